Context: an optimization exercise on an open-source flow, tuned for small area, a short achievable clock period and few clock cycles per item. The choices shown serve that exercise and are no tape-out recipe.
At most, simulation tests tie the RTL to the original design; equivalence was not proved.
Runs are listed by start time; runs that overlapped did not see each other's results, and the first one shown may already differ from the original design.
Some runs may be left out. An edit can pass the tests and still lose a function that they never use.
For runs 9, 10 and 12, only the layout was checked, not whether the RTL still works.
Power figures rest on the tool's default switching activity, not on a simulated workload.

File: design.v
`timescale 1ns/10ps
module geofence (clk,reset,X,Y,valid,is_inside);
input			clk;
input			reset;
input	[9:0]	X;
input	[9:0]	Y;
output			valid;
output			is_inside;
localparam READ_INIT = 3'd0;
localparam READ = 3'd1;
localparam SORT_INIT = 3'd2;
localparam SORT = 3'd3;
localparam CHK = 3'd4;
localparam FINISH = 3'd5;
reg [2:0] currentState;
reg [2:0] nextState;
reg [2:0] cnt;
reg [9:0] x_list [0:6], y_list [0:6];
reg [9:0] obj_x, obj_y;
reg [9:0] left_x, left_y;
reg signed [10:0] sort_list [0:6];
reg sort_index;
reg signed [10:0] vectorA_x, vectorA_y, vectorB_x, vectorB_y;
reg [2:0] chk_cnt;
reg inside_flag;
integer i;
wire [19:0] ans0, ans1;
reg inside_;
wire msb0, msb1;
multiply mul0(.clk(clk), .reset(reset), .a(vectorA_x), .b(vectorB_y), .ans(ans0), .carry(msb0));
multiply mul1(.clk(clk), .reset(reset), .a(vectorA_y), .b(vectorB_x), .ans(ans1), .carry(msb1));
always @(*) begin
    case ({msb0, msb1})
        2'b10: inside_ = 1'b0;
        2'b01: inside_ = (ans0 != 20'd0) || (ans1 != 20'd0);
        2'b00: inside_ = ans0 > ans1;
        2'b11: inside_ = ans1 > ans0; 
        default: inside_ = 1'b0;
    endcase
end
assign valid = (currentState == FINISH);
assign is_inside = inside_flag;
always @(posedge clk or posedge reset) begin
    if (reset) begin
        currentState <= READ_INIT;
    end
    else currentState <= nextState;
end
always @(*) begin
    case (currentState)
		READ_INIT: nextState = READ;
        READ: nextState = (cnt == 3'd6)? SORT_INIT : READ;
        SORT_INIT: nextState = SORT;
        SORT: nextState = (cnt == 3'd6)? CHK : SORT;
        CHK: nextState = (cnt == 3'd6 || (~inside_ && chk_cnt > 1))? FINISH : CHK;
        FINISH: nextState = READ_INIT; 
        default: nextState = READ_INIT;
    endcase
end
always @(posedge clk or posedge reset) begin
    if (reset) begin
        cnt <= 0;
        left_x <= 10'd1023;
        left_y <= 0;
        sort_index <= 0;
		vectorA_x <= 0;
		vectorA_y <= 0;
		vectorB_x <= 0;
		vectorB_y <= 0;
		chk_cnt <= 0;
		inside_flag <= 0;
    end
    else begin
        case (currentState)
			READ_INIT: begin
                obj_x <= X;
                obj_y <= Y;
			end
            READ: begin
				cnt <= cnt + 3'd1;
                x_list[cnt] <= X;
                y_list[cnt] <= Y;
                if (cnt == 3'd0 || X < left_x) begin
                    left_x <= X;
                    left_y <= Y;
                end                
            end
            SORT_INIT: begin
				cnt <= 0;
                for (i = 0; i < 7; i = i + 1) begin
                    sort_list[i] <= (y_list[i] < left_y)? ~x_list[i] + 11'd1 : x_list[i];
                end
            end
            SORT: begin
                cnt <= (cnt == 3'd6)? 3'd0 : cnt + 3'd1;
                sort_index <= ~sort_index;
                if (sort_index) begin
                    for (i = 0; i < 5; i = i + 2) begin
                        sort_list[i] <= (sort_list[i] > sort_list[i + 1])? sort_list[i + 1] : sort_list[i];
                        x_list[i] <= (sort_list[i] > sort_list[i + 1])? x_list[i + 1] : x_list[i];
                        y_list[i] <= (sort_list[i] > sort_list[i + 1])? y_list[i + 1] : y_list[i];
                        sort_list[i + 1] <= (sort_list[i] > sort_list[i + 1])? sort_list[i] : sort_list[i + 1];
                        x_list[i + 1] <= (sort_list[i] > sort_list[i + 1])? x_list[i] : x_list[i + 1];
                        y_list[i + 1] <= (sort_list[i] > sort_list[i + 1])? y_list[i] : y_list[i + 1];
                    end
                end
                else begin
                    for (i = 1; i < 6; i = i + 2) begin
                        sort_list[i] <= (sort_list[i] > sort_list[i + 1])? sort_list[i + 1] : sort_list[i];
                        x_list[i] <= (sort_list[i] > sort_list[i + 1])? x_list[i + 1] : x_list[i];
                        y_list[i] <= (sort_list[i] > sort_list[i + 1])? y_list[i + 1] : y_list[i];
                        sort_list[i + 1] <= (sort_list[i] > sort_list[i + 1])? sort_list[i] : sort_list[i + 1];
                        x_list[i + 1] <= (sort_list[i] > sort_list[i + 1])? x_list[i] : x_list[i + 1];
                        y_list[i + 1] <= (sort_list[i] > sort_list[i + 1])? y_list[i] : y_list[i + 1];
                    end
                end
            end
			CHK: begin
				chk_cnt <= (chk_cnt == 6)? chk_cnt : chk_cnt + 3'd1;
				vectorB_x <= x_list[chk_cnt] - obj_x;
				vectorB_y <= y_list[chk_cnt] - obj_y;
				vectorA_x <= (chk_cnt == 3'd6)? x_list[0] - x_list[chk_cnt] : x_list[chk_cnt + 1] - x_list[chk_cnt];
				vectorA_y <= (chk_cnt == 3'd6)? y_list[0] - y_list[chk_cnt] : y_list[chk_cnt + 1] - y_list[chk_cnt];
				cnt <= (chk_cnt > 1)? cnt + 3'd1 : cnt;
				inside_flag <= inside_;
			end
            FINISH: begin
				cnt <= 0;
                left_x <= 10'd1023;
                chk_cnt <= 0;
            end  
        endcase
    end
end
endmodule
module multiply (
	clk,
	reset,
	a,
	b,
	ans,
    carry
);
parameter  MUL_WIDTH  = 11;
parameter  MUL_RESULT = 21;
input                    clk;
input                  reset;
input [MUL_WIDTH-1:0]      a;
input [MUL_WIDTH-1:0]      b;
output [MUL_RESULT-2:0]  ans;
output                 carry;
reg                             msb;
reg [MUL_RESULT-2:0]            add;
wire [MUL_WIDTH-1:0]      mul_a_reg;
wire [MUL_WIDTH-1:0]      mul_b_reg;
wire [MUL_WIDTH-2:0]   inv_a, inv_b;
wire [19:0]  stored0, stored2, stored4, stored6, stored8;
wire [19:0]  stored1, stored3, stored5, stored7, stored9;
assign inv_a = ~a[9:0] + 10'd1;
assign inv_b = ~b[9:0] + 10'd1;
assign mul_a_reg = (a[10] == 0)? a : {1'b1, inv_a};
assign mul_b_reg = (b[10] == 0)? b : {1'b1, inv_b};
assign ans = add;
assign carry = msb;
assign stored0 = mul_b_reg[0]? mul_a_reg[9:0] : 10'b0;
assign stored1 = mul_b_reg[1]? mul_a_reg[9:0] : 10'b0;
assign stored2 = mul_b_reg[2]? mul_a_reg[9:0] : 10'b0;
assign stored3 = mul_b_reg[3]? mul_a_reg[9:0] : 10'b0;
assign stored4 = mul_b_reg[4]? mul_a_reg[9:0] : 10'b0;
assign stored5 = mul_b_reg[5]? mul_a_reg[9:0] : 10'b0;
assign stored6 = mul_b_reg[6]? mul_a_reg[9:0] : 10'b0;
assign stored7 = mul_b_reg[7]? mul_a_reg[9:0] : 10'b0;
assign stored8 = mul_b_reg[8]? mul_a_reg[9:0] : 10'b0;
assign stored9 = mul_b_reg[9]? mul_a_reg[9:0] : 10'b0;
always @(posedge clk or posedge reset) begin
	if (reset) begin		
		msb<=0;
		add<=0;	
	end
	else begin
		msb <= a[10] ^ b[10];
		add <= ((({stored1, 1'b0} + stored0) + {({stored3, 1'b0} + stored2), 2'b0}) + 
               {(({stored5, 1'b0} + stored4) + {({stored7, 1'b0} + stored6),2'b0}), 4'b0}) + 
               {({stored9, 1'b0} + stored8), 8'b0};
	end
end
endmodule
File: run.sh
#!/bin/bash
# synth_recipe.tcl (not shown) runs the flow's synth.tcl, then flattens the netlist and writes it again
# the make line also repeats each setting of config.mk as NAME=value (left out here)
make -C /OpenROAD-flow-scripts/flow DESIGN_CONFIG=/design/flow/config.mk WORK_HOME=/design/flow/orfs CLKGATE_MAP_FILE= SYNTH_SCRIPT=/design/flow/synth_recipe.tcl finish
File: config.mk
export PLATFORM = sky130hd
export DESIGN_NAME = geofence
export DESIGN_NICKNAME = geofence
export VERILOG_FILES = /design/flow/design.v
export SDC_FILE = /design/flow/constraint.sdc
export NUM_CORES = 4
export LEC_CHECK = 0
export CAP_MARGIN = 20
export CORE_MARGIN = 2
export CORE_UTILIZATION = 40
export SLEW_MARGIN = 20
File: constraint.sdc
create_clock -name core_clock -period 8.0 [get_ports {clk}]
set_input_delay 1.6000 -clock core_clock [delete_from_list [all_inputs] [get_ports {clk}]]
set_output_delay 1.6000 -clock core_clock [all_outputs]
set_load 0.01 [all_outputs]
==> impl_metrics.yaml, run 1 <==
run_status:
  status: "timing/DRC/antenna clean"
cts:
  clk_root_buffer_cell: "clkbuf_16"
  clock_path_buffers: 3
  hold_buffers: 0
  clk_pin_slew_ns: 0.06
  cts_htree_levels: 2
  cts_sinks: 354
  post_cts.repair.setup_buffers: 0
  cts_tree: "built"
  worstSkewPairLatency_ns: 0.63
  cts_resized: 0
  cts_buffers: 44
synth:
  syn_inst: 3613
  synthTopCellsByCount: "427 x nor2_1, 398 x ha_1, 354 x nand2_1"
  syn-cell-area_mm2: 0.0320
  synth-seq-area-share_pct: 31.5
  syn-num-nets: 4079
  synthTopCellsByArea: "edfxtp_1 22%, ha_1 16%, dfrtp_1 8.4%, nor2_1 5.0%, a21oi_1 4.4%"
  avgSynthCellArea_um2: 8.85
  synth-edff-count: 237
  synth_most_common_cell: "nor2_1"
  synth_flop_cell: "edfxtp_1"
  synth_top_area_share_pct: 22.3
  synth_top_area_cell: "edfxtp_1"
  ys_types: 75
  ys_ff_latch: 354
  synth-async-reset-ratio_pct: 33.1
  ys_warn_count: 5
setup_path:
  crit_family: "adder cells"
  start_kind: "register"
  max_stage_delay_ns: 0.64
  slowest_stage: "xor2_1"
  crit_path_frequent_cell: "ha_1"
  crit_type: "register to register"
  cp_num_buf_inv: 2
  arrival_ns: 7.39
  cp.required_ns: 8.46
  cp_max_fo: 11
  end_kind: "register"
floorplan:
  row_count: 103
  dieArea_mm2: 0.0822
  initial_utilization_pct: 40.5
  ioPinCount: 24
  die_w_um: 287
  core_mm2: 0.0790
  fp.dieH_um: 287
sta:
  relSlewSlack_pct: 25.6
  finalSetupTns_ns: 0
  fmax_ghz: 0.144
  worst_slack_ns: 1.07
  finalSetupViolCount: 0
  period_needed_ns: 6.93
  finClkSkew_ns: 0.0462
  drv_slew: 0
  whs_ns: 0.525
  rsz0062_at_grt: "no"
  worst_slew_pin_slew_ns: 1.12
  finalCritPeriodShare_pct: 86.6
  finalHoldViolCount: 0
placement:
  gp_congestion: 0.906
  dp_hpwl_mm: 68.8
  dp_slack_ns: 1.10
  port-buffer-count: 23
global_route:
  first_global_vias: 25140
  antenna_found_initial: 1
  grt_pass1_wl_mm: 145
  gr-total-overflow: 0
  grt_use_total_pct: 22.5
  grt_max_degree: 100
hold_path:
  hold_class: "register to register"
route:
  wl_mm: 93.5
  ant_nets: 0
  drt_iter0_markers: 2457
  firstDrtPassIters: 7
  wl_per_cell_um: 20.0
  drcViolationCount: 0
  vias: 26324
  vias_per_cell: 5.63
final_layout:
  postLayoutCoreUtil_pct: 44.3
  nNetsFinal: 4054
  area_growth_syn_to_layout_pct: 9.56
  fill_cells: 7686
  antenna_cells: 0
  drive_gt1_share_pct: 6.76
run:
  maxCapViolCount: 0
worst register-to-register path: cells and delay by family, from the launching register on:
family,cells,cell delay (ns)
xor+xnor,4,1.16
simple gates,8,1.05
flops,1,0.40
compound gates,6,1.27
buf+inv,2,0.30
fa+ha+maj,7,2.60
flip-flops by register name (all words and copies together), names as in the netlist, 3 cells and up:
| signal | count |
|---|---|
| x_list | 70 |
| mul0.add | 20 |
| vectorB_x | 11 |
| cnt | 3 |
| obj_y | 10 |
| obj_x | 10 |
| mul1.add | 20 |
| vectorA_y | 11 |
| left_x | 10 |
| chk_cnt | 3 |
| y_list | 70 |
| sort_list | 77 |
| currentState | 3 |
| vectorA_x | 11 |
| vectorB_y | 11 |
| left_y | 10 |
layer usage:
layer	wire length (µm)	vias to the layer above	global-route usage [%]
met5	0	-	0
met4	2930	0	7.38
met2	42600	858	36.6
met1	41800	12448	30.9
met3	6250	162	3.05
li1	-	12856	-
kinds of logic (layout without fill, tap and decap cells):
kind of cell | count (synthesis) | in the layout | share of synthesized area (%)
AO/OA/AOI/OAI | 909 | 909 | 18.4
XOR/XNOR | 218 | 218 | 6.12
adder cells (fa/ha/maj) | 444 | 444 | 18.5
buffers and inverters | 408 | 419 | 4.82
flip-flops | 354 | 354 | 31.5
multiplexers | 161 | 161 | 5.27
AND/OR/NAND/NOR | 1119 | 1119 | 15.5
final timing paths:
kind	startpoint	endpoint	slack [ns]	cells after the start
worst min-delay path	left_x[8]	left_x[8]	0.52	2
worst max-delay path	vectorB_x[0]	mul1.add[19]	1.07	27
worst min register to register	left_x[8]	left_x[8]	0.52	2
max in group asynchronous	reset	sort_index	4.67	3
worst max register to register	vectorB_x[0]	mul1.add[19]	1.07	27
min in group asynchronous	reset	cnt[0]	2.01	2
cell type report:
| type | instances | area [µm²] | share of cell area (%) |
|---|---|---|---|
| repair buffers | 80 | 678 | 1.94 |
| inverters | 257 | 967 | 2.76 |
| clock inverters | 15 | 210 | 0.600 |
| flip-flops and latches | 354 | 10100 | 28.7 |
| multi-input cells | 2851 | 20500 | 58.5 |
| well taps | 1050 | 1310 | 3.75 |
| clock buffers | 67 | 1310 | 3.73 |
cell usage in the layout, fill, tap and decap left out, types with 35 or more instances in the layout:
| cell type | n |
|---|---|
| ha_1 | 396 |
| o21a_1 | 67 |
| dfrtp_1 | 105 |
| a31oi_1 | 40 |
| nor2_1 | 426 |
| o21ai_0 | 181 |
| a21o_1 | 67 |
| xnor2_1 | 144 |
| mux2i_1 | 102 |
| a21oi_1 | 281 |
| edfxtp_1 | 237 |
| nand2b_1 | 35 |
| clkbuf_16 | 44 |
| nor3_1 | 75 |
| nor2b_1 | 71 |
| fa_1 | 46 |
| nand2_1 | 353 |
| inv_1 | 256 |
| o211a_1 | 41 |
| xor2_1 | 69 |
| buf_4 | 56 |
| mux2_2 | 59 |
metrics by stage:
stage,instance area (µm²),instances
after floorplan,32000,3613
after global routing,35000,4674
after global placement,33500,4591
final,35000,4674
after detailed placement,33500,4591
after CTS,35000,4673
Testbench counts, summed over its fixed seeds: cycles 56,406, items 2,400.
Power of run 1 is not shown: default switching activity piles up to over one toggle a cycle in this logic, so the estimate is an artifact.
==> run 2, diff against run 1 <==
==> design.v (replaced) <==
`timescale 1ns/10ps
module geofence (clk,reset,X,Y,valid,is_inside);
input           clk;
input           reset;
input   [9:0]   X;
input   [9:0]   Y;
output          valid;
output          is_inside;
reg  [4:0]  cnt;
reg         valid_r;
reg         inside_r;
reg  [9:0]  ox, oy;
reg  signed [10:0] rx [0:6];
reg  signed [10:0] ry [0:6];
reg         rz [0:6];
reg  [2:0]  rk [0:6];
reg         plt [0:6][0:6];    
reg         peq [0:6][0:6];    
reg  signed [10:0] ly;
reg  signed [10:0] sx, sy;
integer i, j, k;
wire in_vtx = (cnt >= 5'd1) && (cnt <= 5'd7);
always @(posedge clk) begin
    if (cnt == 5'd0) begin
        ox <= X;
        oy <= Y;
    end
    if (in_vtx) begin
        rx[0] <= {1'b0, X} - {1'b0, ox};
        ry[0] <= {1'b0, Y} - {1'b0, oy};
        rz[0] <= (X == 10'd0);
    end else begin
        rx[0] <= rx[6];
        ry[0] <= ry[6];
        rz[0] <= rz[6];
    end
    for (i = 1; i < 7; i = i + 1) begin
        rx[i] <= rx[i-1];
        ry[i] <= ry[i-1];
        rz[i] <= rz[i-1];
    end
end
reg        clt [1:6];
reg        ceq [1:6];
reg        newmin;
always @(*) begin
    newmin = 1'b1;
    for (k = 1; k < 7; k = k + 1) begin
        clt[k] = rx[0] < rx[k];
        ceq[k] = rx[0] == rx[k];
        if (k <= cnt - 5'd2) newmin = newmin & clt[k];
    end
end
always @(posedge clk) begin
    for (j = 1; j < 7; j = j + 1)
        if (cnt == j + 2)
            for (i = 0; i < j; i = i + 1) begin
                plt[i][j] <= clt[j-i];
                peq[i][j] <= ceq[j-i];
            end
    if (cnt >= 5'd2 && cnt <= 5'd8 && newmin)
        ly <= ry[0];
end
reg        g [0:6];
reg        lt [0:6][0:6];    
reg  [2:0] rank [0:6];
always @(*) begin
    g[0] = (ry[0] < ly) && !rz[0];
    for (i = 1; i < 7; i = i + 1)
        g[i] = (ry[7-i] < ly) && !rz[7-i];
    for (i = 0; i < 7; i = i + 1)
        for (j = 0; j < 7; j = j + 1) lt[i][j] = 1'b0;
    for (i = 0; i < 7; i = i + 1)
        for (j = i + 1; j < 7; j = j + 1) begin
            if (!g[i] && !g[j])     lt[i][j] = !plt[i][j];
            else if (g[i] && g[j])  lt[i][j] = plt[i][j] || peq[i][j];
            else                    lt[i][j] = g[i];
            lt[j][i] = !lt[i][j];
        end
    for (j = 0; j < 7; j = j + 1) begin
        rank[j] = 3'd0;
        for (i = 0; i < 7; i = i + 1)
            rank[j] = rank[j] + {2'b0, lt[i][j]};
    end
end
always @(posedge clk) begin
    if (cnt == 5'd9) begin
        rk[1] <= rank[0];
        rk[0] <= rank[1];
        for (i = 2; i < 7; i = i + 1)
            rk[8-i] <= rank[i];
    end else begin
        rk[0] <= rk[6];
        for (i = 1; i < 7; i = i + 1)
            rk[i] <= rk[i-1];
    end
end
reg [2:0] tgt;
reg signed [10:0] nsx, nsy;
always @(*) begin
    tgt = (rk[6] == 3'd6) ? 3'd0 : rk[6] + 3'd1;
    nsx = 11'sd0;
    nsy = 11'sd0;
    for (i = 0; i < 7; i = i + 1)
        if (rk[i] == tgt) begin
            nsx = nsx | rx[i];
            nsy = nsy | ry[i];
        end
end
wire [10:0] a1 = sx, b1 = ry[0], a2 = sy, b2 = rx[0];
wire [21:0] ca, cb;
wire p1 = ~(a1[0] & b1[0]);
wire p2 = ~(a1[0] & b1[1]);
wire p3 = ~(a1[0] & b1[2]);
wire p4 = ~(a1[0] & b1[3]);
wire p5 = ~(a1[0] & b1[4]);
wire p6 = ~(a1[0] & b1[5]);
wire p7 = ~(a1[0] & b1[6]);
wire p8 = ~(a1[0] & b1[7]);
wire p9 = ~(a1[0] & b1[8]);
wire p10 = ~(a1[0] & b1[9]);
wire p11 = ~(a1[0] & b1[10]);
wire p12 = ~(a1[1] & b1[0]);
wire p13 = ~(a1[1] & b1[1]);
wire p14 = ~(a1[1] & b1[2]);
wire p15 = ~(a1[1] & b1[3]);
wire p16 = ~(a1[1] & b1[4]);
wire p17 = ~(a1[1] & b1[5]);
wire p18 = ~(a1[1] & b1[6]);
wire p19 = ~(a1[1] & b1[7]);
wire p20 = ~(a1[1] & b1[8]);
wire p21 = ~(a1[1] & b1[9]);
wire p22 = ~(a1[1] & b1[10]);
wire p23 = ~(a1[2] & b1[0]);
wire p24 = ~(a1[2] & b1[1]);
wire p25 = ~(a1[2] & b1[2]);
wire p26 = ~(a1[2] & b1[3]);
wire p27 = ~(a1[2] & b1[4]);
wire p28 = ~(a1[2] & b1[5]);
wire p29 = ~(a1[2] & b1[6]);
wire p30 = ~(a1[2] & b1[7]);
wire p31 = ~(a1[2] & b1[8]);
wire p32 = ~(a1[2] & b1[9]);
wire p33 = ~(a1[2] & b1[10]);
wire p34 = ~(a1[3] & b1[0]);
wire p35 = ~(a1[3] & b1[1]);
wire p36 = ~(a1[3] & b1[2]);
wire p37 = ~(a1[3] & b1[3]);
wire p38 = ~(a1[3] & b1[4]);
wire p39 = ~(a1[3] & b1[5]);
wire p40 = ~(a1[3] & b1[6]);
wire p41 = ~(a1[3] & b1[7]);
wire p42 = ~(a1[3] & b1[8]);
wire p43 = ~(a1[3] & b1[9]);
wire p44 = ~(a1[3] & b1[10]);
wire p45 = ~(a1[4] & b1[0]);
wire p46 = ~(a1[4] & b1[1]);
wire p47 = ~(a1[4] & b1[2]);
wire p48 = ~(a1[4] & b1[3]);
wire p49 = ~(a1[4] & b1[4]);
wire p50 = ~(a1[4] & b1[5]);
wire p51 = ~(a1[4] & b1[6]);
wire p52 = ~(a1[4] & b1[7]);
wire p53 = ~(a1[4] & b1[8]);
wire p54 = ~(a1[4] & b1[9]);
wire p55 = ~(a1[4] & b1[10]);
wire p56 = ~(a1[5] & b1[0]);
wire p57 = ~(a1[5] & b1[1]);
wire p58 = ~(a1[5] & b1[2]);
wire p59 = ~(a1[5] & b1[3]);
wire p60 = ~(a1[5] & b1[4]);
wire p61 = ~(a1[5] & b1[5]);
wire p62 = ~(a1[5] & b1[6]);
wire p63 = ~(a1[5] & b1[7]);
wire p64 = ~(a1[5] & b1[8]);
wire p65 = ~(a1[5] & b1[9]);
wire p66 = ~(a1[5] & b1[10]);
wire p67 = ~(a1[6] & b1[0]);
wire p68 = ~(a1[6] & b1[1]);
wire p69 = ~(a1[6] & b1[2]);
wire p70 = ~(a1[6] & b1[3]);
wire p71 = ~(a1[6] & b1[4]);
wire p72 = ~(a1[6] & b1[5]);
wire p73 = ~(a1[6] & b1[6]);
wire p74 = ~(a1[6] & b1[7]);
wire p75 = ~(a1[6] & b1[8]);
wire p76 = ~(a1[6] & b1[9]);
wire p77 = ~(a1[6] & b1[10]);
wire p78 = ~(a1[7] & b1[0]);
wire p79 = ~(a1[7] & b1[1]);
wire p80 = ~(a1[7] & b1[2]);
wire p81 = ~(a1[7] & b1[3]);
wire p82 = ~(a1[7] & b1[4]);
wire p83 = ~(a1[7] & b1[5]);
wire p84 = ~(a1[7] & b1[6]);
wire p85 = ~(a1[7] & b1[7]);
wire p86 = ~(a1[7] & b1[8]);
wire p87 = ~(a1[7] & b1[9]);
wire p88 = ~(a1[7] & b1[10]);
wire p89 = ~(a1[8] & b1[0]);
wire p90 = ~(a1[8] & b1[1]);
wire p91 = ~(a1[8] & b1[2]);
wire p92 = ~(a1[8] & b1[3]);
wire p93 = ~(a1[8] & b1[4]);
wire p94 = ~(a1[8] & b1[5]);
wire p95 = ~(a1[8] & b1[6]);
wire p96 = ~(a1[8] & b1[7]);
wire p97 = ~(a1[8] & b1[8]);
wire p98 = ~(a1[8] & b1[9]);
wire p99 = ~(a1[8] & b1[10]);
wire p100 = ~(a1[9] & b1[0]);
wire p101 = ~(a1[9] & b1[1]);
wire p102 = ~(a1[9] & b1[2]);
wire p103 = ~(a1[9] & b1[3]);
wire p104 = ~(a1[9] & b1[4]);
wire p105 = ~(a1[9] & b1[5]);
wire p106 = ~(a1[9] & b1[6]);
wire p107 = ~(a1[9] & b1[7]);
wire p108 = ~(a1[9] & b1[8]);
wire p109 = ~(a1[9] & b1[9]);
wire p110 = ~(a1[9] & b1[10]);
wire p111 = ~(a1[10] & b1[0]);
wire p112 = ~(a1[10] & b1[1]);
wire p113 = ~(a1[10] & b1[2]);
wire p114 = ~(a1[10] & b1[3]);
wire p115 = ~(a1[10] & b1[4]);
wire p116 = ~(a1[10] & b1[5]);
wire p117 = ~(a1[10] & b1[6]);
wire p118 = ~(a1[10] & b1[7]);
wire p119 = ~(a1[10] & b1[8]);
wire p120 = ~(a1[10] & b1[9]);
wire p121 = ~(a1[10] & b1[10]);
wire p122 = ~(a2[0] & b2[0]);
wire p123 = ~(a2[0] & b2[1]);
wire p124 = ~(a2[0] & b2[2]);
wire p125 = ~(a2[0] & b2[3]);
wire p126 = ~(a2[0] & b2[4]);
wire p127 = ~(a2[0] & b2[5]);
wire p128 = ~(a2[0] & b2[6]);
wire p129 = ~(a2[0] & b2[7]);
wire p130 = ~(a2[0] & b2[8]);
wire p131 = ~(a2[0] & b2[9]);
wire p132 = ~(a2[0] & b2[10]);
wire p133 = ~(a2[1] & b2[0]);
wire p134 = ~(a2[1] & b2[1]);
wire p135 = ~(a2[1] & b2[2]);
wire p136 = ~(a2[1] & b2[3]);
wire p137 = ~(a2[1] & b2[4]);
wire p138 = ~(a2[1] & b2[5]);
wire p139 = ~(a2[1] & b2[6]);
wire p140 = ~(a2[1] & b2[7]);
wire p141 = ~(a2[1] & b2[8]);
wire p142 = ~(a2[1] & b2[9]);
wire p143 = ~(a2[1] & b2[10]);
wire p144 = ~(a2[2] & b2[0]);
wire p145 = ~(a2[2] & b2[1]);
wire p146 = ~(a2[2] & b2[2]);
wire p147 = ~(a2[2] & b2[3]);
wire p148 = ~(a2[2] & b2[4]);
wire p149 = ~(a2[2] & b2[5]);
wire p150 = ~(a2[2] & b2[6]);
wire p151 = ~(a2[2] & b2[7]);
wire p152 = ~(a2[2] & b2[8]);
wire p153 = ~(a2[2] & b2[9]);
wire p154 = ~(a2[2] & b2[10]);
wire p155 = ~(a2[3] & b2[0]);
wire p156 = ~(a2[3] & b2[1]);
wire p157 = ~(a2[3] & b2[2]);
wire p158 = ~(a2[3] & b2[3]);
wire p159 = ~(a2[3] & b2[4]);
wire p160 = ~(a2[3] & b2[5]);
wire p161 = ~(a2[3] & b2[6]);
wire p162 = ~(a2[3] & b2[7]);
wire p163 = ~(a2[3] & b2[8]);
wire p164 = ~(a2[3] & b2[9]);
wire p165 = ~(a2[3] & b2[10]);
wire p166 = ~(a2[4] & b2[0]);
wire p167 = ~(a2[4] & b2[1]);
wire p168 = ~(a2[4] & b2[2]);
wire p169 = ~(a2[4] & b2[3]);
wire p170 = ~(a2[4] & b2[4]);
wire p171 = ~(a2[4] & b2[5]);
wire p172 = ~(a2[4] & b2[6]);
wire p173 = ~(a2[4] & b2[7]);
wire p174 = ~(a2[4] & b2[8]);
wire p175 = ~(a2[4] & b2[9]);
wire p176 = ~(a2[4] & b2[10]);
wire p177 = ~(a2[5] & b2[0]);
wire p178 = ~(a2[5] & b2[1]);
wire p179 = ~(a2[5] & b2[2]);
wire p180 = ~(a2[5] & b2[3]);
wire p181 = ~(a2[5] & b2[4]);
wire p182 = ~(a2[5] & b2[5]);
wire p183 = ~(a2[5] & b2[6]);
wire p184 = ~(a2[5] & b2[7]);
wire p185 = ~(a2[5] & b2[8]);
wire p186 = ~(a2[5] & b2[9]);
wire p187 = ~(a2[5] & b2[10]);
wire p188 = ~(a2[6] & b2[0]);
wire p189 = ~(a2[6] & b2[1]);
wire p190 = ~(a2[6] & b2[2]);
wire p191 = ~(a2[6] & b2[3]);
wire p192 = ~(a2[6] & b2[4]);
wire p193 = ~(a2[6] & b2[5]);
wire p194 = ~(a2[6] & b2[6]);
wire p195 = ~(a2[6] & b2[7]);
wire p196 = ~(a2[6] & b2[8]);
wire p197 = ~(a2[6] & b2[9]);
wire p198 = ~(a2[6] & b2[10]);
wire p199 = ~(a2[7] & b2[0]);
wire p200 = ~(a2[7] & b2[1]);
wire p201 = ~(a2[7] & b2[2]);
wire p202 = ~(a2[7] & b2[3]);
wire p203 = ~(a2[7] & b2[4]);
wire p204 = ~(a2[7] & b2[5]);
wire p205 = ~(a2[7] & b2[6]);
wire p206 = ~(a2[7] & b2[7]);
wire p207 = ~(a2[7] & b2[8]);
wire p208 = ~(a2[7] & b2[9]);
wire p209 = ~(a2[7] & b2[10]);
wire p210 = ~(a2[8] & b2[0]);
wire p211 = ~(a2[8] & b2[1]);
wire p212 = ~(a2[8] & b2[2]);
wire p213 = ~(a2[8] & b2[3]);
wire p214 = ~(a2[8] & b2[4]);
wire p215 = ~(a2[8] & b2[5]);
wire p216 = ~(a2[8] & b2[6]);
wire p217 = ~(a2[8] & b2[7]);
wire p218 = ~(a2[8] & b2[8]);
wire p219 = ~(a2[8] & b2[9]);
wire p220 = ~(a2[8] & b2[10]);
wire p221 = ~(a2[9] & b2[0]);
wire p222 = ~(a2[9] & b2[1]);
wire p223 = ~(a2[9] & b2[2]);
wire p224 = ~(a2[9] & b2[3]);
wire p225 = ~(a2[9] & b2[4]);
wire p226 = ~(a2[9] & b2[5]);
wire p227 = ~(a2[9] & b2[6]);
wire p228 = ~(a2[9] & b2[7]);
wire p229 = ~(a2[9] & b2[8]);
wire p230 = ~(a2[9] & b2[9]);
wire p231 = ~(a2[9] & b2[10]);
wire p232 = ~(a2[10] & b2[0]);
wire p233 = ~(a2[10] & b2[1]);
wire p234 = ~(a2[10] & b2[2]);
wire p235 = ~(a2[10] & b2[3]);
wire p236 = ~(a2[10] & b2[4]);
wire p237 = ~(a2[10] & b2[5]);
wire p238 = ~(a2[10] & b2[6]);
wire p239 = ~(a2[10] & b2[7]);
wire p240 = ~(a2[10] & b2[8]);
wire p241 = ~(a2[10] & b2[9]);
wire p242 = ~(a2[10] & b2[10]);
wire s243 = p131 ^ p141;
wire c244 = p131 | p141;
wire s245 = p11 ^ p111;
wire c246 = p11 | p111;
wire s247 = p21 ^ p31 ^ p41;
wire c248 = (p21 & p31) | (p41 & (p21 ^ p31));
wire s249 = p142 ^ p152;
wire c250 = p142 & p152;
wire s251 = p22 ^ p112;
wire c252 = p22 | p112;
wire s253 = p32 ^ p42 ^ p52;
wire c254 = (p32 & p42) | (p52 & (p32 ^ p42));
wire s255 = p153 ^ p163;
wire c256 = p153 & p163;
wire s257 = p43 ^ p53 ^ p63;
wire c258 = (p43 & p53) | (p63 & (p43 ^ p53));
wire s259 = p128 ^ p138;
wire c260 = p128 | p138;
wire s261 = p129 ^ p139;
wire c262 = p129 | p139;
wire s263 = p8 ^ p18 ^ p28;
wire c264 = (p8 & p18) | (p28 & (p8 ^ p18));
wire s265 = p149 ^ p159;
wire c266 = p149 & p159;
wire s267 = p130 ^ p140;
wire c268 = p130 | p140;
wire s269 = p9 ^ p19 ^ p29;
wire c270 = (p9 & p19) | (p29 & (p9 ^ p19));
wire s271 = p39 ^ p49 ^ p59;
wire c272 = (p39 & p49) | (p59 & (p39 ^ p49));
wire s273 = p69 ^ p79 ^ p89;
wire c274 = (p69 & p79) | (p89 & (p69 ^ p79));
wire s275 = p150 ^ p160;
wire c276 = p150 & p160;
wire s277 = p10 ^ p20 ^ p30;
wire c278 = (p10 & p20) | (p30 & (p10 ^ p20));
wire s279 = p40 ^ p50 ^ p60;
wire c280 = (p40 & p50) | (p60 & (p40 ^ p50));
wire s281 = p70 ^ p80 ^ p90;
wire c282 = (p70 & p80) | (p90 & (p70 ^ p80));
wire s283 = p151 ^ p161 ^ p171;
wire c284 = (p151 & p161) | (p171 & (p151 ^ p161));
wire s285 = p181 ^ p191 ^ p201;
wire c286 = (p181 & p191) | (p201 & (p181 ^ p191));
wire s287 = p211 ^ p221;
wire c288 = p211 & p221;
wire s289 = p51 ^ p61 ^ p71;
wire c290 = (p51 & p61) | (p71 & (p51 ^ p61));
wire s291 = p81 ^ p91 ^ p101;
wire c292 = (p81 & p91) | (p101 & (p81 ^ p91));
wire s293 = p132 ^ p232 ^ s245;
wire c294 = (p132 & p232) | (s245 & (p132 ^ p232));
wire s295 = p162 ^ p172 ^ p182;
wire c296 = (p162 & p172) | (p182 & (p162 ^ p172));
wire s297 = p192 ^ p202 ^ p212;
wire c298 = (p192 & p202) | (p212 & (p192 ^ p202));
wire s299 = p222 ^ c244 ^ s249;
wire c300 = (p222 & c244) | (s249 & (p222 ^ c244));
wire s301 = p62 ^ p72 ^ p82;
wire c302 = (p62 & p72) | (p82 & (p62 ^ p72));
wire s303 = p92 ^ p102 ^ p143;
wire c304 = (p92 & p102) | (p143 & (p92 ^ p102));
wire s305 = p233 ^ c248 ^ s251;
wire c306 = (p233 & c248) | (s251 & (p233 ^ c248));
wire s307 = p173 ^ p183 ^ p193;
wire c308 = (p173 & p183) | (p193 & (p173 ^ p183));
wire s309 = p203 ^ p213 ^ p223;
wire c310 = (p203 & p213) | (p223 & (p203 ^ p213));
wire s311 = c246 ^ c250 ^ s255;
wire c312 = (c246 & c250) | (s255 & (c246 ^ c250));
wire s313 = p73 ^ p83 ^ p93;
wire c314 = (p73 & p83) | (p93 & (p73 ^ p83));
wire s315 = p103 ^ p154 ^ p234;
wire c316 = (p103 & p154) | (p234 & (p103 ^ p154));
wire s317 = p33 ^ p113 ^ p164;
wire c318 = (p33 & p113) | (p164 & (p33 ^ p113));
wire s319 = p174 ^ p184 ^ p194;
wire c320 = (p174 & p184) | (p194 & (p174 ^ p184));
wire s321 = p204 ^ p214 ^ p224;
wire c322 = (p204 & p214) | (p224 & (p204 ^ p214));
wire i323 = ~c254;
wire s324 = c252 ^ c256 ^ i323;
wire c325 = (c252 & c256) | (i323 & (c252 ^ c256));
wire s326 = p54 ^ p64 ^ p74;
wire c327 = (p54 & p64) | (p74 & (p54 ^ p64));
wire s328 = p84 ^ p94 ^ p104;
wire c329 = (p84 & p94) | (p104 & (p84 ^ p94));
wire s330 = p165 ^ p235 ^ c258;
wire c331 = (p165 & p235) | (c258 & (p165 ^ p235));
wire s332 = p44 ^ p114 ^ p175;
wire c333 = (p44 & p114) | (p175 & (p44 ^ p114));
wire s334 = p185 ^ p195 ^ p205;
wire c335 = (p185 & p195) | (p205 & (p185 ^ p195));
wire s336 = p65 ^ p75 ^ p85;
wire c337 = (p65 & p75) | (p85 & (p65 ^ p75));
wire s338 = p95 ^ p105 ^ p176;
wire c339 = (p95 & p105) | (p176 & (p95 ^ p105));
wire s340 = p55 ^ p115 ^ p186;
wire c341 = (p55 & p115) | (p186 & (p55 ^ p115));
wire s342 = p76 ^ p86 ^ p96;
wire c343 = (p76 & p86) | (p96 & (p76 ^ p86));
wire s344 = p126 ^ p136;
wire c345 = p126 | p136;
wire s346 = p127 ^ p137;
wire c347 = p127 | p137;
wire s348 = p6 ^ p16 ^ p26;
wire c349 = (p6 & p16) | (p26 & (p6 ^ p16));
wire s350 = p147 ^ p157;
wire c351 = p147 & p157;
wire s352 = p7 ^ p17 ^ p27;
wire c353 = (p7 & p17) | (p27 & (p7 ^ p17));
wire s354 = p37 ^ p47 ^ p57;
wire c355 = (p37 & p47) | (p57 & (p37 ^ p47));
wire s356 = p148 ^ p158 ^ p168;
wire c357 = (p148 & p158) | (p168 & (p148 ^ p158));
wire s358 = p178 ^ p188;
wire c359 = p178 & p188;
wire s360 = p38 ^ p48 ^ p58;
wire c361 = (p38 & p48) | (p58 & (p38 ^ p48));
wire s362 = p68 ^ p78 ^ s261;
wire c363 = (p68 & p78) | (s261 & (p68 ^ p78));
wire s364 = p169 ^ p179 ^ p189;
wire c365 = (p169 & p179) | (p189 & (p169 ^ p179));
wire s366 = p199 ^ c260 ^ s265;
wire c367 = (p199 & c260) | (s265 & (p199 ^ c260));
wire s368 = c264 ^ s267 ^ s269;
wire c369 = (c264 & s267) | (s269 & (c264 ^ s267));
wire s370 = p170 ^ p180 ^ p190;
wire c371 = (p170 & p180) | (p190 & (p170 ^ p180));
wire s372 = p200 ^ p210 ^ c262;
wire c373 = (p200 & p210) | (c262 & (p200 ^ p210));
wire i374 = ~s271;
wire s375 = c266 ^ s275 ^ i374;
wire c376 = (c266 & s275) | (i374 & (c266 ^ s275));
wire s377 = p100 ^ s243 ^ c270;
wire c378 = (p100 & s243) | (c270 & (p100 ^ s243));
wire s379 = c272 ^ c274 ^ s277;
wire c380 = (c272 & c274) | (s277 & (c272 ^ c274));
wire s381 = c268 ^ c276 ^ s283;
wire c382 = (c268 & c276) | (s283 & (c268 ^ c276));
wire i383 = ~s279;
wire s384 = s285 ^ s287 ^ i383;
wire c385 = (s285 & s287) | (i383 & (s285 ^ s287));
wire s386 = s247 ^ c278 ^ c280;
wire c387 = (s247 & c278) | (c280 & (s247 ^ c278));
wire s388 = c282 ^ s289 ^ s291;
wire c389 = (c282 & s289) | (s291 & (c282 ^ s289));
wire s390 = c284 ^ c286 ^ c288;
wire c391 = (c284 & c286) | (c288 & (c284 ^ c286));
wire s392 = s295 ^ s297 ^ s299;
wire c393 = (s295 & s297) | (s299 & (s295 ^ s297));
wire s394 = s253 ^ c290 ^ c292;
wire c395 = (s253 & c290) | (c292 & (s253 ^ c290));
wire s396 = c294 ^ s301 ^ s303;
wire c397 = (c294 & s301) | (s303 & (c294 ^ s301));
wire s398 = c296 ^ c298 ^ c300;
wire c399 = (c296 & c298) | (c300 & (c296 ^ c298));
wire s400 = s307 ^ s309 ^ s311;
wire c401 = (s307 & s309) | (s311 & (s307 ^ s309));
wire s402 = s257 ^ c302 ^ c304;
wire c403 = (s257 & c302) | (c304 & (s257 ^ c302));
wire s404 = c306 ^ s313 ^ s315;
wire c405 = (c306 & s313) | (s315 & (c306 ^ s313));
wire s406 = c308 ^ c310 ^ c312;
wire c407 = (c308 & c310) | (c312 & (c308 ^ c310));
wire s408 = s317 ^ s319 ^ s321;
wire c409 = (s317 & s319) | (s321 & (s317 ^ s319));
wire s410 = c314 ^ c316 ^ s326;
wire c411 = (c314 & c316) | (s326 & (c314 ^ c316));
wire s412 = p215 ^ p225 ^ c318;
wire c413 = (p215 & p225) | (c318 & (p215 ^ p225));
wire s414 = c320 ^ c322 ^ c325;
wire c415 = (c320 & c322) | (c325 & (c320 ^ c322));
wire i416 = ~s328;
wire s417 = s332 ^ s334 ^ i416;
wire c418 = (s332 & s334) | (i416 & (s332 ^ s334));
wire s419 = p236 ^ c327 ^ c329;
wire c420 = (p236 & c327) | (c329 & (p236 ^ c327));
wire s421 = c331 ^ s336 ^ s338;
wire c422 = (c331 & s336) | (s338 & (c331 ^ s336));
wire s423 = p196 ^ p206 ^ p216;
wire c424 = (p196 & p206) | (p216 & (p196 ^ p206));
wire s425 = p226 ^ c333 ^ c335;
wire c426 = (p226 & c333) | (c335 & (p226 ^ c333));
wire s427 = p106 ^ p187 ^ p237;
wire c428 = (p106 & p187) | (p237 & (p106 ^ p187));
wire s429 = c337 ^ c339 ^ s342;
wire c430 = (c337 & c339) | (s342 & (c337 ^ c339));
wire s431 = p66 ^ p116 ^ p197;
wire c432 = (p66 & p116) | (p197 & (p66 ^ p116));
wire s433 = p207 ^ p217 ^ p227;
wire c434 = (p207 & p217) | (p227 & (p207 ^ p217));
wire s435 = p87 ^ p97 ^ p107;
wire c436 = (p87 & p97) | (p107 & (p87 ^ p97));
wire s437 = p198 ^ p238 ^ c343;
wire c438 = (p198 & p238) | (c343 & (p198 ^ p238));
wire s439 = p77 ^ p117 ^ p208;
wire c440 = (p77 & p117) | (p208 & (p77 ^ p117));
wire s441 = p98 ^ p108 ^ p209;
wire c442 = (p98 & p108) | (p209 & (p98 ^ p108));
wire s443 = p124 ^ p134;
wire c444 = p124 & p134;
wire s445 = p125 ^ p135;
wire c446 = p125 | p135;
wire s447 = p4 ^ p14 ^ p24;
wire c448 = (p4 & p14) | (p24 & (p4 ^ p14));
wire s449 = p5 ^ p15 ^ p25;
wire c450 = (p5 & p15) | (p25 & (p5 ^ p15));
wire s451 = p35 ^ p45 ^ s344;
wire c452 = (p35 & p45) | (s344 & (p35 ^ p45));
wire s453 = p146 ^ p156;
wire c454 = p146 & p156;
wire s455 = p36 ^ p46 ^ p56;
wire c456 = (p36 & p46) | (p56 & (p36 ^ p46));
wire s457 = p167 ^ p177 ^ c345;
wire c458 = (p167 & p177) | (c345 & (p167 ^ p177));
wire i459 = ~s350;
wire s460 = i459 ^ s346 ^ s348;
wire c461 = (i459 & s346) | (s348 & (i459 ^ s346));
wire s462 = p67 ^ s259 ^ c349;
wire c463 = (p67 & s259) | (c349 & (p67 ^ s259));
wire s464 = c347 ^ c351 ^ s356;
wire c465 = (c347 & c351) | (s356 & (c347 ^ c351));
wire i466 = ~s358;
wire s467 = i466 ^ s352 ^ s354;
wire c468 = (i466 & s352) | (s354 & (i466 ^ s352));
wire s469 = s263 ^ c353 ^ c355;
wire c470 = (s263 & c353) | (c355 & (s263 ^ c353));
wire s471 = c357 ^ c359 ^ s364;
wire c472 = (c357 & c359) | (s364 & (c357 ^ c359));
wire i473 = ~s366;
wire s474 = i473 ^ s360 ^ s362;
wire c475 = (i473 & s360) | (s362 & (i473 ^ s360));
wire s476 = s273 ^ c361 ^ c363;
wire c477 = (s273 & c361) | (c363 & (s273 ^ c361));
wire s478 = c365 ^ c367 ^ s370;
wire c479 = (c365 & c367) | (s370 & (c365 ^ c367));
wire i480 = ~s368;
wire s481 = s372 ^ s375 ^ i480;
wire c482 = (s372 & s375) | (i480 & (s372 ^ s375));
wire s483 = s281 ^ c369 ^ s377;
wire c484 = (s281 & c369) | (s377 & (s281 ^ c369));
wire s485 = c371 ^ c373 ^ c376;
wire c486 = (c371 & c373) | (c376 & (c371 ^ c373));
wire i487 = ~s379;
wire s488 = s381 ^ s384 ^ i487;
wire c489 = (s381 & s384) | (i487 & (s381 ^ s384));
wire s490 = s293 ^ c378 ^ c380;
wire c491 = (s293 & c378) | (c380 & (s293 ^ c378));
wire s492 = c382 ^ c385 ^ s390;
wire c493 = (c382 & c385) | (s390 & (c382 ^ c385));
wire i494 = ~s392;
wire s495 = i494 ^ s386 ^ s388;
wire c496 = (i494 & s386) | (s388 & (i494 ^ s386));
wire s497 = s305 ^ c387 ^ c389;
wire c498 = (s305 & c387) | (c389 & (s305 ^ c387));
wire s499 = c391 ^ c393 ^ s398;
wire c500 = (c391 & c393) | (s398 & (c391 ^ c393));
wire i501 = ~s400;
wire s502 = i501 ^ s394 ^ s396;
wire c503 = (i501 & s394) | (s396 & (i501 ^ s394));
wire s504 = c395 ^ c397 ^ s402;
wire c505 = (c395 & c397) | (s402 & (c395 ^ c397));
wire s506 = s324 ^ c399 ^ c401;
wire c507 = (s324 & c399) | (c401 & (s324 ^ c399));
wire i508 = ~s404;
wire s509 = s406 ^ s408 ^ i508;
wire c510 = (s406 & s408) | (i508 & (s406 ^ s408));
wire s511 = s330 ^ c403 ^ c405;
wire c512 = (s330 & c403) | (c405 & (s330 ^ c403));
wire s513 = c407 ^ c409 ^ s412;
wire c514 = (c407 & c409) | (s412 & (c407 ^ c409));
wire i515 = ~s410;
wire s516 = s414 ^ s417 ^ i515;
wire c517 = (s414 & s417) | (i515 & (s414 ^ s417));
wire s518 = c411 ^ s419 ^ s421;
wire c519 = (c411 & s419) | (s421 & (c411 ^ s419));
wire s520 = s340 ^ c413 ^ c415;
wire c521 = (s340 & c413) | (c415 & (s340 ^ c413));
wire s522 = c418 ^ s423 ^ s425;
wire c523 = (c418 & s423) | (s425 & (c418 ^ s423));
wire s524 = c420 ^ c422 ^ s427;
wire c525 = (c420 & c422) | (s427 & (c420 ^ c422));
wire s526 = c341 ^ c424 ^ c426;
wire c527 = (c341 & c424) | (c426 & (c341 ^ c424));
wire i528 = ~s429;
wire s529 = s431 ^ s433 ^ i528;
wire c530 = (s431 & s433) | (i528 & (s431 ^ s433));
wire s531 = c428 ^ c430 ^ s435;
wire c532 = (c428 & c430) | (s435 & (c428 ^ c430));
wire s533 = p218 ^ p228 ^ c432;
wire c534 = (p218 & p228) | (c432 & (p218 ^ p228));
wire i535 = ~s437;
wire s536 = c434 ^ s439 ^ i535;
wire c537 = (c434 & s439) | (i535 & (c434 ^ s439));
wire s538 = p239 ^ c436 ^ c438;
wire c539 = (p239 & c436) | (c438 & (p239 ^ c436));
wire s540 = p88 ^ p118 ^ p219;
wire c541 = (p88 & p118) | (p219 & (p88 ^ p118));
wire i542 = ~s441;
wire s543 = p229 ^ c440 ^ i542;
wire c544 = (p229 & c440) | (i542 & (p229 ^ c440));
wire s545 = p109 ^ p220 ^ p240;
wire c546 = (p109 & p220) | (p240 & (p109 ^ p220));
wire s547 = p99 ^ p119 ^ p230;
wire c548 = (p99 & p119) | (p230 & (p99 ^ p119));
wire s549 = p123 ^ p133;
wire c550 = p123 & p133;
wire s551 = p144 ^ s443;
wire c552 = p144 | s443;
wire s553 = p3 ^ p13;
wire c554 = ~p3 & ~p13;
wire s555 = p34 ^ s445 ^ s447;
wire c556 = (p34 & s445) | (s447 & (p34 ^ s445));
wire s557 = p145 ^ p155 ^ c444;
wire c558 = (p145 & p155) | (c444 & (p145 ^ p155));
wire s559 = c448 ^ s449 ^ s451;
wire c560 = (c448 & s449) | (s451 & (c448 ^ s449));
wire s561 = p166 ^ c446 ^ s453;
wire c562 = (p166 & c446) | (s453 & (p166 ^ c446));
wire s563 = c450 ^ c452 ^ s455;
wire c564 = (c450 & c452) | (s455 & (c450 ^ c452));
wire i565 = ~s460;
wire s566 = c454 ^ s457 ^ i565;
wire c567 = (c454 & s457) | (i565 & (c454 ^ s457));
wire s568 = c456 ^ c461 ^ s462;
wire c569 = (c456 & c461) | (s462 & (c456 ^ c461));
wire i570 = ~s467;
wire s571 = c458 ^ s464 ^ i570;
wire c572 = (c458 & s464) | (i570 & (c458 ^ s464));
wire s573 = c463 ^ c468 ^ s469;
wire c574 = (c463 & c468) | (s469 & (c463 ^ c468));
wire i575 = ~s474;
wire s576 = c465 ^ s471 ^ i575;
wire c577 = (c465 & s471) | (i575 & (c465 ^ s471));
wire s578 = c470 ^ c475 ^ s476;
wire c579 = (c470 & c475) | (s476 & (c470 ^ c475));
wire s580 = c472 ^ s478 ^ s481;
wire c581 = (c472 & s478) | (s481 & (c472 ^ s478));
wire s582 = c479 ^ c482 ^ s485;
wire c583 = (c479 & c482) | (s485 & (c479 ^ c482));
wire i584 = ~s488;
wire s585 = i584 ^ c477 ^ s483;
wire c586 = (i584 & c477) | (s483 & (i584 ^ c477));
wire s587 = c484 ^ s490 ^ s495;
wire c588 = (c484 & s490) | (s495 & (c484 ^ s490));
wire s589 = c486 ^ c489 ^ s492;
wire c590 = (c486 & c489) | (s492 & (c486 ^ c489));
wire s591 = c491 ^ c496 ^ s497;
wire c592 = (c491 & c496) | (s497 & (c491 ^ c496));
wire i593 = ~s502;
wire s594 = c493 ^ s499 ^ i593;
wire c595 = (c493 & s499) | (i593 & (c493 ^ s499));
wire s596 = c498 ^ c503 ^ s504;
wire c597 = (c498 & c503) | (s504 & (c498 ^ c503));
wire s598 = c500 ^ s506 ^ s509;
wire c599 = (c500 & s506) | (s509 & (c500 ^ s506));
wire s600 = c507 ^ c510 ^ s513;
wire c601 = (c507 & c510) | (s513 & (c507 ^ c510));
wire i602 = ~s516;
wire s603 = i602 ^ c505 ^ s511;
wire c604 = (i602 & c505) | (s511 & (i602 ^ c505));
wire s605 = c514 ^ c517 ^ s520;
wire c606 = (c514 & c517) | (s520 & (c514 ^ c517));
wire i607 = ~s522;
wire s608 = i607 ^ c512 ^ s518;
wire c609 = (i607 & c512) | (s518 & (i607 ^ c512));
wire s610 = c521 ^ c523 ^ s526;
wire c611 = (c521 & c523) | (s526 & (c521 ^ c523));
wire i612 = ~s529;
wire s613 = i612 ^ c519 ^ s524;
wire c614 = (i612 & c519) | (s524 & (i612 ^ c519));
wire s615 = c527 ^ c530 ^ s533;
wire c616 = (c527 & c530) | (s533 & (c527 ^ c530));
wire i617 = ~s536;
wire s618 = i617 ^ c525 ^ s531;
wire c619 = (i617 & c525) | (s531 & (i617 ^ c525));
wire s620 = c534 ^ c537 ^ s540;
wire c621 = (c534 & c537) | (s540 & (c534 ^ c537));
wire i622 = ~s543;
wire s623 = i622 ^ c532 ^ s538;
wire c624 = (i622 & c532) | (s538 & (i622 ^ c532));
wire s625 = c442 ^ c539 ^ s545;
wire c626 = (c442 & c539) | (s545 & (c442 ^ c539));
wire s627 = c541 ^ c544 ^ s547;
wire c628 = (c541 & c544) | (s547 & (c541 ^ c544));
wire s629 = p231 ^ p241 ^ c546;
wire c630 = (p231 & p241) | (c546 & (p231 ^ p241));
wire s631 = p110 ^ p120 ^ c548;
wire c632 = (p110 & p120) | (c548 & (p110 ^ p120));
wire s633 = s549 ^ p2;
wire c634 = s549 & ~p2;
wire i635 = ~p23;
wire s636 = c550 ^ s553 ^ i635;
wire c637 = (c550 & s553) | (i635 & (c550 ^ s553));
wire s638 = c552 ^ c554 ^ s557;
wire c639 = (c552 & c554) | (s557 & (c552 ^ c554));
wire i640 = ~c556;
wire s641 = c558 ^ s561 ^ i640;
wire c642 = (c558 & s561) | (i640 & (c558 ^ s561));
wire i643 = ~c560;
wire s644 = c562 ^ s566 ^ i643;
wire c645 = (c562 & s566) | (i643 & (c562 ^ s566));
wire i646 = ~c564;
wire s647 = c567 ^ s571 ^ i646;
wire c648 = (c567 & s571) | (i646 & (c567 ^ s571));
wire i649 = ~c569;
wire s650 = c572 ^ s576 ^ i649;
wire c651 = (c572 & s576) | (i649 & (c572 ^ s576));
wire i652 = ~c574;
wire s653 = c577 ^ s580 ^ i652;
wire c654 = (c577 & s580) | (i652 & (c577 ^ s580));
wire i655 = ~c579;
wire s656 = c581 ^ s582 ^ i655;
wire c657 = (c581 & s582) | (i655 & (c581 ^ s582));
wire i658 = ~c586;
wire s659 = c583 ^ s589 ^ i658;
wire c660 = (c583 & s589) | (i658 & (c583 ^ s589));
wire i661 = ~c588;
wire s662 = c590 ^ s594 ^ i661;
wire c663 = (c590 & s594) | (i661 & (c590 ^ s594));
wire i664 = ~c592;
wire s665 = c595 ^ s598 ^ i664;
wire c666 = (c595 & s598) | (i664 & (c595 ^ s598));
wire i667 = ~c597;
wire s668 = c599 ^ s600 ^ i667;
wire c669 = (c599 & s600) | (i667 & (c599 ^ s600));
wire i670 = ~c604;
wire s671 = c601 ^ s605 ^ i670;
wire c672 = (c601 & s605) | (i670 & (c601 ^ s605));
wire i673 = ~c609;
wire s674 = c606 ^ s610 ^ i673;
wire c675 = (c606 & s610) | (i673 & (c606 ^ s610));
wire i676 = ~c614;
wire s677 = c611 ^ s615 ^ i676;
wire c678 = (c611 & s615) | (i676 & (c611 ^ s615));
wire i679 = ~c619;
wire s680 = c616 ^ s620 ^ i679;
wire c681 = (c616 & s620) | (i679 & (c616 ^ s620));
wire i682 = ~c624;
wire s683 = c621 ^ s627 ^ i682;
wire c684 = (c621 & s627) | (i682 & (c621 ^ s627));
wire i685 = ~c626;
wire s686 = c628 ^ s631 ^ i685;
wire c687 = (c628 & s631) | (i685 & (c628 ^ s631));
wire i688 = ~p121;
wire s689 = p242 ^ c632 ^ i688;
wire c690 = (p242 & c632) | (i688 & (p242 ^ c632));
wire s691 = p12 ^ s633;
wire c692 = ~p12 & ~s633;
wire i693 = ~s551;
wire s694 = c634 ^ s636 ^ i693;
wire c695 = (c634 & s636) | (i693 & (c634 ^ s636));
wire i696 = ~s555;
wire s697 = c637 ^ s638 ^ i696;
wire c698 = (c637 & s638) | (i696 & (c637 ^ s638));
wire i699 = ~s559;
wire s700 = c639 ^ s641 ^ i699;
wire c701 = (c639 & s641) | (i699 & (c639 ^ s641));
wire i702 = ~s563;
wire s703 = c642 ^ s644 ^ i702;
wire c704 = (c642 & s644) | (i702 & (c642 ^ s644));
wire i705 = ~s568;
wire s706 = c645 ^ s647 ^ i705;
wire c707 = (c645 & s647) | (i705 & (c645 ^ s647));
wire i708 = ~s573;
wire s709 = c648 ^ s650 ^ i708;
wire c710 = (c648 & s650) | (i708 & (c648 ^ s650));
wire i711 = ~s578;
wire s712 = c651 ^ s653 ^ i711;
wire c713 = (c651 & s653) | (i711 & (c651 ^ s653));
wire i714 = ~s585;
wire s715 = c654 ^ s656 ^ i714;
wire c716 = (c654 & s656) | (i714 & (c654 ^ s656));
wire i717 = ~s587;
wire s718 = c657 ^ s659 ^ i717;
wire c719 = (c657 & s659) | (i717 & (c657 ^ s659));
wire i720 = ~s591;
wire s721 = c660 ^ s662 ^ i720;
wire c722 = (c660 & s662) | (i720 & (c660 ^ s662));
wire i723 = ~s596;
wire s724 = c663 ^ s665 ^ i723;
wire c725 = (c663 & s665) | (i723 & (c663 ^ s665));
wire i726 = ~s603;
wire s727 = c666 ^ s668 ^ i726;
wire c728 = (c666 & s668) | (i726 & (c666 ^ s668));
wire i729 = ~s608;
wire s730 = c669 ^ s671 ^ i729;
wire c731 = (c669 & s671) | (i729 & (c669 ^ s671));
wire i732 = ~s613;
wire s733 = c672 ^ s674 ^ i732;
wire c734 = (c672 & s674) | (i732 & (c672 ^ s674));
wire i735 = ~s618;
wire s736 = c675 ^ s677 ^ i735;
wire c737 = (c675 & s677) | (i735 & (c675 ^ s677));
wire i738 = ~s623;
wire s739 = c678 ^ s680 ^ i738;
wire c740 = (c678 & s680) | (i738 & (c678 ^ s680));
wire i741 = ~s625;
wire s742 = c681 ^ s683 ^ i741;
wire c743 = (c681 & s683) | (i741 & (c681 ^ s683));
wire i744 = ~s629;
wire s745 = c684 ^ s686 ^ i744;
wire c746 = (c684 & s686) | (i744 & (c684 ^ s686));
wire i747 = ~c630;
wire s748 = c687 ^ s689 ^ i747;
wire c749 = (c687 & s689) | (i747 & (c687 ^ s689));
assign ca = {c690, c746, c743, c740, c737, c734, c731, c728, c725, c722, c719, c716, c713, c710, c707, c704, c701, c698, c695, c692, s691, p122};
assign cb = {c749, s748, s745, s742, s739, s736, s733, s730, s727, s724, s721, s718, s715, s712, s709, s706, s703, s700, s697, s694, 1'b1, ~p1};
reg  [21:0] csa, csb;
always @(posedge clk) begin
    sx <= nsx;
    sy <= nsy;
    csa <= ca;
    csb <= cb;
end
wire [21:0] dm1 = csa + csb;
wire pass = !dm1[21];
wire chk  = (cnt >= 5'd12) && (cnt <= 5'd18);
always @(posedge clk) begin
    if (reset) begin
        cnt <= 5'd0;
        valid_r <= 1'b0;
    end else begin
        cnt <= valid_r ? 5'd0 : cnt + 5'd1;
        valid_r <= !valid_r && chk && (!pass || cnt == 5'd18);
    end
end
always @(posedge clk)
    inside_r <= pass;
assign valid = valid_r;
assign is_inside = inside_r;
endmodule
==> run 2 against run 1 <==
Core utilization up 0.25 points. Maximum frequency increased by 49%. Non-clock buffer count shrank 51. Critical endpoint is now rk[5][1]. Largest cell class unchanged.
==> impl_metrics.yaml, run 2 <==
sta:
  period_needed_ns: 4.63
  drv_slew: 0
  whs_ns: 0.360
  finClkSkew_ns: 0.0243
  fmax_ghz: 0.216
  worst_slew_pin_slew_ns: 1.08
  finalSetupViolCount: 0
  finalHoldViolCount: 0
  rsz0062_at_grt: "no"
  finalCritPeriodShare_pct: 57.9
  finalSetupTns_ns: 0
  relSlewSlack_pct: 27.8
synth:
  synth-seq-area-share_pct: 34.0
  synth_most_common_cell: "inv_1"
  synthAdderAreaFrac_pct: 33.3
  synth-async-reset-ratio_pct: 0
  synth_top_area_share_pct: 23.8
  synth_flop_cell: "dfxtp_1"
  avgSynthCellArea_um2: 10.6
  ys_warn_count: 12
  yosys.area_share.xor_xnor_pct: 0.818
  synth_top_area_cell: "dfxtp_1"
  synth-edff-count: 73
  synthTopCellsByArea: "dfxtp_1 24%, fa_1 21%, ha_1 13%, edfxtp_1 10%, and2_1 6.3%"
  synth_compound_area_share_pct: 10.6
  syn-cell-area_mm2: 0.0214
  synthTopCellsByCount: "336 x inv_1, 254 x dfxtp_1, 222 x fa_1"
  ys_types: 75
  muxShareOfSynthArea_pct: 1.33
  syn-num-nets: 2481
  synthSimpleGateAreaFrac_pct: 12.5
  synth_top_family_by_area: "adder cells"
  syn_inst: 2022
  ys_ff_latch: 327
setup_path:
  r2r_end: "rk[5][1]"
  crit_type: "register to register"
  end_kind: "register"
  cp-startpoint: "ly[5]"
  r2r_start: "ly[5]"
  start_kind: "register"
  reg2reg_slack_ns: 3.37
  cp.required_ns: 8.46
  r2r.worst_path.cells: 13
  cp_max_fo: 11
  arrival_ns: 5.09
final_layout:
  final_common_cell: "inv_1"
  fill_cells: 4982
  area_growth_syn_to_layout_pct: 9.92
  drive_gt1_share_pct: 5.43
  final_cell_mix: "336 x inv_1, 254 x dfxtp_1, 222 x fa_1"
  top_regs: "rx: 77 flops, ry: 77 flops, csa: 22 flops"
  nNetsFinal: 2476
  layout.cells.non_filler: 2734
  final_cell_area_mm2: 0.0235
run_status:
  status: "timing/DRC/antenna clean"
cts:
  cts_htree_levels: 2
  clk_pin_slew_ns: 0.06
  cts_sinks: 327
  cts_resized: 0
  cts_buffers: 36
  hold_buffers: 0
  clk_root_buffer_cell: "clkbuf_16"
  clock_path_buffers: 3
  cts_tree: "built"
  worstSkewPairLatency_ns: 0.57
  post_cts.repair.setup_buffers: 0
floorplan:
  core_mm2: 0.0528
  dieArea_mm2: 0.0554
  die_w_um: 235
  initial_utilization_pct: 40.6
  ioPinCount: 24
  row_count: 84
  fp.dieH_um: 235
route:
  drcViolationCount: 0
  vias_per_cell: 5.17
  ant_nets: 0
  wl_mm: 52.0
  vias: 14135
  drt_iter0_markers: 839
  firstDrtPassIters: 5
  wl_per_cell_um: 19.0
placement:
  placed_cells_incl_taps: 2667
  dp_hpwl_mm: 39.2
  dpl_cell_area_mm2: 0.0223
  gp_congestion: 0.862
  port-buffer-count: 23
hold_path:
  hold_class: "register to register"
  min_from: "rz[4]"
  min_path_cells: 0
  worst_hold_path.endpoint: "rz[5]"
global_route:
  grt_max_degree: 49
  first_global_vias: 15235
  antenna_found_initial: 2
  grt_use_total_pct: 19.4
  grt_pass1_wl_mm: 84.3
  gr-total-overflow: 0
run:
  maxCapViolCount: 0
run 2: layout make-up:
cell class / count / area, µm² / share of cell area [%]
sequential: 327 / 7280 / 30.9
inverter: 337 / 1260 / 5.38
timing repair buffer: 29 / 275 / 1.17
tap: 688 / 861 / 3.66
clock inverter: 13 / 185 / 0.787
multi-input combinational: 1286 / 12600 / 53.6
clock buffer: 52 / 1040 / 4.44
antenna: 2 / 5.00 / 0.0213
run 2: how the worst max path moves through the flow:
stage               depth (start not counted)  slack, ns       end
floorplan                                  13       3.82   csb[11]
global placement                           14       3.42  rk[2][1]
detailed placement                         13       3.39  rk[5][1]
CTS                                        12       3.39  rk[3][1]
global route                               13       3.05  rk[5][1]
finish                                     13       3.37  rk[5][1]
run 2: layer usage:
layer,part of all wire [%],up-vias,global-route usage [%]
met3,4.0,89,2.91
met1,45,7102,25.7
li1,-,6697,-
met5,0,-,0
met4,2.6,0,5.98
met2,48,247,32.9
run 2: cell families after synthesis:
group                    count (synthesis)
AND/OR/NAND/NOR                        485
adder cells (fa/ha/maj)                437
buffers and inverters                  409
flip-flops                             327
AO/OA/AOI/OAI                          318
multiplexers                            26
XOR/XNOR                                20
run 2: worst max-delay path, stage by stage, from the launching register on:
cell and delay, ns:
edfxtp_1 0.35, inv_1 0.25, ha_1 0.30, a211oi_1 0.24, o21ai_1 0.10, a31oi_1 0.25, o2111ai_1 0.15, a21oi_1 0.71
o32ai_1 0.26, fa_1 0.55, fa_1 0.49, ha_1 0.20, fa_1 0.42, mux2_2 0.27
run 2: metrics by stage:
| step | setup WS (ns) | utilization, % |
|---|---|---|
| floorplan | 3.82 | - |
| global placement | 3.42 | 42.2 |
| detailed placement | 3.39 | 42.2 |
| CTS | 3.39 | 44.6 |
| global route | 3.05 | 44.6 |
| finish | 3.37 | 44.6 |
Testbench counts for the RTL of run 2, summed over its fixed seeds: cycles 41,391, items 2,400.
Power of run 2 is left out for the same reason.
==> run 3, diff against run 2 <==
--- a/config.mk
+++ b/config.mk
@@ -8,4 +8,5 @@
 export CAP_MARGIN = 20
 export CORE_MARGIN = 2
 export CORE_UTILIZATION = 40
+export SETUP_SLACK_MARGIN = 4.0
 export SLEW_MARGIN = 20
==> run 3 against run 2 <==
Cell count up 2.8%. Sequential share of layout area down 0.98 points. Non-clock buffer count up 74. Critical path depth up 2. First-iteration DRC count up 10%. Via count up 3.7%. Clock skew down 0.0046 ns. Core utilization up 2.2 points. Die area unchanged. Critical endpoint is now rk[4][1].
==> impl_metrics.yaml, run 3 <==
synth:
  ys_types: 75
  syn-cell-area_mm2: 0.0214
  avgSynthCellArea_um2: 10.6
  synth_top_area_cell: "dfxtp_1"
  synth_most_common_cell: "inv_1"
  muxShareOfSynthArea_pct: 1.33
  ys_ff_latch: 327
  ys_warn_count: 12
  synthTopCellsByArea: "dfxtp_1 24%, fa_1 21%, ha_1 13%, edfxtp_1 10%, and2_1 6.3%"
  synth-async-reset-ratio_pct: 0
  syn_inst: 2022
  synth_compound_area_share_pct: 10.6
  synthSimpleGateAreaFrac_pct: 12.5
  synth-edff-count: 73
  synthAdderAreaFrac_pct: 33.3
  synth_top_area_share_pct: 23.8
  syn-num-nets: 2481
  synth_flop_cell: "dfxtp_1"
  synthTopCellsByCount: "336 x inv_1, 254 x dfxtp_1, 222 x fa_1"
  synth_top_family_by_area: "adder cells"
  yosys.area_share.xor_xnor_pct: 0.818
  synth-seq-area-share_pct: 34.0
cts:
  cts_htree_levels: 2
  worstSkewPairLatency_ns: 0.58
  cts_tree: "built"
  clk_root_buffer_cell: "clkbuf_16"
  clock_path_buffers: 3
  cts_buffers: 37
  hold_buffers: 0
  clk_pin_slew_ns: 0.07
  cts_sinks: 327
global_route:
  antenna_found_initial: 0
  gr-total-overflow: 0
  first_global_vias: 15471
  grt_use_total_pct: 20.3
  grt_max_degree: 49
  grt_pass1_wl_mm: 87.6
sta:
  worst_slack_ns: 3.82
  rsz0062_at_grt: "yes"
  finalSetupViolCount: 0
  worst_slew_pin_slew_ns: 1.07
  fmax_ghz: 0.239
  period_needed_ns: 4.18
  drv_slew: 0
  finClkSkew_ns: 0.0197
  finalSetupTns_ns: 0
  finalHoldViolCount: 0
  relSlewSlack_pct: 28.9
  whs_ns: 0.365
  finalCritPeriodShare_pct: 52.2
final_layout:
  nNetsFinal: 2553
  drive_gt1_share_pct: 14.6
  final_common_cell: "inv_1"
  area_growth_syn_to_layout_pct: 15.3
  final_cell_area_mm2: 0.0247
  fill_cells: 4899
  antenna_cells: 0
  top_regs: "rx: 77 flops, ry: 77 flops, csa: 22 flops"
  final_cell_mix: "322 x inv_1, 216 x dfxtp_1, 208 x and2_1"
route:
  wl_per_cell_um: 19.7
  drcViolationCount: 0
  vias_per_cell: 5.22
  wl_mm: 55.3
  ant_nets: 0
  drt_iter0_markers: 923
  vias: 14657
  firstDrtPassIters: 5
setup_path:
  cp_max_fo: 8
  crit_type: "register to register"
  start_kind: "register"
  end_kind: "register"
  arrival_ns: 4.64
  cp.required_ns: 8.46
placement:
  dpl_cell_area_mm2: 0.0223
  dp_hpwl_mm: 39.0
  dp_slack_ns: 3.37
  port-buffer-count: 23
  gp_congestion: 0.867
floorplan:
  core_mm2: 0.0528
  die_w_um: 235
  dieArea_mm2: 0.0554
  ioPinCount: 24
  row_count: 84
  initial_utilization_pct: 40.6
  fp.dieH_um: 235
run_status:
  status: "timing/DRC/antenna clean"
run:
  maxCapViolCount: 0
hold_path:
  hold_class: "register to register"
==> run 3: cell counts after synthesis <==
No cell type changed its count.
==> run 3: timing repair <==
item,CTS,global route
pin swaps,45,62
gates cloned,2,0
gates resized for setup,115,50
endpoints found under the setup margin,41,23
setup buffers,52,20
==> run 3: cell families after synthesis <==
| group | Yosys count |
|---|---|
| AND/OR/NAND/NOR | 485 |
| adder cells (fa/ha/maj) | 437 |
| buffers and inverters | 409 |
| flip-flops | 327 |
| AO/OA/AOI/OAI | 318 |
| multiplexers | 26 |
| XOR/XNOR | 20 |
==> run 3: metrics by stage <==
step / utilization [%] / instances
2_1_floorplan: - / 2022
3_3_place_gp: 42.3 / 2669
3_5_place_dp: 42.3 / 2669
4_1_cts: 46.1 / 2790
5_1_grt: 46.8 / 2810
6_report: 46.8 / 2810
==> run 3: final cells by class <==
cell class | count | area (µm²) | area share, %
Clock inverter | 15 | 149 | 0.604
Multi-Input combinational cell | 1288 | 13100 | 52.9
Inverter | 337 | 1270 | 5.14
Timing Repair Buffer | 103 | 882 | 3.58
Tap cell | 688 | 861 | 3.49
Clock buffer | 52 | 1060 | 4.31
Sequential cell | 327 | 7390 | 30.0
==> run 3: path summary, 6_finish.rpt <==
kind | startpoint | endpoint | slack, ns | cells past startpoint
worst max-delay path | ly[2] | rk[4][1] | 3.82 | 15
worst min-delay path | rx[2][10] | rx[3][10] | 0.36 | 0
worst max register to register | ly[2] | rk[4][1] | 3.82 | 15
worst min register to register | rx[2][10] | rx[3][10] | 0.36 | 0
==> run 3: per-layer routing <==
metal	part of all wire, %	track usage [%]	vias to the layer above	wire length [µm]
met2	48	33.9	301	26500
met5	0	0	-	0
li1	-	-	6858	-
met1	45	27.4	7411	25000
met3	3.8	2.57	87	2090
met4	3.0	6.70	0	1660
==> run 3: worst max-delay path, cell delays in order (launching register included) <==
cell	delay (ns)
edfxtp_1	0.39
inv_2	0.15
ha_4	0.22
a21oi_2	0.13
o21ai_2	0.08
a21oi_2	0.15
o21a_1	0.17
o21ai_2	0.08
a311o_2	0.49
o22a_1	0.27
fa_1	0.51
fa_1	0.52
inv_1	0.04
ha_1	0.18
fa_2	0.40
mux2_2	0.28
Power of run 3 is left out for the same reason.
==> run 4, diff against run 3 <==
--- a/config.mk
+++ b/config.mk
@@ -7,6 +7,7 @@
 export LEC_CHECK = 0
 export CAP_MARGIN = 20
 export CORE_MARGIN = 2
-export CORE_UTILIZATION = 40
+export CORE_UTILIZATION = 60
+export PLACE_DENSITY = 0.75
 export SETUP_SLACK_MARGIN = 4.0
 export SLEW_MARGIN = 20
==> run 4 against run 3 <==
Design area fell by 0.64%. Core utilization rose by 23 points. Via count rose by 2.0%. Worst setup slack improved by 0.067 ns. Flip-flop and latch count did not move. Maximum frequency rose by 1.6%. Largest cell class unchanged. Clock skew fell by 0.0033 ns.
==> impl_metrics.yaml, run 4 <==
cts:
  clk_pin_slew_ns: 0.06
  clock_path_buffers: 3
  hold_buffers: 0
  worstSkewPairLatency_ns: 0.57
  cts_sinks: 327
  cts_buffers: 37
  cts_tree: "built"
  clk_root_buffer_cell: "clkbuf_16"
  cts_htree_levels: 2
synth:
  synth_flop_cell: "dfxtp_1"
  synth_top_area_cell: "dfxtp_1"
  synth-edff-count: 73
  ys_ff_latch: 327
  synth_most_common_cell: "inv_1"
  ys_warn_count: 12
  syn_inst: 2022
  syn-cell-area_mm2: 0.0214
  synth_top_area_share_pct: 23.8
  avgSynthCellArea_um2: 10.6
  synthTopCellsByArea: "dfxtp_1 24%, fa_1 21%, ha_1 13%, edfxtp_1 10%, and2_1 6.3%"
  syn-num-nets: 2481
  synth-async-reset-ratio_pct: 0
  synth-seq-area-share_pct: 34.0
  synthTopCellsByCount: "336 x inv_1, 254 x dfxtp_1, 222 x fa_1"
  ys_types: 75
floorplan:
  initial_utilization_pct: 60.6
  fp.dieH_um: 193
  dieArea_mm2: 0.0372
  die_w_um: 193
  core_mm2: 0.0353
  ioPinCount: 24
  row_count: 69
placement:
  dp_hpwl_mm: 37.6
  gp_congestion: 0.910
  port-buffer-count: 23
global_route:
  grt_pass1_wl_mm: 85.6
  first_global_vias: 16091
  grt_max_degree: 26
  gr-total-overflow: 0
  antenna_found_initial: 0
  met1_usage_pct: 37.6
  grt.busiest_layer: "met2"
  use_met2_pct: 51.7
  grt_use_total_pct: 30.4
  use_met3_pct: 4.66
setup_path:
  start_kind: "register"
  cp.required_ns: 8.45
  end_kind: "register"
  cp_max_fo: 5
  crit_type: "register to register"
  arrival_ns: 4.56
sta:
  worst_slew_pin_slew_ns: 1.08
  period_needed_ns: 4.11
  finalSetupTns_ns: 0
  rsz0062_at_grt: "yes"
  relSlewSlack_pct: 28.0
  finClkSkew_ns: 0.0163
  finalSetupViolCount: 0
  drv_slew: 0
  fmax_ghz: 0.243
  finalHoldViolCount: 0
  finalCritPeriodShare_pct: 51.4
final_layout:
  fill_cells: 2540
  final_cell_mix: "312 x inv_1, 212 x dfxtp_1, 204 x and2_1"
  final_common_cell: "inv_1"
  drive_gt1_share_pct: 15.8
  area_growth_syn_to_layout_pct: 14.5
  antenna_cells: 0
  nNetsFinal: 2545
  top_regs: "rx: 77 flops, ry: 77 flops, csa: 22 flops"
route:
  vias: 14947
  vias_per_cell: 5.80
  ant_nets: 0
  wl_per_cell_um: 20.9
  drt_iter0_markers: 930
  drcViolationCount: 0
  wl_mm: 53.8
  firstDrtPassIters: 6
run:
  maxCapViolCount: 0
hold_path:
  hold_class: "register to register"
run_status:
  status: "timing/DRC/antenna clean"
==> run 4: logic make-up after synthesis <==
logic type / Yosys count / share of synthesized area (%)
fa+ha+maj: 437 / 33.3
flops: 327 / 34.0
mux: 26 / 1.33
xor+xnor: 20 / 0.818
buf+inv: 409 / 7.38
compound gates: 318 / 10.6
simple gates: 485 / 12.5
==> run 4: critical path: stages, from the launching register on <==
cell	delay (ns)
edfxtp_1	0.39
inv_4	0.08
buf_6	0.12
ha_4	0.25
nor2b_4	0.15
o21ai_4	0.08
a2111oi_4	0.44
o32ai_4	0.20
buf_6	0.16
o22a_1	0.22
fa_1	0.48
fa_1	0.55
ha_2	0.19
fa_1	0.41
mux2_4	0.26
==> run 4: timing repair <==
action                                 4_1_cts  5_1_grt
pin swaps                                   48       70
gates cloned                                 1        0
endpoints found under the hold margin        0        0
buffers inserted                            48       21
resized for setup                          115      105
setup endpoints to repair                   41       29
==> run 4: worst paths after layout <==
kind,to,slack [ns],startpoint,depth (start not counted)
max,rk[6][1],3.89,ly[2],14
min,rx[5][5],0.37,rx[4][5],0
max reg2reg,rk[6][1],3.89,ly[2],14
min reg2reg,rx[5][5],0.37,rx[4][5],0
==> run 4: stage by stage <==
stage	util (%)	cells	hold WS [ns]	area [µm²]	setup slack, ns
floorplan	-	2022	0.331	21500	3.99
global placement	62.3	2438	0.356	22000	3.43
detailed placement	62.3	2438	0.355	22000	3.41
CTS	67.8	2554	0.365	24000	3.98
global route	69.4	2575	0.371	24500	3.74
finish	69.4	2575	0.366	24500	3.89
==> run 4: final cells by class <==
| class | instances | area, µm² | share of cell area, % |
|---|---|---|---|
| Multi-Input combinational cell | 1287 | 13200 | 53.8 |
| Sequential cell | 327 | 7400 | 30.2 |
| Inverter | 337 | 1270 | 5.19 |
| Clock buffer | 57 | 1080 | 4.42 |
| Timing Repair Buffer | 96 | 867 | 3.54 |
| Tap cell | 461 | 577 | 2.35 |
| Clock inverter | 10 | 113 | 0.459 |
==> run 4: routing by layer <==
layer | vias to the layer above | share of wire, %
li1 | 6832 | -
met1 | 7482 | 41
met2 | 464 | 49
met3 | 169 | 5.3
met4 | 0 | 4.9
met5 | - | 0
Power of run 4 is left out for the same reason.
==> run 5, diff against run 4 <==
--- a/design.v
+++ b/design.v
@@ -7,73 +7,126 @@
 output          valid;
 output          is_inside;
 reg  [4:0]  cnt;
-reg         valid_r;
-reg         inside_r;
+reg         ph0, ph1, in_vtx, st8, chk, last;
+reg  [5:0]  vm;                
 reg  [9:0]  ox, oy;
 reg  signed [10:0] rx [0:6];
 reg  signed [10:0] ry [0:6];
-reg         rz [0:6];
+reg         rg [0:6];
+reg         rl [0:6];          
 reg  [2:0]  rk [0:6];
-reg         plt [0:6][0:6];    
-reg         peq [0:6][0:6];    
-reg  signed [10:0] ly;
+reg         pl [0:6][0:5];     
+reg         pe [0:6][0:5];     
+reg         yl [0:5];          
+reg         nyl, nyp, newl_r;  
 reg  signed [10:0] sx, sy;
 integer i, j, k;
-wire in_vtx = (cnt >= 5'd1) && (cnt <= 5'd7);
+function automatic [10:0] sub10(input [9:0] a, input [9:0] b);
+    reg [9:0] g, p, nb;
+    integer q, d;
+    begin
+        nb = ~b;
+        g = a & nb;
+        p = a | nb;
+        for (d = 1; d < 10; d = d * 2)
+            for (q = 9; q >= d; q = q - 1) begin
+                g[q] = g[q] | (p[q] & g[q-d]);
+                p[q] = p[q] & p[q-d];
+            end
+        sub10 = {~(g[9] | p[9]), (a ^ nb) ^ {g[8:0] | p[8:0], 1'b1}};
+    end
+endfunction
+function automatic [1:0] cmp11(input [10:0] a, input [10:0] b);
+    reg [10:0] ua, ub, g, p;
+    integer q, d;
+    begin
+        ua = {~a[10], a[9:0]};
+        ub = {~b[10], b[9:0]};
+        g = ub & ~ua;
+        p = ub | ~ua;
+        for (d = 1; d < 11; d = d * 2)
+            for (q = 10; q >= d; q = q - 1) begin
+                g[q] = g[q] | (p[q] & g[q-d]);
+                p[q] = p[q] & p[q-d];
+            end
+        cmp11 = {g[10], g[10] | p[10]};
+    end
+endfunction
+wire signed [10:0] nx = sub10(X, ox);
+wire signed [10:0] ny = sub10(Y, oy);
+wire        nz = (X == 10'd0);
+reg  [1:0] cx [0:5];
+reg  [1:0] cy [0:5];
+reg        cl;
+always @(*) begin
+    cl = 1'b0;
+    for (k = 0; k < 6; k = k + 1) begin
+        cx[k] = cmp11(nx, rx[k]);
+        cy[k] = cmp11(ry[k], ny);
+        if (k > 0) cl = cl | (rl[k] & !cy[k][0]);
+    end
+end
+reg        newl, ng;
+reg        gn [0:6];           
+always @(*) begin
+    newl = 1'b1;
+    for (k = 0; k < 6; k = k + 1)
+        newl = newl & (pl[0][k] | !vm[k]);
+    ng = !newl && (newl_r ? nyp : nyl);
+    gn[0] = ng;
+    for (k = 1; k < 7; k = k + 1)
+        gn[k] = newl ? yl[k-1] : rg[k];
+end
 always @(posedge clk) begin
-    if (cnt == 5'd0) begin
+    if (ph0) begin
         ox <= X;
         oy <= Y;
     end
+    for (k = 0; k < 6; k = k + 1) begin
+        pl[0][k] <= cx[k][1];
+        pe[0][k] <= cx[k][0];
+        yl[k] <= cy[k][1];
+    end
+    for (i = 1; i < 7; i = i + 1)
+        for (k = 0; k < 6; k = k + 1) begin
+            pl[i][k] <= pl[i-1][k];
+            pe[i][k] <= pe[i-1][k];
+        end
+    nyl <= cl && !nz;
+    nyp <= !cy[0][0] && !nz;
+    newl_r <= newl;
     if (in_vtx) begin
-        rx[0] <= {1'b0, X} - {1'b0, ox};
-        ry[0] <= {1'b0, Y} - {1'b0, oy};
-        rz[0] <= (X == 10'd0);
+        rx[0] <= nx;
+        ry[0] <= ny;
+        rg[0] <= 1'b0;
     end else begin
         rx[0] <= rx[6];
         ry[0] <= ry[6];
-        rz[0] <= rz[6];
+        rg[0] <= gn[6];
     end
+    rl[0] <= 1'b0;
+    rl[1] <= newl | rl[0];
     for (i = 1; i < 7; i = i + 1) begin
         rx[i] <= rx[i-1];
         ry[i] <= ry[i-1];
-        rz[i] <= rz[i-1];
-    end
-end
-reg        clt [1:6];
-reg        ceq [1:6];
-reg        newmin;
-always @(*) begin
-    newmin = 1'b1;
-    for (k = 1; k < 7; k = k + 1) begin
-        clt[k] = rx[0] < rx[k];
-        ceq[k] = rx[0] == rx[k];
-        if (k <= cnt - 5'd2) newmin = newmin & clt[k];
+        rg[i] <= gn[i-1];
+        if (i > 1) rl[i] <= rl[i-1] & !newl;
     end
 end
-always @(posedge clk) begin
-    for (j = 1; j < 7; j = j + 1)
-        if (cnt == j + 2)
-            for (i = 0; i < j; i = i + 1) begin
-                plt[i][j] <= clt[j-i];
-                peq[i][j] <= ceq[j-i];
-            end
-    if (cnt >= 5'd2 && cnt <= 5'd8 && newmin)
-        ly <= ry[0];
-end
 reg        g [0:6];
 reg        lt [0:6][0:6];    
 reg  [2:0] rank [0:6];
+reg        smax;
+reg        sel0 [0:6];       
 always @(*) begin
-    g[0] = (ry[0] < ly) && !rz[0];
-    for (i = 1; i < 7; i = i + 1)
-        g[i] = (ry[7-i] < ly) && !rz[7-i];
+    for (i = 0; i < 7; i = i + 1)
+        g[i] = gn[6-i];
     for (i = 0; i < 7; i = i + 1)
         for (j = 0; j < 7; j = j + 1) lt[i][j] = 1'b0;
     for (i = 0; i < 7; i = i + 1)
         for (j = i + 1; j < 7; j = j + 1) begin
-            if (!g[i] && !g[j])     lt[i][j] = !plt[i][j];
-            else if (g[i] && g[j])  lt[i][j] = plt[i][j] || peq[i][j];
+            if (!g[i] && !g[j])     lt[i][j] = !pl[6-j][j-1-i];
+            else if (g[i] && g[j])  lt[i][j] = pe[6-j][j-1-i];
             else                    lt[i][j] = g[i];
             lt[j][i] = !lt[i][j];
         end
@@ -82,13 +135,24 @@
         for (i = 0; i < 7; i = i + 1)
             rank[j] = rank[j] + {2'b0, lt[i][j]};
     end
+    smax = 1'b1;
+    for (j = 1; j < 7; j = j + 1)
+        smax = smax & !lt[0][j];
+    sel0[0] = 1'b0;
+    for (j = 1; j < 7; j = j + 1) begin
+        sel0[j] = smax ? 1'b1 : lt[0][j];
+        for (k = 0; k < 7; k = k + 1)
+            if (k != j) begin
+                if (smax) sel0[j] = sel0[j] & !lt[k][j];
+                else if (k != 0) sel0[j] = sel0[j] & !(lt[0][k] & lt[k][j]);
+            end
+    end
 end
 always @(posedge clk) begin
-    if (cnt == 5'd9) begin
-        rk[1] <= rank[0];
-        rk[0] <= rank[1];
-        for (i = 2; i < 7; i = i + 1)
-            rk[8-i] <= rank[i];
+    if (st8) begin
+        rk[0] <= rank[0];
+        for (i = 1; i < 7; i = i + 1)
+            rk[7-i] <= rank[i];
     end else begin
         rk[0] <= rk[6];
         for (i = 1; i < 7; i = i + 1)
@@ -96,13 +160,16 @@
     end
 end
 reg [2:0] tgt;
+reg       sel [0:6];
 reg signed [10:0] nsx, nsy;
 always @(*) begin
     tgt = (rk[6] == 3'd6) ? 3'd0 : rk[6] + 3'd1;
+    for (i = 0; i < 7; i = i + 1)
+        sel[i] = st8 ? sel0[6-i] : (rk[i] == tgt);
     nsx = 11'sd0;
     nsy = 11'sd0;
     for (i = 0; i < 7; i = i + 1)
-        if (rk[i] == tgt) begin
+        if (sel[i]) begin
             nsx = nsx | rx[i];
             nsy = nsy | ry[i];
         end
@@ -869,18 +936,28 @@
 end
 wire [21:0] dm1 = csa + csb;
 wire pass = !dm1[21];
-wire chk  = (cnt >= 5'd12) && (cnt <= 5'd18);
+wire done = chk && (!pass || last);
+wire [4:0] cnt_n = done ? 5'd0 : cnt + 5'd1;
 always @(posedge clk) begin
     if (reset) begin
         cnt <= 5'd0;
-        valid_r <= 1'b0;
+        ph0 <= 1'b1;
+        ph1 <= 1'b0;
+        in_vtx <= 1'b0;
+        st8 <= 1'b0;
+        chk <= 1'b0;
+        last <= 1'b0;
     end else begin
-        cnt <= valid_r ? 5'd0 : cnt + 5'd1;
-        valid_r <= !valid_r && chk && (!pass || cnt == 5'd18);
+        cnt <= cnt_n;
+        ph0 <= cnt_n == 5'd0;
+        ph1 <= cnt_n == 5'd1;
+        in_vtx <= cnt_n >= 5'd1 && cnt_n <= 5'd7;
+        st8 <= cnt_n == 5'd8;
+        chk <= cnt_n >= 5'd10 && cnt_n <= 5'd16;
+        last <= cnt_n == 5'd16;
     end
+    vm <= (ph0 || ph1) ? 6'd0 : {vm[4:0], 1'b1};
 end
-always @(posedge clk)
-    inside_r <= pass;
-assign valid = valid_r;
-assign is_inside = inside_r;
+assign valid = done;
+assign is_inside = pass;
 endmodule
--- a/config.mk
+++ b/config.mk
@@ -5,6 +5,7 @@
 export SDC_FILE = /design/flow/constraint.sdc
 export NUM_CORES = 4
 export LEC_CHECK = 0
+export ABC_AREA = 1
 export CAP_MARGIN = 20
 export CORE_MARGIN = 2
 export CORE_UTILIZATION = 60
==> run 5 against run 4 <==
Clock skew grew 0.0051 ns. Via count grew 23%. Maximum frequency fell by 0.12%. Critical endpoint is now valid. Largest cell class unchanged. Highest routed layer unchanged.
==> impl_metrics.yaml, run 5 <==
cts:
  clk_root_buffer_cell: "clkbuf_16"
  hold_buffers: 0
  worstSkewPairLatency_ns: 0.57
  clk_pin_slew_ns: 0.06
  cts_buffers: 38
  cts_sinks: 338
  clock_path_buffers: 3
  cts_htree_levels: 2
  cts_tree: "built"
power_and_ir_drop:
  p_int_mw: 5.42
  pwr-share-comb_pct: 52.2
  seq_power_share_pct: 28.6
  switching_share_pct: 44.7
  power_density_mw_per_mm2: 391
  ir_worst_vdd_v: 0.000297
  power.leakage_nw: 14.1
  p_switching_mw: 4.38
  p_clk_share_pct: 19.3
floorplan:
  die_w_um: 196
  ioPinCount: 24
  fp.dieH_um: 196
  initial_utilization_pct: 60.8
  row_count: 70
  core_mm2: 0.0365
  dieArea_mm2: 0.0386
synth:
  synth_top_area_cell: "dfxtp_1"
  synth_most_common_cell: "nand2_1"
  synthTopCellsByCount: "808 x nand2_1, 688 x inv_1, 318 x dfxtp_1"
  syn-cell-area_mm2: 0.0222
  synth-seq-area-share_pct: 31.4
  ys_ff_latch: 338
  syn-num-nets: 3283
  synth_top_area_share_pct: 28.7
  synth-async-reset-ratio_pct: 0
  syn_inst: 2944
  synth-edff-count: 20
  ys_types: 47
  synth_flop_cell: "dfxtp_1"
  synthTopCellsByArea: "dfxtp_1 29%, fa_1 20%, nand2_1 14%, inv_1 12%, ha_1 5.5%"
  ys_warn_count: 17
  avgSynthCellArea_um2: 7.54
setup_path:
  cp.required_ns: 6.40
  r2r_start: "ry[0][9]"
  slowest_stage: "dfxtp_1"
  start_kind: "register"
  max_stage_delay_ns: 0.30
  path_cells: "ha_1, nand4_1, buf_6, nor3_4, nand3_2, nand3_4, xor2_2, buf_6, nand2_4, nand2_4, inv_2, buf_6"
  cp_max_fo: 4
  r2r.worst_path.cells: 13
  end_kind: "primary output"
  crit_family: "simple AND/OR/NAND/NOR gates"
  arrival_ns: 2.52
  cp_num_buf_inv: 4
  reg2reg_slack_ns: 4.06
  worstSetupPathDepth: 12
  crit_path_frequent_cell: "buf_6"
  r2r_end: "csb[12]"
  crit_type: "register to primary output"
sta:
  period_needed_ns: 4.12
  fmax_ghz: 0.243
  worst_slack_ns: 3.88
  finalSetupViolCount: 0
  rsz0062_at_grt: "yes"
  relSlewSlack_pct: 30.9
  worst_slew_pin_slew_ns: 1.03
  finalHoldViolCount: 0
  finalSetupTns_ns: 0
  finClkSkew_ns: 0.0214
  finalCritPeriodShare_pct: 51.4
  drv_slew: 0
final_layout:
  ff_latch_area_mm2: 0.00710
  drive_gt1_share_pct: 10.4
  area_growth_syn_to_layout_pct: 12.8
  antenna_cells: 0
  multiInputGateArea_mm2: 0.0126
  final_common_cell: "nand2_1"
  final_cell_area_mm2: 0.0251
  top_regs: "rx: 77 flops, ry: 77 flops, csa: 22 flops"
  fill_cells: 3033
  final_cell_mix: "790 x nand2_1, 678 x inv_1, 273 x dfxtp_1"
  nNetsFinal: 3328
global_route:
  antenna_found_initial: 0
  first_global_vias: 18490
  gr-total-overflow: 0
  grt_max_degree: 40
  grt_pass1_wl_mm: 96.1
  grt_use_total_pct: 32.0
route:
  wl_per_cell_um: 17.1
  vias_per_cell: 5.29
  ant_nets: 0
  vias: 18447
  wl_mm: 59.6
  drt_iter0_markers: 1599
  drcViolationCount: 0
  firstDrtPassIters: 6
run:
  maxCapViolCount: 0
hold_path:
  hold_class: "register to register"
  min_path_cells: 0
  min_from: "pe[24]"
  worst_hold_path.endpoint: "pe[30]"
placement:
  port-buffer-count: 23
  dp_slack_ns: 3.38
  gp_congestion: 0.933
  dpl_cell_area_mm2: 0.0227
  dp_hpwl_mm: 43.6
run_status:
  status: "timing/DRC/antenna clean"
## run 5: cell types whose count changed in the layout (fill, tap and decap cells not counted), moves of 27 or more
cell,delta
a21oi_1,+33
nand2_2,+27
nand2_1,+721
o21ai_0,+97
dfxtp_1,+61
inv_1,+366
a22oi_1,-68
nor2_1,+125
and2_1,-204
edfxtp_1,-53
nand3_1,+87
ha_1,-103
## run 5: worst max path at each step
stage,from,slack (ns),endpoint
final,csb[11],3.88,valid
after global routing,csa[2],3.80,valid
after CTS,csb[11],3.83,valid
after detailed placement,Y[6],3.38,nyl
after global placement,X[0],3.49,pe[2]
after floorplan,ry[0][10],4.01,csb[11]
## run 5: per-layer routing
metal	share of wire, %	track usage [%]	vias up
li1	-	-	8815
met1	42	42.2	8784
met2	47	52.8	682
met3	6.9	4.88	166
met4	4.5	14.3	0
met5	0	0	-
## run 5: layout make-up
| type | instances | area share [%] |
|---|---|---|
| Multi-Input combinational cell | 1822 | 50.2 |
| Sequential cell | 338 | 28.3 |
| Inverter | 697 | 10.5 |
| Clock buffer | 49 | 4.24 |
| Timing Repair Buffer | 92 | 3.24 |
| Tap cell | 468 | 2.34 |
| Clock inverter | 20 | 1.16 |
## run 5: cell families (layout without fill, tap and decap cells)
group / Yosys count / in the layout / synth area share [%]
XOR/XNOR: 16 / 16 / 0.631
AND/OR/NAND/NOR: 1208 / 1209 / 22.3
AO/OA/AOI/OAI: 280 / 280 / 6.82
flip-flops: 338 / 338 / 31.4
adder cells (fa/ha/maj): 317 / 317 / 25.3
buffers and inverters: 785 / 858 / 13.6
## run 5: repair_timing
action,in CTS,in global routing
pin swaps,8,30
setup endpoints to repair,23,56
buffers inserted,23,34
gates cloned,0,1
gates resized for setup,89,109
## run 5: power groups by stage
stage	clock, mW	sequential, mW	combinational, mW
after floorplan	0	2.54	3.59
after global placement	0	2.82	4.48
after detailed placement	0	2.84	4.70
after CTS	1.91	2.79	4.93
after global routing	1.98	2.85	5.95
final	1.89	2.80	5.12
## run 5: metrics by stage
stage | utilization, % | std cells | hold WS [ns] | power, mW
2_1_floorplan | - | 2944 | 0.324 | 6.13
4_1_cts | 66.9 | 3451 | 0.343 | 9.63
3_3_place_gp | 62.2 | 3359 | 0.331 | 7.30
6_report | 68.6 | 3486 | 0.342 | 9.81
3_5_place_dp | 62.2 | 3359 | 0.331 | 7.53
5_1_grt | 68.6 | 3486 | 0.351 | 10.8
Testbench counts for the RTL of run 5, summed over its fixed seeds: cycles 34,026, items 2,400.
==> run 6, diff against run 5 <==
==> design.v (replaced) <==
`timescale 1ns/10ps
module geofence (clk,reset,X,Y,valid,is_inside);
input           clk;
input           reset;
input   [9:0]   X;
input   [9:0]   Y;
output          valid;
output          is_inside;
reg  [4:0]  cnt;
reg         ph0, ph1, in_vtx, st8, chk, last;
reg  [5:0]  vm;                
reg  [9:0]  ox, oy;
reg  signed [10:0] rx [0:6];
reg  signed [10:0] ry [0:6];
reg         rg [0:6];
reg         rl [0:6];          
reg  [2:0]  rk [0:6];
reg         pl [0:6][0:5];     
reg         pe [0:6][0:5];     
reg         yl [0:5];          
reg         nyl, nyp, newl_r;  
reg  signed [10:0] sx, sy;
integer i, j, k;
function automatic [10:0] sub10(input [9:0] a, input [9:0] b);
    reg [9:0] g, p, nb;
    integer q, d;
    begin
        nb = ~b;
        g = a & nb;
        p = a | nb;
        for (d = 1; d < 10; d = d * 2)
            for (q = 9; q >= d; q = q - 1) begin
                g[q] = g[q] | (p[q] & g[q-d]);
                p[q] = p[q] & p[q-d];
            end
        sub10 = {~(g[9] | p[9]), (a ^ nb) ^ {g[8:0] | p[8:0], 1'b1}};
    end
endfunction
function automatic [1:0] cmp11(input [10:0] a, input [10:0] b);
    reg [10:0] ua, ub, g, p;
    integer q, d;
    begin
        ua = {~a[10], a[9:0]};
        ub = {~b[10], b[9:0]};
        g = ub & ~ua;
        p = ub | ~ua;
        for (d = 1; d < 11; d = d * 2)
            for (q = 10; q >= d; q = q - 1) begin
                g[q] = g[q] | (p[q] & g[q-d]);
                p[q] = p[q] & p[q-d];
            end
        cmp11 = {g[10], g[10] | p[10]};
    end
endfunction
wire signed [10:0] nx = sub10(X, ox);
wire signed [10:0] ny = sub10(Y, oy);
wire        nz = (X == 10'd0);
reg  [1:0] cx [0:5];
reg  [1:0] cy [0:5];
reg        cl;
always @(*) begin
    cl = 1'b0;
    for (k = 0; k < 6; k = k + 1) begin
        cx[k] = cmp11(nx, rx[k]);
        cy[k] = cmp11(ry[k], ny);
        if (k > 0) cl = cl | (rl[k] & !cy[k][0]);
    end
end
reg        newl, ng;
reg        gn [0:6];           
always @(*) begin
    newl = 1'b1;
    for (k = 0; k < 6; k = k + 1)
        newl = newl & (pl[0][k] | !vm[k]);
    ng = !newl && (newl_r ? nyp : nyl);
    gn[0] = ng;
    for (k = 1; k < 7; k = k + 1)
        gn[k] = newl ? yl[k-1] : rg[k];
end
always @(posedge clk) begin
    if (ph0) begin
        ox <= X;
        oy <= Y;
    end
    for (k = 0; k < 6; k = k + 1) begin
        pl[0][k] <= cx[k][1];
        pe[0][k] <= cx[k][0];
        yl[k] <= cy[k][1];
    end
    for (i = 1; i < 7; i = i + 1)
        for (k = 0; k < 6; k = k + 1) begin
            pl[i][k] <= pl[i-1][k];
            pe[i][k] <= pe[i-1][k];
        end
    nyl <= cl && !nz;
    nyp <= !cy[0][0] && !nz;
    newl_r <= newl;
    if (in_vtx) begin
        rx[0] <= nx;
        ry[0] <= ny;
        rg[0] <= 1'b0;
    end else begin
        rx[0] <= rx[6];
        ry[0] <= ry[6];
        rg[0] <= gn[6];
    end
    rl[0] <= 1'b0;
    rl[1] <= newl | rl[0];
    for (i = 1; i < 7; i = i + 1) begin
        rx[i] <= rx[i-1];
        ry[i] <= ry[i-1];
        rg[i] <= gn[i-1];
        if (i > 1) rl[i] <= rl[i-1] & !newl;
    end
end
reg        g [0:6];
reg        lt [0:6][0:6];    
reg  [2:0] rank [0:6];
reg        smax;
reg        sel0 [0:6];       
always @(*) begin
    for (i = 0; i < 7; i = i + 1)
        g[i] = gn[6-i];
    for (i = 0; i < 7; i = i + 1)
        for (j = 0; j < 7; j = j + 1) lt[i][j] = 1'b0;
    for (i = 0; i < 7; i = i + 1)
        for (j = i + 1; j < 7; j = j + 1) begin
            if (!g[i] && !g[j])     lt[i][j] = !pl[6-j][j-1-i];
            else if (g[i] && g[j])  lt[i][j] = pe[6-j][j-1-i];
            else                    lt[i][j] = g[i];
            lt[j][i] = !lt[i][j];
        end
    for (j = 0; j < 7; j = j + 1) begin
        rank[j] = 3'd0;
        for (i = 0; i < 7; i = i + 1)
            rank[j] = rank[j] + {2'b0, lt[i][j]};
    end
    smax = 1'b1;
    for (j = 1; j < 7; j = j + 1)
        smax = smax & !lt[0][j];
    sel0[0] = 1'b0;
    for (j = 1; j < 7; j = j + 1) begin
        sel0[j] = smax ? 1'b1 : lt[0][j];
        for (k = 0; k < 7; k = k + 1)
            if (k != j) begin
                if (smax) sel0[j] = sel0[j] & !lt[k][j];
                else if (k != 0) sel0[j] = sel0[j] & !(lt[0][k] & lt[k][j]);
            end
    end
end
always @(posedge clk) begin
    if (st8) begin
        rk[0] <= rank[0];
        for (i = 1; i < 7; i = i + 1)
            rk[7-i] <= rank[i];
    end else begin
        rk[0] <= rk[6];
        for (i = 1; i < 7; i = i + 1)
            rk[i] <= rk[i-1];
    end
end
reg [2:0] tgt;
reg       sel [0:6];
reg signed [10:0] nsx, nsy;
always @(*) begin
    tgt = (rk[6] == 3'd6) ? 3'd0 : rk[6] + 3'd1;
    for (i = 0; i < 7; i = i + 1)
        sel[i] = st8 ? sel0[6-i] : (rk[i] == tgt);
    nsx = 11'sd0;
    nsy = 11'sd0;
    for (i = 0; i < 7; i = i + 1)
        if (sel[i]) begin
            nsx = nsx | rx[i];
            nsy = nsy | ry[i];
        end
end
wire [10:0] a1 = sx, b1 = ry[0], a2 = sy, b2 = rx[0];
wire [21:0] ca, cb;
wire p1 = ~(a1[0] & b1[0]);
wire p2 = ~(a1[0] & b1[1]);
wire p3 = ~(a1[0] & b1[2]);
wire p4 = ~(a1[0] & b1[3]);
wire p5 = ~(a1[0] & b1[4]);
wire p6 = ~(a1[0] & b1[5]);
wire p7 = ~(a1[0] & b1[6]);
wire p8 = ~(a1[0] & b1[7]);
wire p9 = ~(a1[0] & b1[8]);
wire p10 = ~(a1[0] & b1[9]);
wire p11 = ~(a1[0] & b1[10]);
wire p12 = ~(a1[1] & b1[0]);
wire p13 = ~(a1[1] & b1[1]);
wire p14 = ~(a1[1] & b1[2]);
wire p15 = ~(a1[1] & b1[3]);
wire p16 = ~(a1[1] & b1[4]);
wire p17 = ~(a1[1] & b1[5]);
wire p18 = ~(a1[1] & b1[6]);
wire p19 = ~(a1[1] & b1[7]);
wire p20 = ~(a1[1] & b1[8]);
wire p21 = ~(a1[1] & b1[9]);
wire p22 = ~(a1[1] & b1[10]);
wire p23 = ~(a1[2] & b1[0]);
wire p24 = ~(a1[2] & b1[1]);
wire p25 = ~(a1[2] & b1[2]);
wire p26 = ~(a1[2] & b1[3]);
wire p27 = ~(a1[2] & b1[4]);
wire p28 = ~(a1[2] & b1[5]);
wire p29 = ~(a1[2] & b1[6]);
wire p30 = ~(a1[2] & b1[7]);
wire p31 = ~(a1[2] & b1[8]);
wire p32 = ~(a1[2] & b1[9]);
wire p33 = ~(a1[2] & b1[10]);
wire p34 = ~(a1[3] & b1[0]);
wire p35 = ~(a1[3] & b1[1]);
wire p36 = ~(a1[3] & b1[2]);
wire p37 = ~(a1[3] & b1[3]);
wire p38 = ~(a1[3] & b1[4]);
wire p39 = ~(a1[3] & b1[5]);
wire p40 = ~(a1[3] & b1[6]);
wire p41 = ~(a1[3] & b1[7]);
wire p42 = ~(a1[3] & b1[8]);
wire p43 = ~(a1[3] & b1[9]);
wire p44 = ~(a1[3] & b1[10]);
wire p45 = ~(a1[4] & b1[0]);
wire p46 = ~(a1[4] & b1[1]);
wire p47 = ~(a1[4] & b1[2]);
wire p48 = ~(a1[4] & b1[3]);
wire p49 = ~(a1[4] & b1[4]);
wire p50 = ~(a1[4] & b1[5]);
wire p51 = ~(a1[4] & b1[6]);
wire p52 = ~(a1[4] & b1[7]);
wire p53 = ~(a1[4] & b1[8]);
wire p54 = ~(a1[4] & b1[9]);
wire p55 = ~(a1[4] & b1[10]);
wire p56 = ~(a1[5] & b1[0]);
wire p57 = ~(a1[5] & b1[1]);
wire p58 = ~(a1[5] & b1[2]);
wire p59 = ~(a1[5] & b1[3]);
wire p60 = ~(a1[5] & b1[4]);
wire p61 = ~(a1[5] & b1[5]);
wire p62 = ~(a1[5] & b1[6]);
wire p63 = ~(a1[5] & b1[7]);
wire p64 = ~(a1[5] & b1[8]);
wire p65 = ~(a1[5] & b1[9]);
wire p66 = ~(a1[5] & b1[10]);
wire p67 = ~(a1[6] & b1[0]);
wire p68 = ~(a1[6] & b1[1]);
wire p69 = ~(a1[6] & b1[2]);
wire p70 = ~(a1[6] & b1[3]);
wire p71 = ~(a1[6] & b1[4]);
wire p72 = ~(a1[6] & b1[5]);
wire p73 = ~(a1[6] & b1[6]);
wire p74 = ~(a1[6] & b1[7]);
wire p75 = ~(a1[6] & b1[8]);
wire p76 = ~(a1[6] & b1[9]);
wire p77 = ~(a1[6] & b1[10]);
wire p78 = ~(a1[7] & b1[0]);
wire p79 = ~(a1[7] & b1[1]);
wire p80 = ~(a1[7] & b1[2]);
wire p81 = ~(a1[7] & b1[3]);
wire p82 = ~(a1[7] & b1[4]);
wire p83 = ~(a1[7] & b1[5]);
wire p84 = ~(a1[7] & b1[6]);
wire p85 = ~(a1[7] & b1[7]);
wire p86 = ~(a1[7] & b1[8]);
wire p87 = ~(a1[7] & b1[9]);
wire p88 = ~(a1[7] & b1[10]);
wire p89 = ~(a1[8] & b1[0]);
wire p90 = ~(a1[8] & b1[1]);
wire p91 = ~(a1[8] & b1[2]);
wire p92 = ~(a1[8] & b1[3]);
wire p93 = ~(a1[8] & b1[4]);
wire p94 = ~(a1[8] & b1[5]);
wire p95 = ~(a1[8] & b1[6]);
wire p96 = ~(a1[8] & b1[7]);
wire p97 = ~(a1[8] & b1[8]);
wire p98 = ~(a1[8] & b1[9]);
wire p99 = ~(a1[8] & b1[10]);
wire p100 = ~(a1[9] & b1[0]);
wire p101 = ~(a1[9] & b1[1]);
wire p102 = ~(a1[9] & b1[2]);
wire p103 = ~(a1[9] & b1[3]);
wire p104 = ~(a1[9] & b1[4]);
wire p105 = ~(a1[9] & b1[5]);
wire p106 = ~(a1[9] & b1[6]);
wire p107 = ~(a1[9] & b1[7]);
wire p108 = ~(a1[9] & b1[8]);
wire p109 = ~(a1[9] & b1[9]);
wire p110 = ~(a1[9] & b1[10]);
wire p111 = ~(a1[10] & b1[0]);
wire p112 = ~(a1[10] & b1[1]);
wire p113 = ~(a1[10] & b1[2]);
wire p114 = ~(a1[10] & b1[3]);
wire p115 = ~(a1[10] & b1[4]);
wire p116 = ~(a1[10] & b1[5]);
wire p117 = ~(a1[10] & b1[6]);
wire p118 = ~(a1[10] & b1[7]);
wire p119 = ~(a1[10] & b1[8]);
wire p120 = ~(a1[10] & b1[9]);
wire p121 = ~(a1[10] & b1[10]);
wire p122 = ~(a2[0] & b2[0]);
wire p123 = ~(a2[0] & b2[1]);
wire p124 = ~(a2[0] & b2[2]);
wire p125 = ~(a2[0] & b2[3]);
wire p126 = ~(a2[0] & b2[4]);
wire p127 = ~(a2[0] & b2[5]);
wire p128 = ~(a2[0] & b2[6]);
wire p129 = ~(a2[0] & b2[7]);
wire p130 = ~(a2[0] & b2[8]);
wire p131 = ~(a2[0] & b2[9]);
wire p132 = ~(a2[0] & b2[10]);
wire p133 = ~(a2[1] & b2[0]);
wire p134 = ~(a2[1] & b2[1]);
wire p135 = ~(a2[1] & b2[2]);
wire p136 = ~(a2[1] & b2[3]);
wire p137 = ~(a2[1] & b2[4]);
wire p138 = ~(a2[1] & b2[5]);
wire p139 = ~(a2[1] & b2[6]);
wire p140 = ~(a2[1] & b2[7]);
wire p141 = ~(a2[1] & b2[8]);
wire p142 = ~(a2[1] & b2[9]);
wire p143 = ~(a2[1] & b2[10]);
wire p144 = ~(a2[2] & b2[0]);
wire p145 = ~(a2[2] & b2[1]);
wire p146 = ~(a2[2] & b2[2]);
wire p147 = ~(a2[2] & b2[3]);
wire p148 = ~(a2[2] & b2[4]);
wire p149 = ~(a2[2] & b2[5]);
wire p150 = ~(a2[2] & b2[6]);
wire p151 = ~(a2[2] & b2[7]);
wire p152 = ~(a2[2] & b2[8]);
wire p153 = ~(a2[2] & b2[9]);
wire p154 = ~(a2[2] & b2[10]);
wire p155 = ~(a2[3] & b2[0]);
wire p156 = ~(a2[3] & b2[1]);
wire p157 = ~(a2[3] & b2[2]);
wire p158 = ~(a2[3] & b2[3]);
wire p159 = ~(a2[3] & b2[4]);
wire p160 = ~(a2[3] & b2[5]);
wire p161 = ~(a2[3] & b2[6]);
wire p162 = ~(a2[3] & b2[7]);
wire p163 = ~(a2[3] & b2[8]);
wire p164 = ~(a2[3] & b2[9]);
wire p165 = ~(a2[3] & b2[10]);
wire p166 = ~(a2[4] & b2[0]);
wire p167 = ~(a2[4] & b2[1]);
wire p168 = ~(a2[4] & b2[2]);
wire p169 = ~(a2[4] & b2[3]);
wire p170 = ~(a2[4] & b2[4]);
wire p171 = ~(a2[4] & b2[5]);
wire p172 = ~(a2[4] & b2[6]);
wire p173 = ~(a2[4] & b2[7]);
wire p174 = ~(a2[4] & b2[8]);
wire p175 = ~(a2[4] & b2[9]);
wire p176 = ~(a2[4] & b2[10]);
wire p177 = ~(a2[5] & b2[0]);
wire p178 = ~(a2[5] & b2[1]);
wire p179 = ~(a2[5] & b2[2]);
wire p180 = ~(a2[5] & b2[3]);
wire p181 = ~(a2[5] & b2[4]);
wire p182 = ~(a2[5] & b2[5]);
wire p183 = ~(a2[5] & b2[6]);
wire p184 = ~(a2[5] & b2[7]);
wire p185 = ~(a2[5] & b2[8]);
wire p186 = ~(a2[5] & b2[9]);
wire p187 = ~(a2[5] & b2[10]);
wire p188 = ~(a2[6] & b2[0]);
wire p189 = ~(a2[6] & b2[1]);
wire p190 = ~(a2[6] & b2[2]);
wire p191 = ~(a2[6] & b2[3]);
wire p192 = ~(a2[6] & b2[4]);
wire p193 = ~(a2[6] & b2[5]);
wire p194 = ~(a2[6] & b2[6]);
wire p195 = ~(a2[6] & b2[7]);
wire p196 = ~(a2[6] & b2[8]);
wire p197 = ~(a2[6] & b2[9]);
wire p198 = ~(a2[6] & b2[10]);
wire p199 = ~(a2[7] & b2[0]);
wire p200 = ~(a2[7] & b2[1]);
wire p201 = ~(a2[7] & b2[2]);
wire p202 = ~(a2[7] & b2[3]);
wire p203 = ~(a2[7] & b2[4]);
wire p204 = ~(a2[7] & b2[5]);
wire p205 = ~(a2[7] & b2[6]);
wire p206 = ~(a2[7] & b2[7]);
wire p207 = ~(a2[7] & b2[8]);
wire p208 = ~(a2[7] & b2[9]);
wire p209 = ~(a2[7] & b2[10]);
wire p210 = ~(a2[8] & b2[0]);
wire p211 = ~(a2[8] & b2[1]);
wire p212 = ~(a2[8] & b2[2]);
wire p213 = ~(a2[8] & b2[3]);
wire p214 = ~(a2[8] & b2[4]);
wire p215 = ~(a2[8] & b2[5]);
wire p216 = ~(a2[8] & b2[6]);
wire p217 = ~(a2[8] & b2[7]);
wire p218 = ~(a2[8] & b2[8]);
wire p219 = ~(a2[8] & b2[9]);
wire p220 = ~(a2[8] & b2[10]);
wire p221 = ~(a2[9] & b2[0]);
wire p222 = ~(a2[9] & b2[1]);
wire p223 = ~(a2[9] & b2[2]);
wire p224 = ~(a2[9] & b2[3]);
wire p225 = ~(a2[9] & b2[4]);
wire p226 = ~(a2[9] & b2[5]);
wire p227 = ~(a2[9] & b2[6]);
wire p228 = ~(a2[9] & b2[7]);
wire p229 = ~(a2[9] & b2[8]);
wire p230 = ~(a2[9] & b2[9]);
wire p231 = ~(a2[9] & b2[10]);
wire p232 = ~(a2[10] & b2[0]);
wire p233 = ~(a2[10] & b2[1]);
wire p234 = ~(a2[10] & b2[2]);
wire p235 = ~(a2[10] & b2[3]);
wire p236 = ~(a2[10] & b2[4]);
wire p237 = ~(a2[10] & b2[5]);
wire p238 = ~(a2[10] & b2[6]);
wire p239 = ~(a2[10] & b2[7]);
wire p240 = ~(a2[10] & b2[8]);
wire p241 = ~(a2[10] & b2[9]);
wire p242 = ~(a2[10] & b2[10]);
wire s243 = p131 ^ p141;
wire c244 = p131 | p141;
wire s245 = p11 ^ p111;
wire c246 = p11 | p111;
wire s247, c248;
fadd us247 (.a(p21), .b(p31), .c(p41), .s(s247), .co(c248));
wire s249 = p142 ^ p152;
wire c250 = p142 & p152;
wire s251 = p22 ^ p112;
wire c252 = p22 | p112;
wire s253, c254;
fadd us253 (.a(p32), .b(p42), .c(p52), .s(s253), .co(c254));
wire s255 = p153 ^ p163;
wire c256 = p153 & p163;
wire s257, c258;
fadd us257 (.a(p43), .b(p53), .c(p63), .s(s257), .co(c258));
wire s259 = p128 ^ p138;
wire c260 = p128 | p138;
wire s261 = p129 ^ p139;
wire c262 = p129 | p139;
wire s263, c264;
fadd us263 (.a(p8), .b(p18), .c(p28), .s(s263), .co(c264));
wire s265 = p149 ^ p159;
wire c266 = p149 & p159;
wire s267 = p130 ^ p140;
wire c268 = p130 | p140;
wire s269, c270;
fadd us269 (.a(p9), .b(p19), .c(p29), .s(s269), .co(c270));
wire s271, c272;
fadd us271 (.a(p39), .b(p49), .c(p59), .s(s271), .co(c272));
wire s273, c274;
fadd us273 (.a(p69), .b(p79), .c(p89), .s(s273), .co(c274));
wire s275 = p150 ^ p160;
wire c276 = p150 & p160;
wire s277, c278;
fadd us277 (.a(p10), .b(p20), .c(p30), .s(s277), .co(c278));
wire s279, c280;
fadd us279 (.a(p40), .b(p50), .c(p60), .s(s279), .co(c280));
wire s281, c282;
fadd us281 (.a(p70), .b(p80), .c(p90), .s(s281), .co(c282));
wire s283, c284;
fadd us283 (.a(p151), .b(p161), .c(p171), .s(s283), .co(c284));
wire s285, c286;
fadd us285 (.a(p181), .b(p191), .c(p201), .s(s285), .co(c286));
wire s287 = p211 ^ p221;
wire c288 = p211 & p221;
wire s289, c290;
fadd us289 (.a(p51), .b(p61), .c(p71), .s(s289), .co(c290));
wire s291, c292;
fadd us291 (.a(p81), .b(p91), .c(p101), .s(s291), .co(c292));
wire s293, c294;
fadd us293 (.a(p132), .b(p232), .c(s245), .s(s293), .co(c294));
wire s295, c296;
fadd us295 (.a(p162), .b(p172), .c(p182), .s(s295), .co(c296));
wire s297, c298;
fadd us297 (.a(p192), .b(p202), .c(p212), .s(s297), .co(c298));
wire s299, c300;
fadd us299 (.a(p222), .b(c244), .c(s249), .s(s299), .co(c300));
wire s301, c302;
fadd us301 (.a(p62), .b(p72), .c(p82), .s(s301), .co(c302));
wire s303, c304;
fadd us303 (.a(p92), .b(p102), .c(p143), .s(s303), .co(c304));
wire s305, c306;
fadd us305 (.a(p233), .b(c248), .c(s251), .s(s305), .co(c306));
wire s307, c308;
fadd us307 (.a(p173), .b(p183), .c(p193), .s(s307), .co(c308));
wire s309, c310;
fadd us309 (.a(p203), .b(p213), .c(p223), .s(s309), .co(c310));
wire s311, c312;
fadd us311 (.a(c246), .b(c250), .c(s255), .s(s311), .co(c312));
wire s313, c314;
fadd us313 (.a(p73), .b(p83), .c(p93), .s(s313), .co(c314));
wire s315, c316;
fadd us315 (.a(p103), .b(p154), .c(p234), .s(s315), .co(c316));
wire s317, c318;
fadd us317 (.a(p33), .b(p113), .c(p164), .s(s317), .co(c318));
wire s319, c320;
fadd us319 (.a(p174), .b(p184), .c(p194), .s(s319), .co(c320));
wire s321, c322;
fadd us321 (.a(p204), .b(p214), .c(p224), .s(s321), .co(c322));
wire i323 = ~c254;
wire s324, c325;
fadd us324 (.a(c252), .b(c256), .c(i323), .s(s324), .co(c325));
wire s326, c327;
fadd us326 (.a(p54), .b(p64), .c(p74), .s(s326), .co(c327));
wire s328, c329;
fadd us328 (.a(p84), .b(p94), .c(p104), .s(s328), .co(c329));
wire s330, c331;
fadd us330 (.a(p165), .b(p235), .c(c258), .s(s330), .co(c331));
wire s332, c333;
fadd us332 (.a(p44), .b(p114), .c(p175), .s(s332), .co(c333));
wire s334, c335;
fadd us334 (.a(p185), .b(p195), .c(p205), .s(s334), .co(c335));
wire s336, c337;
fadd us336 (.a(p65), .b(p75), .c(p85), .s(s336), .co(c337));
wire s338, c339;
fadd us338 (.a(p95), .b(p105), .c(p176), .s(s338), .co(c339));
wire s340, c341;
fadd us340 (.a(p55), .b(p115), .c(p186), .s(s340), .co(c341));
wire s342, c343;
fadd us342 (.a(p76), .b(p86), .c(p96), .s(s342), .co(c343));
wire s344 = p126 ^ p136;
wire c345 = p126 | p136;
wire s346 = p127 ^ p137;
wire c347 = p127 | p137;
wire s348, c349;
fadd us348 (.a(p6), .b(p16), .c(p26), .s(s348), .co(c349));
wire s350 = p147 ^ p157;
wire c351 = p147 & p157;
wire s352, c353;
fadd us352 (.a(p7), .b(p17), .c(p27), .s(s352), .co(c353));
wire s354, c355;
fadd us354 (.a(p37), .b(p47), .c(p57), .s(s354), .co(c355));
wire s356, c357;
fadd us356 (.a(p148), .b(p158), .c(p168), .s(s356), .co(c357));
wire s358 = p178 ^ p188;
wire c359 = p178 & p188;
wire s360, c361;
fadd us360 (.a(p38), .b(p48), .c(p58), .s(s360), .co(c361));
wire s362, c363;
fadd us362 (.a(p68), .b(p78), .c(s261), .s(s362), .co(c363));
wire s364, c365;
fadd us364 (.a(p169), .b(p179), .c(p189), .s(s364), .co(c365));
wire s366, c367;
fadd us366 (.a(p199), .b(c260), .c(s265), .s(s366), .co(c367));
wire s368, c369;
fadd us368 (.a(c264), .b(s267), .c(s269), .s(s368), .co(c369));
wire s370, c371;
fadd us370 (.a(p170), .b(p180), .c(p190), .s(s370), .co(c371));
wire s372, c373;
fadd us372 (.a(p200), .b(p210), .c(c262), .s(s372), .co(c373));
wire i374 = ~s271;
wire s375, c376;
fadd us375 (.a(c266), .b(s275), .c(i374), .s(s375), .co(c376));
wire s377, c378;
fadd us377 (.a(p100), .b(s243), .c(c270), .s(s377), .co(c378));
wire s379, c380;
fadd us379 (.a(c272), .b(c274), .c(s277), .s(s379), .co(c380));
wire s381, c382;
fadd us381 (.a(c268), .b(c276), .c(s283), .s(s381), .co(c382));
wire i383 = ~s279;
wire s384, c385;
fadd us384 (.a(s285), .b(s287), .c(i383), .s(s384), .co(c385));
wire s386, c387;
fadd us386 (.a(s247), .b(c278), .c(c280), .s(s386), .co(c387));
wire s388, c389;
fadd us388 (.a(c282), .b(s289), .c(s291), .s(s388), .co(c389));
wire s390, c391;
fadd us390 (.a(c284), .b(c286), .c(c288), .s(s390), .co(c391));
wire s392, c393;
fadd us392 (.a(s295), .b(s297), .c(s299), .s(s392), .co(c393));
wire s394, c395;
fadd us394 (.a(s253), .b(c290), .c(c292), .s(s394), .co(c395));
wire s396, c397;
fadd us396 (.a(c294), .b(s301), .c(s303), .s(s396), .co(c397));
wire s398, c399;
fadd us398 (.a(c296), .b(c298), .c(c300), .s(s398), .co(c399));
wire s400, c401;
fadd us400 (.a(s307), .b(s309), .c(s311), .s(s400), .co(c401));
wire s402, c403;
fadd us402 (.a(s257), .b(c302), .c(c304), .s(s402), .co(c403));
wire s404, c405;
fadd us404 (.a(c306), .b(s313), .c(s315), .s(s404), .co(c405));
wire s406, c407;
fadd us406 (.a(c308), .b(c310), .c(c312), .s(s406), .co(c407));
wire s408, c409;
fadd us408 (.a(s317), .b(s319), .c(s321), .s(s408), .co(c409));
wire s410, c411;
fadd us410 (.a(c314), .b(c316), .c(s326), .s(s410), .co(c411));
wire s412, c413;
fadd us412 (.a(p215), .b(p225), .c(c318), .s(s412), .co(c413));
wire s414, c415;
fadd us414 (.a(c320), .b(c322), .c(c325), .s(s414), .co(c415));
wire i416 = ~s328;
wire s417, c418;
fadd us417 (.a(s332), .b(s334), .c(i416), .s(s417), .co(c418));
wire s419, c420;
fadd us419 (.a(p236), .b(c327), .c(c329), .s(s419), .co(c420));
wire s421, c422;
fadd us421 (.a(c331), .b(s336), .c(s338), .s(s421), .co(c422));
wire s423, c424;
fadd us423 (.a(p196), .b(p206), .c(p216), .s(s423), .co(c424));
wire s425, c426;
fadd us425 (.a(p226), .b(c333), .c(c335), .s(s425), .co(c426));
wire s427, c428;
fadd us427 (.a(p106), .b(p187), .c(p237), .s(s427), .co(c428));
wire s429, c430;
fadd us429 (.a(c337), .b(c339), .c(s342), .s(s429), .co(c430));
wire s431, c432;
fadd us431 (.a(p66), .b(p116), .c(p197), .s(s431), .co(c432));
wire s433, c434;
fadd us433 (.a(p207), .b(p217), .c(p227), .s(s433), .co(c434));
wire s435, c436;
fadd us435 (.a(p87), .b(p97), .c(p107), .s(s435), .co(c436));
wire s437, c438;
fadd us437 (.a(p198), .b(p238), .c(c343), .s(s437), .co(c438));
wire s439, c440;
fadd us439 (.a(p77), .b(p117), .c(p208), .s(s439), .co(c440));
wire s441, c442;
fadd us441 (.a(p98), .b(p108), .c(p209), .s(s441), .co(c442));
wire s443 = p124 ^ p134;
wire c444 = p124 & p134;
wire s445 = p125 ^ p135;
wire c446 = p125 | p135;
wire s447, c448;
fadd us447 (.a(p4), .b(p14), .c(p24), .s(s447), .co(c448));
wire s449, c450;
fadd us449 (.a(p5), .b(p15), .c(p25), .s(s449), .co(c450));
wire s451, c452;
fadd us451 (.a(p35), .b(p45), .c(s344), .s(s451), .co(c452));
wire s453 = p146 ^ p156;
wire c454 = p146 & p156;
wire s455, c456;
fadd us455 (.a(p36), .b(p46), .c(p56), .s(s455), .co(c456));
wire s457, c458;
fadd us457 (.a(p167), .b(p177), .c(c345), .s(s457), .co(c458));
wire i459 = ~s350;
wire s460, c461;
fadd us460 (.a(i459), .b(s346), .c(s348), .s(s460), .co(c461));
wire s462, c463;
fadd us462 (.a(p67), .b(s259), .c(c349), .s(s462), .co(c463));
wire s464, c465;
fadd us464 (.a(c347), .b(c351), .c(s356), .s(s464), .co(c465));
wire i466 = ~s358;
wire s467, c468;
fadd us467 (.a(i466), .b(s352), .c(s354), .s(s467), .co(c468));
wire s469, c470;
fadd us469 (.a(s263), .b(c353), .c(c355), .s(s469), .co(c470));
wire s471, c472;
fadd us471 (.a(c357), .b(c359), .c(s364), .s(s471), .co(c472));
wire i473 = ~s366;
wire s474, c475;
fadd us474 (.a(i473), .b(s360), .c(s362), .s(s474), .co(c475));
wire s476, c477;
fadd us476 (.a(s273), .b(c361), .c(c363), .s(s476), .co(c477));
wire s478, c479;
fadd us478 (.a(c365), .b(c367), .c(s370), .s(s478), .co(c479));
wire i480 = ~s368;
wire s481, c482;
fadd us481 (.a(s372), .b(s375), .c(i480), .s(s481), .co(c482));
wire s483, c484;
fadd us483 (.a(s281), .b(c369), .c(s377), .s(s483), .co(c484));
wire s485, c486;
fadd us485 (.a(c371), .b(c373), .c(c376), .s(s485), .co(c486));
wire i487 = ~s379;
wire s488, c489;
fadd us488 (.a(s381), .b(s384), .c(i487), .s(s488), .co(c489));
wire s490, c491;
fadd us490 (.a(s293), .b(c378), .c(c380), .s(s490), .co(c491));
wire s492, c493;
fadd us492 (.a(c382), .b(c385), .c(s390), .s(s492), .co(c493));
wire i494 = ~s392;
wire s495, c496;
fadd us495 (.a(i494), .b(s386), .c(s388), .s(s495), .co(c496));
wire s497, c498;
fadd us497 (.a(s305), .b(c387), .c(c389), .s(s497), .co(c498));
wire s499, c500;
fadd us499 (.a(c391), .b(c393), .c(s398), .s(s499), .co(c500));
wire i501 = ~s400;
wire s502, c503;
fadd us502 (.a(i501), .b(s394), .c(s396), .s(s502), .co(c503));
wire s504, c505;
fadd us504 (.a(c395), .b(c397), .c(s402), .s(s504), .co(c505));
wire s506, c507;
fadd us506 (.a(s324), .b(c399), .c(c401), .s(s506), .co(c507));
wire i508 = ~s404;
wire s509, c510;
fadd us509 (.a(s406), .b(s408), .c(i508), .s(s509), .co(c510));
wire s511, c512;
fadd us511 (.a(s330), .b(c403), .c(c405), .s(s511), .co(c512));
wire s513, c514;
fadd us513 (.a(c407), .b(c409), .c(s412), .s(s513), .co(c514));
wire i515 = ~s410;
wire s516, c517;
fadd us516 (.a(s414), .b(s417), .c(i515), .s(s516), .co(c517));
wire s518, c519;
fadd us518 (.a(c411), .b(s419), .c(s421), .s(s518), .co(c519));
wire s520, c521;
fadd us520 (.a(s340), .b(c413), .c(c415), .s(s520), .co(c521));
wire s522, c523;
fadd us522 (.a(c418), .b(s423), .c(s425), .s(s522), .co(c523));
wire s524, c525;
fadd us524 (.a(c420), .b(c422), .c(s427), .s(s524), .co(c525));
wire s526, c527;
fadd us526 (.a(c341), .b(c424), .c(c426), .s(s526), .co(c527));
wire i528 = ~s429;
wire s529, c530;
fadd us529 (.a(s431), .b(s433), .c(i528), .s(s529), .co(c530));
wire s531, c532;
fadd us531 (.a(c428), .b(c430), .c(s435), .s(s531), .co(c532));
wire s533, c534;
fadd us533 (.a(p218), .b(p228), .c(c432), .s(s533), .co(c534));
wire i535 = ~s437;
wire s536, c537;
fadd us536 (.a(c434), .b(s439), .c(i535), .s(s536), .co(c537));
wire s538, c539;
fadd us538 (.a(p239), .b(c436), .c(c438), .s(s538), .co(c539));
wire s540, c541;
fadd us540 (.a(p88), .b(p118), .c(p219), .s(s540), .co(c541));
wire i542 = ~s441;
wire s543, c544;
fadd us543 (.a(p229), .b(c440), .c(i542), .s(s543), .co(c544));
wire s545, c546;
fadd us545 (.a(p109), .b(p220), .c(p240), .s(s545), .co(c546));
wire s547, c548;
fadd us547 (.a(p99), .b(p119), .c(p230), .s(s547), .co(c548));
wire s549 = p123 ^ p133;
wire c550 = p123 & p133;
wire s551 = p144 ^ s443;
wire c552 = p144 | s443;
wire s553 = p3 ^ p13;
wire c554 = ~p3 & ~p13;
wire s555, c556;
fadd us555 (.a(p34), .b(s445), .c(s447), .s(s555), .co(c556));
wire s557, c558;
fadd us557 (.a(p145), .b(p155), .c(c444), .s(s557), .co(c558));
wire s559, c560;
fadd us559 (.a(c448), .b(s449), .c(s451), .s(s559), .co(c560));
wire s561, c562;
fadd us561 (.a(p166), .b(c446), .c(s453), .s(s561), .co(c562));
wire s563, c564;
fadd us563 (.a(c450), .b(c452), .c(s455), .s(s563), .co(c564));
wire i565 = ~s460;
wire s566, c567;
fadd us566 (.a(c454), .b(s457), .c(i565), .s(s566), .co(c567));
wire s568, c569;
fadd us568 (.a(c456), .b(c461), .c(s462), .s(s568), .co(c569));
wire i570 = ~s467;
wire s571, c572;
fadd us571 (.a(c458), .b(s464), .c(i570), .s(s571), .co(c572));
wire s573, c574;
fadd us573 (.a(c463), .b(c468), .c(s469), .s(s573), .co(c574));
wire i575 = ~s474;
wire s576, c577;
fadd us576 (.a(c465), .b(s471), .c(i575), .s(s576), .co(c577));
wire s578, c579;
fadd us578 (.a(c470), .b(c475), .c(s476), .s(s578), .co(c579));
wire s580, c581;
fadd us580 (.a(c472), .b(s478), .c(s481), .s(s580), .co(c581));
wire s582, c583;
fadd us582 (.a(c479), .b(c482), .c(s485), .s(s582), .co(c583));
wire i584 = ~s488;
wire s585, c586;
fadd us585 (.a(i584), .b(c477), .c(s483), .s(s585), .co(c586));
wire s587, c588;
fadd us587 (.a(c484), .b(s490), .c(s495), .s(s587), .co(c588));
wire s589, c590;
fadd us589 (.a(c486), .b(c489), .c(s492), .s(s589), .co(c590));
wire s591, c592;
fadd us591 (.a(c491), .b(c496), .c(s497), .s(s591), .co(c592));
wire i593 = ~s502;
wire s594, c595;
fadd us594 (.a(c493), .b(s499), .c(i593), .s(s594), .co(c595));
wire s596, c597;
fadd us596 (.a(c498), .b(c503), .c(s504), .s(s596), .co(c597));
wire s598, c599;
fadd us598 (.a(c500), .b(s506), .c(s509), .s(s598), .co(c599));
wire s600, c601;
fadd us600 (.a(c507), .b(c510), .c(s513), .s(s600), .co(c601));
wire i602 = ~s516;
wire s603, c604;
fadd us603 (.a(i602), .b(c505), .c(s511), .s(s603), .co(c604));
wire s605, c606;
fadd us605 (.a(c514), .b(c517), .c(s520), .s(s605), .co(c606));
wire i607 = ~s522;
wire s608, c609;
fadd us608 (.a(i607), .b(c512), .c(s518), .s(s608), .co(c609));
wire s610, c611;
fadd us610 (.a(c521), .b(c523), .c(s526), .s(s610), .co(c611));
wire i612 = ~s529;
wire s613, c614;
fadd us613 (.a(i612), .b(c519), .c(s524), .s(s613), .co(c614));
wire s615, c616;
fadd us615 (.a(c527), .b(c530), .c(s533), .s(s615), .co(c616));
wire i617 = ~s536;
wire s618, c619;
fadd us618 (.a(i617), .b(c525), .c(s531), .s(s618), .co(c619));
wire s620, c621;
fadd us620 (.a(c534), .b(c537), .c(s540), .s(s620), .co(c621));
wire i622 = ~s543;
wire s623, c624;
fadd us623 (.a(i622), .b(c532), .c(s538), .s(s623), .co(c624));
wire s625, c626;
fadd us625 (.a(c442), .b(c539), .c(s545), .s(s625), .co(c626));
wire s627, c628;
fadd us627 (.a(c541), .b(c544), .c(s547), .s(s627), .co(c628));
wire s629, c630;
fadd us629 (.a(p231), .b(p241), .c(c546), .s(s629), .co(c630));
wire s631, c632;
fadd us631 (.a(p110), .b(p120), .c(c548), .s(s631), .co(c632));
wire s633 = s549 ^ p2;
wire c634 = s549 & ~p2;
wire i635 = ~p23;
wire s636, c637;
fadd us636 (.a(c550), .b(s553), .c(i635), .s(s636), .co(c637));
wire s638, c639;
fadd us638 (.a(c552), .b(c554), .c(s557), .s(s638), .co(c639));
wire i640 = ~c556;
wire s641, c642;
fadd us641 (.a(c558), .b(s561), .c(i640), .s(s641), .co(c642));
wire i643 = ~c560;
wire s644, c645;
fadd us644 (.a(c562), .b(s566), .c(i643), .s(s644), .co(c645));
wire i646 = ~c564;
wire s647, c648;
fadd us647 (.a(c567), .b(s571), .c(i646), .s(s647), .co(c648));
wire i649 = ~c569;
wire s650, c651;
fadd us650 (.a(c572), .b(s576), .c(i649), .s(s650), .co(c651));
wire i652 = ~c574;
wire s653, c654;
fadd us653 (.a(c577), .b(s580), .c(i652), .s(s653), .co(c654));
wire i655 = ~c579;
wire s656, c657;
fadd us656 (.a(c581), .b(s582), .c(i655), .s(s656), .co(c657));
wire i658 = ~c586;
wire s659, c660;
fadd us659 (.a(c583), .b(s589), .c(i658), .s(s659), .co(c660));
wire i661 = ~c588;
wire s662, c663;
fadd us662 (.a(c590), .b(s594), .c(i661), .s(s662), .co(c663));
wire i664 = ~c592;
wire s665, c666;
fadd us665 (.a(c595), .b(s598), .c(i664), .s(s665), .co(c666));
wire i667 = ~c597;
wire s668, c669;
fadd us668 (.a(c599), .b(s600), .c(i667), .s(s668), .co(c669));
wire i670 = ~c604;
wire s671, c672;
fadd us671 (.a(c601), .b(s605), .c(i670), .s(s671), .co(c672));
wire i673 = ~c609;
wire s674, c675;
fadd us674 (.a(c606), .b(s610), .c(i673), .s(s674), .co(c675));
wire i676 = ~c614;
wire s677, c678;
fadd us677 (.a(c611), .b(s615), .c(i676), .s(s677), .co(c678));
wire i679 = ~c619;
wire s680, c681;
fadd us680 (.a(c616), .b(s620), .c(i679), .s(s680), .co(c681));
wire i682 = ~c624;
wire s683, c684;
fadd us683 (.a(c621), .b(s627), .c(i682), .s(s683), .co(c684));
wire i685 = ~c626;
wire s686, c687;
fadd us686 (.a(c628), .b(s631), .c(i685), .s(s686), .co(c687));
wire i688 = ~p121;
wire s689, c690;
fadd us689 (.a(p242), .b(c632), .c(i688), .s(s689), .co(c690));
wire s691 = p12 ^ s633;
wire c692 = ~p12 & ~s633;
wire i693 = ~s551;
wire s694, c695;
fadd us694 (.a(c634), .b(s636), .c(i693), .s(s694), .co(c695));
wire i696 = ~s555;
wire s697, c698;
fadd us697 (.a(c637), .b(s638), .c(i696), .s(s697), .co(c698));
wire i699 = ~s559;
wire s700, c701;
fadd us700 (.a(c639), .b(s641), .c(i699), .s(s700), .co(c701));
wire i702 = ~s563;
wire s703, c704;
fadd us703 (.a(c642), .b(s644), .c(i702), .s(s703), .co(c704));
wire i705 = ~s568;
wire s706, c707;
fadd us706 (.a(c645), .b(s647), .c(i705), .s(s706), .co(c707));
wire i708 = ~s573;
wire s709, c710;
fadd us709 (.a(c648), .b(s650), .c(i708), .s(s709), .co(c710));
wire i711 = ~s578;
wire s712, c713;
fadd us712 (.a(c651), .b(s653), .c(i711), .s(s712), .co(c713));
wire i714 = ~s585;
wire s715, c716;
fadd us715 (.a(c654), .b(s656), .c(i714), .s(s715), .co(c716));
wire i717 = ~s587;
wire s718, c719;
fadd us718 (.a(c657), .b(s659), .c(i717), .s(s718), .co(c719));
wire i720 = ~s591;
wire s721, c722;
fadd us721 (.a(c660), .b(s662), .c(i720), .s(s721), .co(c722));
wire i723 = ~s596;
wire s724, c725;
fadd us724 (.a(c663), .b(s665), .c(i723), .s(s724), .co(c725));
wire i726 = ~s603;
wire s727, c728;
fadd us727 (.a(c666), .b(s668), .c(i726), .s(s727), .co(c728));
wire i729 = ~s608;
wire s730, c731;
fadd us730 (.a(c669), .b(s671), .c(i729), .s(s730), .co(c731));
wire i732 = ~s613;
wire s733, c734;
fadd us733 (.a(c672), .b(s674), .c(i732), .s(s733), .co(c734));
wire i735 = ~s618;
wire s736, c737;
fadd us736 (.a(c675), .b(s677), .c(i735), .s(s736), .co(c737));
wire i738 = ~s623;
wire s739, c740;
fadd us739 (.a(c678), .b(s680), .c(i738), .s(s739), .co(c740));
wire i741 = ~s625;
wire s742, c743;
fadd us742 (.a(c681), .b(s683), .c(i741), .s(s742), .co(c743));
wire i744 = ~s629;
wire s745, c746;
fadd us745 (.a(c684), .b(s686), .c(i744), .s(s745), .co(c746));
wire i747 = ~c630;
wire s748, c749;
fadd us748 (.a(c687), .b(s689), .c(i747), .s(s748), .co(c749));
assign ca = {c690, c746, c743, c740, c737, c734, c731, c728, c725, c722, c719, c716, c713, c710, c707, c704, c701, c698, c695, c692, s691, p122};
assign cb = {c749, s748, s745, s742, s739, s736, s733, s730, s727, s724, s721, s718, s715, s712, s709, s706, s703, s700, s697, s694, 1'b1, ~p1};
reg  [21:0] csa, csb;
always @(posedge clk) begin
    sx <= nsx;
    sy <= nsy;
    csa <= ca;
    csb <= cb;
end
reg  [20:0] tg, tp;
integer q, d;
always @(*) begin
    tg = csa[20:0] & csb[20:0];
    tp = csa[20:0] | csb[20:0];
    for (d = 1; d < 16; d = d * 2)
        for (q = 2 * d - 1; q < 21; q = q + 2 * d) begin
            tg[q] = tg[q] | (tp[q] & tg[q-d]);
            tp[q] = tp[q] & tp[q-d];
        end
end
wire c20 = tg[19] | (tp[19] & tg[15]);
wire c21 = tg[20] | (tp[20] & c20);
wire pass = !(csa[21] ^ csb[21] ^ c21);
wire done = chk && (!pass || last);
wire [4:0] cnt_n = done ? 5'd0 : cnt + 5'd1;
always @(posedge clk) begin
    if (reset) begin
        cnt <= 5'd0;
        ph0 <= 1'b1;
        ph1 <= 1'b0;
        in_vtx <= 1'b0;
        st8 <= 1'b0;
        chk <= 1'b0;
        last <= 1'b0;
    end else begin
        cnt <= cnt_n;
        ph0 <= cnt_n == 5'd0;
        ph1 <= cnt_n == 5'd1;
        in_vtx <= cnt_n >= 5'd1 && cnt_n <= 5'd7;
        st8 <= cnt_n == 5'd8;
        chk <= cnt_n >= 5'd10 && cnt_n <= 5'd16;
        last <= cnt_n == 5'd16;
    end
    vm <= (ph0 || ph1) ? 6'd0 : {vm[4:0], 1'b1};
end
assign valid = done;
assign is_inside = pass;
endmodule
module fadd (a, b, c, s, co);
input  a, b, c;
output s, co;
assign s = a ^ b ^ c;
assign co = (a & b) | (c & (a ^ b));
endmodule
--- a/config.mk
+++ b/config.mk
@@ -12,3 +12,5 @@
 export PLACE_DENSITY = 0.75
 export SETUP_SLACK_MARGIN = 4.0
 export SLEW_MARGIN = 20
+export SYNTH_HIERARCHICAL = 1
+export SYNTH_MINIMUM_KEEP_SIZE = 0
==> run 6 against run 5 <==
Still clean on timing, DRC and antenna. Synthesized cell count fell by 9.6%. First-iteration DRC count fell by 12%. Design area is 5.4% lower. Core utilization decreased by 0.13 points. Clock skew down 0.0029 ns. Wire length shrank 3.6%. Global-route usage grew 0.055 points. Largest power group unchanged. Highest routed layer unchanged.
==> impl_metrics.yaml, run 6 <==
final_layout:
  fill_cells: 2735
  top_regs: "rx: 77 flops, ry: 77 flops, csa: 22 flops"
  final_cell_area_mm2: 0.0237
  nNetsFinal: 3003
  final_common_cell: "nand2_1"
  antenna_cells: 0
  postLayoutCoreUtil_pct: 68.5
  final_cell_mix: "783 x nand2_1, 370 x inv_1, 275 x dfxtp_1"
  area_growth_syn_to_layout_pct: 12.2
  drive_gt1_share_pct: 10.8
sta:
  finalSetupViolCount: 0
  drv_slew: 0
  whs_ns: 0.336
  relSlewSlack_pct: 31.8
  finalHoldViolCount: 0
  finalSetupTns_ns: 0
  worst_slew_pin_slew_ns: 1.02
  finClkSkew_ns: 0.0185
  fmax_ghz: 0.253
  finalCritPeriodShare_pct: 49.4
  rsz0062_at_grt: "yes"
  period_needed_ns: 3.95
route:
  firstDrtPassIters: 6
  wl_mm: 57.5
  vias_per_cell: 5.53
  vias: 17533
  drt_iter0_markers: 1403
  wl_per_cell_um: 18.1
  ant_nets: 0
  drcViolationCount: 0
cts:
  clk_pin_slew_ns: 0.06
  clock_path_buffers: 3
  cts_buffers: 39
  cts_htree_levels: 2
  clk_root_buffer_cell: "clkbuf_16"
  cts_sinks: 338
  worstSkewPairLatency_ns: 0.57
  cts_tree: "built"
hold_path:
  hold_class: "register to register"
setup_path:
  crit_type: "register to register"
  cp_max_fo: 11
  start_kind: "register"
  cp.required_ns: 8.44
  arrival_ns: 4.39
  end_kind: "register"
floorplan:
  dieArea_mm2: 0.0367
  fp.dieH_um: 192
  core_mm2: 0.0346
  ioPinCount: 24
  die_w_um: 192
  row_count: 68
  initial_utilization_pct: 61.0
synth:
  synth-async-reset-ratio_pct: 0
  ys_types: 54
  synth-seq-area-share_pct: 33.0
  syn_inst: 2660
  synthTopCellsByArea: "dfxtp_1 30%, fa_1 21%, nand2_1 14%, inv_1 6.6%, ha_1 4.6%"
  synth_top_area_cell: "dfxtp_1"
  synthTopCellsByCount: "808 x nand2_1, 374 x inv_1, 318 x dfxtp_1"
  synth_most_common_cell: "nand2_1"
  synth_top_area_share_pct: 30.1
  avgSynthCellArea_um2: 7.95
  synth_flop_cell: "dfxtp_1"
  syn-cell-area_mm2: 0.0211
  syn-num-nets: 2980
  ys_warn_count: 23
  synth-edff-count: 20
  ys_ff_latch: 338
global_route:
  grt_pass1_wl_mm: 90.4
  antenna_found_initial: 0
  first_global_vias: 17177
  grt_use_total_pct: 32.1
  grt_max_degree: 47
  gr-total-overflow: 0
run:
  maxCapViolCount: 0
power_and_ir_drop:
  power_density_mw_per_mm2: 365
  finalPower_mw: 8.65
  power.leakage_nw: 10.8
  ir_worst_vdd_v: 0.000518
placement:
  gp_congestion: 0.942
  port-buffer-count: 23
  dp_hpwl_mm: 41.4
  dpl_cell_area_mm2: 0.0216
run_status:
  status: "timing/DRC/antenna clean"
[run 6: cell types whose count changed after synthesis, moves of 5 or more]
cell,before,now
ha_1,97,78
o211ai_1,1,8
o21ai_0,149,115
buf_2,9,4
a211oi_1,2,10
clkinv_1,0,6
inv_1,688,374
nor2_1,188,235
nand3b_1,4,13
nand3_1,129,152
a21oi_1,79,50
[run 6: critical path, cell delays in order, from the launching register on]
cell and delay (ns):
dfxtp_1 0.66, nand2_1 0.18, fa_1 0.53, inv_1 0.06
fa_1 0.46, fa_1 0.52, inv_1 0.05, fa_1 0.41
inv_1 0.07, fa_1 0.43, fa_1 0.46
[run 6: final cells by class]
type | instances | area, µm² | area share (%)
Sequential cell | 338 | 7070 | 29.8
Clock buffer | 53 | 1170 | 4.94
Timing Repair Buffer | 65 | 578 | 2.44
Inverter | 385 | 1450 | 6.12
Tap cell | 455 | 569 | 2.40
Clock inverter | 18 | 178 | 0.749
Multi-Input combinational cell | 1854 | 12700 | 53.5
[run 6: cells by family after synthesis]
family                     synth area share [%]
and+or+nand+nor                            25.4
buffers and inverters                      8.71
DFF                                        33.0
adders and majority gates                  25.5
AOI/OAI and AO/OA                          6.64
xor gates and xnor gates                  0.829
[run 6: where the power goes]
group	total, mW	internal [mW]	switching [mW]
clock	1.86	1.10	0.754
combinational	4.10	1.54	2.56
sequential	2.70	2.22	0.479
[run 6: path summary, 6_finish.rpt]
check	from	to	slack (ns)	cells after the start
setup / recovery	sx[9]	csb[14]	4.05	10
hold / removal	rx[2][2]	rx[3][2]	0.34	0
setup reg to reg	sx[9]	csb[14]	4.05	10
hold reg to reg	rx[2][2]	rx[3][2]	0.34	0
[run 6: metrics by stage]
stage,std cells,setup WS [ns]
floorplan,2660,3.99
global placement,3063,3.26
detailed placement,3064,3.35
CTS,3149,3.95
global route,3168,3.88
finish,3168,4.05
[run 6: timing repair]
item | CTS | global route
pin swaps | 6 | 22
hold buffers | 0 | 0
buffers inserted | 14 | 17
gates cloned | 0 | 2
endpoints found under the setup margin | 31 | 64
gates resized for setup | 78 | 109
endpoints found under the hold margin | 0 | 0
[run 6: per-layer routing]
layer | vias up | part of all wire [%] | global-route usage, %
met5 | - | 0 | 0
met4 | 0 | 4.5 | 14.3
met3 | 172 | 7.8 | 5.23
met2 | 795 | 47 | 52.7
met1 | 8335 | 41 | 42.0
li1 | 8231 | - | -
[run 6: modules after synthesis, one instance, submodules excluded]
module	cells inside	cell area, µm²
geofence	2461	17200
fadd	1	20.0
Testbench counts for the RTL of run 6, summed over its fixed seeds: cycles 34,026, items 2,400.
==> run 7, diff against run 6 <==
--- a/design.v
+++ b/design.v
@@ -927,28 +927,45 @@
 fadd us748 (.a(c687), .b(s689), .c(i747), .s(s748), .co(c749));
 assign ca = {c690, c746, c743, c740, c737, c734, c731, c728, c725, c722, c719, c716, c713, c710, c707, c704, c701, c698, c695, c692, s691, p122};
 assign cb = {c749, s748, s745, s742, s739, s736, s733, s730, s727, s724, s721, s718, s715, s712, s709, s706, s703, s700, s697, s694, 1'b1, ~p1};
-reg  [21:0] csa, csb;
+function automatic carry8(input [7:0] a, input [7:0] b);
+    reg [7:0] g, p;
+    integer q, d;
+    begin
+        g = a & b;
+        p = a | b;
+        for (d = 1; d < 8; d = d * 2)
+            for (q = 2 * d - 1; q < 8; q = q + 2 * d) begin
+                g[q] = g[q] | (p[q] & g[q-d]);
+                p[q] = p[q] & p[q-d];
+            end
+        carry8 = g[7];
+    end
+endfunction
+reg  [21:8] csa, csb;
+reg         cs8;
 always @(posedge clk) begin
     sx <= nsx;
     sy <= nsy;
-    csa <= ca;
-    csb <= cb;
+    csa <= ca[21:8];
+    csb <= cb[21:8];
+    cs8 <= carry8(ca[7:0], cb[7:0]);
 end
-reg  [20:0] tg, tp;
+reg  [12:0] tg, tp;
 integer q, d;
 always @(*) begin
-    tg = csa[20:0] & csb[20:0];
-    tp = csa[20:0] | csb[20:0];
-    for (d = 1; d < 16; d = d * 2)
-        for (q = 2 * d - 1; q < 21; q = q + 2 * d) begin
+    tg = csa[20:8] & csb[20:8];
+    tp = csa[20:8] | csb[20:8];
+    for (d = 1; d < 8; d = d * 2)
+        for (q = 2 * d - 1; q < 13; q = q + 2 * d) begin
             tg[q] = tg[q] | (tp[q] & tg[q-d]);
             tp[q] = tp[q] & tp[q-d];
         end
 end
-wire c20 = tg[19] | (tp[19] & tg[15]);
-wire c21 = tg[20] | (tp[20] & c20);
+wire c16 = tg[7] | (tp[7] & cs8);
+wire c20 = tg[11] | (tp[11] & c16);
+wire c21 = tg[12] | (tp[12] & c20);
 wire pass = !(csa[21] ^ csb[21] ^ c21);
-wire done = chk && (!pass || last);
+wire done = last || (chk && !pass);
 wire [4:0] cnt_n = done ? 5'd0 : cnt + 5'd1;
 always @(posedge clk) begin
     if (reset) begin
--- a/config.mk
+++ b/config.mk
@@ -10,7 +10,7 @@
 export CORE_MARGIN = 2
 export CORE_UTILIZATION = 60
 export PLACE_DENSITY = 0.75
-export SETUP_SLACK_MARGIN = 4.0
+export SETUP_SLACK_MARGIN = 3.5
 export SLEW_MARGIN = 20
 export SYNTH_HIERARCHICAL = 1
 export SYNTH_MINIMUM_KEEP_SIZE = 0
==> run 7 against run 6 <==
Largest cell class unchanged. Clock-buffer cell count shrank 7. Worst setup slack lost 0.41 ns. First-iteration DRC count grew 21%. Highest routed layer unchanged. Design area shrank 5.7%. Flip-flop and latch count shrank 14. Critical path depth grew 6. Global-route usage shrank 0.73 points. Non-clock buffer count shrank 31.
==> impl_metrics.yaml, run 7 <==
sta:
  finalHoldViolCount: 0
  worst_slew_pin_slew_ns: 0.949
  finalSetupTns_ns: 0
  finalSetupViolCount: 0
  relSlewSlack_pct: 36.1
  period_needed_ns: 4.36
  rsz0062_at_grt: "no"
  fmax_ghz: 0.229
  drv_slew: 0
  finalCritPeriodShare_pct: 54.5
  finClkSkew_ns: 0.0286
setup_path:
  end_kind: "register"
  arrival_ns: 4.80
  r2r.worst_path.cells: 10
  cp_max_fo: 11
  crit_type: "primary input to register"
  r2r_start: "sy[3]"
  reg2reg_slack_ns: 3.69
  r2r_end: "csb[11]"
  cp.required_ns: 8.44
  start_kind: "primary input"
route:
  drt_iter0_markers: 1704
  vias_per_cell: 5.47
  drcViolationCount: 0
  ant_nets: 0
  vias: 16789
  firstDrtPassIters: 6
  wl_mm: 54.8
  wl_per_cell_um: 17.9
synth:
  synthAdderAreaFrac_pct: 26.1
  ys_warn_count: 23
  avgSynthCellArea_um2: 7.92
  synth_flop_cell: "dfxtp_1"
  muxShareOfSynthArea_pct: 0
  synthSimpleGateAreaFrac_pct: 24.7
  synthTopCellsByCount: "808 x nand2_1, 378 x inv_1, 304 x dfxtp_1"
  synth_top_area_cell: "dfxtp_1"
  ys_ff_latch: 324
  synth-async-reset-ratio_pct: 0
  synth_top_family_by_area: "adder cells"
  synth_most_common_cell: "nand2_1"
  syn-cell-area_mm2: 0.0206
  synth_top_area_share_pct: 29.5
  synth_compound_area_share_pct: 6.94
  syn_inst: 2606
  synth-edff-count: 20
  ys_types: 51
  yosys.area_share.xor_xnor_pct: 0.976
  synth-seq-area-share_pct: 32.4
  syn-num-nets: 2926
  synthTopCellsByArea: "dfxtp_1 29%, fa_1 21%, nand2_1 15%, inv_1 6.9%, ha_1 4.7%"
floorplan:
  dieArea_mm2: 0.0359
  initial_utilization_pct: 61.2
  ioPinCount: 24
  row_count: 67
  die_w_um: 189
  fp.dieH_um: 189
  core_mm2: 0.0337
global_route:
  grt_max_degree: 41
  grt_use_total_pct: 31.4
  grt_pass1_wl_mm: 87.5
  antenna_found_initial: 1
  gr-total-overflow: 0
  first_global_vias: 16703
cts:
  cts_tree: "built"
  cts_buffers: 35
  cts_sinks: 324
  clk_pin_slew_ns: 0.06
  hold_buffers: 0
  post_cts.repair.setup_buffers: 0
  worstSkewPairLatency_ns: 0.56
  clock_path_buffers: 3
  clk_root_buffer_cell: "clkbuf_16"
  cts_htree_levels: 2
run:
  maxCapViolCount: 0
placement:
  port-buffer-count: 23
  dp_hpwl_mm: 41.0
  gp_congestion: 0.974
hold_path:
  hold_class: "register to register"
  min_path_cells: 0
  min_from: "rx[4][6]"
  worst_hold_path.endpoint: "rx[5][6]"
run_status:
  status: "timing/DRC/antenna clean"
final_layout:
  final_cell_mix: "803 x nand2_1, 378 x inv_1, 293 x dfxtp_1"
  area_growth_syn_to_layout_pct: 8.39
  drive_gt1_share_pct: 5.57
  antenna_cells: 0
  top_regs: "rx: 77 flops, ry: 77 flops"
  nNetsFinal: 2914
  final_common_cell: "nand2_1"
## run 7: cell types whose count changed after synthesis, moves of 5 or more
cell	before	now
nor3_1	16	6
clkbuf_1	67	62
a31oi_1	6	12
nand3b_1	13	8
dfxtp_1	318	304
nor2_1	235	219
nand3_1	152	134
a211oi_1	10	0
a22oi_1	2	9
## run 7: cells by family after synthesis
| kind of cell | Yosys count |
|---|---|
| simple gates | 1245 |
| fa+ha+maj | 299 |
| compound gates | 245 |
| xor+xnor | 23 |
| buf+inv | 470 |
| flops | 324 |
## run 7: routing by layer
| metal | share of wire [%] | global-route usage (%) | routed length (µm) | vias to the layer above |
|---|---|---|---|---|
| li1 | - | - | - | 7984 |
| met1 | 43 | 42.5 | 23500 | 7972 |
| met2 | 46 | 51.6 | 25500 | 700 |
| met3 | 7.3 | 4.76 | 4030 | 133 |
| met4 | 3.3 | 10.9 | 1800 | 0 |
| met5 | 0 | 0 | 0 | - |
## run 7: how the worst max path moves through the flow
stage                         from       to  slack (ns)  cells after the start
after floorplan           ry[0][9]  csb[12]        3.81                     10
after global placement        Y[3]      nyp        3.25                     16
after detailed placement      Y[3]      nyp        3.19                     16
after CTS                   csa[8]    valid        3.50                     13
after global routing          Y[7]      nyp        3.51                     16
final                         Y[2]      nyp        3.64                     16
## run 7: cell type report
class,instances,area [µm²]
Timing Repair Buffer,34,315
Tap cell,448,561
Clock buffer,46,978
Fill cell,2890,11300
Multi-Input combinational cell,1812,12200
Sequential cell,324,6700
Inverter,387,1460
Clock inverter,16,185
## run 7: what timing repair did
| action | 4_1_cts | 5_1_grt |
|---|---|---|
| gates cloned | 0 | 0 |
| setup endpoints to repair | 5 | 32 |
| resized for setup | 10 | 19 |
| pin swaps | 1 | 1 |
## run 7: modules after synthesis, one instance, submodules excluded
module | flops+latches | cells inside | cell area (µm²) | copies in the design
fadd | 0 | 1 | 20.0 | 199
geofence | 324 | 2407 | 16700 | 1
## run 7: critical path: stages
cell and delay (ns):
clkdlybuf4s50_1 0.52, inv_1 0.06, ha_1 0.22, nor2_1 0.13, inv_1 0.09, nor2_1 0.19, and2_1 0.17, nand2_1 0.07
nand3_1 0.37, nor2_1 0.11, a31oi_1 0.27, nand3_1 0.13, nor3b_1 0.42, nand2_1 0.16, nand4_1 0.21, nor2_1 0.06
## run 7: through the flow
stage                     std cells  setup WS (ns)  utilization (%)  instance area [µm²]  hold WS [ns]
after floorplan                2606           3.81                -                20600         0.323
after global placement         3005           3.25             62.7                21100         0.325
after detailed placement       3005           3.19             62.7                21100         0.334
after CTS                      3067           3.50             66.3                22300         0.337
after global routing           3067           3.51             66.4                22400         0.348
final                          3067           3.64             66.4                22400         0.338
Testbench counts for the RTL of run 7, summed over its fixed seeds: cycles 34,026, items 2,400.
Power of run 7 is not shown: the default activity estimate is doubtful for this run.
==> run 8, diff against run 7 <==
--- a/design.v
+++ b/design.v
@@ -20,6 +20,7 @@
 reg         yl [0:5];          
 reg         nyl, nyp, newl_r;  
 reg  signed [10:0] sx, sy;
+reg         bxp, bxn, byp, byn;    
 integer i, j, k;
 function automatic [10:0] sub10(input [9:0] a, input [9:0] b);
     reg [9:0] g, p, nb;
@@ -92,6 +93,12 @@
             pl[i][k] <= pl[i-1][k];
             pe[i][k] <= pe[i-1][k];
         end
+    if (in_vtx) begin
+        bxp <= (bxp || ph1) && !nx[10];
+        bxn <= (bxn || ph1) && (nx[10] || X == ox);
+        byp <= (byp || ph1) && !ny[10];
+        byn <= (byn || ph1) && (ny[10] || Y == oy);
+    end
     nyl <= cl && !nz;
     nyp <= !cy[0][0] && !nz;
     newl_r <= newl;
@@ -965,7 +972,8 @@
 wire c20 = tg[11] | (tp[11] & c16);
 wire c21 = tg[12] | (tp[12] & c20);
 wire pass = !(csa[21] ^ csb[21] ^ c21);
-wire done = last || (chk && !pass);
+wire boxout = bxp || bxn || byp || byn;
+wire done = last || (chk && !pass) || (st8 && boxout);
 wire [4:0] cnt_n = done ? 5'd0 : cnt + 5'd1;
 always @(posedge clk) begin
     if (reset) begin
@@ -988,7 +996,7 @@
     vm <= (ph0 || ph1) ? 6'd0 : {vm[4:0], 1'b1};
 end
 assign valid = done;
-assign is_inside = pass;
+assign is_inside = pass && !st8;
 endmodule
 module fadd (a, b, c, s, co);
 input  a, b, c;
--- a/config.mk
+++ b/config.mk
@@ -9,8 +9,9 @@
 export CAP_MARGIN = 20
 export CORE_MARGIN = 2
 export CORE_UTILIZATION = 60
+export CTS_BUF_LIST = sky130_fd_sc_hd__clkbuf_4 sky130_fd_sc_hd__clkbuf_8
 export PLACE_DENSITY = 0.75
-export SETUP_SLACK_MARGIN = 3.5
+export SETUP_SLACK_MARGIN = 4.0
 export SLEW_MARGIN = 20
 export SYNTH_HIERARCHICAL = 1
 export SYNTH_MINIMUM_KEEP_SIZE = 0
==> run 8 against run 7 <==
Flip-flop and latch count increased by 4. Wire length grew 8.2%. Clock-buffer cell count up 30. Maximum frequency grew 8.0%. Core utilization up 2.4 points. Worst setup slack improved by 0.32 ns. Critical path type is now register to primary output.
==> impl_metrics.yaml, run 8 <==
placement:
  dpl_cell_area_mm2: 0.0216
  gp_congestion: 0.931
  dp_hpwl_mm: 42.0
  port-buffer-count: 23
  placed_cells_incl_taps: 3038
  dp_slack_ns: 3.34
global_route:
  grt_max_degree: 47
  first_global_vias: 17577
  gr-total-overflow: 0
  antenna_found_initial: 0
  grt_use_total_pct: 32.7
  grt_pass1_wl_mm: 92.2
synth:
  ys_types: 53
  ys_ff_latch: 328
  synth_flop_cell: "dfxtp_1"
  synth-seq-area-share_pct: 32.3
  syn-cell-area_mm2: 0.0211
  syn-num-nets: 2951
  synth_top_area_cell: "dfxtp_1"
  synth_most_common_cell: "nand2_1"
  avgSynthCellArea_um2: 8.01
  syn_inst: 2631
  synth-edff-count: 24
  ys_warn_count: 23
  synth_top_area_share_pct: 28.9
  synthTopCellsByArea: "dfxtp_1 29%, fa_1 21%, nand2_1 14%, inv_1 6.4%, ha_1 4.6%"
  synth-async-reset-ratio_pct: 0
  synthTopCellsByCount: "770 x nand2_1, 359 x inv_1, 304 x dfxtp_1"
route:
  vias_per_cell: 5.66
  firstDrtPassIters: 8
  wl_per_cell_um: 18.6
  wl_mm: 59.3
  drcViolationCount: 0
  ant_nets: 0
  drt_iter0_markers: 1835
  vias: 18067
sta:
  relSlewSlack_pct: 45.9
  worst_slack_ns: 3.97
  drv_slew: 0
  whs_ns: 0.339
  finalSetupViolCount: 0
  finalCritPeriodShare_pct: 50.4
  worst_slew_pin_slew_ns: 0.809
  finalSetupTns_ns: 0
  period_needed_ns: 4.03
  finalHoldViolCount: 0
  fmax_ghz: 0.248
  finClkSkew_ns: 0.0365
  rsz0062_at_grt: "yes"
final_layout:
  layout.cells.non_filler: 3192
  fill_cells: 2783
  nNetsFinal: 3016
  drive_gt1_share_pct: 13.9
  final_cell_area_mm2: 0.0237
  final_cell_mix: "748 x nand2_1, 353 x inv_1, 262 x dfxtp_1"
  final_common_cell: "nand2_1"
  ff_latch_area_mm2: 0.00692
  multiInputGateArea_mm2: 0.0128
  top_regs: "rx: 77 flops, ry: 77 flops"
  area_growth_syn_to_layout_pct: 12.7
cts:
  clk_pin_slew_ns: 0.06
  clk_root_buffer_cell: "clkbuf_8"
  clock_path_buffers: 3
  worstSkewPairLatency_ns: 0.68
  cts_tree: "built"
  cts_buffers: 53
  cts_sinks: 328
  cts_htree_levels: 2
setup_path:
  start_kind: "register"
  crit_type: "register to primary output"
  r2r.worst_path.cells: 9
  cp.required_ns: 6.40
  cp_max_fo: 2
  arrival_ns: 2.43
  end_kind: "primary output"
run:
  maxCapViolCount: 0
power_and_ir_drop:
  power_density_mw_per_mm2: 360
  ir_worst_vdd_v: 0.000276
  power.leakage_nw: 10.7
floorplan:
  core_mm2: 0.0345
  row_count: 68
  initial_utilization_pct: 61.0
  dieArea_mm2: 0.0366
  die_w_um: 191
  fp.dieH_um: 191
  ioPinCount: 24
hold_path:
  min_path_cells: 0
  hold_class: "register to register"
run_status:
  status: "timing/DRC/antenna clean"
==> run 8: routing by layer <==
metal	share of wire, %	track usage [%]	vias to the layer above
met1	40	43.5	8575
met2	46	52.0	1014
met5	0	0	-
met3	9.7	5.49	213
met4	4.4	16.0	0
li1	-	-	8265
==> run 8: final cells by class <==
class | count | area share [%]
Multi-Input combinational cell | 1846 | 54.0
Sequential cell | 328 | 29.2
Inverter | 372 | 5.92
Clock buffer | 76 | 3.98
Timing Repair Buffer | 95 | 3.59
Tap cell | 455 | 2.40
Clock inverter | 19 | 0.933
Antenna cell | 1 | 0.0105
==> run 8: logic make-up after synthesis <==
group	synth area share, %
adder cells (fa/ha/maj)	25.5
AND/OR/NAND/NOR	26.0
AO/OA/AOI/OAI	6.78
flip-flops	32.3
XOR/XNOR	0.908
buffers and inverters	8.50
==> run 8: timing repair <==
action | 4_1_cts | 5_1_grt
endpoints found under the setup margin | 45 | 67
buffers inserted | 26 | 31
hold buffers | 0 | 0
gates cloned | 0 | 1
pin swaps | 11 | 35
resized for setup | 92 | 100
==> run 8: worst paths after layout <==
check                           slack (ns)  startpoint         to
worst min register to register        0.34      pe[18]     pe[24]
worst max-delay path                  3.97     csa[11]  is_inside
worst min-delay path                  0.34      pe[18]     pe[24]
worst max register to register        4.05       sx[5]    csb[16]
==> run 8: worst max-delay path, stage by stage, from the launching register on <==
cell,delay (ns)
dfxtp_2,0.32
or2_4,0.25
nand3_2,0.06
nand2_2,0.06
o21ai_2,0.18
nand3_4,0.12
nand2_2,0.08
nand2_2,0.07
o21ai_4,0.08
nand3_2,0.12
buf_6,0.14
a21oi_4,0.16
buf_6,0.13
==> run 8: stage by stage <==
stage / util, % / power [mW]
4_1_cts: 67.0 / 8.34
2_1_floorplan: - / 5.37
6_report: 68.7 / 8.54
5_1_grt: 68.7 / 9.27
3_3_place_gp: 62.5 / 6.44
3_5_place_dp: 62.5 / 6.58
==> run 8: per-module statistics from Yosys (local to each module, per instance) <==
module	cells inside	area (µm²)
geofence	2432	17100
fadd	1	20.0
==> run 8: where the power goes <==
group / leakage (nW) / switching, mW / internal [mW] / total, mW
registers: 2.80 / 0.488 / 2.18 / 2.67
clock network: 0.610 / 0.714 / 0.897 / 1.61
logic: 7.25 / 2.61 / 1.65 / 4.26
total: 10.7 / 3.82 / 4.72 / 8.54
Testbench counts for the RTL of run 8, summed over its fixed seeds: cycles 30,239, items 2,400.
==> run 9, diff against run 8 <==
--- a/design.v
+++ b/design.v
@@ -95,9 +95,9 @@
         end
     if (in_vtx) begin
         bxp <= (bxp || ph1) && !nx[10];
-        bxn <= (bxn || ph1) && (nx[10] || X == ox);
+        bxn <= (bxn || ph1) && (nx[10] || nx == 11'd0);
         byp <= (byp || ph1) && !ny[10];
-        byn <= (byn || ph1) && (ny[10] || Y == oy);
+        byn <= (byn || ph1) && (ny[10] || ny == 11'd0);
     end
     nyl <= cl && !nz;
     nyp <= !cy[0][0] && !nz;
--- a/config.mk
+++ b/config.mk
@@ -8,9 +8,10 @@
 export ABC_AREA = 1
 export CAP_MARGIN = 20
 export CORE_MARGIN = 2
-export CORE_UTILIZATION = 60
-export CTS_BUF_LIST = sky130_fd_sc_hd__clkbuf_4 sky130_fd_sc_hd__clkbuf_8
-export PLACE_DENSITY = 0.75
+export CORE_UTILIZATION = 70
+export CTS_CLUSTER_DIAMETER = 100
+export CTS_CLUSTER_SIZE = 30
+export PLACE_DENSITY = 0.85
 export SETUP_SLACK_MARGIN = 4.0
 export SLEW_MARGIN = 20
 export SYNTH_HIERARCHICAL = 1
==> run 9 against run 8 <==
First-iteration DRC count grew 28%. Total power grew 13%. Sequential share of layout area grew 0.52 points. Maximum frequency grew 1.1%. Critical path type is now register to register. Largest power group unchanged. Highest routed layer is now met5.
==> impl_metrics.yaml, run 9 <==
run_status:
  status: "timing/DRC/antenna clean"
placement:
  placed_cells_incl_taps: 3016
  dp_slack_ns: 3.27
  gp_congestion: 0.991
  port-buffer-count: 23
  dp_hpwl_mm: 42.9
  dpl_cell_area_mm2: 0.0215
cts:
  hold_buffers: 0
  worstSkewPairLatency_ns: 0.54
  cts_tree: "built"
  cts_sinks: 328
  clk_pin_slew_ns: 0.11
  cts_htree_levels: 1
  clk_root_buffer_cell: "clkbuf_16"
  cts_buffers: 16
  clock_path_buffers: 3
global_route:
  grt_use_total_pct: 38.0
  first_global_vias: 17751
  use_met3_pct: 6.88
  gr-total-overflow: 0
  antenna_found_initial: 1
  grt_pass1_wl_mm: 92.3
  grt.busiest_layer: "met2"
  grt_max_degree: 44
  use_met2_pct: 61.8
  met1_usage_pct: 50.0
setup_path:
  max_stage_delay_ns: 0.56
  r2r_start: "rx[0][9]"
  cp.required_ns: 8.41
  start_kind: "register"
  slowest_stage: "fa_1"
  cp_max_fo: 6
  reg2reg_slack_ns: 4.01
  crit_family: "adder cells"
  path_cells: "buf_8, nand2_2, ha_4, fa_1, fa_1, inv_2, fa_1, inv_2, fa_2, fa_1, fa_1"
  crit_path_frequent_cell: "fa_1"
  r2r_end: "csb[11]"
  cp_num_buf_inv: 3
  crit_type: "register to register"
  cp-startpoint: "rx[0][9]"
  r2r.worst_path.cells: 11
  worstSetupPathDepth: 11
  crit_path_end: "csb[11]"
  end_kind: "register"
  arrival_ns: 4.41
sta:
  worst_slack_ns: 4.01
  rsz0062_at_grt: "yes"
  finalSetupTns_ns: 0
  relSlewSlack_pct: 28.3
  finClkSkew_ns: 0.0201
  finalCritPeriodShare_pct: 49.9
  finalSetupViolCount: 0
  period_needed_ns: 3.99
  drv_slew: 0
  finalHoldViolCount: 0
  fmax_ghz: 0.251
  worst_slew_pin_slew_ns: 1.06
final_layout:
  final_cell_area_mm2: 0.0233
  layout.cells.non_filler: 3115
  nNetsFinal: 3038
  antenna_cells: 0
  final_cell_mix: "773 x nand2_1, 380 x inv_1, 257 x dfxtp_1"
  drive_gt1_share_pct: 11.6
  top_regs: "rx: 77 flops, ry: 77 flops"
  final_common_cell: "nand2_1"
  area_growth_syn_to_layout_pct: 10.4
run:
  maxCapViolCount: 0
route:
  firstDrtPassIters: 14
  drcViolationCount: 0
  vias: 18514
  wl_per_cell_um: 19.8
  wl_mm: 61.7
  vias_per_cell: 5.94
  drt_iter0_markers: 2351
  ant_nets: 0
floorplan:
  ioPinCount: 24
  dieArea_mm2: 0.0316
  core_mm2: 0.0297
  fp.dieH_um: 178
  row_count: 63
  initial_utilization_pct: 71.2
  die_w_um: 178
synth:
  ys_ff_latch: 328
  synthTopCellsByCount: "798 x nand2_1, 391 x inv_1, 304 x dfxtp_1"
  synth_flop_cell: "dfxtp_1"
  syn-num-nets: 3002
  avgSynthCellArea_um2: 7.89
  synth-async-reset-ratio_pct: 0
  syn-cell-area_mm2: 0.0212
  ys_types: 51
  synth_most_common_cell: "nand2_1"
  synth_top_area_cell: "dfxtp_1"
  synth_top_area_share_pct: 28.8
  syn_inst: 2682
  synthTopCellsByArea: "dfxtp_1 29%, fa_1 21%, nand2_1 14%, inv_1 6.9%, ha_1 4.6%"
  synth-seq-area-share_pct: 32.2
  synth-edff-count: 24
  ys_warn_count: 23
power_and_ir_drop:
  p_switching_mw: 4.64
  pwr-share-comb_pct: 60.2
  p_clk_share_pct: 10.3
  power.leakage_nw: 10.6
  switching_share_pct: 48.2
  seq_power_share_pct: 29.6
  p_int_mw: 4.98
  ir_worst_vdd_v: 0.000230
  power_density_mw_per_mm2: 412
hold_path:
  hold_class: "register to register"
run 9: changes by cell type in the layout (fill, tap and decap cells not counted), moves of 16 or more:
cell and delta:
clkbuf_16 +17, clkbuf_4 -16, a21oi_1 +45, inv_1 +27, clkbuf_8 -60, nand2_1 +25
run 9: logic make-up after synthesis:
logic type	count (synthesis)	synth area share, %
simple gates	1271	25.1
buf+inv	489	9.11
flops	328	32.2
fa+ha+maj	298	25.4
compound gates	268	7.04
xor+xnor	28	1.16
run 9: power groups by stage:
stage	sequential (mW)	clock, mW	combinational (mW)
floorplan	2.49	0	3.94
global placement	2.83	0	4.81
detailed placement	2.85	0	5.16
CTS	2.81	0.998	5.42
global route	2.88	1.05	6.53
finish	2.84	0.991	5.79
run 9: cell type report:
class,count,area (µm²)
well taps,390,488
clock buffers,20,437
flip-flops and latches,328,6930
multi-input cells,1867,13000
inverters,401,1510
repair buffers,104,946
clock inverters,5,82.6
fillers,2044,6370
run 9: how the worst min path moves through the flow:
stage	cells past startpoint	to	from
after floorplan	0	pe[14]	pe[8]
after global placement	0	pe[14]	pe[8]
after detailed placement	0	pl[12]	pl[6]
after CTS	0	pl[12]	pl[6]
after global routing	0	pl[12]	pl[6]
final	0	pl[12]	pl[6]
run 9: per-module statistics from Yosys, one instance, submodules excluded:
| module | area, µm² | cells |
|---|---|---|
| fadd | 20.0 | 1 |
| geofence | 17200 | 2483 |
run 9: what timing repair did:
action                     CTS  global route
setup endpoints to repair   64            71
gates resized for setup    102           141
pin swaps                   14            46
cloned                       1             2
buffers inserted            24            47
run 9: metrics by stage:
step / util [%] / total power [mW] / hold WS (ns)
after floorplan: - / 6.43 / 0.324
after global placement: 72.4 / 7.64 / 0.328
after detailed placement: 72.4 / 8.01 / 0.333
after CTS: 75.7 / 9.23 / 0.354
after global routing: 78.6 / 10.5 / 0.353
final: 78.6 / 9.62 / 0.352
run 9: routing by layer:
layer | vias up | wire [µm]
li1 | 8317 | -
met2 | 1244 | 28200
met4 | 2 | 3250
met1 | 8662 | 23500
met5 | - | 16
met3 | 289 | 6640
run 9: worst register-to-register path: stages, from the launching register on:
cell and delay (ns):
dfxtp_2 0.35, buf_8 0.15, nand2_2 0.08, ha_4 0.29, fa_1 0.46, fa_1 0.56, inv_2 0.05, fa_1 0.49
inv_2 0.06, fa_2 0.54, fa_1 0.42, fa_1 0.43
==> run 10, diff against run 9 <==
--- a/config.mk
+++ b/config.mk
@@ -8,10 +8,10 @@
 export ABC_AREA = 1
 export CAP_MARGIN = 20
 export CORE_MARGIN = 2
-export CORE_UTILIZATION = 70
+export CORE_UTILIZATION = 60
 export CTS_CLUSTER_DIAMETER = 100
 export CTS_CLUSTER_SIZE = 30
-export PLACE_DENSITY = 0.85
+export PLACE_DENSITY = 0.75
 export SETUP_SLACK_MARGIN = 4.0
 export SLEW_MARGIN = 20
 export SYNTH_HIERARCHICAL = 1
==> run 10 against run 9 <==
Still clean. Synthesized cell count did not move. Clock skew increased by 0.021 ns. Flip-flop and latch count is the same. Cell count grew 2.2%. Critical path depth did not move. Sequential power hardly changed. Design area increased by 0.58%. Non-clock buffer count up 5. Via count fell by 2.6%. Critical path type unchanged.
==> impl_metrics.yaml, run 10 <==
placement:
  dp_slack_ns: 3.24
  gp_congestion: 0.979
  dp_hpwl_mm: 42.1
  dpl_cell_area_mm2: 0.0216
  port-buffer-count: 23
sta:
  rsz0062_at_grt: "yes"
  finClkSkew_ns: 0.0412
  finalHoldViolCount: 0
  finalSetupViolCount: 0
  relSlewSlack_pct: 39.3
  finalCritPeriodShare_pct: 50.7
  fmax_ghz: 0.246
  finalSetupTns_ns: 0
  drv_slew: 0
  worst_slew_pin_slew_ns: 0.909
  worst_slack_ns: 3.94
  period_needed_ns: 4.06
global_route:
  first_global_vias: 17262
  gr-total-overflow: 0
  use_met3_pct: 6.65
  met1_usage_pct: 43.4
  use_met2_pct: 50.8
  grt.busiest_layer: "met2"
  grt_pass1_wl_mm: 91.3
  grt_use_total_pct: 32.2
  antenna_found_initial: 0
  grt_max_degree: 44
synth:
  ys_types: 51
  synth-edff-count: 24
  synthTopCellsByCount: "798 x nand2_1, 391 x inv_1, 304 x dfxtp_1"
  synth_flop_cell: "dfxtp_1"
  synth-async-reset-ratio_pct: 0
  syn-num-nets: 3002
  syn-cell-area_mm2: 0.0212
  synth-seq-area-share_pct: 32.2
  synth_top_area_cell: "dfxtp_1"
  synth_most_common_cell: "nand2_1"
  ys_ff_latch: 328
  synth_top_area_share_pct: 28.8
  ys_warn_count: 23
  syn_inst: 2682
  avgSynthCellArea_um2: 7.89
  synthTopCellsByArea: "dfxtp_1 29%, fa_1 21%, nand2_1 14%, inv_1 6.9%, ha_1 4.6%"
floorplan:
  die_w_um: 192
  row_count: 68
  core_mm2: 0.0346
  dieArea_mm2: 0.0368
  ioPinCount: 24
  initial_utilization_pct: 61.1
  fp.dieH_um: 192
setup_path:
  crit_type: "register to register"
  cp.required_ns: 8.40
  start_kind: "register"
  slowest_stage: "fa_1"
  cp_max_fo: 4
  path_cells: "buf_8, nand2_4, ha_4, fa_1, fa_1, inv_1, fa_1, inv_2, fa_2, fa_2, fa_1"
  cp_num_buf_inv: 3
  crit_path_frequent_cell: "fa_1"
  max_stage_delay_ns: 0.57
  arrival_ns: 4.46
  end_kind: "register"
  crit_family: "adder cells"
final_layout:
  area_growth_syn_to_layout_pct: 11.0
  final_common_cell: "nand2_1"
  top_regs: "rx: 77 flops, ry: 77 flops"
  nNetsFinal: 3044
  antenna_cells: 0
  postLayoutCoreUtil_pct: 67.8
  drive_gt1_share_pct: 11.9
  final_cell_area_mm2: 0.0235
  fill_cells: 2791
  final_cell_mix: "771 x nand2_1, 382 x inv_1, 258 x dfxtp_1"
cts:
  clk_pin_slew_ns: 0.11
  clock_path_buffers: 3
  cts_sinks: 328
  cts_htree_levels: 1
  clk_root_buffer_cell: "clkbuf_16"
  worstSkewPairLatency_ns: 0.55
  hold_buffers: 0
  cts_buffers: 16
  cts_tree: "built"
power_and_ir_drop:
  power_density_mw_per_mm2: 402
  switching_share_pct: 47.8
  p_int_mw: 4.93
  ir_worst_vdd_v: 0.000324
  pwr-share-comb_pct: 59.8
  power.leakage_nw: 10.6
  p_switching_mw: 4.51
  p_clk_share_pct: 10.3
  seq_power_share_pct: 29.9
route:
  vias_per_cell: 5.66
  wl_per_cell_um: 18.8
  wl_mm: 59.8
  firstDrtPassIters: 8
  ant_nets: 0
  drcViolationCount: 0
  vias: 18034
  drt_iter0_markers: 1814
hold_path:
  hold_class: "register to register"
run:
  maxCapViolCount: 0
run_status:
  status: "timing/DRC/antenna clean"
## run 10: cell counts after synthesis
No cell type changed its count.
## run 10: stage by stage
stage               hold slack, ns  total power [mW]  cells
floorplan                    0.324              6.43   2682
global placement             0.329              7.68   3082
detailed placement           0.331              7.91   3082
CTS                          0.348              9.09   3135
global route                 0.358              10.4   3185
finish                       0.345              9.44   3185
## run 10: logic make-up (layout without fill, tap and decap cells)
group	count (synthesis)	after routing	synth area share [%]
AND/OR/NAND/NOR	1271	1274	25.1
AO/OA/AOI/OAI	268	268	7.04
flip-flops	328	328	32.2
buffers and inverters	489	534	9.11
adder cells (fa/ha/maj)	298	298	25.4
XOR/XNOR	28	28	1.16
## run 10: cell type report
| class | instances | area (µm²) | share of cell area (%) |
|---|---|---|---|
| Sequential cell | 328 | 6930 | 29.5 |
| Clock inverter | 6 | 88.8 | 0.378 |
| Inverter | 401 | 1510 | 6.44 |
| Tap cell | 455 | 569 | 2.42 |
| Multi-Input combinational cell | 1868 | 13000 | 55.3 |
| Timing Repair Buffer | 109 | 1000 | 4.26 |
| Clock buffer | 18 | 408 | 1.74 |
## run 10: timing repair
item | CTS | global route
pin swaps | 16 | 38
buffers inserted | 28 | 47
endpoints found under the setup margin | 65 | 76
gates cloned | 1 | 3
gates resized for setup | 100 | 149
## run 10: modules after synthesis, one instance, submodules excluded
| module | cells | flip-flops and latches | copies in the design |
|---|---|---|---|
| fadd | 1 | 0 | 199 |
| geofence | 2483 | 328 | 1 |
## run 10: worst paths after layout
path	cells past startpoint	slack [ns]	startpoint	endpoint
max	11	3.94	rx[0][8]	csb[11]
min	0	0.34	rx[1][2]	rx[2][2]
max reg2reg	11	3.94	rx[0][8]	csb[11]
min reg2reg	0	0.34	rx[1][2]	rx[2][2]
## run 10: metal layers
layer	share of wire (%)	wire length [µm]
met5	0	0
met4	4.3	2580
met3	11	6630
met2	45	26800
met1	40	23800
## run 10: power groups by stage
stage,logic [mW],clock network (mW),registers [mW]
floorplan,3.94,0,2.49
CTS,5.30,0.987,2.80
global placement,4.84,0,2.84
finish,5.64,0.973,2.82
global route,6.45,1.04,2.87
detailed placement,5.06,0,2.85
==> run 11, diff against run 10 <==
--- a/design.v
+++ b/design.v
@@ -7,8 +7,7 @@
 output          valid;
 output          is_inside;
 reg  [4:0]  cnt;
-reg         ph0, ph1, in_vtx, st8, chk, last;
-reg  [5:0]  vm;                
+reg         ph0, ph1, ph2, in_vtx, st8, chk, last;
 reg  [9:0]  ox, oy;
 reg  signed [10:0] rx [0:6];
 reg  signed [10:0] ry [0:6];
@@ -70,9 +69,9 @@
 reg        newl, ng;
 reg        gn [0:6];           
 always @(*) begin
-    newl = 1'b1;
+    newl = ph2;
     for (k = 0; k < 6; k = k + 1)
-        newl = newl & (pl[0][k] | !vm[k]);
+        newl = newl | (rl[k+1] & pl[0][k]);
     ng = !newl && (newl_r ? nyp : nyl);
     gn[0] = ng;
     for (k = 1; k < 7; k = k + 1)
@@ -980,6 +979,7 @@
         cnt <= 5'd0;
         ph0 <= 1'b1;
         ph1 <= 1'b0;
+        ph2 <= 1'b0;
         in_vtx <= 1'b0;
         st8 <= 1'b0;
         chk <= 1'b0;
@@ -988,12 +988,12 @@
         cnt <= cnt_n;
         ph0 <= cnt_n == 5'd0;
         ph1 <= cnt_n == 5'd1;
+        ph2 <= cnt_n == 5'd2;
         in_vtx <= cnt_n >= 5'd1 && cnt_n <= 5'd7;
         st8 <= cnt_n == 5'd8;
         chk <= cnt_n >= 5'd10 && cnt_n <= 5'd16;
         last <= cnt_n == 5'd16;
     end
-    vm <= (ph0 || ph1) ? 6'd0 : {vm[4:0], 1'b1};
 end
 assign valid = done;
 assign is_inside = pass && !st8;
--- a/config.mk
+++ b/config.mk
@@ -9,8 +9,6 @@
 export CAP_MARGIN = 20
 export CORE_MARGIN = 2
 export CORE_UTILIZATION = 60
-export CTS_CLUSTER_DIAMETER = 100
-export CTS_CLUSTER_SIZE = 30
 export PLACE_DENSITY = 0.75
 export SETUP_SLACK_MARGIN = 4.0
 export SLEW_MARGIN = 20
==> run 11 against run 10 <==
Sequential power is 7.4% lower. Design area is 1.1% higher. Critical endpoint unchanged. Clock-buffer cell count rose by 28. Wire length up 0.25%. Cell count is 0.13% lower.
==> impl_metrics.yaml, run 11 <==
run_status:
  status: "timing/DRC/antenna clean"
run:
  maxCapViolCount: 0
floorplan:
  initial_utilization_pct: 60.9
  fp.dieH_um: 191
  ioPinCount: 24
  die_w_um: 191
  dieArea_mm2: 0.0366
  core_mm2: 0.0345
  row_count: 68
synth:
  synth_top_area_cell: "dfxtp_1"
  syn-cell-area_mm2: 0.0210
  avgSynthCellArea_um2: 7.89
  synth-edff-count: 24
  yosys.area_share.xor_xnor_pct: 0.791
  syn_inst: 2666
  synthTopCellsByCount: "820 x nand2_1, 383 x inv_1, 300 x dfxtp_1"
  ys_types: 48
  synth_most_common_cell: "nand2_1"
  synthTopCellsByArea: "dfxtp_1 29%, fa_1 21%, nand2_1 15%, inv_1 6.8%, ha_1 4.6%"
  synth-async-reset-ratio_pct: 0
  ys_warn_count: 23
  ys_ff_latch: 324
  synth_compound_area_share_pct: 7.80
  synth_top_area_share_pct: 28.5
  synthAdderAreaFrac_pct: 25.6
  syn-num-nets: 2986
  synth-seq-area-share_pct: 32.0
  synth_top_family_by_area: "adder cells"
  synthSimpleGateAreaFrac_pct: 24.8
  muxShareOfSynthArea_pct: 0
  synth_flop_cell: "dfxtp_1"
final_layout:
  final_cell_mix: "800 x nand2_1, 373 x inv_1, 257 x dfxtp_1"
  postLayoutCoreUtil_pct: 68.7
  top_regs: "rx: 77 flops, ry: 77 flops"
  final_common_cell: "nand2_1"
  drive_gt1_share_pct: 12.0
  nNetsFinal: 3021
  antenna_cells: 0
  area_growth_syn_to_layout_pct: 12.8
cts:
  cts_htree_levels: 2
  cts_tree: "built"
  clk_pin_slew_ns: 0.07
  cts_buffers: 36
  cts_sinks: 324
  hold_buffers: 0
  clock_path_buffers: 3
  worstSkewPairLatency_ns: 0.54
  clk_root_buffer_cell: "clkbuf_16"
power_and_ir_drop:
  finalPower_mw: 9.14
  power.leakage_nw: 10.5
  ir_worst_vdd_v: 0.000619
  power_density_mw_per_mm2: 385
setup_path:
  cp.required_ns: 8.40
  start_kind: "register"
  crit_path_frequent_cell: "fa_1"
  end_kind: "register"
  crit_type: "register to register"
  cp_num_buf_inv: 2
  worstSetupPathDepth: 10
  arrival_ns: 4.38
  cp_max_fo: 5
  r2r.worst_path.cells: 10
  crit_family: "adder cells"
  slowest_stage: "fa_1"
  path_cells: "nand2_4, ha_4, fa_1, fa_1, inv_1, fa_1, inv_2, fa_1, fa_1, fa_1"
  max_stage_delay_ns: 0.56
placement:
  port-buffer-count: 23
  gp_congestion: 0.937
  dp_slack_ns: 3.07
  dp_hpwl_mm: 41.8
sta:
  drv_slew: 0
  relSlewSlack_pct: 27.0
  worst_slew_pin_slew_ns: 1.09
  whs_ns: 0.342
  finalSetupViolCount: 0
  rsz0062_at_grt: "yes"
  fmax_ghz: 0.251
  finClkSkew_ns: 0.0199
  finalSetupTns_ns: 0
  finalCritPeriodShare_pct: 49.8
  finalHoldViolCount: 0
  worst_slack_ns: 4.02
  period_needed_ns: 3.98
global_route:
  antenna_found_initial: 1
  grt_use_total_pct: 32.9
  grt_pass1_wl_mm: 92.6
  first_global_vias: 17719
  gr-total-overflow: 0
  grt_max_degree: 50
route:
  vias: 17831
  wl_mm: 60.0
  drcViolationCount: 0
  firstDrtPassIters: 6
  ant_nets: 0
  vias_per_cell: 5.61
  drt_iter0_markers: 1629
  wl_per_cell_um: 18.9
hold_path:
  min_path_cells: 0
  hold_class: "register to register"
-- run 11: cell types whose count changed after synthesis, sizes merged, moves of 4 or more --
| cell | before | now |
|---|---|---|
| nand3 | 152 | 127 |
| nand2 | 819 | 841 |
| inv | 401 | 385 |
| o21ai | 129 | 143 |
| nor2 | 227 | 217 |
| xor2 | 25 | 15 |
| o211ai | 2 | 9 |
| a21oi | 94 | 88 |
| dfxtp | 304 | 300 |
| o21bai | 6 | 2 |
-- run 11: worst paths after layout --
check,startpoint,end,slack [ns]
worst min-delay path,pe[12],pe[18],0.34
worst max register to register,rx[0][8],csb[11],4.02
worst max-delay path,rx[0][8],csb[11],4.02
worst min register to register,pe[12],pe[18],0.34
-- run 11: power by group --
| group | switching [mW] | internal [mW] | total, mW |
|---|---|---|---|
| clock | 0.694 | 0.988 | 1.68 |
| sequential | 0.473 | 2.13 | 2.61 |
| combinational | 3.09 | 1.77 | 4.85 |
-- run 11: cell type report --
type,count,area (µm²)
Multi-Input combinational cell,1866,12900
Clock buffer,46,1000
Fill cell,2758,10800
Clock inverter,17,190
Inverter,387,1460
Sequential cell,324,6840
Tap cell,455,569
Timing Repair Buffer,86,817
-- run 11: per-layer routing --
layer | vias to the layer above | wire (µm) | track usage [%]
met1 | 8461 | 23800 | 41.9
met5 | - | 9 | 0
li1 | 8310 | - | -
met4 | 2 | 3230 | 16.8
met3 | 203 | 4730 | 5.29
met2 | 855 | 28200 | 54.2
-- run 11: stage by stage --
stage	cells	cell area, µm²
6_report	3181	23700
5_1_grt	3181	23700
4_1_cts	3153	23100
3_5_place_dp	3065	21500
3_3_place_gp	3065	21500
2_1_floorplan	2666	21100
-- run 11: what timing repair did --
action	in CTS	in global routing
setup buffers	25	26
setup endpoints to repair	64	72
pin swaps	6	34
gates cloned	0	2
gates resized for setup	91	123
-- run 11: kinds of logic after synthesis --
logic type	count (synthesis)
flip-flops	324
AND/OR/NAND/NOR	1264
adder cells (fa/ha/maj)	299
buffers and inverters	478
XOR/XNOR	19
AO/OA/AOI/OAI	282
-- run 11: Yosys stat by module, one instance, submodules excluded --
module | copies in the design | flops+latches | area, µm² | cells inside
geofence | 1 | 324 | 17100 | 2467
fadd | 199 | 0 | 20.0 | 1
Testbench counts for the RTL of run 11, summed over its fixed seeds: cycles 30,239, items 2,400.
==> run 12, diff against run 11 <==
--- a/design.v
+++ b/design.v
@@ -7,19 +7,19 @@
 output          valid;
 output          is_inside;
 reg  [4:0]  cnt;
-reg         ph0, ph1, ph2, in_vtx, st8, chk, last;
+reg         ph0, ph2, in_vtx, st8, st9, chk, last;
 reg  [9:0]  ox, oy;
 reg  signed [10:0] rx [0:6];
 reg  signed [10:0] ry [0:6];
-reg         rg [0:6];
+reg         nzr;               
+reg         rg [0:6];          
 reg         rl [0:6];          
 reg  [2:0]  rk [0:6];
-reg         pl [0:6][0:5];     
-reg         pe [0:6][0:5];     
-reg         yl [0:5];          
-reg         nyl, nyp, newl_r;  
+reg         pl [1:6][0:5];     
+reg         pe [1:6][0:5];     
 reg  signed [10:0] sx, sy;
 reg         bxp, bxn, byp, byn;    
+reg         pr;                
 integer i, j, k;
 function automatic [10:0] sub10(input [9:0] a, input [9:0] b);
     reg [9:0] g, p, nb;
@@ -54,67 +54,64 @@
 endfunction
 wire signed [10:0] nx = sub10(X, ox);
 wire signed [10:0] ny = sub10(Y, oy);
-wire        nz = (X == 10'd0);
-reg  [1:0] cx [0:5];
-reg  [1:0] cy [0:5];
-reg        cl;
-always @(*) begin
-    cl = 1'b0;
-    for (k = 0; k < 6; k = k + 1) begin
-        cx[k] = cmp11(nx, rx[k]);
-        cy[k] = cmp11(ry[k], ny);
-        if (k > 0) cl = cl | (rl[k] & !cy[k][0]);
+always @(posedge clk) begin
+    if (ph0) begin
+        ox <= X;
+        oy <= Y;
+    end
+    if (in_vtx) begin
+        rx[0] <= nx;
+        ry[0] <= ny;
+        nzr <= (X == 10'd0);
+    end else begin
+        rx[0] <= rx[6];
+        ry[0] <= ry[6];
+    end
+    for (i = 1; i < 7; i = i + 1) begin
+        rx[i] <= rx[i-1];
+        ry[i] <= ry[i-1];
     end
 end
+reg first;
+always @(posedge clk) begin
+    if (in_vtx) begin
+        bxp <= (bxp || first) && !nx[10];
+        bxn <= (bxn || first) && (nx[10] || nx == 11'd0);
+        byp <= (byp || first) && !ny[10];
+        byn <= (byn || first) && (ny[10] || ny == 11'd0);
+    end
+end
+reg  [1:0] cx [1:6];
+reg  [1:0] cy [1:6];
 reg        newl, ng;
 reg        gn [0:6];           
 always @(*) begin
     newl = ph2;
-    for (k = 0; k < 6; k = k + 1)
-        newl = newl | (rl[k+1] & pl[0][k]);
-    ng = !newl && (newl_r ? nyp : nyl);
-    gn[0] = ng;
+    ng = 1'b0;
+    for (k = 1; k < 7; k = k + 1) begin
+        cx[k] = cmp11(rx[0], rx[k]);
+        cy[k] = cmp11(ry[k], ry[0]);
+        newl = newl | (rl[k] & cx[k][1]);
+        ng = ng | (rl[k] & !cy[k][0]);
+    end
+    gn[0] = !newl && ng && !nzr;
     for (k = 1; k < 7; k = k + 1)
-        gn[k] = newl ? yl[k-1] : rg[k];
+        gn[k] = newl ? cy[k][1] : rg[k];
 end
 always @(posedge clk) begin
-    if (ph0) begin
-        ox <= X;
-        oy <= Y;
-    end
-    for (k = 0; k < 6; k = k + 1) begin
-        pl[0][k] <= cx[k][1];
-        pe[0][k] <= cx[k][0];
-        yl[k] <= cy[k][1];
+    for (k = 1; k < 7; k = k + 1) begin
+        pl[1][k-1] <= cx[k][1];
+        pe[1][k-1] <= cx[k][0];
     end
-    for (i = 1; i < 7; i = i + 1)
+    for (i = 2; i < 7; i = i + 1)
         for (k = 0; k < 6; k = k + 1) begin
             pl[i][k] <= pl[i-1][k];
             pe[i][k] <= pe[i-1][k];
         end
-    if (in_vtx) begin
-        bxp <= (bxp || ph1) && !nx[10];
-        bxn <= (bxn || ph1) && (nx[10] || nx == 11'd0);
-        byp <= (byp || ph1) && !ny[10];
-        byn <= (byn || ph1) && (ny[10] || ny == 11'd0);
-    end
-    nyl <= cl && !nz;
-    nyp <= !cy[0][0] && !nz;
-    newl_r <= newl;
-    if (in_vtx) begin
-        rx[0] <= nx;
-        ry[0] <= ny;
-        rg[0] <= 1'b0;
-    end else begin
-        rx[0] <= rx[6];
-        ry[0] <= ry[6];
-        rg[0] <= gn[6];
-    end
     rl[0] <= 1'b0;
-    rl[1] <= newl | rl[0];
+    rl[1] <= newl;
+    rg[0] <= gn[6];
     for (i = 1; i < 7; i = i + 1) begin
-        rx[i] <= rx[i-1];
-        ry[i] <= ry[i-1];
         rg[i] <= gn[i-1];
         if (i > 1) rl[i] <= rl[i-1] & !newl;
     end
@@ -126,13 +123,13 @@
 reg        sel0 [0:6];       
 always @(*) begin
     for (i = 0; i < 7; i = i + 1)
-        g[i] = gn[6-i];
+        g[i] = rg[(7-i)%7];
     for (i = 0; i < 7; i = i + 1)
         for (j = 0; j < 7; j = j + 1) lt[i][j] = 1'b0;
     for (i = 0; i < 7; i = i + 1)
         for (j = i + 1; j < 7; j = j + 1) begin
-            if (!g[i] && !g[j])     lt[i][j] = !pl[6-j][j-1-i];
-            else if (g[i] && g[j])  lt[i][j] = pe[6-j][j-1-i];
+            if (!g[i] && !g[j])     lt[i][j] = !pl[7-j][j-1-i];
+            else if (g[i] && g[j])  lt[i][j] = pe[7-j][j-1-i];
             else                    lt[i][j] = g[i];
             lt[j][i] = !lt[i][j];
         end
@@ -142,23 +139,21 @@
             rank[j] = rank[j] + {2'b0, lt[i][j]};
     end
     smax = 1'b1;
-    for (j = 1; j < 7; j = j + 1)
-        smax = smax & !lt[0][j];
-    sel0[0] = 1'b0;
-    for (j = 1; j < 7; j = j + 1) begin
-        sel0[j] = smax ? 1'b1 : lt[0][j];
+    for (j = 0; j < 7; j = j + 1)
+        if (j != 1) smax = smax & !lt[1][j];
+    for (j = 0; j < 7; j = j + 1) begin
+        sel0[j] = (j == 1) ? 1'b0 : smax ? 1'b1 : lt[1][j];
         for (k = 0; k < 7; k = k + 1)
-            if (k != j) begin
+            if (k != j && j != 1) begin
                 if (smax) sel0[j] = sel0[j] & !lt[k][j];
-                else if (k != 0) sel0[j] = sel0[j] & !(lt[0][k] & lt[k][j]);
+                else if (k != 1) sel0[j] = sel0[j] & !(lt[1][k] & lt[k][j]);
             end
     end
 end
 always @(posedge clk) begin
-    if (st8) begin
-        rk[0] <= rank[0];
-        for (i = 1; i < 7; i = i + 1)
-            rk[7-i] <= rank[i];
+    if (st9) begin
+        for (i = 0; i < 7; i = i + 1)
+            rk[(8-i)%7] <= rank[i];
     end else begin
         rk[0] <= rk[6];
         for (i = 1; i < 7; i = i + 1)
@@ -171,7 +166,7 @@
 always @(*) begin
     tgt = (rk[6] == 3'd6) ? 3'd0 : rk[6] + 3'd1;
     for (i = 0; i < 7; i = i + 1)
-        sel[i] = st8 ? sel0[6-i] : (rk[i] == tgt);
+        sel[i] = st9 ? sel0[(7-i)%7] : (rk[i] == tgt);
     nsx = 11'sd0;
     nsy = 11'sd0;
     for (i = 0; i < 7; i = i + 1)
@@ -181,6 +176,8 @@
         end
 end
 wire [10:0] a1 = sx, b1 = ry[0], a2 = sy, b2 = rx[0];
+wire [80:0] mid;
+reg  [80:0] midr;
 wire [21:0] ca, cb;
 wire p1 = ~(a1[0] & b1[0]);
 wire p2 = ~(a1[0] & b1[1]);
@@ -814,189 +811,174 @@
 fadd us629 (.a(p231), .b(p241), .c(c546), .s(s629), .co(c630));
 wire s631, c632;
 fadd us631 (.a(p110), .b(p120), .c(c548), .s(s631), .co(c632));
-wire s633 = s549 ^ p2;
-wire c634 = s549 & ~p2;
-wire i635 = ~p23;
-wire s636, c637;
-fadd us636 (.a(c550), .b(s553), .c(i635), .s(s636), .co(c637));
-wire s638, c639;
-fadd us638 (.a(c552), .b(c554), .c(s557), .s(s638), .co(c639));
-wire i640 = ~c556;
-wire s641, c642;
-fadd us641 (.a(c558), .b(s561), .c(i640), .s(s641), .co(c642));
-wire i643 = ~c560;
-wire s644, c645;
-fadd us644 (.a(c562), .b(s566), .c(i643), .s(s644), .co(c645));
-wire i646 = ~c564;
-wire s647, c648;
-fadd us647 (.a(c567), .b(s571), .c(i646), .s(s647), .co(c648));
-wire i649 = ~c569;
-wire s650, c651;
-fadd us650 (.a(c572), .b(s576), .c(i649), .s(s650), .co(c651));
-wire i652 = ~c574;
-wire s653, c654;
-fadd us653 (.a(c577), .b(s580), .c(i652), .s(s653), .co(c654));
-wire i655 = ~c579;
-wire s656, c657;
-fadd us656 (.a(c581), .b(s582), .c(i655), .s(s656), .co(c657));
-wire i658 = ~c586;
-wire s659, c660;
-fadd us659 (.a(c583), .b(s589), .c(i658), .s(s659), .co(c660));
-wire i661 = ~c588;
-wire s662, c663;
-fadd us662 (.a(c590), .b(s594), .c(i661), .s(s662), .co(c663));
-wire i664 = ~c592;
-wire s665, c666;
-fadd us665 (.a(c595), .b(s598), .c(i664), .s(s665), .co(c666));
-wire i667 = ~c597;
-wire s668, c669;
-fadd us668 (.a(c599), .b(s600), .c(i667), .s(s668), .co(c669));
-wire i670 = ~c604;
-wire s671, c672;
-fadd us671 (.a(c601), .b(s605), .c(i670), .s(s671), .co(c672));
-wire i673 = ~c609;
-wire s674, c675;
-fadd us674 (.a(c606), .b(s610), .c(i673), .s(s674), .co(c675));
-wire i676 = ~c614;
-wire s677, c678;
-fadd us677 (.a(c611), .b(s615), .c(i676), .s(s677), .co(c678));
-wire i679 = ~c619;
-wire s680, c681;
-fadd us680 (.a(c616), .b(s620), .c(i679), .s(s680), .co(c681));
-wire i682 = ~c624;
-wire s683, c684;
-fadd us683 (.a(c621), .b(s627), .c(i682), .s(s683), .co(c684));
-wire i685 = ~c626;
-wire s686, c687;
-fadd us686 (.a(c628), .b(s631), .c(i685), .s(s686), .co(c687));
-wire i688 = ~p121;
-wire s689, c690;
-fadd us689 (.a(p242), .b(c632), .c(i688), .s(s689), .co(c690));
-wire s691 = p12 ^ s633;
-wire c692 = ~p12 & ~s633;
-wire i693 = ~s551;
+assign mid = {c632, c630, p121, p242, s631, s629, c628, c626, s627, s625, c624, c621, s623, s620, c619, c616, s618, s615, c614, c611, s613, s610, c609, c606, s608, s605, c604, c601, s603, s600, c599, c597, s598, s596, c595, c592, s594, s591, c590, c588, s589, s587, c586, c583, s585, s582, c581, c579, s580, s578, c577, c574, s576, s573, c572, c569, s571, s568, c567, c564, s566, s563, c562, c560, s561, s559, c558, c556, s557, s555, c554, c552, s553, s551, c550, p23, s549, p12, p2, p1, p122};
+wire s633 = midr[4] ^ midr[2];
+wire c634 = midr[4] & ~midr[2];
+wire i635 = ~midr[5];
+wire s636 = midr[6] ^ midr[8] ^ i635;
+wire c637 = (midr[6] & midr[8]) | (i635 & (midr[6] ^ midr[8]));
+wire s638 = midr[9] ^ midr[10] ^ midr[12];
+wire c639 = (midr[9] & midr[10]) | (midr[12] & (midr[9] ^ midr[10]));
+wire i640 = ~midr[13];
+wire s641 = midr[14] ^ midr[16] ^ i640;
+wire c642 = (midr[14] & midr[16]) | (i640 & (midr[14] ^ midr[16]));
+wire i643 = ~midr[17];
+wire s644 = midr[18] ^ midr[20] ^ i643;
+wire c645 = (midr[18] & midr[20]) | (i643 & (midr[18] ^ midr[20]));
+wire i646 = ~midr[21];
+wire s647 = midr[22] ^ midr[24] ^ i646;
+wire c648 = (midr[22] & midr[24]) | (i646 & (midr[22] ^ midr[24]));
+wire i649 = ~midr[25];
+wire s650 = midr[26] ^ midr[28] ^ i649;
+wire c651 = (midr[26] & midr[28]) | (i649 & (midr[26] ^ midr[28]));
+wire i652 = ~midr[29];
+wire s653 = midr[30] ^ midr[32] ^ i652;
+wire c654 = (midr[30] & midr[32]) | (i652 & (midr[30] ^ midr[32]));
+wire i655 = ~midr[33];
+wire s656 = midr[34] ^ midr[35] ^ i655;
+wire c657 = (midr[34] & midr[35]) | (i655 & (midr[34] ^ midr[35]));
+wire i658 = ~midr[38];
+wire s659 = midr[37] ^ midr[40] ^ i658;
+wire c660 = (midr[37] & midr[40]) | (i658 & (midr[37] ^ midr[40]));
+wire i661 = ~midr[41];
+wire s662 = midr[42] ^ midr[44] ^ i661;
+wire c663 = (midr[42] & midr[44]) | (i661 & (midr[42] ^ midr[44]));
+wire i664 = ~midr[45];
+wire s665 = midr[46] ^ midr[48] ^ i664;
+wire c666 = (midr[46] & midr[48]) | (i664 & (midr[46] ^ midr[48]));
+wire i667 = ~midr[49];
+wire s668 = midr[50] ^ midr[51] ^ i667;
+wire c669 = (midr[50] & midr[51]) | (i667 & (midr[50] ^ midr[51]));
+wire i670 = ~midr[54];
+wire s671 = midr[53] ^ midr[55] ^ i670;
+wire c672 = (midr[53] & midr[55]) | (i670 & (midr[53] ^ midr[55]));
+wire i673 = ~midr[58];
+wire s674 = midr[57] ^ midr[59] ^ i673;
+wire c675 = (midr[57] & midr[59]) | (i673 & (midr[57] ^ midr[59]));
+wire i676 = ~midr[62];
+wire s677 = midr[61] ^ midr[63] ^ i676;
+wire c678 = (midr[61] & midr[63]) | (i676 & (midr[61] ^ midr[63]));
+wire i679 = ~midr[66];
+wire s680 = midr[65] ^ midr[67] ^ i679;
+wire c681 = (midr[65] & midr[67]) | (i679 & (midr[65] ^ midr[67]));
+wire i682 = ~midr[70];
+wire s683 = midr[69] ^ midr[72] ^ i682;
+wire c684 = (midr[69] & midr[72]) | (i682 & (midr[69] ^ midr[72]));
+wire i685 = ~midr[73];
+wire s686 = midr[74] ^ midr[76] ^ i685;
+wire c687 = (midr[74] & midr[76]) | (i685 & (midr[74] ^ midr[76]));
+wire i688 = ~midr[78];
+wire s689 = midr[77] ^ midr[80] ^ i688;
+wire c690 = (midr[77] & midr[80]) | (i688 & (midr[77] ^ midr[80]));
+wire s691 = midr[3] ^ s633;
+wire c692 = ~midr[3] & ~s633;
+wire i693 = ~midr[7];
 wire s694, c695;
 fadd us694 (.a(c634), .b(s636), .c(i693), .s(s694), .co(c695));
-wire i696 = ~s555;
+wire i696 = ~midr[11];
 wire s697, c698;
 fadd us697 (.a(c637), .b(s638), .c(i696), .s(s697), .co(c698));
-wire i699 = ~s559;
+wire i699 = ~midr[15];
 wire s700, c701;
 fadd us700 (.a(c639), .b(s641), .c(i699), .s(s700), .co(c701));
-wire i702 = ~s563;
+wire i702 = ~midr[19];
 wire s703, c704;
 fadd us703 (.a(c642), .b(s644), .c(i702), .s(s703), .co(c704));
-wire i705 = ~s568;
+wire i705 = ~midr[23];
 wire s706, c707;
 fadd us706 (.a(c645), .b(s647), .c(i705), .s(s706), .co(c707));
-wire i708 = ~s573;
+wire i708 = ~midr[27];
 wire s709, c710;
 fadd us709 (.a(c648), .b(s650), .c(i708), .s(s709), .co(c710));
-wire i711 = ~s578;
+wire i711 = ~midr[31];
 wire s712, c713;
 fadd us712 (.a(c651), .b(s653), .c(i711), .s(s712), .co(c713));
-wire i714 = ~s585;
+wire i714 = ~midr[36];
 wire s715, c716;
 fadd us715 (.a(c654), .b(s656), .c(i714), .s(s715), .co(c716));
-wire i717 = ~s587;
+wire i717 = ~midr[39];
 wire s718, c719;
 fadd us718 (.a(c657), .b(s659), .c(i717), .s(s718), .co(c719));
-wire i720 = ~s591;
+wire i720 = ~midr[43];
 wire s721, c722;
 fadd us721 (.a(c660), .b(s662), .c(i720), .s(s721), .co(c722));
-wire i723 = ~s596;
+wire i723 = ~midr[47];
 wire s724, c725;
 fadd us724 (.a(c663), .b(s665), .c(i723), .s(s724), .co(c725));
-wire i726 = ~s603;
+wire i726 = ~midr[52];
 wire s727, c728;
 fadd us727 (.a(c666), .b(s668), .c(i726), .s(s727), .co(c728));
-wire i729 = ~s608;
+wire i729 = ~midr[56];
 wire s730, c731;
 fadd us730 (.a(c669), .b(s671), .c(i729), .s(s730), .co(c731));
-wire i732 = ~s613;
+wire i732 = ~midr[60];
 wire s733, c734;
 fadd us733 (.a(c672), .b(s674), .c(i732), .s(s733), .co(c734));
-wire i735 = ~s618;
+wire i735 = ~midr[64];
 wire s736, c737;
 fadd us736 (.a(c675), .b(s677), .c(i735), .s(s736), .co(c737));
-wire i738 = ~s623;
+wire i738 = ~midr[68];
 wire s739, c740;
 fadd us739 (.a(c678), .b(s680), .c(i738), .s(s739), .co(c740));
-wire i741 = ~s625;
+wire i741 = ~midr[71];
 wire s742, c743;
 fadd us742 (.a(c681), .b(s683), .c(i741), .s(s742), .co(c743));
-wire i744 = ~s629;
+wire i744 = ~midr[75];
 wire s745, c746;
 fadd us745 (.a(c684), .b(s686), .c(i744), .s(s745), .co(c746));
-wire i747 = ~c630;
+wire i747 = ~midr[79];
 wire s748, c749;
 fadd us748 (.a(c687), .b(s689), .c(i747), .s(s748), .co(c749));
-assign ca = {c690, c746, c743, c740, c737, c734, c731, c728, c725, c722, c719, c716, c713, c710, c707, c704, c701, c698, c695, c692, s691, p122};
-assign cb = {c749, s748, s745, s742, s739, s736, s733, s730, s727, s724, s721, s718, s715, s712, s709, s706, s703, s700, s697, s694, 1'b1, ~p1};
-function automatic carry8(input [7:0] a, input [7:0] b);
-    reg [7:0] g, p;
-    integer q, d;
-    begin
-        g = a & b;
-        p = a | b;
-        for (d = 1; d < 8; d = d * 2)
-            for (q = 2 * d - 1; q < 8; q = q + 2 * d) begin
-                g[q] = g[q] | (p[q] & g[q-d]);
-                p[q] = p[q] & p[q-d];
-            end
-        carry8 = g[7];
-    end
-endfunction
-reg  [21:8] csa, csb;
-reg         cs8;
+assign ca = {c690, c746, c743, c740, c737, c734, c731, c728, c725, c722, c719, c716, c713, c710, c707, c704, c701, c698, c695, c692, s691, midr[0]};
+assign cb = {c749, s748, s745, s742, s739, s736, s733, s730, s727, s724, s721, s718, s715, s712, s709, s706, s703, s700, s697, s694, 1'b1, ~midr[1]};
 always @(posedge clk) begin
     sx <= nsx;
     sy <= nsy;
-    csa <= ca[21:8];
-    csb <= cb[21:8];
-    cs8 <= carry8(ca[7:0], cb[7:0]);
+    midr <= mid;
 end
-reg  [12:0] tg, tp;
+reg  [20:0] tg, tp;
 integer q, d;
 always @(*) begin
-    tg = csa[20:8] & csb[20:8];
-    tp = csa[20:8] | csb[20:8];
-    for (d = 1; d < 8; d = d * 2)
-        for (q = 2 * d - 1; q < 13; q = q + 2 * d) begin
+    tg = ca[20:0] & cb[20:0];
+    tp = ca[20:0] | cb[20:0];
+    for (d = 1; d < 16; d = d * 2)
+        for (q = 2 * d - 1; q < 21; q = q + 2 * d) begin
             tg[q] = tg[q] | (tp[q] & tg[q-d]);
             tp[q] = tp[q] & tp[q-d];
         end
 end
-wire c16 = tg[7] | (tp[7] & cs8);
-wire c20 = tg[11] | (tp[11] & c16);
-wire c21 = tg[12] | (tp[12] & c20);
-wire pass = !(csa[21] ^ csb[21] ^ c21);
+wire c20 = tg[19] | (tp[19] & tg[15]);
+wire c21 = tg[20] | (tp[20] & c20);
+wire pass = !(ca[21] ^ cb[21] ^ c21);
 wire boxout = bxp || bxn || byp || byn;
-wire done = last || (chk && !pass) || (st8 && boxout);
+wire done = last || (chk && !pr) || (st8 && boxout);
 wire [4:0] cnt_n = done ? 5'd0 : cnt + 5'd1;
 always @(posedge clk) begin
+    pr <= pass;
     if (reset) begin
         cnt <= 5'd0;
         ph0 <= 1'b1;
-        ph1 <= 1'b0;
+        first <= 1'b0;
         ph2 <= 1'b0;
         in_vtx <= 1'b0;
         st8 <= 1'b0;
+        st9 <= 1'b0;
         chk <= 1'b0;
         last <= 1'b0;
     end else begin
         cnt <= cnt_n;
         ph0 <= cnt_n == 5'd0;
-        ph1 <= cnt_n == 5'd1;
+        first <= cnt_n == 5'd1;
         ph2 <= cnt_n == 5'd2;
         in_vtx <= cnt_n >= 5'd1 && cnt_n <= 5'd7;
         st8 <= cnt_n == 5'd8;
-        chk <= cnt_n >= 5'd10 && cnt_n <= 5'd16;
-        last <= cnt_n == 5'd16;
+        st9 <= cnt_n == 5'd9;
+        chk <= cnt_n >= 5'd12 && cnt_n <= 5'd18;
+        last <= cnt_n == 5'd18;
     end
 end
 assign valid = done;
-assign is_inside = pass && !st8;
+assign is_inside = pr && !st8;
 endmodule
 module fadd (a, b, c, s, co);
 input  a, b, c;
--- a/config.mk
+++ b/config.mk
@@ -8,9 +8,9 @@
 export ABC_AREA = 1
 export CAP_MARGIN = 20
 export CORE_MARGIN = 2
-export CORE_UTILIZATION = 60
-export PLACE_DENSITY = 0.75
-export SETUP_SLACK_MARGIN = 4.0
+export CORE_UTILIZATION = 70
+export PLACE_DENSITY = 0.85
+export SETUP_SLACK_MARGIN = 4.7
 export SLEW_MARGIN = 20
 export SYNTH_HIERARCHICAL = 1
 export SYNTH_MINIMUM_KEEP_SIZE = 0
==> run 12 against run 11 <==
Still clean. Sequential power is 8.0% higher. Flip-flop and latch count up 48. Maximum frequency rose by 20%. Combinational power is 31% lower. Highest routed layer is now met4.
==> impl_metrics.yaml, run 12 <==
run_status:
  status: "timing/DRC/antenna clean"
synth:
  syn-num-nets: 2921
  synth_top_area_cell: "dfxtp_1"
  synth_top_area_share_pct: 32.2
  synth-async-reset-ratio_pct: 0
  syn_inst: 2601
  synth-seq-area-share_pct: 35.7
  ys_types: 55
  synth_most_common_cell: "nand2_1"
  ys_warn_count: 22
  synth_flop_cell: "dfxtp_1"
  avgSynthCellArea_um2: 8.29
  synthTopCellsByArea: "dfxtp_1 32%, fa_1 20%, nand2_1 12%, inv_1 7.3%, ha_1 4.5%"
  synth-edff-count: 25
  synthTopCellsByCount: "684 x nand2_1, 420 x inv_1, 347 x dfxtp_1"
  ys_ff_latch: 372
  syn-cell-area_mm2: 0.0216
setup_path:
  path_cells: "inv_1, nor2_1, clkdlybuf4s50_1"
  max_stage_delay_ns: 0.57
  slowest_stage: "clkdlybuf4s50_1"
  crit_family: "buffers and inverters"
  cp_num_buf_inv: 2
  cp_max_fo: 2
  cp.required_ns: 6.40
  arrival_ns: 1.71
  end_kind: "primary output"
  crit_type: "register to primary output"
  cp-startpoint: "pr"
  start_kind: "register"
  r2r_start: "rx[0][9]"
sta:
  period_needed_ns: 3.31
  drv_slew: 0
  finalSetupViolCount: 0
  finClkSkew_ns: 0.0201
  finalHoldViolCount: 0
  worst_slew_pin_slew_ns: 1.07
  relSlewSlack_pct: 27.9
  finalCritPeriodShare_pct: 41.4
  finalSetupTns_ns: 0
  rsz0062_at_grt: "no"
  fmax_ghz: 0.302
final_layout:
  largest_register_ffs: 81
  nNetsFinal: 2913
  antenna_cells: 0
  drive_gt1_share_pct: 6.68
  regMostFlops: "midr"
  layout.cells.non_filler: 3016
  final_common_cell: "nand2_1"
  area_growth_syn_to_layout_pct: 9.27
  final_cell_mix: "683 x nand2_1, 417 x inv_1, 319 x dfxtp_1"
  top_regs: "midr: 81 flops, rx: 77 flops, ry: 77 flops"
floorplan:
  ioPinCount: 24
  die_w_um: 180
  initial_utilization_pct: 70.7
  row_count: 64
  dieArea_mm2: 0.0322
  fp.dieH_um: 180
  core_mm2: 0.0305
route:
  wl_per_cell_um: 19.1
  ant_nets: 0
  drt_iter0_markers: 1888
  wl_mm: 57.6
  firstDrtPassIters: 8
  vias_per_cell: 5.91
  vias: 17837
  drcViolationCount: 0
power_and_ir_drop:
  seq_power_share_pct: 34.9
  p_int_mw: 4.69
  p_clk_share_pct: 23.6
  pwr-share-comb_pct: 41.4
  power_density_mw_per_mm2: 343
  ir_worst_vdd_v: 0.000210
  switching_share_pct: 42.0
  power.leakage_nw: 10.4
  p_switching_mw: 3.39
placement:
  gp_congestion: 0.940
  port-buffer-count: 23
  placed_cells_incl_taps: 2944
  dp_hpwl_mm: 40.7
global_route:
  grt_pass1_wl_mm: 92.0
  first_global_vias: 18364
  antenna_found_initial: 0
  grt_use_total_pct: 35.7
  gr-total-overflow: 0
  grt_max_degree: 50
cts:
  clk_pin_slew_ns: 0.06
  cts_htree_levels: 2
  cts_buffers: 38
  hold_buffers: 0
  clock_path_buffers: 3
  cts_sinks: 372
  cts_tree: "built"
  worstSkewPairLatency_ns: 0.55
  clk_root_buffer_cell: "clkbuf_16"
hold_path:
  hold_class: "register to register"
  min_from: "pl[3]"
run:
  maxCapViolCount: 0
==> run 12: worst paths after layout <==
check	endpoint	slack [ns]	cells after the start
min reg2reg	pl[9]	0.35	0
max	is_inside	4.69	3
min	pl[9]	0.35	0
max reg2reg	midr[44]	4.75	9
==> run 12: modules after synthesis, one instance, submodules excluded <==
module / area (µm²) / cells
fadd: 20.0 / 1
geofence: 18000 / 2421
==> run 12: area by class of cell <==
cell class                 count  area, µm²
clock inverter                18        277
clock buffer                  49       1070
inverter                     426       1600
timing repair buffer          45        399
multi-input combinational   1710      12000
sequential                   372       7740
tap                          396        495
fill                        2045       6930
==> run 12: cells by family (layout without fill, tap and decap cells) <==
| logic type | count (synthesis) | count (layout) | share of synthesized area [%] |
|---|---|---|---|
| AOI/OAI and AO/OA | 335 | 335 | 8.95 |
| xor gates and xnor gates | 28 | 28 | 1.14 |
| adders and majority gates | 298 | 298 | 24.9 |
| and+or+nand+nor | 1048 | 1049 | 19.7 |
| DFF | 372 | 372 | 35.7 |
| buffers and inverters | 520 | 538 | 9.55 |
==> run 12: worst register-to-register path, cell delays in order, from the launching register on <==
cell and delay [ns]:
dfxtp_1 0.32, buf_4 0.29, nand2_1 0.11, ha_1 0.34
fa_1 0.47, fa_1 0.50, inv_1 0.06, fa_1 0.54
inv_1 0.06, fa_1 0.43
==> run 12: power groups by stage <==
stage | clock network [mW] | logic, mW | registers (mW)
6_report | 1.91 | 3.35 | 2.82
5_1_grt | 2.00 | 3.77 | 2.86
4_1_cts | 1.92 | 3.24 | 2.78
3_5_place_dp | 0 | 3.19 | 2.81
3_3_place_gp | 0 | 3.05 | 2.79
2_1_floorplan | 0 | 2.35 | 2.59
==> run 12: stage by stage <==
step	total power [mW]	setup WS (ns)	instance area (µm²)	hold slack, ns	utilization (%)
4_1_cts	7.94	4.61	23400	0.344	76.6
6_report	8.08	4.69	23600	0.347	77.3
5_1_grt	8.63	4.64	23600	0.354	77.3
2_1_floorplan	4.95	4.69	21600	0.324	-
3_3_place_gp	5.84	4.28	22000	0.329	72.0
3_5_place_dp	6.00	4.20	22000	0.331	72.0
==> run 12: routing by layer <==
metal  routed length, µm  track usage, %
met1               21900            45.1
met2               26700            57.9
met3                5530            6.65
met4                3510            20.5
met5                   0               0
==> run 12: repair_timing <==
item / in CTS / in global routing
pin swaps: 1 / 4
setup endpoints to repair: 46 / 60
buffers inserted: 1 / 3
gates resized for setup: 19 / 64
cloned: 0 / 1
==> run 13, diff against run 12 <==
--- a/design.v
+++ b/design.v
@@ -7,7 +7,8 @@
 output          valid;
 output          is_inside;
 reg  [4:0]  cnt;
-reg         ph0, ph2, in_vtx, st8, st9, chk, last;
+reg         ph0, ph2, in_vtx, st7, st9;
+reg         valid_r;
 reg  [9:0]  ox, oy;
 reg  signed [10:0] rx [0:6];
 reg  signed [10:0] ry [0:6];
@@ -17,7 +18,7 @@
 reg  [2:0]  rk [0:6];
 reg         pl [1:6][0:5];     
 reg         pe [1:6][0:5];     
-reg  signed [10:0] sx, sy;
+reg  signed [10:0] sx, sy, hx, hy;
 reg         bxp, bxn, byp, byn;    
 reg         pr;                
 integer i, j, k;
@@ -76,9 +77,9 @@
 always @(posedge clk) begin
     if (in_vtx) begin
         bxp <= (bxp || first) && !nx[10];
-        bxn <= (bxn || first) && (nx[10] || nx == 11'd0);
+        bxn <= (bxn || first) && (nx[10] || X == ox);
         byp <= (byp || first) && !ny[10];
-        byn <= (byn || first) && (ny[10] || ny == 11'd0);
+        byn <= (byn || first) && (ny[10] || Y == oy);
     end
 end
 reg  [1:0] cx [1:6];
@@ -175,7 +176,7 @@
             nsy = nsy | ry[i];
         end
 end
-wire [10:0] a1 = sx, b1 = ry[0], a2 = sy, b2 = rx[0];
+wire [10:0] a1 = sx, b1 = hy, a2 = sy, b2 = hx;
 wire [80:0] mid;
 reg  [80:0] midr;
 wire [21:0] ca, cb;
@@ -934,6 +935,8 @@
 always @(posedge clk) begin
     sx <= nsx;
     sy <= nsy;
+    hx <= rx[6];
+    hy <= ry[6];
     midr <= mid;
 end
 reg  [20:0] tg, tp;
@@ -950,35 +953,35 @@
 wire c20 = tg[19] | (tp[19] & tg[15]);
 wire c21 = tg[20] | (tp[20] & c20);
 wire pass = !(ca[21] ^ cb[21] ^ c21);
-wire boxout = bxp || bxn || byp || byn;
-wire done = last || (chk && !pr) || (st8 && boxout);
-wire [4:0] cnt_n = done ? 5'd0 : cnt + 5'd1;
+wire boxout = (bxp && !nx[10]) || (bxn && (nx[10] || X == ox)) ||
+              (byp && !ny[10]) || (byn && (ny[10] || Y == oy));
+wire [4:0] cnt_n = valid_r ? 5'd0 : cnt + 5'd1;
+wire chk_n  = cnt_n >= 5'd12 && cnt_n <= 5'd18;
+wire last_n = cnt_n == 5'd18;
 always @(posedge clk) begin
-    pr <= pass;
+    pr <= pass && !st7;
     if (reset) begin
         cnt <= 5'd0;
+        valid_r <= 1'b0;
         ph0 <= 1'b1;
         first <= 1'b0;
         ph2 <= 1'b0;
         in_vtx <= 1'b0;
-        st8 <= 1'b0;
+        st7 <= 1'b0;
         st9 <= 1'b0;
-        chk <= 1'b0;
-        last <= 1'b0;
     end else begin
         cnt <= cnt_n;
+        valid_r <= last_n || (chk_n && !pass) || (st7 && boxout);
         ph0 <= cnt_n == 5'd0;
         first <= cnt_n == 5'd1;
         ph2 <= cnt_n == 5'd2;
         in_vtx <= cnt_n >= 5'd1 && cnt_n <= 5'd7;
-        st8 <= cnt_n == 5'd8;
+        st7 <= cnt_n == 5'd7;
         st9 <= cnt_n == 5'd9;
-        chk <= cnt_n >= 5'd12 && cnt_n <= 5'd18;
-        last <= cnt_n == 5'd18;
     end
 end
-assign valid = done;
-assign is_inside = pr && !st8;
+assign valid = valid_r;
+assign is_inside = pr;
 endmodule
 module fadd (a, b, c, s, co);
 input  a, b, c;
--- a/config.mk
+++ b/config.mk
@@ -10,7 +10,7 @@
 export CORE_MARGIN = 2
 export CORE_UTILIZATION = 70
 export PLACE_DENSITY = 0.85
-export SETUP_SLACK_MARGIN = 4.7
+export SETUP_SLACK_MARGIN = 4.8
 export SLEW_MARGIN = 20
 export SYNTH_HIERARCHICAL = 1
 export SYNTH_MINIMUM_KEEP_SIZE = 0
==> run 13 against run 12 <==
Critical path depth rose by 10. Cell count rose by 2.1%. Area after synthesis rose by 2.5%. Maximum frequency rose by 4.4%. Flip-flop and latch count rose by 21. Largest cell class unchanged. Highest routed layer unchanged.
==> impl_metrics.yaml, run 13 <==
synth:
  syn_inst: 2649
  ys_types: 47
  synth-async-reset-ratio_pct: 0
  ys_ff_latch: 393
  synth-edff-count: 25
  synth-seq-area-share_pct: 36.7
  synthTopCellsByArea: "dfxtp_1 33%, fa_1 20%, nand2_1 12%, inv_1 7.0%, ha_1 4.4%"
  synthAdderAreaFrac_pct: 24.3
  syn-cell-area_mm2: 0.0221
  synth_top_family_by_area: "adder cells"
  synth_most_common_cell: "nand2_1"
  synth_flop_cell: "dfxtp_1"
  synth_compound_area_share_pct: 8.06
  synth_top_area_share_pct: 33.3
  yosys.area_share.xor_xnor_pct: 1.07
  avgSynthCellArea_um2: 8.35
  ys_warn_count: 22
  syn-num-nets: 2969
  synthSimpleGateAreaFrac_pct: 20.6
  muxShareOfSynthArea_pct: 0
  synthTopCellsByCount: "713 x nand2_1, 410 x inv_1, 368 x dfxtp_1"
  synth_top_area_cell: "dfxtp_1"
global_route:
  grt_use_total_pct: 34.5
  gr-total-overflow: 0
  first_global_vias: 17896
  antenna_found_initial: 0
  grt_pass1_wl_mm: 90.0
  grt_max_degree: 44
run_status:
  status: "timing/DRC/antenna clean"
setup_path:
  slowest_stage: "clkdlybuf4s50_1"
  crit_path_frequent_cell: "nand2_1"
  r2r_start: "sy[6]"
  cp_max_fo: 4
  r2r_end: "midr[39]"
  max_stage_delay_ns: 0.51
  end_kind: "register"
  arrival_ns: 3.58
  path_cells: "clkdlybuf4s50_1, inv_1, ha_1, nor2_2, nand2_1, nor2_2, nand2_1, nand4_1, nand2_1, nand2_2, nand3_2, a21oi_2, a21oi_1"
  cp.required_ns: 8.41
  reg2reg_slack_ns: 4.85
  cp-startpoint: "Y[2]"
  crit_path_end: "valid_r"
  r2r.worst_path.cells: 6
  crit_type: "primary input to register"
  start_kind: "primary input"
hold_path:
  hold_class: "register to register"
final_layout:
  postLayoutCoreUtil_pct: 77.2
  layout.cells.non_filler: 3078
  antenna_cells: 0
  drive_gt1_share_pct: 7.85
  nNetsFinal: 2967
  final_cell_mix: "709 x nand2_1, 407 x inv_1, 332 x dfxtp_1"
  largest_register_ffs: 81
  final_cell_area_mm2: 0.0242
  top_regs: "midr: 81 flops, rx: 77 flops, ry: 77 flops"
  final_common_cell: "nand2_1"
  area_growth_syn_to_layout_pct: 9.28
  regMostFlops: "midr"
cts:
  cts_tree: "built"
  cts_htree_levels: 2
  cts_buffers: 41
  clk_pin_slew_ns: 0.06
  worstSkewPairLatency_ns: 0.54
  cts_sinks: 393
  clock_path_buffers: 3
  clk_root_buffer_cell: "clkbuf_16"
sta:
  relSlewSlack_pct: 35.1
  worst_slew_pin_slew_ns: 0.963
  period_needed_ns: 3.17
  finalSetupTns_ns: 0
  finalHoldViolCount: 0
  fmax_ghz: 0.315
  finClkSkew_ns: 0.0145
  finalSetupViolCount: 0
  finalCritPeriodShare_pct: 39.6
  drv_slew: 0
  rsz0062_at_grt: "yes"
floorplan:
  dieArea_mm2: 0.0330
  ioPinCount: 24
  fp.dieH_um: 182
  die_w_um: 182
  initial_utilization_pct: 70.6
  core_mm2: 0.0313
  row_count: 65
route:
  top_layer_used: "met4"
  wl_mm: 57.1
  firstDrtPassIters: 8
  drcViolationCount: 0
  route.met2.wl_mm: 26.9
  wl_met1_mm: 21.6
  ant_nets: 0
  vias: 17878
  wl_per_cell_um: 18.6
  drt_iter0_markers: 2137
  met3WireLength_mm: 5.61
  vias_per_cell: 5.81
placement:
  port-buffer-count: 23
  dpl_cell_area_mm2: 0.0224
  gp_congestion: 0.992
  dp_hpwl_mm: 40.5
  placed_cells_incl_taps: 2987
run:
  maxCapViolCount: 0
[run 13: Yosys stat by module, one instance, submodules excluded]
module / copies in the design / cell area, µm² / cells / flops+latches
geofence: 1 / 18500 / 2469 / 393
fadd: 180 / 20.0 / 1 / 0
[run 13: metrics by stage]
step,setup slack (ns),hold WS (ns)
after floorplan,4.87,0.324
after global placement,4.19,0.330
after detailed placement,4.18,0.336
after CTS,4.79,0.341
after global routing,4.73,0.354
final,4.83,0.346
[run 13: worst max-delay path: cells and delay by family]
family / cells / cell delay, ns
AND/OR/NAND/NOR: 8 / 0.95
buffers and inverters: 2 / 0.57
adder cells (fa/ha/maj): 1 / 0.26
AO/OA/AOI/OAI: 2 / 0.20
[run 13: layer usage]
metal,up-vias,global-route usage [%]
met4,0,16.7
met1,8401,43.1
met3,238,6.76
li1,8186,-
met2,1053,57.9
met5,-,0
[run 13: cells by family after synthesis]
family	after synthesis
AO/OA/AOI/OAI	319
XOR/XNOR	27
flip-flops	393
AND/OR/NAND/NOR	1102
adder cells (fa/ha/maj)	298
buffers and inverters	510
[run 13: final cells by class]
| type | instances | area (µm²) |
|---|---|---|
| Inverter | 418 | 1570 |
| Clock inverter | 17 | 134 |
| Timing Repair Buffer | 45 | 410 |
| Sequential cell | 393 | 8190 |
| Tap cell | 402 | 503 |
| Multi-Input combinational cell | 1748 | 12100 |
| Clock buffer | 55 | 1220 |
| Fill cell | 2093 | 7140 |
[run 13: worst min-delay path by stage]
| stage | startpoint | to | depth (start not counted) |
|---|---|---|---|
| after floorplan | pl[19] | pl[25] | 0 |
| after global placement | pl[19] | pl[25] | 0 |
| after detailed placement | pl[4] | pl[10] | 0 |
| after CTS | ry[2][1] | ry[3][1] | 0 |
| after global routing | rx[3][6] | rx[4][6] | 0 |
| final | ry[2][1] | ry[3][1] | 0 |
[run 13: what timing repair did]
action / CTS / global route
endpoints found under the setup margin: 47 / 60
gates cloned: 0 / 2
hold buffers: 0 / 0
setup buffers: 0 / 17
gates resized for setup: 27 / 77
pin swaps: 0 / 10
Testbench counts for the RTL of run 13, summed over its fixed seeds: cycles 32,845, items 2,400.
Power of run 13 is not shown: the default activity estimate is doubtful for this run.
==> run 14, diff against run 13 <==
--- a/config.mk
+++ b/config.mk
@@ -10,7 +10,7 @@
 export CORE_MARGIN = 2
 export CORE_UTILIZATION = 70
 export PLACE_DENSITY = 0.85
-export SETUP_SLACK_MARGIN = 4.8
+export SETUP_SLACK_MARGIN = 5.0
 export SLEW_MARGIN = 20
 export SYNTH_HIERARCHICAL = 1
 export SYNTH_MINIMUM_KEEP_SIZE = 0
==> run 14 against run 13 <==
Die area unchanged. Cell count is 2.2% higher. Critical path depth down 4.
==> impl_metrics.yaml, run 14 <==
run_status:
  status: "timing/DRC/antenna clean"
setup_path:
  r2r.worst_path.cells: 9
  r2r_start: "hx[9]"
  r2r_end: "midr[44]"
  reg2reg_slack_ns: 4.92
  end_kind: "register"
  crit_type: "register to register"
  slowest_stage: "fa_1"
  arrival_ns: 3.50
  max_stage_delay_ns: 0.54
  path_cells: "buf_4, nand2_4, ha_4, fa_1, fa_1, inv_2, fa_1, inv_1, fa_1"
  cp_max_fo: 4
  crit_path_frequent_cell: "fa_1"
  cp.required_ns: 8.42
  start_kind: "register"
route:
  vias: 18899
  firstDrtPassIters: 7
  wl_mm: 64.3
  drcViolationCount: 0
  drt_iter0_markers: 2268
  wl_per_cell_um: 20.4
  ant_nets: 0
  vias_per_cell: 6.01
floorplan:
  die_w_um: 182
  row_count: 65
  initial_utilization_pct: 70.6
  fp.dieH_um: 182
  dieArea_mm2: 0.0330
  core_mm2: 0.0313
  ioPinCount: 24
global_route:
  gr-total-overflow: 0
  met1_usage_pct: 44.3
  first_global_vias: 18462
  antenna_found_initial: 1
  grt.busiest_layer: "met2"
  grt_max_degree: 44
  use_met3_pct: 7.24
  grt_pass1_wl_mm: 93.3
  use_met2_pct: 60.7
  grt_use_total_pct: 36.0
sta:
  period_needed_ns: 3.08
  rsz0062_at_grt: "yes"
  finalCritPeriodShare_pct: 38.5
  finalSetupTns_ns: 0
  finClkSkew_ns: 0.0228
  finalHoldViolCount: 0
  relSlewSlack_pct: 28.4
  worst_slew_pin_slew_ns: 1.06
  drv_slew: 0
  fmax_ghz: 0.325
  finalSetupViolCount: 0
hold_path:
  hold_class: "register to register"
  worst_hold_path.endpoint: "pl[6]"
  min_path_cells: 0
  min_from: "pl[0]"
synth:
  syn_inst: 2649
  ys_warn_count: 22
  synth-edff-count: 25
  syn-num-nets: 2969
  ys_ff_latch: 393
  synth_top_area_share_pct: 33.3
  synth-seq-area-share_pct: 36.7
  synth_flop_cell: "dfxtp_1"
  ys_types: 47
  synthTopCellsByArea: "dfxtp_1 33%, fa_1 20%, nand2_1 12%, inv_1 7.0%, ha_1 4.4%"
  avgSynthCellArea_um2: 8.35
  synth-async-reset-ratio_pct: 0
  synthTopCellsByCount: "713 x nand2_1, 410 x inv_1, 368 x dfxtp_1"
  synth_most_common_cell: "nand2_1"
  synth_top_area_cell: "dfxtp_1"
  syn-cell-area_mm2: 0.0221
placement:
  dp_hpwl_mm: 40.3
  gp_congestion: 0.979
  port-buffer-count: 23
  dpl_cell_area_mm2: 0.0224
final_layout:
  regMostFlops: "midr"
  area_growth_syn_to_layout_pct: 14.0
  final_cell_area_mm2: 0.0252
  final_common_cell: "nand2_1"
  nNetsFinal: 3031
  top_regs: "midr: 81 flops, rx: 77 flops, ry: 77 flops"
  final_cell_mix: "691 x nand2_1, 388 x inv_1, 316 x dfxtp_1"
  largest_register_ffs: 81
  drive_gt1_share_pct: 13.3
  antenna_cells: 0
cts:
  clk_root_buffer_cell: "clkbuf_16"
  cts_tree: "built"
  clock_path_buffers: 3
  cts_sinks: 393
  cts_htree_levels: 2
  cts_buffers: 41
  hold_buffers: 0
  worstSkewPairLatency_ns: 0.56
  clk_pin_slew_ns: 0.07
run:
  maxCapViolCount: 0
run 14: cell counts after synthesis:
Identical to the previous run, type by type.
run 14: timing repair:
item,4_1_cts,5_1_grt
buffers inserted,33,46
cloned,0,4
gates resized for setup,125,137
pin swaps,14,40
setup endpoints to repair,74,66
run 14: worst max-delay path by stage:
stage                 from        to  slack, ns  cells after the start
global route         rg[5]     sy[5]       4.91                     17
floorplan            sx[1]  midr[48]       4.98                      8
global placement      X[1]  rx[0][8]       4.24                     14
finish               hx[9]  midr[44]       4.92                      9
CTS                 hy[10]  midr[44]       4.92                     10
detailed placement    Y[7]   valid_r       4.19                     13
run 14: metrics by stage:
stage	setup WS [ns]	hold slack (ns)	util, %	std cells
after floorplan	4.98	0.324	-	2649
after global placement	4.24	0.328	71.6	2987
after detailed placement	4.19	0.330	71.6	2987
after CTS	4.92	0.343	78.0	3095
after global routing	4.91	0.341	80.5	3145
final	4.92	0.337	80.5	3145
run 14: kinds of logic (layout without fill, tap and decap cells):
logic type	Yosys count	after routing	share of synthesized area [%]
and+or+nand+nor	1102	1106	20.6
buffers and inverters	510	600	9.27
DFF	393	393	36.7
AOI/OAI and AO/OA	319	319	8.06
adders and majority gates	298	298	24.3
xor gates and xnor gates	27	27	1.07
run 14: area by class of cell:
class                      count  area, µm²
sequential                   393       8270
clock buffer                  54       1200
multi-input combinational   1750      12500
clock inverter                21        317
fill                        1867       6100
inverter                     418       1580
tap                          402        503
timing repair buffer         107        892
run 14: critical path, delay by kind of cell, from the launching register on:
family	cells	cell delay, ns
fa+ha+maj	5	2.19
flops	1	0.44
simple gates	1	0.06
buf+inv	3	0.24
run 14: routing by layer:
layer | wire, µm | part of all wire [%] | up-vias
li1 | - | - | 8315
met1 | 22500 | 35 | 8858
met2 | 30000 | 47 | 1361
met3 | 7220 | 11 | 363
met4 | 4490 | 7.0 | 2
met5 | 12 | 0.019 | -
run 14: Yosys stat by module, one instance, submodules excluded:
module / cell area (µm²) / cells inside / flip-flops and latches / copies in the design
geofence: 18500 / 2469 / 393 / 1
fadd: 20.0 / 1 / 0 / 180
Power of run 14 is not shown: the default activity estimate is doubtful for this run.
==> run 15, diff against run 14 <==
--- a/config.mk
+++ b/config.mk
@@ -9,8 +9,10 @@
 export CAP_MARGIN = 20
 export CORE_MARGIN = 2
 export CORE_UTILIZATION = 70
+export CTS_CLUSTER_DIAMETER = 90
+export CTS_CLUSTER_SIZE = 28
 export PLACE_DENSITY = 0.85
-export SETUP_SLACK_MARGIN = 5.0
+export SETUP_SLACK_MARGIN = 4.8
 export SLEW_MARGIN = 20
 export SYNTH_HIERARCHICAL = 1
 export SYNTH_MINIMUM_KEEP_SIZE = 0
==> run 15 against run 14 <==
Still clean on timing, DRC and antenna. Flip-flop and latch count is the same. Core utilization down 5.8 points. First-iteration DRC count down 16%. Largest cell class unchanged. Highest routed layer is now met4.
==> impl_metrics.yaml, run 15 <==
final_layout:
  area_growth_syn_to_layout_pct: 5.84
  final_cell_mix: "709 x nand2_1, 408 x inv_1, 329 x dfxtp_1"
  postLayoutCoreUtil_pct: 74.8
  regMostFlops: "midr"
  fill_cells: 2260
  largest_register_ffs: 81
  nNetsFinal: 2948
  antenna_cells: 0
  top_regs: "midr: 81 flops, rx: 77 flops, ry: 77 flops"
  final_cell_area_mm2: 0.0234
  drive_gt1_share_pct: 6.57
  final_common_cell: "nand2_1"
synth:
  synth_top_area_cell: "dfxtp_1"
  synthTopCellsByArea: "dfxtp_1 33%, fa_1 20%, nand2_1 12%, inv_1 7.0%, ha_1 4.4%"
  synth_top_area_share_pct: 33.3
  avgSynthCellArea_um2: 8.35
  syn-cell-area_mm2: 0.0221
  synth-seq-area-share_pct: 36.7
  ys_ff_latch: 393
  synth_flop_cell: "dfxtp_1"
  synth-edff-count: 25
  synthTopCellsByCount: "713 x nand2_1, 410 x inv_1, 368 x dfxtp_1"
  syn-num-nets: 2969
  ys_warn_count: 22
  syn_inst: 2649
  synth_most_common_cell: "nand2_1"
  ys_types: 47
  synth-async-reset-ratio_pct: 0
setup_path:
  start_kind: "register"
  arrival_ns: 1.55
  crit_family: "buffers and inverters"
  cp.required_ns: 6.40
  worstSetupPathDepth: 1
  cp_max_fo: 5
  r2r.worst_path.cells: 7
  cp_num_buf_inv: 1
  end_kind: "primary output"
  crit_type: "register to primary output"
  slowest_stage: "clkdlybuf4s50_1"
  max_stage_delay_ns: 0.57
  path_cells: "clkdlybuf4s50_1"
cts:
  cts_htree_levels: 1
  worstSkewPairLatency_ns: 0.55
  clk_root_buffer_cell: "clkbuf_16"
  cts_tree: "built"
  hold_buffers: 0
  cts_buffers: 18
  clock_path_buffers: 3
  clk_pin_slew_ns: 0.11
  cts_sinks: 393
floorplan:
  initial_utilization_pct: 70.6
  fp.dieH_um: 182
  row_count: 65
  dieArea_mm2: 0.0330
  ioPinCount: 24
  die_w_um: 182
  core_mm2: 0.0313
route:
  drcViolationCount: 0
  ant_nets: 0
  wl_per_cell_um: 18.3
  vias: 17586
  wl_mm: 55.7
  vias_per_cell: 5.79
  firstDrtPassIters: 6
  drt_iter0_markers: 1908
run:
  maxCapViolCount: 0
hold_path:
  hold_class: "register to register"
  min_path_cells: 0
sta:
  worst_slack_ns: 4.85
  finClkSkew_ns: 0.0243
  period_needed_ns: 3.15
  finalSetupViolCount: 0
  relSlewSlack_pct: 42.5
  finalCritPeriodShare_pct: 39.3
  rsz0062_at_grt: "yes"
  fmax_ghz: 0.318
  worst_slew_pin_slew_ns: 0.854
  drv_slew: 0
  finalSetupTns_ns: 0
  finalHoldViolCount: 0
placement:
  gp_congestion: 0.992
  dp_slack_ns: 4.18
  port-buffer-count: 23
  dp_hpwl_mm: 40.5
  dpl_cell_area_mm2: 0.0224
global_route:
  grt_max_degree: 44
  antenna_found_initial: 0
  grt_use_total_pct: 33.3
  gr-total-overflow: 0
  grt_pass1_wl_mm: 87.2
  first_global_vias: 17354
run_status:
  status: "timing/DRC/antenna clean"
## run 15: changes by cell type in the layout (fill, tap and decap cells not counted), sizes merged
cell,previous run,this run
clkdlybuf4s50,1,20
nand2,721,720
bufinv,7,0
clkinvlp,5,2
dlymetal6s2s,12,3
inv,419,418
dlygate4sd2,10,0
buf,82,25
clkbuf,56,22
clkinv,8,3
## run 15: routing by layer
metal / wire length (µm) / vias to the layer above / track usage [%]
li1: - / 8125 / -
met1: 21200 / 8282 / 42.7
met2: 26400 / 976 / 55.5
met3: 5330 / 203 / 5.60
met4: 2730 / 0 / 15.6
met5: 0 / - / 0
## run 15: final timing paths
path | start | end | slack (ns)
min | ry[3][1] | ry[4][1] | 0.35
max reg2reg | hy[9] | midr[56] | 4.87
min reg2reg | ry[3][1] | ry[4][1] | 0.35
max | valid_r | valid | 4.85
## run 15: logic make-up after synthesis
family | after synthesis | synth area share (%)
DFF | 393 | 36.7
xor gates and xnor gates | 27 | 1.07
AOI/OAI and AO/OA | 319 | 8.06
buffers and inverters | 510 | 9.27
adders and majority gates | 298 | 24.3
and+or+nand+nor | 1102 | 20.6
## run 15: cell type report
class | instances | area (µm²) | area share (%)
inverter | 418 | 1570 | 6.71
tap | 402 | 503 | 2.15
clock buffer | 22 | 465 | 1.99
timing repair buffer | 48 | 435 | 1.86
sequential | 393 | 8200 | 35.0
clock inverter | 5 | 56.3 | 0.241
multi-input combinational | 1749 | 12200 | 52.0
## run 15: Yosys stat by module, one instance, submodules excluded
module    cells  times used
fadd          1         180
geofence   2469           1
## run 15: through the flow
stage | cells | hold WS (ns)
final | 3037 | 0.349
after global placement | 2987 | 0.330
after floorplan | 2649 | 0.324
after detailed placement | 2987 | 0.336
after global routing | 3037 | 0.363
after CTS | 3014 | 0.354
## run 15: timing repair
item	4_1_cts	5_1_grt
endpoints found under the setup margin	48	59
setup buffers	0	20
hold endpoints to repair	0	0
pin swaps	0	9
cloned	0	3
resized for setup	31	82
Power of run 15 is not shown: the default activity estimate is doubtful for this run.
==> run 16, diff against run 15 <==
--- a/config.mk
+++ b/config.mk
@@ -9,8 +9,8 @@
 export CAP_MARGIN = 20
 export CORE_MARGIN = 2
 export CORE_UTILIZATION = 70
-export CTS_CLUSTER_DIAMETER = 90
-export CTS_CLUSTER_SIZE = 28
+export CTS_CLUSTER_DIAMETER = 80
+export CTS_CLUSTER_SIZE = 22
 export PLACE_DENSITY = 0.85
 export SETUP_SLACK_MARGIN = 4.8
 export SLEW_MARGIN = 20
==> run 16 against run 15 <==
Maximum frequency down 1.3%. Via count about the same. Critical path depth up 5. Register-to-register slack worse by 0.06 ns. First-iteration DRC count up 8.8%. Non-clock buffer count down 5. Core utilization up 0.32 points. Design area up 0.43%. Synthesized cell count unchanged. Flip-flop and latch count unchanged. Area after synthesis unchanged. Global-route usage up 0.27 points. Still clean.
==> impl_metrics.yaml, run 16 <==
run_status:
  status: "timing/DRC/antenna clean"
placement:
  dpl_cell_area_mm2: 0.0224
  dp_slack_ns: 4.18
  gp_congestion: 0.992
  port-buffer-count: 23
  dp_hpwl_mm: 40.5
synth:
  synthTopCellsByCount: "713 x nand2_1, 410 x inv_1, 368 x dfxtp_1"
  synth_top_area_share_pct: 33.3
  syn-cell-area_mm2: 0.0221
  synth-seq-area-share_pct: 36.7
  ys_types: 47
  synthTopCellsByArea: "dfxtp_1 33%, fa_1 20%, nand2_1 12%, inv_1 7.0%, ha_1 4.4%"
  syn_inst: 2649
  synth-async-reset-ratio_pct: 0
  ys_warn_count: 22
  synth_top_area_cell: "dfxtp_1"
  synth_most_common_cell: "nand2_1"
  avgSynthCellArea_um2: 8.35
  syn-num-nets: 2969
  synth-edff-count: 25
  ys_ff_latch: 393
  synth_flop_cell: "dfxtp_1"
hold_path:
  min_path_cells: 0
  hold_class: "register to register"
  worst_hold_path.endpoint: "rx[3][7]"
  min_from: "rx[2][7]"
sta:
  period_needed_ns: 3.19
  drv_slew: 0
  worst_slack_ns: 4.81
  worst_slew_pin_slew_ns: 0.926
  finalSetupViolCount: 0
  finalCritPeriodShare_pct: 39.8
  finalSetupTns_ns: 0
  relSlewSlack_pct: 37.6
  finClkSkew_ns: 0.0160
  finalHoldViolCount: 0
  fmax_ghz: 0.314
  rsz0062_at_grt: "no"
setup_path:
  cp.required_ns: 8.42
  end_kind: "register"
  crit_type: "register to register"
  r2r_start: "sx[5]"
  start_kind: "register"
  max_stage_delay_ns: 0.58
  slowest_stage: "dfxtp_2"
  crit_path_frequent_cell: "fa_1"
  reg2reg_slack_ns: 4.81
  r2r.worst_path.cells: 6
  arrival_ns: 3.61
  r2r_end: "midr[56]"
  path_cells: "nand2_1, fa_1, fa_1, fa_1, fa_1, fa_1"
  cp_max_fo: 11
floorplan:
  die_w_um: 182
  core_mm2: 0.0313
  fp.dieH_um: 182
  initial_utilization_pct: 70.6
  row_count: 65
  dieArea_mm2: 0.0330
  ioPinCount: 24
cts:
  hold_buffers: 0
  cts_buffers: 23
  clk_root_buffer_cell: "clkbuf_16"
  worstSkewPairLatency_ns: 0.56
  clk_pin_slew_ns: 0.09
  clock_path_buffers: 3
  cts_sinks: 393
  cts_tree: "built"
  cts_htree_levels: 1
route:
  route.met2.wl_mm: 26.2
  top_layer_used: "met4"
  ant_nets: 0
  drcViolationCount: 0
  wl_mm: 55.9
  vias: 17587
  wl_per_cell_um: 18.4
  drt_iter0_markers: 2075
  firstDrtPassIters: 6
  met3WireLength_mm: 5.38
  vias_per_cell: 5.79
  wl_met1_mm: 21.2
global_route:
  grt_max_degree: 44
  antenna_found_initial: 0
  grt_use_total_pct: 33.6
  first_global_vias: 17527
  grt_pass1_wl_mm: 87.9
  gr-total-overflow: 0
final_layout:
  top_regs: "midr: 81 flops, rx: 77 flops, ry: 77 flops"
  antenna_cells: 0
  largest_register_ffs: 81
  area_growth_syn_to_layout_pct: 6.30
  regMostFlops: "midr"
  final_cell_mix: "709 x nand2_1, 409 x inv_1, 331 x dfxtp_1"
  final_cell_area_mm2: 0.0235
  final_common_cell: "nand2_1"
  fill_cells: 2239
  drive_gt1_share_pct: 6.41
  nNetsFinal: 2948
run:
  maxCapViolCount: 0
## run 16: metal layers
| metal | up-vias | track usage [%] |
|---|---|---|
| met1 | 8205 | 42.7 |
| li1 | 8132 | - |
| met2 | 1000 | 56.6 |
| met3 | 250 | 5.64 |
| met5 | - | 0 |
| met4 | 0 | 15.5 |
## run 16: how the worst max path moves through the flow
stage	startpoint	to	slack, ns
after detailed placement	X[0]	rx[0][8]	4.18
after floorplan	sx[1]	midr[48]	4.87
after CTS	sx[1]	midr[48]	4.80
after global placement	X[1]	rx[0][8]	4.19
final	sx[5]	midr[56]	4.81
after global routing	rg[1]	rk[2][1]	4.77
## run 16: cell type report
| type | instances | area, µm² | share of cell area (%) |
|---|---|---|---|
| sequential | 393 | 8190 | 34.8 |
| tap | 402 | 503 | 2.14 |
| multi-input combinational | 1749 | 12200 | 51.7 |
| timing repair buffer | 43 | 388 | 1.65 |
| inverter | 418 | 1570 | 6.68 |
| clock inverter | 6 | 87.6 | 0.373 |
| clock buffer | 29 | 608 | 2.59 |
## run 16: per-stage QoR
stage	cells	hold WS (ns)	utilization (%)
final	3040	0.348	75.1
after global routing	3040	0.355	75.1
after CTS	3022	0.352	74.0
after detailed placement	2987	0.336	71.6
after global placement	2987	0.330	71.6
after floorplan	2649	0.324	-
## run 16: repair_timing
action,4_1_cts,5_1_grt
pin swaps,0,7
resized for setup,30,73
gates cloned,0,3
endpoints found under the setup margin,45,55
buffers inserted,0,15
## run 16: modules after synthesis, one instance, submodules excluded
| module | times used | area (µm²) | flops+latches | cells |
|---|---|---|---|---|
| fadd | 180 | 20.0 | 0 | 1 |
| geofence | 1 | 18500 | 393 | 2469 |
## run 16: worst max-delay path, delay by kind of cell (launching register included)
kind                       cells  cell delay, ns
adders and majority gates      5            2.33
DFF                            1            0.58
and+or+nand+nor                1            0.13
## run 16: cell families after synthesis
group	after synthesis	synth area share, %
AND/OR/NAND/NOR	1102	20.6
buffers and inverters	510	9.27
flip-flops	393	36.7
AO/OA/AOI/OAI	319	8.06
adder cells (fa/ha/maj)	298	24.3
XOR/XNOR	27	1.07
Power of run 16 is not shown: the default activity estimate is doubtful for this run.
==> run 17, diff against run 16 <==
--- a/config.mk
+++ b/config.mk
@@ -9,8 +9,8 @@
 export CAP_MARGIN = 20
 export CORE_MARGIN = 2
 export CORE_UTILIZATION = 70
-export CTS_CLUSTER_DIAMETER = 80
-export CTS_CLUSTER_SIZE = 22
+export CTS_CLUSTER_DIAMETER = 90
+export CTS_CLUSTER_SIZE = 26
 export PLACE_DENSITY = 0.85
 export SETUP_SLACK_MARGIN = 4.8
 export SLEW_MARGIN = 20
==> run 17 against run 16 <==
First-iteration DRC count fell by 5.8%. Worst setup slack improved by 0.038 ns. Wire length rose by 0.14%. Flip-flop and latch count did not move. Register-to-register slack improved by 0.05 ns. Area after synthesis did not move. Critical endpoint is now valid.
==> impl_metrics.yaml, run 17 <==
route:
  firstDrtPassIters: 8
  wl_per_cell_um: 18.4
  wl_mm: 56.0
  vias: 17641
  ant_nets: 0
  vias_per_cell: 5.80
  drt_iter0_markers: 1955
  drcViolationCount: 0
synth:
  ys_ff_latch: 393
  synth-edff-count: 25
  muxShareOfSynthArea_pct: 0
  synthTopCellsByArea: "dfxtp_1 33%, fa_1 20%, nand2_1 12%, inv_1 7.0%, ha_1 4.4%"
  ys_warn_count: 22
  synth_top_family_by_area: "adder cells"
  synthSimpleGateAreaFrac_pct: 20.6
  synth_flop_cell: "dfxtp_1"
  synth-async-reset-ratio_pct: 0
  ys_types: 47
  synth_most_common_cell: "nand2_1"
  synth_top_area_share_pct: 33.3
  synth-seq-area-share_pct: 36.7
  syn-cell-area_mm2: 0.0221
  synth_top_area_cell: "dfxtp_1"
  syn_inst: 2649
  avgSynthCellArea_um2: 8.35
  synthTopCellsByCount: "713 x nand2_1, 410 x inv_1, 368 x dfxtp_1"
  yosys.area_share.xor_xnor_pct: 1.07
  syn-num-nets: 2969
  synth_compound_area_share_pct: 8.06
  synthAdderAreaFrac_pct: 24.3
run_status:
  status: "timing/DRC/antenna clean"
final_layout:
  largest_register_ffs: 81
  drive_gt1_share_pct: 6.59
  area_growth_syn_to_layout_pct: 5.97
  final_cell_mix: "709 x nand2_1, 408 x inv_1, 330 x dfxtp_1"
  nNetsFinal: 2951
  top_regs: "midr: 81 flops, rx: 77 flops, ry: 77 flops"
  antenna_cells: 0
  final_common_cell: "nand2_1"
  regMostFlops: "midr"
floorplan:
  core_mm2: 0.0313
  row_count: 65
  initial_utilization_pct: 70.6
  ioPinCount: 24
  dieArea_mm2: 0.0330
  fp.dieH_um: 182
  die_w_um: 182
cts:
  cts_tree: "built"
  hold_buffers: 0
  clk_root_buffer_cell: "clkbuf_16"
  worstSkewPairLatency_ns: 0.55
  cts_htree_levels: 1
  clock_path_buffers: 3
  cts_buffers: 19
  clk_pin_slew_ns: 0.10
  cts_sinks: 393
setup_path:
  crit_family: "buffers and inverters"
  r2r.worst_path.cells: 6
  r2r_end: "midr[52]"
  slowest_stage: "clkdlybuf4s50_1"
  cp.required_ns: 6.40
  end_kind: "primary output"
  start_kind: "register"
  arrival_ns: 1.55
  reg2reg_slack_ns: 4.86
  cp_max_fo: 5
  cp_num_buf_inv: 1
  crit_type: "register to primary output"
  path_cells: "clkdlybuf4s50_1"
  r2r_start: "sy[6]"
  max_stage_delay_ns: 0.57
sta:
  finClkSkew_ns: 0.0166
  rsz0062_at_grt: "no"
  finalHoldViolCount: 0
  fmax_ghz: 0.318
  worst_slew_pin_slew_ns: 0.990
  finalSetupTns_ns: 0
  relSlewSlack_pct: 33.3
  finalCritPeriodShare_pct: 39.4
  drv_slew: 0
  period_needed_ns: 3.15
  finalSetupViolCount: 0
global_route:
  gr-total-overflow: 0
  grt_use_total_pct: 33.4
  grt_pass1_wl_mm: 87.5
  first_global_vias: 17387
  grt_max_degree: 44
  antenna_found_initial: 0
hold_path:
  worst_hold_path.endpoint: "ry[4][1]"
  hold_class: "register to register"
  min_path_cells: 0
  min_from: "ry[3][1]"
placement:
  dp_hpwl_mm: 40.5
  port-buffer-count: 23
  gp_congestion: 0.992
run:
  maxCapViolCount: 0
==> run 17: cell types whose count changed in the layout (fill, tap and decap cells not counted), sizes merged <==
| cell | change |
|---|---|
| buf | +7 |
| clkbuf | -5 |
| clkdlybuf4s50 | -2 |
| dlymetal6s2s | +2 |
| clkinv | +1 |
| clkinvlp | -1 |
| inv | -1 |
==> run 17: what timing repair did <==
item | 4_1_cts | 5_1_grt
gates cloned | 0 | 3
pin swaps | 0 | 9
resized for setup | 31 | 78
hold endpoints to repair | 0 | 0
buffers inserted | 0 | 22
setup endpoints to repair | 47 | 59
==> run 17: logic make-up after synthesis <==
logic type	count (synthesis)
AND/OR/NAND/NOR	1102
buffers and inverters	510
flip-flops	393
AO/OA/AOI/OAI	319
adder cells (fa/ha/maj)	298
XOR/XNOR	27
==> run 17: how the worst max path moves through the flow <==
stage | endpoint | slack, ns | cells past startpoint | startpoint
finish | valid | 4.85 | 1 | valid_r
global route | valid_r | 4.76 | 15 | X[6]
CTS | sy[1] | 4.79 | 14 | rg[5]
detailed placement | rx[0][8] | 4.18 | 14 | X[0]
global placement | rx[0][8] | 4.19 | 14 | X[1]
floorplan | midr[48] | 4.87 | 8 | sx[1]
==> run 17: area by class of cell <==
class                      instances  area, µm²
clock buffer                      24        494
multi-input combinational       1749      12200
sequential                       393       8190
clock inverter                     5       63.8
tap                              402        503
inverter                         418       1570
timing repair buffer              50        443
fill                            2256       7880
==> run 17: routing by layer <==
metal	vias up	GRT usage, %	wire length, µm
li1	8135	-	-
met1	8296	42.9	21600
met2	974	56.1	26300
met3	236	5.40	5170
met4	0	15.3	2830
met5	-	0	0
==> run 17: Yosys stat by module (local to each module, per instance) <==
module,copies in the design,flip-flops and latches,cells
fadd,180,0,1
geofence,1,393,2469
==> run 17: per-stage QoR <==
step                      utilization, %  instance area (µm²)  setup WS [ns]  std cells  hold slack (ns)
after floorplan                        -                22100           4.87       2649            0.324
after global placement              71.6                22400           4.19       2987            0.330
after detailed placement            71.6                22400           4.18       2987            0.336
after CTS                           73.5                23000           4.79       3016            0.350
after global routing                74.8                23400           4.76       3041            0.363
final                               74.8                23400           4.85       3041            0.352
Power of run 17 is not shown: the default activity estimate is doubtful for this run.
==> run 18, diff against run 17 <==
--- a/config.mk
+++ b/config.mk
@@ -11,7 +11,7 @@
 export CORE_UTILIZATION = 70
 export CTS_CLUSTER_DIAMETER = 90
 export CTS_CLUSTER_SIZE = 26
-export PLACE_DENSITY = 0.85
+export PLACE_DENSITY = 0.9
 export SETUP_SLACK_MARGIN = 4.8
 export SLEW_MARGIN = 20
 export SYNTH_HIERARCHICAL = 1
==> run 18 against run 17 <==
Clock skew grew 0.0031 ns. Die area unchanged. Register-to-register slack hardly changed. Non-clock buffer count shrank 10. Largest cell class unchanged. Highest routed layer unchanged.
==> impl_metrics.yaml, run 18 <==
cts:
  cts_htree_levels: 1
  clk_root_buffer_cell: "clkbuf_16"
  cts_buffers: 19
  worstSkewPairLatency_ns: 0.54
  cts_sinks: 393
  clk_pin_slew_ns: 0.11
  cts_tree: "built"
  clock_path_buffers: 3
run:
  maxCapViolCount: 0
setup_path:
  cp_max_fo: 4
  crit_type: "primary input to register"
  reg2reg_slack_ns: 4.85
  arrival_ns: 3.64
  cp_num_buf_inv: 4
  path_cells: "clkdlybuf4s50_1, inv_1, ha_4, o21ai_0, a21oi_1, nand4_1, buf_4, nand2_1, nand2_1, inv_1, nand3_2, a21oi_2, a21oi_1"
  cp.required_ns: 8.41
  end_kind: "register"
  crit_family: "buffers and inverters"
  max_stage_delay_ns: 0.46
  start_kind: "primary input"
  slowest_stage: "clkdlybuf4s50_1"
route:
  vias: 17732
  vias_per_cell: 5.86
  wl_per_cell_um: 18.4
  ant_nets: 0
  drcViolationCount: 0
  wl_mm: 55.7
  drt_iter0_markers: 2323
  firstDrtPassIters: 6
floorplan:
  row_count: 65
  initial_utilization_pct: 70.6
  die_w_um: 182
  fp.dieH_um: 182
  dieArea_mm2: 0.0330
  ioPinCount: 24
  core_mm2: 0.0313
final_layout:
  antenna_cells: 0
  largest_register_ffs: 81
  final_cell_mix: "709 x nand2_1, 405 x inv_1, 329 x dfxtp_1"
  drive_gt1_share_pct: 6.33
  top_regs: "midr: 81 flops, rx: 77 flops, ry: 77 flops"
  nNetsFinal: 2939
  area_growth_syn_to_layout_pct: 5.44
  final_common_cell: "nand2_1"
  regMostFlops: "midr"
synth:
  synthTopCellsByArea: "dfxtp_1 33%, fa_1 20%, nand2_1 12%, inv_1 7.0%, ha_1 4.4%"
  ys_warn_count: 22
  avgSynthCellArea_um2: 8.35
  syn_inst: 2649
  synth_top_area_share_pct: 33.3
  syn-num-nets: 2969
  synthTopCellsByCount: "713 x nand2_1, 410 x inv_1, 368 x dfxtp_1"
  ys_types: 47
  synth_flop_cell: "dfxtp_1"
  synth-edff-count: 25
  synth-async-reset-ratio_pct: 0
  synth_top_area_cell: "dfxtp_1"
  synth_most_common_cell: "nand2_1"
  ys_ff_latch: 393
  syn-cell-area_mm2: 0.0221
  synth-seq-area-share_pct: 36.7
sta:
  finalCritPeriodShare_pct: 40.4
  worst_slew_pin_slew_ns: 0.954
  finalHoldViolCount: 0
  period_needed_ns: 3.23
  relSlewSlack_pct: 35.7
  worst_slack_ns: 4.77
  finClkSkew_ns: 0.0197
  drv_slew: 0
  rsz0062_at_grt: "yes"
  finalSetupViolCount: 0
  finalSetupTns_ns: 0
  fmax_ghz: 0.310
hold_path:
  hold_class: "register to register"
global_route:
  grt_use_total_pct: 33.7
  gr-total-overflow: 0
  first_global_vias: 17766
  grt_max_degree: 44
  antenna_found_initial: 0
  grt_pass1_wl_mm: 88.1
placement:
  gp_congestion: 0.973
  port-buffer-count: 23
  dp_slack_ns: 4.13
  dp_hpwl_mm: 40.5
run_status:
  status: "timing/DRC/antenna clean"
-- run 18: cell counts after synthesis --
No cell type changed its count.
-- run 18: routing by layer --
metal / GRT usage (%) / vias to the layer above / share of wire (%)
met2: 55.7 / 1021 / 47
met3: 5.80 / 245 / 9.1
li1: - / 8107 / -
met5: 0 / - / 0
met1: 42.5 / 8359 / 38
met4: 18.3 / 0 / 6.0
-- run 18: cell type report --
cell class,instances,area [µm²]
multi-input cells,1747,12200
flip-flops and latches,393,8190
fillers,2146,7990
inverters,418,1570
well taps,402,503
clock buffers,22,487
repair buffers,40,373
clock inverters,4,38.8
-- run 18: stage by stage --
stage / cells / area [µm²] / hold slack, ns / utilization [%]
6_report: 3026 / 23300 / 0.347 / 74.5
5_1_grt: 3026 / 23300 / 0.356 / 74.5
4_1_cts: 3014 / 23000 / 0.342 / 73.5
3_5_place_dp: 2986 / 22400 / 0.335 / 71.6
3_3_place_gp: 2986 / 22400 / 0.331 / 71.6
2_1_floorplan: 2649 / 22100 / 0.324 / -
-- run 18: worst paths after layout --
| kind | startpoint | to | cells past startpoint |
|---|---|---|---|
| worst max-delay path | Y[7] | valid_r | 13 |
| worst min-delay path | ry[2][10] | ry[3][10] | 0 |
| worst max register to register | sy[8] | midr[44] | 7 |
| worst min register to register | ry[2][10] | ry[3][10] | 0 |
-- run 18: cell families after synthesis --
kind of cell,after synthesis,synth area share [%]
AOI/OAI and AO/OA,319,8.06
DFF,393,36.7
and+or+nand+nor,1102,20.6
adders and majority gates,298,24.3
buffers and inverters,510,9.27
xor gates and xnor gates,27,1.07
-- run 18: per-module statistics from Yosys, one instance, submodules excluded --
module / cells inside / copies in the design / flip-flops and latches
fadd: 1 / 180 / 0
geofence: 2469 / 1 / 393
-- run 18: timing repair --
action                                  CTS  global route
hold buffers                              0             0
endpoints found under the setup margin   52            61
pin swaps                                 1            11
gates resized for setup                  25            86
cloned                                    0             1
setup buffers                             2            11
Power of run 18 is not shown: the default activity estimate is doubtful for this run.
==> run 19, diff against run 18 <==
--- a/config.mk
+++ b/config.mk
@@ -11,8 +11,8 @@
 export CORE_UTILIZATION = 70
 export CTS_CLUSTER_DIAMETER = 90
 export CTS_CLUSTER_SIZE = 26
-export PLACE_DENSITY = 0.9
-export SETUP_SLACK_MARGIN = 4.8
+export PLACE_DENSITY = 0.85
+export SETUP_SLACK_MARGIN = 5.0
 export SLEW_MARGIN = 20
 export SYNTH_HIERARCHICAL = 1
 export SYNTH_MINIMUM_KEEP_SIZE = 0
==> run 19 against run 18 <==
Flip-flop and latch count stayed put. Global-route usage is 0.16 points higher. Sequential share of layout area fell by 0.71 points. Die area stayed put. Area after synthesis unchanged. Cell count rose by 1.7%. Synthesized cell count did not move. Clock skew down 0.0041 ns. Wire length increased by 2.8%. Design area rose by 2.8%. Largest cell class unchanged. Worst hold slack got worse by 0.0055 ns.
==> impl_metrics.yaml, run 19 <==
placement:
  dp_hpwl_mm: 40.3
  port-buffer-count: 23
  gp_congestion: 0.979
final_layout:
  regMostFlops: "midr"
  top_regs: "midr: 81 flops, rx: 77 flops, ry: 77 flops"
  fill_cells: 2181
  final_common_cell: "nand2_1"
  final_cell_mix: "692 x nand2_1, 393 x inv_1, 317 x dfxtp_1"
  area_growth_syn_to_layout_pct: 8.44
  drive_gt1_share_pct: 10.6
  largest_register_ffs: 81
  antenna_cells: 0
  nNetsFinal: 2988
setup_path:
  end_kind: "register"
  crit_type: "register to register"
  start_kind: "register"
  cp.required_ns: 8.46
  cp_max_fo: 18
  arrival_ns: 3.50
synth:
  avgSynthCellArea_um2: 8.35
  syn-cell-area_mm2: 0.0221
  synth-edff-count: 25
  ys_types: 47
  synthTopCellsByArea: "dfxtp_1 33%, fa_1 20%, nand2_1 12%, inv_1 7.0%, ha_1 4.4%"
  syn-num-nets: 2969
  syn_inst: 2649
  synth_top_area_cell: "dfxtp_1"
  synth_top_area_share_pct: 33.3
  synthTopCellsByCount: "713 x nand2_1, 410 x inv_1, 368 x dfxtp_1"
  synth-async-reset-ratio_pct: 0
  synth_most_common_cell: "nand2_1"
  synth-seq-area-share_pct: 36.7
  ys_ff_latch: 393
  ys_warn_count: 22
  synth_flop_cell: "dfxtp_1"
sta:
  finalSetupViolCount: 0
  rsz0062_at_grt: "yes"
  drv_slew: 0
  finalHoldViolCount: 0
  finalSetupTns_ns: 0
  worst_slew_pin_slew_ns: 0.869
  relSlewSlack_pct: 42.0
  fmax_ghz: 0.330
  finClkSkew_ns: 0.0156
  finalCritPeriodShare_pct: 37.9
  period_needed_ns: 3.03
floorplan:
  fp.dieH_um: 182
  initial_utilization_pct: 70.6
  core_mm2: 0.0313
  row_count: 65
  dieArea_mm2: 0.0330
  ioPinCount: 24
  die_w_um: 182
global_route:
  grt_max_degree: 44
  grt_pass1_wl_mm: 88.6
  gr-total-overflow: 0
  grt_use_total_pct: 33.8
  first_global_vias: 17756
  antenna_found_initial: 0
cts:
  cts_htree_levels: 1
  cts_sinks: 393
  clk_pin_slew_ns: 0.10
  worstSkewPairLatency_ns: 0.55
  clk_root_buffer_cell: "clkbuf_16"
  clock_path_buffers: 3
  cts_tree: "built"
  cts_buffers: 19
run_status:
  status: "timing/DRC/antenna clean"
route:
  wl_mm: 57.3
  vias_per_cell: 5.81
  drcViolationCount: 0
  ant_nets: 0
  wl_per_cell_um: 18.6
  firstDrtPassIters: 7
  vias: 17882
  drt_iter0_markers: 1972
hold_path:
  hold_class: "register to register"
run:
  maxCapViolCount: 0
-- run 19: cell counts after synthesis --
Identical to the previous run, type by type.
-- run 19: final cells by class --
| type | instances | area [µm²] | share of cell area [%] |
|---|---|---|---|
| clock buffers | 23 | 490 | 2.05 |
| clock inverters | 4 | 36.3 | 0.151 |
| inverters | 418 | 1570 | 6.55 |
| multi-input cells | 1747 | 12400 | 51.5 |
| flip-flops and latches | 393 | 8250 | 34.4 |
| well taps | 402 | 503 | 2.10 |
| repair buffers | 89 | 776 | 3.23 |
-- run 19: critical path, cell delays in order, from the launching register on --
cell	delay [ns]
dfxtp_2	0.46
inv_2	0.09
o21ai_1	0.22
o21ai_4	0.13
buf_4	0.16
ha_1	0.20
inv_1	0.09
nor2_4	0.05
nand3_4	0.20
a21oi_1	0.15
nor2_2	0.41
nand3_4	0.32
a21boi_0	0.26
nor2_1	0.08
nand2_1	0.12
-- run 19: kinds of logic after synthesis --
logic type	after synthesis	synth area share, %
fa+ha+maj	298	24.3
simple gates	1102	20.6
flops	393	36.7
buf+inv	510	9.27
compound gates	319	8.06
xor+xnor	27	1.07
-- run 19: per-module statistics from Yosys, one instance, submodules excluded --
module,cells inside,cell area (µm²),flip-flops and latches,copies in the design
fadd,1,20.0,0,180
geofence,2469,18500,393,1
-- run 19: what timing repair did --
item,CTS,global route
gates resized for setup,115,121
pin swaps,14,41
hold buffers,0,0
buffers inserted,36,25
gates cloned,0,1
setup endpoints to repair,73,65
-- run 19: worst paths after layout --
path | slack [ns] | startpoint | cells past startpoint | to
setup reg to reg | 4.97 | rg[6] | 14 | sy[2]
setup / recovery | 4.97 | rg[6] | 14 | sy[2]
hold reg to reg | 0.34 | pl[19] | 0 | pl[25]
hold / removal | 0.34 | pl[19] | 0 | pl[25]
-- run 19: stage by stage --
step / worst slack (ns) / area [µm²] / instances / hold WS (ns) / utilization, %
floorplan: 4.98 / 22100 / 2649 / 0.324 / -
global placement: 4.24 / 22400 / 2987 / 0.328 / 71.6
detailed placement: 4.19 / 22400 / 2987 / 0.330 / 71.6
CTS: 4.99 / 23500 / 3050 / 0.344 / 74.9
global route: 4.91 / 24000 / 3076 / 0.339 / 76.6
finish: 4.97 / 24000 / 3076 / 0.341 / 76.6
-- run 19: routing by layer --
| layer | share of wire, % | track usage (%) | up-vias |
|---|---|---|---|
| li1 | - | - | 8195 |
| met1 | 38 | 42.7 | 8357 |
| met2 | 47 | 57.6 | 1081 |
| met3 | 10 | 6.16 | 249 |
| met4 | 5.1 | 14.4 | 0 |
| met5 | 0 | 0 | - |
Power of run 19 is not shown: the default activity estimate is doubtful for this run.
==> run 20, diff against run 19 <==
--- a/config.mk
+++ b/config.mk
@@ -5,14 +5,14 @@
 export SDC_FILE = /design/flow/constraint.sdc
 export NUM_CORES = 4
 export LEC_CHECK = 0
-export ABC_AREA = 1
+export ABC_AREA = 0
 export CAP_MARGIN = 20
 export CORE_MARGIN = 2
 export CORE_UTILIZATION = 70
 export CTS_CLUSTER_DIAMETER = 90
 export CTS_CLUSTER_SIZE = 26
 export PLACE_DENSITY = 0.85
-export SETUP_SLACK_MARGIN = 5.0
+export SETUP_SLACK_MARGIN = 4.8
 export SLEW_MARGIN = 20
 export SYNTH_HIERARCHICAL = 1
 export SYNTH_MINIMUM_KEEP_SIZE = 0
==> run 20 against run 19 <==
Critical endpoint is now valid_r. Flip-flop and latch count stayed put. Cell count is 20% lower. Clock skew hardly changed. Die area is 4.5% lower. Global-route usage is 1.8 points higher. Non-clock buffer count is 16 lower. Maximum frequency is 11% lower. Register-to-register slack worse by 0.38 ns. Still clean on timing, DRC and antenna. Worst setup slack worse by 0.38 ns. Wire length is 1.9% lower.
==> impl_metrics.yaml, run 20 <==
setup_path:
  cp-startpoint: "midr[16]"
  crit_family: "adder cells"
  max_stage_delay_ns: 0.60
  worstSetupPathDepth: 12
  reg2reg_slack_ns: 4.59
  start_kind: "register"
  end_kind: "register"
  cp_num_buf_inv: 2
  cp.required_ns: 8.42
  path_cells: "inv_2, fa_1, inv_2, fa_2, a211oi_2, o211ai_1, nand4_1, o31ai_2, maj3_2, o221ai_4, xnor2_4, a221o_1"
  crit_path_frequent_cell: "inv_2"
  r2r_end: "valid_r"
  crit_path_end: "valid_r"
  arrival_ns: 3.83
  crit_type: "register to register"
  cp_max_fo: 4
  r2r.worst_path.cells: 12
  slowest_stage: "fa_2"
  r2r_start: "midr[16]"
sta:
  finClkSkew_ns: 0.0155
  rsz0062_at_grt: "yes"
  worst_slew_pin_slew_ns: 0.986
  relSlewSlack_pct: 34.2
  finalCritPeriodShare_pct: 42.7
  finalHoldViolCount: 0
  drv_slew: 0
  period_needed_ns: 3.41
  fmax_ghz: 0.293
  finalSetupViolCount: 0
  finalSetupTns_ns: 0
cts:
  clk_root_buffer_cell: "clkbuf_16"
  cts_tree: "built"
  hold_buffers: 0
  cts_buffers: 19
  clock_path_buffers: 3
  cts_sinks: 393
  cts_htree_levels: 1
  worstSkewPairLatency_ns: 0.53
  clk_pin_slew_ns: 0.10
floorplan:
  fp.dieH_um: 178
  ioPinCount: 24
  core_mm2: 0.0296
  die_w_um: 178
  initial_utilization_pct: 71.1
  dieArea_mm2: 0.0315
  row_count: 63
global_route:
  grt_pass1_wl_mm: 86.6
  grt_max_degree: 35
  antenna_found_initial: 1
  first_global_vias: 16275
  grt_use_total_pct: 35.6
  gr-total-overflow: 0
final_layout:
  top_regs: "midr: 81 flops, rx: 77 flops, ry: 77 flops"
  final_cell_mix: "329 x dfxtp_1, 296 x nand2_1, 232 x inv_1"
  regMostFlops: "midr"
  final_common_cell: "dfxtp_1"
  antenna_cells: 0
  drive_gt1_share_pct: 12.6
  nNetsFinal: 2391
  largest_register_ffs: 81
  area_growth_syn_to_layout_pct: 8.75
synth:
  synth-edff-count: 25
  syn-num-nets: 2381
  syn_inst: 2061
  synthTopCellsByArea: "dfxtp_1 35%, fa_1 21%, nand2_1 5.3%, ha_1 4.6%, inv_1 4.4%"
  avgSynthCellArea_um2: 10.2
  synth_top_area_cell: "dfxtp_1"
  ys_types: 85
  synth-seq-area-share_pct: 38.5
  synthTopCellsByCount: "368 x dfxtp_1, 297 x nand2_1, 246 x inv_1"
  synth_top_area_share_pct: 34.9
  ys_ff_latch: 393
  ys_warn_count: 22
  synth_most_common_cell: "dfxtp_1"
  synth-async-reset-ratio_pct: 0
  synth_flop_cell: "dfxtp_1"
  syn-cell-area_mm2: 0.0211
route:
  vias: 15876
  vias_per_cell: 6.44
  drt_iter0_markers: 1854
  drcViolationCount: 0
  ant_nets: 0
  firstDrtPassIters: 7
  wl_mm: 56.2
  wl_per_cell_um: 22.8
placement:
  dp_hpwl_mm: 40.2
  port-buffer-count: 23
  gp_congestion: 0.960
run_status:
  status: "timing/DRC/antenna clean"
run:
  maxCapViolCount: 0
hold_path:
  hold_class: "register to register"
run 20: kinds of logic after synthesis:
group	share of synthesized area (%)
XOR/XNOR	1.25
buffers and inverters	6.33
adder cells (fa/ha/maj)	27.0
multiplexers	2.39
AND/OR/NAND/NOR	12.9
AO/OA/AOI/OAI	11.7
flip-flops	38.5
run 20: worst min-delay path by stage:
stage	from	to	slack (ns)	depth (start not counted)
floorplan	pe[4]	pe[10]	0.32	0
global placement	pe[24]	pe[30]	0.33	0
detailed placement	pe[4]	pe[10]	0.33	0
CTS	pe[19]	pe[25]	0.35	0
global route	pl[14]	pl[20]	0.35	0
finish	pe[19]	pe[25]	0.35	0
run 20: repair_timing:
item | 4_1_cts | 5_1_grt
endpoints found under the setup margin | 68 | 55
setup buffers | 31 | 12
resized for setup | 108 | 86
pin swaps | 28 | 39
run 20: Yosys stat by module, one instance, submodules excluded:
module / cells / copies in the design / area (µm²)
geofence: 1881 / 1 / 17500
fadd: 1 / 180 / 20.0
run 20: per-layer routing:
layer | wire (µm) | global-route usage, % | share of wire (%) | vias up
li1 | - | - | - | 6866
met1 | 21000 | 44.2 | 37 | 7766
met2 | 27200 | 59.9 | 48 | 987
met3 | 4920 | 6.30 | 8.7 | 255
met4 | 3080 | 18.4 | 5.5 | 2
met5 | 14 | 0 | 0.025 | -
run 20: final cells by class:
type / instances / area (µm²)
flip-flops and latches: 393 / 8200
well taps: 390 / 488
inverters: 262 / 1020
clock buffers: 23 / 500
multi-input cells: 1322 / 12100
repair buffers: 73 / 631
clock inverters: 3 / 26.3
fillers: 1900 / 6710
run 20: metrics by stage:
stage / setup slack, ns / area (µm²) / utilization, % / std cells / hold WS, ns
after floorplan: 4.24 / 21200 / - / 2061 / 0.323
after global placement: 3.49 / 21600 / 72.9 / 2397 / 0.329
final: 4.59 / 22900 / 77.4 / 2466 / 0.348
after CTS: 4.63 / 22600 / 76.3 / 2454 / 0.346
after global routing: 4.45 / 22900 / 77.4 / 2466 / 0.350
after detailed placement: 3.41 / 21600 / 72.9 / 2397 / 0.334
Power of run 20 is left out: the tool's default activity adds up to more than one toggle a clock period on the data nets, which glitch-free logic cannot reach.
==> run 21, diff against run 20 <==
--- a/config.mk
+++ b/config.mk
@@ -12,7 +12,7 @@
 export CTS_CLUSTER_DIAMETER = 90
 export CTS_CLUSTER_SIZE = 26
 export PLACE_DENSITY = 0.85
-export SETUP_SLACK_MARGIN = 4.8
+export SETUP_SLACK_MARGIN = 5.0
 export SLEW_MARGIN = 20
 export SYNTH_HIERARCHICAL = 1
 export SYNTH_MINIMUM_KEEP_SIZE = 0
==> run 21 against run 20 <==
Still clean on timing, DRC and antenna. Via count is 2.2% higher. Clock-buffer cell count is 2 higher. Worst setup slack worse by 0.0098 ns. First-iteration DRC count is 4.5% higher. Non-clock buffer count is 76 higher. Sequential share of layout area is 1.2 points lower. Maximum frequency is 0.28% lower. Cell count is 3.1% higher. Critical path type is now primary input to register. Largest cell class unchanged.
==> impl_metrics.yaml, run 21 <==
synth:
  ys_ff_latch: 393
  synth-async-reset-ratio_pct: 0
  ys_warn_count: 22
  syn_inst: 2061
  synth_flop_cell: "dfxtp_1"
  avgSynthCellArea_um2: 10.2
  syn-num-nets: 2381
  ys_types: 85
  synth_top_area_cell: "dfxtp_1"
  synth-seq-area-share_pct: 38.5
  synth_top_area_share_pct: 34.9
  syn-cell-area_mm2: 0.0211
  synthTopCellsByCount: "368 x dfxtp_1, 297 x nand2_1, 246 x inv_1"
  synth-edff-count: 25
  synthTopCellsByArea: "dfxtp_1 35%, fa_1 21%, nand2_1 5.3%, ha_1 4.6%, inv_1 4.4%"
  synth_most_common_cell: "dfxtp_1"
placement:
  dp_hpwl_mm: 39.8
  gp_congestion: 0.980
  port-buffer-count: 23
sta:
  worst_slew_pin_slew_ns: 0.988
  fmax_ghz: 0.292
  period_needed_ns: 3.42
  rsz0062_at_grt: "yes"
  finalHoldViolCount: 0
  relSlewSlack_pct: 34.1
  finClkSkew_ns: 0.0174
  drv_slew: 0
  finalSetupTns_ns: 0
  finalCritPeriodShare_pct: 42.8
  finalSetupViolCount: 0
final_layout:
  ff_latch_area_mm2: 0.00826
  multiInputGateArea_mm2: 0.0123
  antenna_cells: 0
  top_regs: "midr: 81 flops, rx: 77 flops, ry: 77 flops"
  drive_gt1_share_pct: 17.9
  regMostFlops: "midr"
  final_cell_mix: "314 x dfxtp_1, 296 x nand2_1, 226 x inv_1"
  nNetsFinal: 2467
  fill_cells: 1713
  largest_register_ffs: 81
  final_common_cell: "dfxtp_1"
  postLayoutCoreUtil_pct: 80.7
  area_growth_syn_to_layout_pct: 13.4
cts:
  cts_tree: "built"
  cts_buffers: 19
  clk_root_buffer_cell: "clkbuf_16"
  clock_path_buffers: 3
  cts_sinks: 393
  cts_htree_levels: 1
  hold_buffers: 0
  clk_pin_slew_ns: 0.11
  worstSkewPairLatency_ns: 0.54
floorplan:
  row_count: 63
  ioPinCount: 24
  dieArea_mm2: 0.0315
  fp.dieH_um: 178
  initial_utilization_pct: 71.1
  die_w_um: 178
  core_mm2: 0.0296
setup_path:
  max_stage_delay_ns: 0.40
  end_kind: "register"
  cp.required_ns: 8.43
  r2r.worst_path.cells: 12
  slowest_stage: "o41a_1"
  arrival_ns: 3.85
  r2r_end: "valid_r"
  crit_type: "primary input to register"
  path_cells: "buf_12, inv_12, ha_4, or3_4, o221a_4, o31a_1, o31ai_4, a21boi_1, o41a_1, a221o_1"
  reg2reg_slack_ns: 4.61
  r2r_start: "midr[14]"
  cp_max_fo: 3
  start_kind: "primary input"
  crit_family: "compound AO/OA/AOI/OAI gates"
  cp_num_buf_inv: 2
route:
  met3WireLength_mm: 5.33
  firstDrtPassIters: 8
  wl_met1_mm: 21.4
  drt_iter0_markers: 1937
  wl_mm: 57.5
  wl_per_cell_um: 22.6
  drcViolationCount: 0
  top_layer_used: "met4"
  vias_per_cell: 6.38
  vias: 16222
  ant_nets: 0
  route.met2.wl_mm: 27.7
hold_path:
  min_path_cells: 0
  min_from: "pe[24]"
  worst_hold_path.endpoint: "pe[30]"
  hold_class: "register to register"
global_route:
  grt_use_total_pct: 36.2
  gr-total-overflow: 0
  grt_max_degree: 35
  first_global_vias: 16687
  grt_pass1_wl_mm: 88.5
  antenna_found_initial: 1
run:
  maxCapViolCount: 0
run_status:
  status: "timing/DRC/antenna clean"
[run 21: area by class of cell]
class / count / area share (%)
Multi-Input combinational cell: 1322 / 51.4
Sequential cell: 393 / 34.5
Timing Repair Buffer: 149 / 5.39
Inverter: 262 / 4.34
Clock buffer: 25 / 2.21
Tap cell: 390 / 2.04
Clock inverter: 2 / 0.0994
[run 21: per-stage QoR]
stage,instances,area [µm²],hold WS [ns],worst slack [ns]
finish,2543,23900,0.354,4.58
global route,2543,23900,0.361,4.53
CTS,2481,23100,0.355,4.66
detailed placement,2397,21700,0.336,3.42
global placement,2397,21700,0.327,3.49
floorplan,2061,21300,0.323,4.24
[run 21: modules after synthesis, one instance, submodules excluded]
module | flip-flops and latches | area [µm²]
geofence | 393 | 17500
fadd | 0 | 20.0
[run 21: worst max-delay path by stage]
stage | cells past startpoint | start | slack, ns | to
after floorplan | 10 | Y[0] | 4.24 | valid_r
after global placement | 11 | Y[0] | 3.49 | valid_r
after detailed placement | 11 | Y[0] | 3.42 | valid_r
after CTS | 11 | Y[0] | 4.66 | valid_r
after global routing | 12 | midr[16] | 4.53 | valid_r
final | 10 | X[3] | 4.58 | valid_r
[run 21: routing by layer]
metal  up-vias  GRT usage (%)
met2      1017           60.7
met3       254           7.22
met4         0           16.9
met5         -              0
li1       7028              -
met1      7923           45.3
[run 21: worst register-to-register path, delay by kind of cell (launching register included)]
kind            cells  cell delay, ns
fa+ha+maj           3            1.39
compound gates      5            1.12
flops               1            0.33
xor+xnor            1            0.21
simple gates        1            0.14
buf+inv             2            0.10
[run 21: what timing repair did]
| item | CTS | global route |
|---|---|---|
| gates resized for setup | 184 | 105 |
| endpoints found under the setup margin | 92 | 70 |
| setup buffers | 57 | 60 |
| gates cloned | 0 | 2 |
| pin swaps | 37 | 65 |
[run 21: cells by family (layout without fill, tap and decap cells)]
logic type               Yosys count  in the layout  share of synthesized area (%)
AND/OR/NAND/NOR                  595            595                           12.9
flip-flops                       393            393                           38.5
buffers and inverters            346            438                           6.33
adder cells (fa/ha/maj)          328            328                           27.0
AO/OA/AOI/OAI                    323            323                           11.7
multiplexers                      46             46                           2.39
XOR/XNOR                          30             30                           1.25
Power of run 21 is left out for the same reason.

[separate check: timing with driven ports]
Ports are ideal in the flow. The routed layouts listed here were re-timed in OpenROAD.
Step 1 sets driving cells, clkbuf_16 on the clock port and buf_2 on the other inputs (assumed; they add their load-dependent delay and slew).
Step 2, shift: input delay + t, output delay - t, t = (earliest + latest rising clock arrival at the registers) / 2. This alone moves slack from input paths to output paths.
Three values: ideal, step 1, step 2; two values: the first two.
run | t (ns) | setup WS [ns] | hold slack, ns | clock arrival spread, ns | pins driven straight from the clock port
run 1 | 0.669 | 1.073 / 1.073 / 1.073 | 0.525 / 0.525 / 0.525 | 0.050 / 0.050 | 1
run 2 | 0.611 | 3.366 / 3.366 / 3.366 | 0.360 / 0.360 / 0.360 | 0.025 / 0.025 | 1
run 3 | 0.629 | 3.823 / 3.823 / 3.677 | 0.365 / 0.365 / 0.365 | 0.020 / 0.020 | 1
run 4 | 0.615 | 3.890 / 3.890 / 3.705 | 0.366 / 0.366 / 0.366 | 0.017 / 0.016 | 1
run 5 | 0.610 | 3.885 / 3.830 / 3.619 | 0.342 / 0.342 / 0.342 | 0.022 / 0.022 | 1
run 6 | 0.612 | 4.049 / 4.034 / 3.580 | 0.336 / 0.336 / 0.336 | 0.018 / 0.018 | 1
run 7 | 0.597 | 3.641 / 3.668 / 3.070 | 0.338 / 0.338 / 0.338 | 0.028 / 0.029 | 1
run 8 | 0.710 | 3.966 / 3.913 / 3.543 | 0.339 / 0.339 / 0.339 | 0.039 / 0.039 | 1
run 9 | 0.587 | 4.008 / 4.004 / 3.587 | 0.352 / 0.352 / 0.352 | 0.020 / 0.020 | 1
run 10 | 0.587 | 3.943 / 3.943 / 3.631 | 0.345 / 0.345 / 0.345 | 0.041 / 0.041 | 1
run 11 | 0.585 | 4.016 / 4.016 / 3.599 | 0.342 / 0.342 / 0.342 | 0.022 / 0.021 | 1
run 12 | 0.592 | 4.689 / 4.633 / 4.240 | 0.347 / 0.347 / 0.347 | 0.020 / 0.020 | 1
run 13 | 0.589 | 4.829 / 4.807 / 4.266 | 0.346 / 0.346 / 0.346 | 0.015 / 0.015 | 1
run 14 | 0.603 | 4.921 / 4.921 / 4.555 | 0.337 / 0.337 / 0.337 | 0.024 / 0.024 | 1
run 15 | 0.589 | 4.854 / 4.802 / 4.328 | 0.349 / 0.349 / 0.349 | 0.025 / 0.025 | 1
run 16 | 0.600 | 4.813 / 4.798 / 4.326 | 0.348 / 0.348 / 0.348 | 0.017 / 0.016 | 1
run 17 | 0.593 | 4.851 / 4.796 / 4.353 | 0.352 / 0.352 / 0.352 | 0.017 / 0.017 | 1
run 18 | 0.591 | 4.770 / 4.804 / 4.213 | 0.347 / 0.347 / 0.347 | 0.021 / 0.020 | 1
run 19 | 0.591 | 4.967 / 4.967 / 4.560 | 0.341 / 0.341 / 0.341 | 0.016 / 0.016 | 1
run 20 | 0.575 | 4.586 / 4.583 / 4.008 | 0.348 / 0.348 / 0.348 | 0.017 / 0.017 | 1
run 21 | 0.579 | 4.576 / 4.566 / 3.986 | 0.354 / 0.354 / 0.354 | 0.019 / 0.019 | 1
After both steps every run listed still meets setup and hold. The setup slack of run 21, which loses most, moves by -0.010 ns with the drivers and by -0.590 ns with both steps.
